Source: an optimization exercise on an open RTL-to-GDS flow (aim: small area). Production flows keep margins and buffers that such runs may drop.
At most, simulation tests tie the RTL to the original design; equivalence was not proved.
Order is by start time. A run may have started before the one above it ended, and the first run may already hold edits.
Not every run is shown, and edits may drop behaviour that the tests do not exercise.
No functional check of the RTL was part of runs 1 to 6.
Power is estimated from default activity; no workload was simulated.

### flow/config.mk
export PLATFORM = sky130hd
export DESIGN_NAME = turbosound
export DESIGN_NICKNAME = turbosound
export VERILOG_FILES = /design/flow/design.v
export SDC_FILE = /design/flow/constraint.sdc
export NUM_CORES = 4
export LEC_CHECK = 0
export CAP_MARGIN = 20
export CORE_MARGIN = 2
export CORE_UTILIZATION = 40
export SLEW_MARGIN = 20
### flow/constraint.sdc
create_clock -name core_clock -period 10.0 [get_ports {clk}]
set_input_delay 2.0000 -clock core_clock [delete_from_list [all_inputs] [get_ports {clk}]]
set_output_delay 2.0000 -clock core_clock [all_outputs]
set_load 0.01 [all_outputs]
### flow/design.v
`timescale 1ns / 1ps
`default_nettype none
module ay_3_8192 (
  input wire clk,
  input wire clken,
  input wire rst_n,
  input wire a8,
  input wire bdir,
  input wire bc1,
  input wire bc2,
  input wire [7:0] din,
  output reg [7:0] dout,
  output reg oe_n,
  output reg [7:0] channel_a,
  output reg [7:0] channel_b,
  output reg [7:0] channel_c,
  input wire [7:0] port_a_din,
  output wire [7:0] port_a_dout,
  output wire port_a_oe_n
  );
  reg [11:0] period_a, period_b, period_c;
  reg [4:0] noise_period;
  reg [7:0] enable_chan;
    wire input_enable_b_n = enable_chan[7];
    wire input_enable_a_n = enable_chan[6];
    assign port_a_oe_n    = ~enable_chan[6];   
    wire enable_noise_c_n = enable_chan[5];
    wire enable_noise_b_n = enable_chan[4];
    wire enable_noise_a_n = enable_chan[3];
    wire enable_tone_c_n  = enable_chan[2];
    wire enable_tone_b_n  = enable_chan[1];
    wire enable_tone_a_n  = enable_chan[0];
  reg ampmode_a, ampmode_b, ampmode_c;
  reg [3:0] amp_a, amp_b, amp_c;
  reg [15:0] envelope_period;
  reg [3:0] envelope_shape;
    wire cont   = envelope_shape[3];
    wire attack = envelope_shape[2];
    wire altern = envelope_shape[1];
    wire hold   = envelope_shape[0];
  reg [7:0] reg_port_a, reg_port_b;
  assign port_a_dout = reg_port_a;
  reg [7:0] regaddr;
  always @(posedge clk) begin
    if (rst_n == 1'b0) begin
      regaddr         <= 4'h0;
      period_a        <= 12'h000;
      period_b        <= 12'h000;
      period_c        <= 12'h000;
      noise_period    <= 5'b00000;
      enable_chan     <= 8'hFF;
      ampmode_a       <= 1'b0;
      ampmode_b       <= 1'b0;
      ampmode_c       <= 1'b0;
      amp_a           <= 4'b0000;
      amp_b           <= 4'b0000;
      amp_c           <= 4'b0000;
      envelope_period <= 16'h0000;
      envelope_shape  <= 4'b0000;
      reg_port_a      <= 8'h00;
      reg_port_b      <= 8'h00;
    end
    else begin  
      if (a8 == 1'b1) begin
        case ({bdir,bc2,bc1})
          3'b001,
          3'b100,
          3'b111: regaddr <= din;   
          3'b110: 
            begin  
              if (regaddr[7:4] == 4'b0000) begin
                case (regaddr[3:0])
                  4'd0 : period_a[7:0]         <= din;
                  4'd1 : period_a[11:8]        <= din[3:0];
                  4'd2 : period_b[7:0]         <= din;
                  4'd3 : period_b[11:8]        <= din[3:0];
                  4'd4 : period_c[7:0]         <= din;
                  4'd5 : period_c[11:8]        <= din[3:0];
                  4'd6 : noise_period          <= din[4:0];
                  4'd7 : enable_chan           <= din;
                  4'd8 : {ampmode_a,amp_a}     <= din[4:0];
                  4'd9 : {ampmode_b,amp_b}     <= din[4:0];
                  4'd10: {ampmode_c,amp_c}     <= din[4:0];
                  4'd11: envelope_period[7:0]  <= din;
                  4'd12: envelope_period[15:8] <= din;
                  4'd13: envelope_shape        <= din[3:0];
                  4'd14: reg_port_a            <= din;
                  4'd15: reg_port_b            <= din;
                endcase
              end
            end
        endcase
      end
    end
  end
  reg reset_envelope;
  always @* begin
    if (a8 == 1'b1 && {bdir,bc2,bc1} == 3'b110 && regaddr == 8'd13)
      reset_envelope = 1'b1;
    else
      reset_envelope = 1'b0;
  end
  always @* begin
    dout = 8'hFF;
    oe_n = 1'b1;
    if (a8 == 1'b1) begin
      if ({bdir,bc2,bc1} == 3'b011) begin
        if (regaddr[7:4] == 4'b0000) begin
          oe_n = 1'b0;
          case (regaddr[3:0])
            4'd0 : dout = period_a[7:0];
            4'd1 : dout = {4'b0000, period_a[11:8]};
            4'd2 : dout = period_b[7:0];
            4'd3 : dout = {4'b0000, period_b[11:8]};
            4'd4 : dout = period_c[7:0];
            4'd5 : dout = {4'b0000, period_c[11:8]};
            4'd6 : dout = {3'b000, noise_period};
            4'd7 : dout = enable_chan;
            4'd8 : dout = {3'b000, ampmode_a, amp_a};
            4'd9 : dout = {3'b000, ampmode_b, amp_b};
            4'd10: dout = {3'b000, ampmode_c, amp_c};
            4'd11: dout = envelope_period[7:0];
            4'd12: dout = envelope_period[15:8];
            4'd13: dout = {4'b0000, envelope_shape};
            4'd14: dout = (input_enable_a_n == 1'b0)? port_a_din : reg_port_a;
            4'd15: dout = (input_enable_b_n == 1'b0)? 8'hFF : reg_port_b;   
            default: dout = 8'hFF;
          endcase
        end
      end
    end
  end
  reg [15:0] divprescaler; 
  wire clken_presc = divprescaler[0] | divprescaler[8];
  wire clken_presc_env = divprescaler[0];
  always @(posedge clk) begin
    if (rst_n == 1'b0)
      divprescaler <= 16'h0001;
    else if (clken == 1'b1)
      divprescaler <= {divprescaler[14:0], divprescaler[15]};
  end
  reg tone_a, tone_b, tone_c, tone_noise;
  reg [11:0] counter_tone_a, counter_tone_b, counter_tone_c;
  reg [4:0] counter_noise;
  reg [16:0] noise_shiftreg;
  always @(posedge clk) begin
    if (rst_n == 1'b0) begin
      tone_a <= 1'b0;
      tone_b <= 1'b0;
      tone_c <= 1'b0;
      tone_noise <= 1'b0;
      counter_tone_a <= 12'h001;
      counter_tone_b <= 12'h001;
      counter_tone_c <= 12'h001;
      counter_noise <= 5'b00001;
      noise_shiftreg <= 17'h00001;
    end
    else begin
      if (clken == 1'b1 && clken_presc == 1'b1) begin
        if (counter_tone_a >= period_a) begin
          tone_a <= ~tone_a;
          counter_tone_a <= 12'h001;
        end
        else begin
          counter_tone_a <= counter_tone_a + 12'h001;
        end
        if (counter_tone_b >= period_b) begin
          tone_b <= ~tone_b;
          counter_tone_b <= 12'h001;
        end
        else begin
          counter_tone_b <= counter_tone_b + 12'h001;
        end
        if (counter_tone_c >= period_c) begin
          tone_c <= ~tone_c;
          counter_tone_c <= 12'h001;
        end
        else begin
          counter_tone_c <= counter_tone_c + 12'h001;
        end
        if (counter_noise >= noise_period) begin
          counter_noise <= 5'b00001;
          noise_shiftreg <= {noise_shiftreg[0] ^ noise_shiftreg[3], noise_shiftreg[16:1]};
          tone_noise <= tone_noise ^ noise_shiftreg[0];   
        end
        else begin
          counter_noise <= counter_noise + 5'b00001;
        end
      end  
    end   
  end   
  wire tone_noise_a = (tone_a | enable_tone_a_n) & (tone_noise | enable_noise_a_n);
  wire tone_noise_b = (tone_b | enable_tone_b_n) & (tone_noise | enable_noise_b_n);
  wire tone_noise_c = (tone_c | enable_tone_c_n) & (tone_noise | enable_noise_c_n);
  reg [3:0] envelope;
  reg [4:0] envelope_sample_seq;
  reg env_shape_first_period;
  reg [15:0] counter_envelope;
  always @(posedge clk) begin
    if (rst_n == 1'b0 || reset_envelope == 1'b1) begin
      envelope_sample_seq <= 5'h00;
      env_shape_first_period <= 1'b1;
      counter_envelope <= 16'h0001;
    end
    else begin
      if (clken == 1'b1 && clken_presc_env == 1'b1) begin
        if (counter_envelope >= envelope_period) begin
          counter_envelope <= 16'h0001;
          if (envelope_sample_seq == 5'b0_1111)
            env_shape_first_period <= 1'b0;
          envelope_sample_seq <= envelope_sample_seq + 5'h01;
        end
        else
          counter_envelope <= counter_envelope + 16'd1;
      end
    end
  end
  always @* begin
    envelope = 4'b1111;
    if (env_shape_first_period == 1'b1) begin    
      if (attack == 1'b1)                        
        envelope = envelope_sample_seq[3:0];
      else
        envelope = ~envelope_sample_seq[3:0];
    end
    else begin                                   
      if (cont == 1'b0)                          
        envelope = 4'b0000;
      else begin                                
        if (hold == 1'b1) begin                  
          case ({attack,altern})
            2'b00, 2'b11: envelope = 4'b0000;
            2'b01, 2'b10: envelope = 4'b1111;
          endcase
        end
        else begin                               
          case ({attack,altern})
            2'b00: envelope = ~envelope_sample_seq[3:0];
            2'b01: 
              if (envelope_sample_seq[4] == 1'b0)
                envelope = ~envelope_sample_seq[3:0];
              else
                envelope = envelope_sample_seq[3:0];
            2'b10: envelope = envelope_sample_seq[3:0];
            2'b11:
              if (envelope_sample_seq[4] == 1'b0)
                envelope = envelope_sample_seq[3:0];
              else
                envelope = ~envelope_sample_seq[3:0];
          endcase
        end
      end
    end
  end
  reg [3:0] linear_chan_a, linear_chan_b, linear_chan_c;
  always @(posedge clk) begin
    if (clken == 1'b1) begin
      linear_chan_a <= ((ampmode_a == 1'b0)? amp_a : envelope) & {4{tone_noise_a}};
      linear_chan_b <= ((ampmode_b == 1'b0)? amp_b : envelope) & {4{tone_noise_b}};
      linear_chan_c <= ((ampmode_c == 1'b0)? amp_c : envelope) & {4{tone_noise_c}};
    end
  end
  localparam [127:0] lin2log = {8'd255, 8'd208, 8'd166, 8'd130,
                                8'd98,  8'd77,  8'd55,  8'd34,
                                8'd29,  8'd18,  8'd13,  8'd9,
                                8'd6,   8'd4,   8'd3,   8'd0};
  always @(posedge clk) begin
    if (clken == 1'b1) begin
      channel_a <= lin2log[linear_chan_a*8 +: 8];
      channel_b <= lin2log[linear_chan_b*8 +: 8];
      channel_c <= lin2log[linear_chan_c*8 +: 8];
    end
  end
endmodule
`timescale 1ns / 1ps
`default_nettype none
module turbosound (
    input wire clk,
		input wire clk35en,
		input wire clk175en,
    input wire reset_n,
    input wire disable_ay,
    input wire disable_turboay,
    input wire bdir,
    input wire bc1,
    input wire [7:0] din,
    output reg [7:0] dout,
    output reg oe,
    output reg midi_out,
    output wire [23:0] audio_out_ay1_splitted,
    output wire [23:0] audio_out_ay2_splitted
    );
	reg ay_select;
	always @(posedge clk) begin
		if (reset_n==1'b0)
			ay_select <= 1'b1;    
		else if (disable_ay == 1'b0 && disable_turboay == 1'b0 && bdir && bc1 && din[7:1]==7'b1111111)   
			ay_select <= din[0];   
	end
	wire oe_n_ay1, oe_n_ay2;
	wire [7:0] dout_ay1, dout_ay2;
  wire [7:0] port_a_ay1, port_a_ay2;
  always @* begin
    if (ay_select == 1'b0) begin
      midi_out = port_a_ay2[2];
      dout = dout_ay2;
      if (!disable_ay && !disable_turboay)
        oe = ~oe_n_ay2;
      else
        oe = 1'b0;
    end
    else begin
      midi_out = port_a_ay1[2];
      dout = dout_ay1;
      if (!disable_ay)
        oe = ~oe_n_ay1;
      else
        oe = 1'b0;
    end
  end
  ay_3_8192 ay1 (
    .clk(clk),
	  .clken(~disable_ay & clk175en),
	  .rst_n(reset_n),
	  .a8(ay_select),
	  .bdir(bdir),
	  .bc1(bc1),
	  .bc2(1'b1),
	  .din(din),
	  .dout(dout_ay1),
	  .oe_n(oe_n_ay1),
	  .channel_a(audio_out_ay1_splitted[23:16]),
	  .channel_b(audio_out_ay1_splitted[15:8]),
	  .channel_c(audio_out_ay1_splitted[7:0]),
    .port_a_din(8'h00),
	  .port_a_dout(port_a_ay1),
	  .port_a_oe_n()
  );
  ay_3_8192 ay2 (
    .clk(clk),
	  .clken(~disable_ay & ~disable_turboay & clk175en),
	  .rst_n(reset_n),
	  .a8(~ay_select),
	  .bdir(bdir),
	  .bc1(bc1),
	  .bc2(1'b1),
	  .din(din),
	  .dout(dout_ay2),
	  .oe_n(oe_n_ay2),
	  .channel_a(audio_out_ay2_splitted[23:16]),
	  .channel_b(audio_out_ay2_splitted[15:8]),
	  .channel_c(audio_out_ay2_splitted[7:0]),
    .port_a_din(8'h00),
	  .port_a_dout(port_a_ay2),
	  .port_a_oe_n()
  );
endmodule
### flow/run.sh
#!/bin/bash
# synth_recipe.tcl (not shown) runs the flow's synth.tcl, then flattens the netlist and writes it again
# the make line also repeats each setting of config.mk as NAME=value (left out here)
make -C /OpenROAD-flow-scripts/flow DESIGN_CONFIG=/design/flow/config.mk WORK_HOME=/design/flow/orfs CLKGATE_MAP_FILE= SYNTH_SCRIPT=/design/flow/synth_recipe.tcl finish
==> flow_results.org, run 1 <==
** Worst setup path
- STA classifies the critical path startpoint as an input port.
- In this run the critical register-to-register path is launched from ay1.regaddr[0].
- Reg-to-reg critical path endpoint :: ay1.counter_envelope[15]
- Req. time, crit path :: 8000 ps
- Endpoint arrival time on the critical path :: 4750 ps
- The worst setup path is captured at an output pin.
- Reg-to-reg setup timing slack :: 6810 ps
- Crit path kind :: in2out
- The largest single stage delay on the critical path is 600 ps.
- Maximum fanout along the worst path :: 5
- Among all stages on the critical path, the largest delay is contributed by sky130_fd_sc_hd__nor3b_1.
- Walking the worst path, the cells encountered are clkdlybuf4s50_1 -> nand2b_1 -> nor3b_1 -> nand2_1 -> a2111oi_0 -> nor3b_1 -> clkdlybuf4s50_1.
- Worst R2R Path Depth :: 6

** Global route
- Fraction of met3 tracks used by global routing :: 3.351%
- Entering global routing, the biggest net connects 106 pins.
- Grt total ovfl :: 0
- Across every metal layer, demand over resource in global routing totals 20.81%.
- Number of antenna violations at the first check in global routing :: 2
- GR met1 Demand/Resource :: 29.27%
- Global routing used 32.60% of the available met2 tracks.
- The layer flagged by global routing as most heavily used is met2.
- Global-route wire length before repair :: 107,100 µm
- The via count of the first global-routing pass came to 19,650.

** Detailed routing
- Detailed-route vias per instance :: 5.522
- In this run, the number of DRC markers left after iteration 0 of detailed routing was 1,698.
- Total DRC errors in the routed layout :: 0
- Post-route antenna net violation count :: 0
- Wire length per cell :: 17.93 µm
- Detailed routing inserted a total of 20,700 vias.
- Before antenna repair, the detailed router went through 6 iterations.
- After detailed routing, the total wire length is 67,220 µm.

** Place
- Once detailed placement completed, the half-perimeter wirelength came to 46,800 µm.
- RePlAce Congestion :: 0.9212
- The placed instances occupy a cell area of 26,110 µm².
- Port buffering added 72 buffers.

** Finish
- The finished cells cover 27,810 µm².
- Share of layout cells above drive strength 1 :: 5.069%
- The repair_antennas step left the layout with diodes totalling 0.
- Net count, final :: 3,094
- Total of fill cells in the finished design :: 5,858
- Core utilization of the finished layout :: 45.23%
- Registers take 10,510 µm².
- Compared with the post-synthesis result, the final layout area differs by 12.29%.
- The multi-input combinational cells in the finished layout cover a total of 12,990 µm².

** Logic synthesis
- Synthesis produced a netlist with a net count of 3,102.
- Warnings, synthesis :: 2
- In the synthesized netlist the async set-or-reset flop fraction comes to 0%.
- Yosys instantiated no cell more often than sky130_fd_sc_hd__nand2_1.
- Synth top cells by count :: sky130_fd_sc_hd__nand2_1 (422), sky130_fd_sc_hd__dfxtp_1 (417), sky130_fd_sc_hd__nor2_1 (275)
- Post-synthesis instance area :: 24,770 µm²
- Counting flops and latches in the post-synthesis netlist gives 489.
- Post-synthesis sequential area ratio :: 42.43%
- The cell count after synthesis came out at 2,928.
- For this run, the leading register cell type out of synthesis is sky130_fd_sc_hd__dfxtp_1.
- Counting distinct cell types in the post-synthesis netlist gives 80.
- Per-instance average area after synthesis :: 8.459 µm²
- Yosys mapped a number of flops with a built-in enable equal to 72.
- Of the post-synthesis cell area, the dominant cell type holds 33.71%.
- Dominant cell type by area after synthesis :: sky130_fd_sc_hd__dfxtp_1
- Cell types occupying the most area after synthesis :: sky130_fd_sc_hd__dfxtp_1 (34%), sky130_fd_sc_hd__edfxtp_1 (8.7%), sky130_fd_sc_hd__ha_1 (8.0%)

** Run
- Max-cap violations in this run came to 0.

** Power and ir drop
- In this run the power density over the cells is 153.0 nW/µm².
- Leakage :: 10.48 nW
- Summing internal, switching and leakage power gives 4.254 mW.
- Highest ir drop seen on vdd :: 0.0001097 V

** Clock tree
- After clock tree synthesis, the clock-pin slew on the worst setup and hold paths is 60 ps.
- Number of buffers added by the clock tree synthesis step :: 51
- Clock sink count :: 489
- Count of instances resized after the clock tree is built :: 0
- CTS placed an instance of sky130_fd_sc_hd__clkbuf_16 at the clock tree root.
- Once the clock tree was built, the setup fixing pass inserted 0 buffers.
- In this run the number of H-tree levels came out at 2.
- CTS Buffer Depth :: 3
- Hold bufs inserted after CTS :: 0
- Clock tree from TritonCTS :: done
- For the worst-skew pair, the clock arrives at the later sink with an insertion delay of 590 ps.

** STA
- For the pin with the worst max-slew slack, the measured transition is 1038 ps.
- For this run, the top clock speed supported by timing is 148.1 MHz.
- Setup tns final :: 0 ps
- After layout, the worst path uses 67.53% of the clock period.
- Slew headroom :: 30.77%
- Setup violations remaining at the end of the flow were counted as 0.
- The final max-slew violation count is 0.
- Between clock sinks in the finished design, the worst skew comes to 14.71 ps.
- For the finished layout, the period the worst path requires is 6753 ps.
- The count of endpoints failing hold in the final timing report was 0.
- Setup repair after global routing left no endpoint under its margin.

** Floorplanning
- The die is 252.8 µm tall.
- Area of the die :: 63,930 µm²
- Number of top-level pins :: 74
- Initial standard-cell utilization of the core :: 40.28%
- The core region is 61,480 µm².
- Number of core rows :: 91
- Die extent in x :: 252.8 µm

** Min path
- In this run the worst hold path is classified as reg2reg.
- The path with the worst hold slack has its endpoint at ay1.divprescaler[6].
- Hold depth :: 2
- Startpoint of the most critical hold path :: ay1.divprescaler[5]

** Status
- Status :: finished clean
[metrics by stage]
| stage | hold slack, ps | instances | setup slack, ps |
|---|---|---|---|
| 2_1_floorplan | 431.2 | 2928 | 4806 |
| 3_3_place_gp | 436.3 | 3657 | 3216 |
| 3_5_place_dp | 444.2 | 3657 | 3260 |
| 4_1_cts | 453.1 | 3749 | 3253 |
| 5_1_grt | 468.9 | 3749 | 3053 |
| 6_report | 454.8 | 3749 | 3247 |
[kinds of logic (layout without fill, tap and decap cells)]
kind of cell,after synthesis,after routing,share of synthesized area [%]
flip-flops,489,489,42.43
AND/OR/NAND/NOR,1131,1131,20.71
buffers and inverters,332,363,5.183
adder cells (fa/ha/maj),158,158,7.982
multiplexers,144,144,6.098
AO/OA/AOI/OAI,561,561,13.60
XOR/XNOR,113,113,3.996
[how the worst max path moves through the flow]
stage          cells after the start  from  slack (ps)       to
5_1_grt                            7  bdir        3050  dout[3]
3_5_place_dp                       7  bdir        3260  dout[3]
2_1_floorplan                      7  bdir        4810  dout[4]
4_1_cts                            7  bdir        3250  dout[3]
6_report                           7   bc1        3250  dout[3]
3_3_place_gp                       6  bdir        3220  dout[2]
[critical path, delay by kind of cell]
family	cells	cell delay, ps
AO/OA/AOI/OAI	1	490
AND/OR/NAND/NOR	4	1160
buffers and inverters	2	1090
[cell usage in the layout (no fill, tap or decap), types with 17 or more instances in the layout]
master | Yosys | routed
sky130_fd_sc_hd__xor2_1 | 76 | 76
sky130_fd_sc_hd__clkdlybuf4s50_1 | 0 | 71
sky130_fd_sc_hd__a211oi_1 | 42 | 42
sky130_fd_sc_hd__nor3_1 | 22 | 21
sky130_fd_sc_hd__nor2_1 | 275 | 273
sky130_fd_sc_hd__o22ai_1 | 19 | 19
sky130_fd_sc_hd__mux2i_1 | 134 | 134
sky130_fd_sc_hd__nor2b_1 | 22 | 20
sky130_fd_sc_hd__xnor2_1 | 37 | 37
sky130_fd_sc_hd__nand4_1 | 32 | 32
sky130_fd_sc_hd__clkbuf_1 | 139 | 17
sky130_fd_sc_hd__and2_1 | 24 | 24
sky130_fd_sc_hd__nand2b_1 | 38 | 38
sky130_fd_sc_hd__o21ai_0 | 102 | 97
sky130_fd_sc_hd__dfxtp_1 | 417 | 417
sky130_fd_sc_hd__nand3_1 | 211 | 211
sky130_fd_sc_hd__and3_1 | 30 | 30
sky130_fd_sc_hd__buf_4 | 3 | 39
sky130_fd_sc_hd__inv_1 | 157 | 157
sky130_fd_sc_hd__nand2_1 | 422 | 422
sky130_fd_sc_hd__clkbuf_16 | 0 | 52
sky130_fd_sc_hd__a21oi_1 | 256 | 256
sky130_fd_sc_hd__ha_1 | 158 | 158
sky130_fd_sc_hd__edfxtp_1 | 72 | 72
[flip-flops by register name, summed over array words and instances (netlist names), 16 cells and up]
signal and cells:
ay1.divprescaler 16, ay2.envelope_period 16, ay1.noise_shiftreg 17, ay2.noise_shiftreg 17, ay1.envelope_period 16, ay1.counter_envelope 16, ay2.divprescaler 16, ay2.counter_envelope 16
[power by group]
part	switching, mW	internal (mW)	leakage, nW
logic	0.161	0.0804	5.60
registers	0.0231	2.02	4.05
clock network	0.806	1.17	0.833
total	0.990	3.26	10.5
[final cells by class]
| cell class | count | area share [%] |
|---|---|---|
| clock inverters | 15 | 0.8368 |
| multi-input cells | 2107 | 46.72 |
| repair buffers | 111 | 3.626 |
| well taps | 790 | 3.554 |
| inverters | 160 | 2.191 |
| flip-flops and latches | 489 | 37.79 |
| clock buffers | 77 | 5.282 |
[per-layer routing]
layer	vias to the layer above	wire (µm)
met3	141	4032
li1	10100	-
met4	4	2043
met2	581	29760
met1	9873	31370
met5	-	21
==> run 2, diff against run 1 <==
==> flow/design.v (replaced) <==
`timescale 1ns / 1ps
`default_nettype none
module ay_period_counter #(parameter W = 12) (
  input wire clk,
  input wire rst_n,        
  input wire tick,
  input wire [W-1:0] period,
  output wire wrap
  );
  reg [W-1:0] cnt;
  reg [W:0] ge;            
  reg [W:0] cy;            
  reg [W-1:0] nxt;
  integer i;
  always @* begin
    ge[0] = 1'b1;
    cy[0] = tick;
    for (i = 0; i < W; i = i + 1) begin
      ge[i+1] = (cnt[i] & ~period[i]) | ((cnt[i] | ~period[i]) & ge[i]);
      cy[i+1] = cy[i] & cnt[i];
      nxt[i]  = cnt[i] ^ cy[i];
    end
  end
  assign wrap = tick & ge[W];
  wire clr = ~rst_n | wrap;
  always @(posedge clk)
    cnt <= clr ? {{(W-1){1'b0}}, 1'b1} : nxt;
endmodule
module ay_3_8192 (
  input wire clk,
  input wire clken,
  input wire rst_n,
  input wire a8,
  input wire bdir,
  input wire bc1,
  input wire [7:0] din,
  input wire [7:0] din_z,      
  output reg [7:0] dout,       
  output wire rd_ok,           
  output wire midi,            
  output wire [7:0] channel_a,
  output wire [7:0] channel_b,
  output wire [7:0] channel_c
  );
  reg [3:0] ra;
  reg ra_ok;
  wire latch = a8 & bdir & bc1;
  always @(posedge clk)
    if (~rst_n | latch) begin
      ra    <= din_z[3:0];
      ra_ok <= ~rst_n | (din[7:4] == 4'b0000);
    end
  wire wr = a8 & bdir & ~bc1 & ra_ok;
  assign rd_ok = ~bdir & bc1 & ra_ok;
  wire [15:0] we;
  genvar g;
  generate
    for (g = 0; g < 16; g = g + 1) begin : dec
      assign we[g] = ~rst_n | (wr & (ra == g));
    end
  endgenerate
  reg [11:0] period_a, period_b, period_c;
  reg [4:0] noise_period;
  reg [7:0] enable_chan;
  reg [4:0] vol_a, vol_b, vol_c;    
  reg [15:0] envelope_period;
  reg [3:0] envelope_shape;
  reg [7:0] reg_port_a, reg_port_b;
  always @(posedge clk) begin
    if (we[0])  period_a[7:0]         <= din_z;
    if (we[1])  period_a[11:8]        <= din_z[3:0];
    if (we[2])  period_b[7:0]         <= din_z;
    if (we[3])  period_b[11:8]        <= din_z[3:0];
    if (we[4])  period_c[7:0]         <= din_z;
    if (we[5])  period_c[11:8]        <= din_z[3:0];
    if (we[6])  noise_period          <= din_z[4:0];
    if (we[7])  enable_chan           <= din | {8{~rst_n}};
    if (we[8])  vol_a                 <= din_z[4:0];
    if (we[9])  vol_b                 <= din_z[4:0];
    if (we[10]) vol_c                 <= din_z[4:0];
    if (we[11]) envelope_period[7:0]  <= din_z;
    if (we[12]) envelope_period[15:8] <= din_z;
    if (we[13]) envelope_shape        <= din_z[3:0];
    if (we[14]) reg_port_a            <= din_z;
    if (we[15]) reg_port_b            <= din_z;
  end
  assign midi = reg_port_a[2];
  always @* begin
    case (ra)
      4'd0 : dout = period_a[7:0];
      4'd1 : dout = {4'b0000, period_a[11:8]};
      4'd2 : dout = period_b[7:0];
      4'd3 : dout = {4'b0000, period_b[11:8]};
      4'd4 : dout = period_c[7:0];
      4'd5 : dout = {4'b0000, period_c[11:8]};
      4'd6 : dout = {3'b000, noise_period};
      4'd7 : dout = enable_chan;
      4'd8 : dout = {3'b000, vol_a};
      4'd9 : dout = {3'b000, vol_b};
      4'd10: dout = {3'b000, vol_c};
      4'd11: dout = envelope_period[7:0];
      4'd12: dout = envelope_period[15:8];
      4'd13: dout = {4'b0000, envelope_shape};
      4'd14: dout = reg_port_a & {8{enable_chan[6]}};
      default: dout = reg_port_b | {8{~enable_chan[7]}};
    endcase
  end
  reg [3:0] presc;
  always @(posedge clk)
    presc <= {4{rst_n}} & (presc + {3'b000, clken});
  wire tick     = clken & (presc[2:0] == 3'b000);
  wire tick_env = tick & ~presc[3];
  wire wrap_a, wrap_b, wrap_c, wrap_n;
  ay_period_counter #(12) cnt_a (.clk(clk), .rst_n(rst_n), .tick(tick), .period(period_a), .wrap(wrap_a));
  ay_period_counter #(12) cnt_b (.clk(clk), .rst_n(rst_n), .tick(tick), .period(period_b), .wrap(wrap_b));
  ay_period_counter #(12) cnt_c (.clk(clk), .rst_n(rst_n), .tick(tick), .period(period_c), .wrap(wrap_c));
  ay_period_counter #(5)  cnt_n (.clk(clk), .rst_n(rst_n), .tick(tick), .period(noise_period), .wrap(wrap_n));
  reg tone_a, tone_b, tone_c, tone_noise;
  reg [16:0] noise_shiftreg;
  always @(posedge clk) begin
    tone_a     <= rst_n & (tone_a ^ wrap_a);
    tone_b     <= rst_n & (tone_b ^ wrap_b);
    tone_c     <= rst_n & (tone_c ^ wrap_c);
    tone_noise <= rst_n & (tone_noise ^ (wrap_n & noise_shiftreg[0]));
    if (~rst_n | wrap_n)
      noise_shiftreg <= rst_n ? {noise_shiftreg[0] ^ noise_shiftreg[3], noise_shiftreg[16:1]} : 17'h00001;
  end
  wire tone_noise_a = (tone_a | enable_chan[0]) & (tone_noise | enable_chan[3]);
  wire tone_noise_b = (tone_b | enable_chan[1]) & (tone_noise | enable_chan[4]);
  wire tone_noise_c = (tone_c | enable_chan[2]) & (tone_noise | enable_chan[5]);
  wire env_rst_n = rst_n & ~(wr & (ra == 4'd13));
  wire wrap_e;
  ay_period_counter #(16) cnt_e (.clk(clk), .rst_n(env_rst_n), .tick(tick_env), .period(envelope_period), .wrap(wrap_e));
  reg [4:0] env_seq;
  reg env_first;
  always @(posedge clk) begin
    if (~env_rst_n | wrap_e)
      env_seq <= {5{env_rst_n}} & (env_seq + 5'd1);
    env_first <= ~env_rst_n | (env_first & ~(wrap_e & (env_seq[3:0] == 4'b1111) & ~env_seq[4]));
  end
  wire cont   = envelope_shape[3];
  wire attack = envelope_shape[2];
  wire altern = envelope_shape[1];
  wire hold   = envelope_shape[0];
  reg [3:0] envelope;
  always @* begin
    if (env_first)
      envelope = env_seq[3:0] ^ {4{~attack}};
    else if (~cont)
      envelope = 4'b0000;
    else if (hold)
      envelope = {4{attack ^ altern}};
    else
      envelope = env_seq[3:0] ^ {4{~attack ^ (altern & env_seq[4])}};
  end
  reg [3:0] lin_a, lin_b, lin_c;      
  reg [3:0] lvl_a, lvl_b, lvl_c;      
  always @(posedge clk) begin
    if (clken) begin
      lin_a <= (vol_a[4] ? envelope : vol_a[3:0]) & {4{tone_noise_a}};
      lin_b <= (vol_b[4] ? envelope : vol_b[3:0]) & {4{tone_noise_b}};
      lin_c <= (vol_c[4] ? envelope : vol_c[3:0]) & {4{tone_noise_c}};
      lvl_a <= lin_a;
      lvl_b <= lin_b;
      lvl_c <= lin_c;
    end
  end
  localparam [127:0] lin2log = {8'd255, 8'd208, 8'd166, 8'd130,
                                8'd98,  8'd77,  8'd55,  8'd34,
                                8'd29,  8'd18,  8'd13,  8'd9,
                                8'd6,   8'd4,   8'd3,   8'd0};
  assign channel_a = lin2log[lvl_a*8 +: 8];
  assign channel_b = lin2log[lvl_b*8 +: 8];
  assign channel_c = lin2log[lvl_c*8 +: 8];
endmodule
`timescale 1ns / 1ps
`default_nettype none
module turbosound (
    input wire clk,
    input wire clk35en,
    input wire clk175en,
    input wire reset_n,
    input wire disable_ay,
    input wire disable_turboay,
    input wire bdir,
    input wire bc1,
    input wire [7:0] din,
    output reg [7:0] dout,
    output reg oe,
    output reg midi_out,
    output wire [23:0] audio_out_ay1_splitted,
    output wire [23:0] audio_out_ay2_splitted
    );
  reg ay_select;
  wire sel_en = ~reset_n | (~disable_ay & ~disable_turboay & bdir & bc1 & (&din[7:1]));
  always @(posedge clk)
    if (sel_en)
      ay_select <= ~reset_n | din[0];
  wire [7:0] din_z = din & {8{reset_n}};
  wire rd_ok1, rd_ok2;
  wire [7:0] dout_ay1, dout_ay2;
  wire midi1, midi2;
  always @* begin
    if (ay_select == 1'b0) begin
      midi_out = midi2;
      dout = dout_ay2;
      oe = ~disable_ay & ~disable_turboay & rd_ok2;
    end
    else begin
      midi_out = midi1;
      dout = dout_ay1;
      oe = ~disable_ay & rd_ok1;
    end
  end
  ay_3_8192 ay1 (
    .clk(clk),
    .clken(~disable_ay & clk175en),
    .rst_n(reset_n),
    .a8(ay_select),
    .bdir(bdir),
    .bc1(bc1),
    .din(din),
    .din_z(din_z),
    .dout(dout_ay1),
    .rd_ok(rd_ok1),
    .midi(midi1),
    .channel_a(audio_out_ay1_splitted[23:16]),
    .channel_b(audio_out_ay1_splitted[15:8]),
    .channel_c(audio_out_ay1_splitted[7:0])
  );
  ay_3_8192 ay2 (
    .clk(clk),
    .clken(~disable_ay & ~disable_turboay & clk175en),
    .rst_n(reset_n),
    .a8(~ay_select),
    .bdir(bdir),
    .bc1(bc1),
    .din(din),
    .din_z(din_z),
    .dout(dout_ay2),
    .rd_ok(rd_ok2),
    .midi(midi2),
    .channel_a(audio_out_ay2_splitted[23:16]),
    .channel_b(audio_out_ay2_splitted[15:8]),
    .channel_c(audio_out_ay2_splitted[7:0])
  );
endmodule
--- a/flow/config.mk
+++ b/flow/config.mk
@@ -7,5 +7,8 @@
 export LEC_CHECK = 0
+export ABC_AREA = 1
 export CAP_MARGIN = 20
 export CORE_MARGIN = 2
-export CORE_UTILIZATION = 40
+export CORE_UTILIZATION = 60
+export CTS_BUF_LIST = sky130_fd_sc_hd__clkbuf_8
+export CTS_CLUSTER_SIZE = 30
 export SLEW_MARGIN = 20
==> flow_results.org, run 2 <==
** STA
- Setup repair after global routing missed its margin :: no
- After routing, the total negative slack on setup checks comes to 0 ps.
- Tightest Pin Transition :: 1123 ps
- Worst Hold Slack :: 415.7 ps
- The final max-slew violation count came to 0.
- The count of endpoints failing hold in the final timing report is 0.
- The routed design could run at a clock period as short as 6427 ps.
- Setup violations remaining at the end of the flow were counted as 0.
- Max Fclk :: 155.6 MHz
- Of the available clock period, the critical path in the final layout requires 64.27%.
- On the final layout, the worst clock skew is 38.74 ps.
- The worst pin sits at a relative slew slack of 23.18%.

** Floorplanning
- Number of core rows :: 67
- The floorplan step set the die width to 188.3 µm.
- The die covers 35,470 µm².
- Initial standard-cell utilization of the core :: 60.80%
- Die outline height :: 188.3 µm
- In this run the standard cell core region covers 33,530 µm².
- 74 I/O pins were placed.

** Place
- Detail Placement HPWL :: 32,850 µm
- Count of input and output buffers :: 72
- RePlAce Congestion :: 0.8927

** Finish
- Net count, final :: 2,358
- From synthesis to final layout, the design area changed by 12.69%.
- In the final layout, the registers with the most flip-flops are ay1.noise_shiftreg x17, ay2.noise_shiftreg x17.
- Share of layout cells above drive strength 1 :: 6.167%
- Leaving out fill and tap cells, the most frequent cell in the layout is sky130_fd_sc_hd__inv_1.
- Antenna cells :: 0
- In the layout the commonest cells are sky130_fd_sc_hd__inv_1 (483), sky130_fd_sc_hd__nand2_1 (337), sky130_fd_sc_hd__edfxtp_1 (303).

** Logic synthesis
- Proportion of synthesized flip-flops having asynchronous set or reset :: 0%
- The average instance in the mapped netlist occupies 9.774 µm².
- Post-synthesis instance area :: 20,390 µm²
- Flip-flop cell with the highest count after synthesis :: sky130_fd_sc_hd__edfxtp_1
- The top cell type by area accounts for 44.63% of the synthesized area.
- The synthesized design contains 435 register bits.
- When the netlist entered floorplanning its net count stood at 2,232.
- Sorting the synthesized cells by area gives the leading types as sky130_fd_sc_hd__edfxtp_1 (45%), sky130_fd_sc_hd__dfxtp_1 (13%), sky130_fd_sc_hd__inv_1 (8.3%).
- Number of cells produced by synthesis :: 2,086
- Number of enable-type register cells in the synthesized netlist :: 303
- Of all cell types, the one taking the most synthesized area is sky130_fd_sc_hd__edfxtp_1.
- For this run, the number of Yosys warnings is 5.
- sky130_fd_sc_hd__inv_1 is the most common cell in the netlist.
- Post-synthesis sequential area ratio :: 57.59%
- Synth top cells by count :: sky130_fd_sc_hd__inv_1 (449), sky130_fd_sc_hd__nand2_1 (337), sky130_fd_sc_hd__edfxtp_1 (303)
- Yosys mapped the design onto 53 distinct sky130hd cell types.

** Min path
- In this run the most critical hold path is launched from ay2.lin_b[0].
- Class of the worst hold path :: reg2reg
- Hold Crit Endpoint :: ay2.lvl_b[0]
- Counting instances, the worst hold path has a depth of 0.

** Power and ir drop
- In this run the static leakage power is 10.22 nW.
- Power per standard cell area :: 168.4 nW/µm²
- Highest ir drop seen on vdd :: 0.0001151 V

** Run
- Across the run, the number of max-cap violations was 0.

** Worst setup path
- At the worst endpoint, the required time is 10,460 ps.
- Critical path's most frequent cell :: sky130_fd_sc_hd__ha_1
- The critical path contains buffers and inverters numbering 3 combined.
- Of all nets on the critical path, the largest fanout is 26.
- Crit path kind :: in2reg
- On the worst path, the slowest cell contributes a delay of 560 ps.
- STA puts the critical path data arrival time at 6890 ps.
- Reg-to-reg setup timing slack :: 5490 ps
- For the worst flop-to-flop path, the logic depth is 21.
- Walking the worst path, the cells encountered are clkdlybuf4s50_1 -> nor2_2 -> buf_4 -> and2_1 -> inv_1 -> nor2_1 -> ha_1 -> ha_1 -> ha_1 -> ha_1 -> ha_1 -> ha_1 -> ha_1 -> ha_1 -> ha_1 -> ha_1 -> ha_1 -> ha_1 -> ha_1 -> ha_1 -> ha_1 -> xnor2_1 -> nor2_1.
- The endpoint identified for the worst register-to-register timing path is ay1.cnt_e.cnt[15].
- The worst setup path is captured at a flop.
- The worst setup path is launched from an input port.
- On the critical path the largest part of the delay comes from adder cells.
- Reg-to-reg startpoint :: ay1.presc[2]
- Critical Path Slowest Stage Cell :: sky130_fd_sc_hd__clkdlybuf4s50_1

** Clock tree
- TritonCTS built the clock tree.
- At the later pin of the worst-skew pair, clock insertion delay measures 630 ps.
- The clock passes through at most 3 buffers.
- TritonCTS created 73 clock buffers.
- CTS H-tree lvls :: 3
- Post-CTS setup-driven buffer insertion count :: 0
- The tree built by TritonCTS fans out to 435 sinks.
- Clock root buffer :: sky130_fd_sc_hd__clkbuf_8
- Count of instances resized after the clock tree is built :: 0
- Clock-pin slew reported for the worst setup and hold paths after clock tree synthesis :: 60 ps
- Hold repair after CTS inserted 0 buffers.

** Global route
- Number of antenna violations at the first check in global routing :: 0
- The via count of the first global-routing pass was 14,150.
- Entering global routing, the biggest net connects 59 pins.
- The first global-routing pass estimated 73,050 µm of wire.
- Global routing consumed, over all layers together, 26.57% of the routing resources.
- For this run the aggregate overflow at the end of global routing stands at 0.

** Detailed routing
- Post-route antenna net violation count :: 0
- After detailed routing, the average wire length per cell comes to 16.95 µm.
- The routed design has 46,080 µm of wire.
- Overall via count from detail_route :: 14,720
- In the routed design, unresolved DRC markers number 0.
- Violation count after the first detailed-route iteration :: 1,199
- Dividing the detail-routed via count by the number of cells gives 5.415.
- First drt pass iteration count :: 5

** Status
- Status :: finished clean
-- run 2: cell types whose count changed after synthesis, sizes merged, moves of 57 or more --
| cell | previous run | this run |
|---|---|---|
| nor2 | 278 | 221 |
| inv | 160 | 449 |
| nand2 | 422 | 341 |
| edfxtp | 72 | 303 |
| dfxtp | 417 | 132 |
| clkbuf | 139 | 15 |
| xor2 | 76 | 8 |
| mux2i | 134 | 0 |
| nand3 | 211 | 42 |
| a21oi | 256 | 55 |
-- run 2: stage by stage --
step | area, µm² | utilization [%] | power, mW | cells | setup WS, ps
3_3_place_gp | 21600 | 64.42 | 2.411 | 2585 | 3034
6_report | 22980 | 68.52 | 3.869 | 2718 | 3573
5_1_grt | 22980 | 68.52 | 4.013 | 2718 | 3266
2_1_floorplan | 20390 | - | 2.286 | 2086 | 3091
3_5_place_dp | 21610 | 64.43 | 2.422 | 2585 | 2946
4_1_cts | 22970 | 68.50 | 3.892 | 2718 | 3555
-- run 2: where the power goes --
group	switching, mW	internal, mW	total [mW]
clock network	0.708	0.772	1.48
registers	0.0526	2.02	2.07
logic	0.207	0.109	0.316
-- run 2: kinds of logic after synthesis --
family,after synthesis,synth area share (%)
AO/OA/AOI/OAI,349,10.83
XOR/XNOR,31,1.332
adder cells (fa/ha/maj),133,8.144
buffers and inverters,482,9.052
flip-flops,435,57.59
AND/OR/NAND/NOR,656,13.06
-- run 2: area by class of cell --
| class | instances | area [µm²] |
|---|---|---|
| Sequential cell | 435 | 11740 |
| Fill cell | 2631 | 10560 |
| Multi-Input combinational cell | 1169 | 6819 |
| Inverter | 450 | 1689 |
| Clock buffer | 81 | 1115 |
| Timing Repair Buffer | 83 | 800.8 |
| Tap cell | 448 | 560.5 |
| Clock inverter | 52 | 250.2 |
-- run 2: layer usage --
metal / routed length, µm / vias to the layer above / share of wire, % / GRT usage, %
met5: 0 / - / 0 / 0
met4: 1229 / 0 / 2.7 / 9.976
met3: 4094 / 92 / 8.9 / 5.848
met2: 20690 / 565 / 45 / 41.51
met1: 20060 / 6857 / 44 / 36.68
li1: - / 7204 / - / -
-- run 2: how the worst max path moves through the flow --
stage                          startpoint                 to  slack (ps)  depth (start not counted)
after global placement         disable_ay  ay1.cnt_e.cnt[15]        3030                         23
final                          disable_ay  ay1.cnt_e.cnt[15]        3570                         23
after floorplan           disable_turboay  ay2.cnt_e.cnt[15]        3090                         22
after detailed placement       disable_ay  ay1.cnt_e.cnt[15]        2950                         23
after global routing           disable_ay  ay1.cnt_e.cnt[15]        3270                         23
after CTS                      disable_ay  ay1.cnt_e.cnt[15]        3550                         23
==> run 3, diff against run 2 <==
--- a/flow/config.mk
+++ b/flow/config.mk
@@ -10,5 +10,5 @@
 export CORE_MARGIN = 2
-export CORE_UTILIZATION = 60
-export CTS_BUF_LIST = sky130_fd_sc_hd__clkbuf_8
-export CTS_CLUSTER_SIZE = 30
+export CORE_UTILIZATION = 70
+export CTS_BUF_LIST = sky130_fd_sc_hd__clkbuf_4
+export CTS_CLUSTER_SIZE = 20
 export SLEW_MARGIN = 20
==> flow_results.org, run 3 <==
** STA
- The final max-slew violation count is 0.
- Derived from the worst setup path, the maximum achievable clock frequency is 159.4 MHz.
- Dividing the final minimum period by the clock period gives 62.75%.
- Setup repair after global routing left no endpoint under its margin.
- Fin. Hold Viols :: 0
- The smallest clock period supported by the final layout is computed as 6275 ps.
- At the pin with the least slew margin, the transition time is 1170 ps.
- On the final layout, the worst clock skew is 45.95 ps.
- Measured against its own limit, the worst slew margin works out to 21.20%.
- Adding up every negative setup slack in the final design gives 0 ps.
- Setup violations remaining at the end of the flow were counted as 0.

** Floorplanning
- Measured along the y axis, the die boundary spans 174.7 µm.
- Number of core rows :: 62
- Core Region :: 28,700 µm²
- For this configuration, the core starts out at a cell density of 71.03%.
- In this run the count of I/O pins placed on the die edge is 74.
- Area of the die :: 30,510 µm²
- The floorplan step set the die width to 174.7 µm.

** Logic synthesis
- Post-synthesis xor/xnor area fraction :: 1.332%
- Top cell type's share of synthesized area :: 44.63%
- The commonest cells after synthesis are sky130_fd_sc_hd__inv_1 (449), sky130_fd_sc_hd__nand2_1 (337), sky130_fd_sc_hd__edfxtp_1 (303).
- Per-instance average area after synthesis :: 9.774 µm²
- Proportion of synthesized flip-flops having asynchronous set or reset :: 0%
- Distinct cells, synth :: 53
- Synthesis handed over a netlist of 2,086 instances.
- Most common cell in the netlist :: sky130_fd_sc_hd__inv_1
- Dominant cell type by area after synthesis :: sky130_fd_sc_hd__edfxtp_1
- Synthesis produced a netlist with a net count of 2,232.
- Count of state elements after synthesis :: 435
- The synthesized netlist devotes 8.144% of its cell area to adder and majority cells.
- During synthesis, Yosys emitted a total of 5 warnings.
- By area the synthesized netlist is led by sky130_fd_sc_hd__edfxtp_1 (45%), sky130_fd_sc_hd__dfxtp_1 (13%), sky130_fd_sc_hd__inv_1 (8.3%).
- Number of enable-type register cells in the synthesized netlist :: 303
- By area, the combinational part of the netlist is dominated by simple AND/OR/NAND/NOR gates.
- For this run, the leading register cell type out of synthesis is sky130_fd_sc_hd__edfxtp_1.
- Post-synthesis compound-gate area fraction :: 10.83%
- After synthesis, flip-flops and latches occupy 57.59% of the total area.
- After Yosys synthesis, and, or, nand and nor cells account for 13.06% of the synthesized area.
- After synthesis, the share of cell area in mux cells is 0%.
- Post-synthesis instance area :: 20,390 µm²

** Worst setup path
- Critical path launch point type :: input port
- Reg-to-reg setup timing slack :: 5430 ps
- Worst R2R Path Depth :: 21
- Critical Path Slowest Stage Cell :: sky130_fd_sc_hd__clkdlybuf4s50_1
- Endpoint arrival time on the critical path :: 6860 ps
- Crit path kind :: in2reg
- The startpoint identified for the worst register-to-register timing path is ay2.presc[2].
- Following the worst setup path forward leads to its endpoint at ay1.cnt_e.cnt[15].
- The endpoint identified for the worst register-to-register timing path is ay2.cnt_e.cnt[15].
- The most critical setup path has its startpoint at disable_ay.
- List of cells traversed by the critical path :: clkdlybuf4s50_1 -> nor2_2 -> buf_4 -> and2_1 -> inv_1 -> nor2_1 -> ha_1 -> ha_1 -> ha_1 -> ha_1 -> ha_1 -> ha_1 -> ha_1 -> ha_1 -> ha_1 -> ha_1 -> ha_1 -> ha_1 -> ha_1 -> ha_1 -> ha_1 -> xnor2_1 -> nor2_1
- Critical path's largest stage delay :: 590 ps
- Maximum fanout along the worst path :: 26
- Req. time, crit path :: 10,580 ps
- Sort of element at the end of the critical path :: flop
- In this design, the critical path's most frequently occurring cell is sky130_fd_sc_hd__ha_1.

** Global route
- Fraction of met3 tracks used by global routing :: 6.854%
- Global routing used 40.56% of the available met1 tracks.
- Overall fraction of global-route tracks in use :: 30.49%
- Entering global routing, the biggest net connects 70 pins.
- The layer flagged by global routing as most heavily used is met2.
- Global-route wire length before repair :: 72,870 µm
- Number of global-route vias before repair :: 14,690
- GR met2 Demand/Resource :: 49.82%
- Global routing finished with a remaining overflow of 0.
- Number of antenna violations at the first check in global routing :: 1

** Power and ir drop
- Power per standard cell area :: 169.1 nW/µm²
- Across the VDD grid, the largest voltage drop is 0.0001730 V.
- The analysis attributes to cell leakage a power of 10.24 nW.

** Clock tree
- Clock root buffer :: sky130_fd_sc_hd__clkbuf_4
- Clock sink count :: 435
- After clock tree synthesis, the flow added hold-fix buffers numbering 0.
- Buffers added to address setup during post-CTS repair amount to 0.
- After clock tree synthesis, the clock-pin slew on the worst setup and hold paths is 60 ps.
- Count of instances resized after the clock tree is built :: 0
- Clock insertion delay at the later pin of the skew report :: 780 ps
- TritonCTS built the clock tree.
- Number of buffers added by the clock tree synthesis step :: 103
- No sink is reached through more buffers than the 3 on the longest clock path.
- CTS H-tree lvls :: 3

** Finish
- Share of layout cells above drive strength 1 :: 9.653%
- In the final layout, the registers with the most flip-flops are ay1.noise_shiftreg x17, ay2.noise_shiftreg x17.
- Core utilization of the finished layout :: 79.93%
- Commonest cells after routing, fill and taps aside :: sky130_fd_sc_hd__inv_1 (449), sky130_fd_sc_hd__nand2_1 (337), sky130_fd_sc_hd__edfxtp_1 (303)
- Net count, final :: 2,389
- The library cell used most frequently in the layout, excluding fill and tap cells, is sky130_fd_sc_hd__inv_1.
- The filler cells instantiated in the layout total 1,890.
- Compared with the post-synthesis result, the final layout area differs by 12.53%.

** Place
- Count of input and output buffers :: 72
- Detail Placement HPWL :: 32,350 µm
- Routability-driven placement finished with a final weighted congestion of 0.9596.

** Detailed routing
- Total Wirelength :: 46,190 µm
- Violation count after the first detailed-route iteration :: 1,643
- First drt pass iteration count :: 8
- For this run, design rule violations remaining after detail routing come to 0.
- The count of nets left with antenna violations once routing finished came out at 0.
- Detailed routing inserted a total of 15,280 vias.
- Detailed-route vias per instance :: 5.626
- Wire length per cell :: 17.01 µm

** Min path
- Class of the worst hold path :: reg2reg
- Startpoint of the most critical hold path :: ay1.lin_b[0]

** Status
- Status :: finished clean

** Run
- Number of maximum-capacitance constraint violations :: 0
==> run 3: cell counts after synthesis <==
No cell type changed its count.
==> run 3: cell type report <==
class / instances / area [µm²] / area share, %
antenna: 1 / 2.502 / 0.01091
clock buffer: 160 / 1201 / 5.235
clock inverter: 33 / 206.4 / 0.8998
inverter: 450 / 1689 / 7.362
multi-input combinational: 1169 / 6819 / 29.72
sequential: 435 / 11740 / 51.18
tap: 384 / 480.5 / 2.094
timing repair buffer: 84 / 803.3 / 3.501
==> run 3: cell families after synthesis <==
family | after synthesis
AND/OR/NAND/NOR | 656
buffers and inverters | 482
flip-flops | 435
AO/OA/AOI/OAI | 349
adder cells (fa/ha/maj) | 133
XOR/XNOR | 31
==> run 3: power breakdown <==
part | leakage, nW | internal (mW) | switching, mW
Clock | 0.841 | 0.787 | 0.702
Sequential | 4.11 | 2.02 | 0.0532
Combinational | 5.29 | 0.110 | 0.208
==> run 3: per-layer routing <==
| layer | vias up | share of wire (%) |
|---|---|---|
| li1 | 7341 | - |
| met4 | 0 | 2.4 |
| met2 | 766 | 47 |
| met5 | - | 0 |
| met3 | 103 | 10 |
| met1 | 7071 | 40 |
==> run 3: through the flow <==
step	setup WS [ps]	cell area, µm²	hold slack [ps]	instances	total power [mW]
2_1_floorplan	3091	20390	400.3	2086	2.286
5_1_grt	3495	22940	422.2	2716	4.023
6_report	3725	22940	420.2	2716	3.879
3_3_place_gp	3110	21510	401.0	2520	2.403
3_5_place_dp	3012	21510	404.5	2520	2.418
4_1_cts	3760	22920	421.3	2713	3.885
==> run 3: worst max-delay path, delay by kind of cell <==
kind	cells	cell delay [ps]
AND/OR/NAND/NOR	4	560
XOR/XNOR	1	130
buffers and inverters	3	1150
adder cells (fa/ha/maj)	15	3000
==> run 3: worst min path at each step <==
stage / end / slack [ps] / cells past startpoint
floorplan: ay1.lvl_a[0] / 400 / 0
global placement: ay1.lvl_a[3] / 400 / 0
detailed placement: ay2.lvl_c[1] / 400 / 0
CTS: ay2.lvl_b[2] / 420 / 0
global route: ay1.lvl_b[3] / 420 / 0
finish: ay1.lvl_b[0] / 420 / 0
==> run 4, diff against run 3 <==
==> flow/flow/run.sh (new file) <==
#!/bin/bash
# Standard ORFS layout (standard.sh, unchanged synthesis) with two changes:
#  - clock tree: no dummy loads, larger sink clusters, clkbuf_8 buffers
#  - port buffers: buf_1 instead of the default choice
set -euo pipefail
export CTS_ARGS="-sink_clustering_enable -repair_clock_nets -dont_use_dummy_load -sink_clustering_size 15 -sink_clustering_max_diameter 80 -buf_list sky130_fd_sc_hd__clkbuf_8"
export BUFFER_PORTS_ARGS="-buffer_cell sky130_fd_sc_hd__buf_1"
bash standard.sh > standard.log 2>&1
==> flow/standard.sh (new file) <==
#!/bin/bash
# synth_recipe.tcl (not shown) runs the flow's synth.tcl, then flattens the netlist and writes it again
# the make line also repeats each setting of config.mk as NAME=value (left out here)
make -C /OpenROAD-flow-scripts/flow DESIGN_CONFIG=/design/flow/config.mk WORK_HOME=/design/flow/orfs CLKGATE_MAP_FILE= SYNTH_SCRIPT=/design/flow/synth_recipe.tcl "${@:-finish}"
--- a/flow/config.mk
+++ b/flow/config.mk
@@ -10,5 +10,3 @@
 export CORE_MARGIN = 2
-export CORE_UTILIZATION = 70
-export CTS_BUF_LIST = sky130_fd_sc_hd__clkbuf_4
-export CTS_CLUSTER_SIZE = 20
+export CORE_UTILIZATION = 60
 export SLEW_MARGIN = 20
removed: flow/run.sh
==> flow_results.org, run 4 <==
** Logic synthesis
- The synthesized netlist contains 53 unique library cells.
- Ranked by instance count, the synthesized netlist is headed by sky130_fd_sc_hd__inv_1 (449), sky130_fd_sc_hd__nand2_1 (337), sky130_fd_sc_hd__edfxtp_1 (303).
- Simple-gate portion of the synthesized area :: 13.06%
- Adder-cell area share of the yosys netlist :: 8.144%
- In the synthesized netlist the async set-or-reset flop fraction comes to 0%.
- In this run the cell area of the synthesized design comes to 20,390 µm².
- Post-synthesis compound-gate area fraction :: 10.83%
- After synthesis, the largest family of logic cells by area is simple AND/OR/NAND/NOR gates.
- Averaged over all synthesized cells, the footprint is 9.774 µm².
- Of all cell types, the one taking the most synthesized area is sky130_fd_sc_hd__edfxtp_1.
- Post-synthesis xor/xnor area fraction :: 1.332%
- The most used flip-flop cell after synthesis is sky130_fd_sc_hd__edfxtp_1.
- Yosys instantiated no cell more often than sky130_fd_sc_hd__inv_1.
- Of the post-synthesis cell area, the part taken by muxes is 0%.
- Of the post-synthesis cell area, the dominant cell type holds 44.63%.
- Cell types occupying the most area after synthesis :: sky130_fd_sc_hd__edfxtp_1 (45%), sky130_fd_sc_hd__dfxtp_1 (13%), sky130_fd_sc_hd__inv_1 (8.3%)
- Warnings, synthesis :: 5
- Number of enable-type register cells in the synthesized netlist :: 303
- Count of state elements after synthesis :: 435
- Of the synthesized area, sequential elements account for 57.59%.
- Number of cells produced by synthesis :: 2,086
- Counting every net in the synthesized netlist gives 2,232.

** Clock tree
- Number of buffers added by the clock tree synthesis step :: 35
- CTS H-tree lvls :: 2
- Post-CTS setup-driven buffer insertion count :: 0
- The tree built by TritonCTS fans out to 435 sinks.
- For the worst-skew pair, the clock arrives at the later sink with an insertion delay of 580 ps.
- Clock root buffer :: sky130_fd_sc_hd__clkbuf_8
- Clock-pin slew was measured on the worst setup and hold paths at 100 ps.
- Count of instances resized after the clock tree is built :: 0
- CTS Buffer Depth :: 3
- Clock tree from TritonCTS :: done
- Buffers inserted to repair hold after CTS numbered 0.

** Worst setup path
- Req. time, crit path :: 10,450 ps
- The critical path is of the in2reg type.
- Endpoint arrival time on the critical path :: 6510 ps
- In this run the worst path has a maximum fanout of 26.
- Sort of element at the end of the critical path :: flop
- The worst setup path is launched from an input port.

** Detailed routing
- In this run, the number of DRC markers left after iteration 0 of detailed routing was 1,217.
- First drt pass iteration count :: 6
- Using the TritonRoute via totals, the vias-per-cell ratio works out to 5.462.
- In this run the remaining antenna-violating nets after routing total 0.
- After detailed routing, the average wire length per cell comes to 17.31 µm.
- Overall via count from detail_route :: 14,320
- After detailed routing, the number of remaining DRC violations is 0.
- The final layout contains routed wiring with a total length of 45,380 µm.

** Finish
- Share of layout cells above drive strength 1 :: 3.867%
- Cell Count, Final, Fillers Out :: 2,622
- For this run, the post-layout net count is 2,320.
- Post-route cell area :: 21,650 µm²
- Commonest cells after routing, fill and taps aside :: sky130_fd_sc_hd__inv_1 (449), sky130_fd_sc_hd__nand2_1 (337), sky130_fd_sc_hd__edfxtp_1 (303)
- Compared with the post-synthesis result, the final layout area differs by 6.205%.
- After filler insertion, the fill cell instance count of the layout stands at 2,835.
- Cells fill 64.57% of the core in the end.
- Most frequent standard cell in the layout excluding fill and tap cells :: sky130_fd_sc_hd__inv_1
- The largest registers in the layout are ay1.noise_shiftreg x17, ay2.noise_shiftreg x17.

** Place
- Once placement completed, the tool counted placed cells totaling 2,585.
- Input and output buffers added on the ports amount to 72.
- At the end of routability-driven placement, the weighted congestion stood at 0.9375.
- Once placement finished, the instance area stood at 21,160 µm².
- Detail Placement HPWL :: 32,790 µm
- OpenSTA, run right after detailed placement, puts the worst setup slack at 3335 ps.

** Power and ir drop
- Summing internal, switching and leakage power gives 3.224 mW.
- The share of total power dissipated in combinational logic is 9.1%.
- Dividing total power by cell area gives a power density of 148.9 nW/µm².
- VDD sags by at most 0.0001273 V.
- In this run, flip-flops and latches consume 64.2% of the power.
- Cell Int Power :: 2.420 mW
- Clock power frac :: 26.7%
- Net switching is 24.94% of the power.
- Leakage :: 9.457 nW
- Power spent charging and discharging nets :: 803.9 µW

** Floorplanning
- Row generation in the floorplan step produced 67 rows.
- Number of top-level pins :: 74
- Core Region :: 33,530 µm²
- Area of the die :: 35,470 µm²
- Initial standard-cell utilization of the core :: 60.80%
- The die is 188.3 µm tall.
- Die extent in x :: 188.3 µm

** STA
- Setup tns final :: 0 ps
- Setup repair after global routing missed its margin :: no
- Slew headroom :: 24.46%
- Crit path time final :: 6062 ps
- Max Fclk :: 165.0 MHz
- The worst path uses 60.62% of the clock period.
- Setup violations remaining at the end of the flow were counted as 0.
- Worst path setup slack after routing :: 3938 ps
- Fin. Hold Viols :: 0
- Tightest Pin Transition :: 1121 ps
- Pins over their slew limit :: 0
- Max Clock Skew :: 44.71 ps
- The tightest hold path in the finished design has a slack of 423.1 ps.

** Global route
- Number of antenna violations at the first check in global routing :: 2
- Entering global routing, the biggest net connects 69 pins.
- Global-route wire length before repair :: 71,640 µm
- Number of global-route vias before repair :: 13,620
- In the global route stage, overall resource usage came out at 26.00%.
- Grt total ovfl :: 0

** Status
- The flow ran to the end and the layout has no timing, DRC or antenna violations.

** Min path
- Class of the worst hold path :: reg2reg

** Run
- Across the run, the number of max-cap violations was 0.
[run 4: path summary, 6_finish.rpt]
path                                   start  slack (ps)  cells after the start           endpoint
worst max-delay path              disable_ay        3940                     23  ay2.cnt_e.cnt[15]
worst min-delay path            ay1.lin_c[3]         420                      0       ay1.lvl_c[3]
worst max register to register  ay2.presc[2]        5440                     21  ay2.cnt_e.cnt[15]
worst min register to register  ay1.lin_c[3]         420                      0       ay1.lvl_c[3]
[run 4: area by class of cell]
| type | instances | area, µm² | area share (%) |
|---|---|---|---|
| antenna | 2 | 5.005 | 0.02311 |
| multi-input combinational | 1169 | 6819 | 31.49 |
| clock buffer | 35 | 481.7 | 2.225 |
| inverter | 450 | 1689 | 7.801 |
| timing repair buffer | 83 | 356.6 | 1.647 |
| sequential | 435 | 11740 | 54.22 |
| tap | 448 | 560.5 | 2.589 |
[run 4: power groups by stage]
stage | combinational (mW) | sequential (mW) | clock (mW)
after detailed placement | 0.290 | 2.11 | 0
after floorplan | 0.199 | 2.09 | 0
after global placement | 0.282 | 2.11 | 0
after CTS | 0.292 | 2.07 | 0.880
final | 0.294 | 2.07 | 0.862
after global routing | 0.329 | 2.08 | 0.938
[run 4: routing by layer]
metal  track usage, %  up-vias  share of wire [%]
met4            6.821        0                2.1
li1                 -     7073                  -
met5                0        -                  0
met3            4.749       73                7.9
met1            36.86     6680                 45
met2            41.64      495                 45
[run 4: cells by family after synthesis]
family / Yosys count
adders and majority gates: 133
DFF: 435
and+or+nand+nor: 656
xor gates and xnor gates: 31
buffers and inverters: 482
AOI/OAI and AO/OA: 349
[run 4: critical path: stages]
cell,delay [ps]
sky130_fd_sc_hd__buf_1,200
sky130_fd_sc_hd__nor3_2,70
sky130_fd_sc_hd__buf_4,240
sky130_fd_sc_hd__and2_1,420
sky130_fd_sc_hd__inv_1,240
sky130_fd_sc_hd__nor2_1,100
sky130_fd_sc_hd__ha_1,220
sky130_fd_sc_hd__ha_1,210
sky130_fd_sc_hd__ha_1,190
sky130_fd_sc_hd__ha_1,190
sky130_fd_sc_hd__ha_1,200
sky130_fd_sc_hd__ha_1,190
sky130_fd_sc_hd__ha_1,200
sky130_fd_sc_hd__ha_1,200
sky130_fd_sc_hd__ha_1,190
sky130_fd_sc_hd__ha_1,200
sky130_fd_sc_hd__ha_1,200
sky130_fd_sc_hd__ha_1,210
sky130_fd_sc_hd__ha_1,200
sky130_fd_sc_hd__ha_1,220
sky130_fd_sc_hd__ha_1,210
sky130_fd_sc_hd__xnor2_1,140
sky130_fd_sc_hd__nor2_1,60
==> run 5, diff against run 4 <==
--- a/flow/design.v
+++ b/flow/design.v
@@ -6,3 +6,3 @@
   input wire tick,
-  input wire [W-1:0] period,
+  input wire [W-1:0] period_n,    
   output wire wrap
@@ -18,3 +18,3 @@
     for (i = 0; i < W; i = i + 1) begin
-      ge[i+1] = (cnt[i] & ~period[i]) | ((cnt[i] | ~period[i]) & ge[i]);
+      ge[i+1] = (cnt[i] & period_n[i]) | ((cnt[i] | period_n[i]) & ge[i]);
       cy[i+1] = cy[i] & cnt[i];
@@ -61,7 +61,7 @@
   endgenerate
-  reg [11:0] period_a, period_b, period_c;
-  reg [4:0] noise_period;
+  reg [11:0] period_a_n, period_b_n, period_c_n;    
+  reg [4:0] noise_period_n;
   reg [7:0] enable_chan;
   reg [4:0] vol_a, vol_b, vol_c;    
-  reg [15:0] envelope_period;
+  reg [15:0] envelope_period_n;
   reg [3:0] envelope_shape;
@@ -69,9 +69,9 @@
   always @(posedge clk) begin
-    if (we[0])  period_a[7:0]         <= din_z;
-    if (we[1])  period_a[11:8]        <= din_z[3:0];
-    if (we[2])  period_b[7:0]         <= din_z;
-    if (we[3])  period_b[11:8]        <= din_z[3:0];
-    if (we[4])  period_c[7:0]         <= din_z;
-    if (we[5])  period_c[11:8]        <= din_z[3:0];
-    if (we[6])  noise_period          <= din_z[4:0];
+    if (we[0])  period_a_n[7:0]       <= ~din_z;
+    if (we[1])  period_a_n[11:8]      <= ~din_z[3:0];
+    if (we[2])  period_b_n[7:0]       <= ~din_z;
+    if (we[3])  period_b_n[11:8]      <= ~din_z[3:0];
+    if (we[4])  period_c_n[7:0]       <= ~din_z;
+    if (we[5])  period_c_n[11:8]      <= ~din_z[3:0];
+    if (we[6])  noise_period_n        <= ~din_z[4:0];
     if (we[7])  enable_chan           <= din | {8{~rst_n}};
@@ -80,4 +80,4 @@
     if (we[10]) vol_c                 <= din_z[4:0];
-    if (we[11]) envelope_period[7:0]  <= din_z;
-    if (we[12]) envelope_period[15:8] <= din_z;
+    if (we[11]) envelope_period_n[7:0]  <= ~din_z;
+    if (we[12]) envelope_period_n[15:8] <= ~din_z;
     if (we[13]) envelope_shape        <= din_z[3:0];
@@ -89,9 +89,9 @@
     case (ra)
-      4'd0 : dout = period_a[7:0];
-      4'd1 : dout = {4'b0000, period_a[11:8]};
-      4'd2 : dout = period_b[7:0];
-      4'd3 : dout = {4'b0000, period_b[11:8]};
-      4'd4 : dout = period_c[7:0];
-      4'd5 : dout = {4'b0000, period_c[11:8]};
-      4'd6 : dout = {3'b000, noise_period};
+      4'd0 : dout = ~period_a_n[7:0];
+      4'd1 : dout = {4'b0000, ~period_a_n[11:8]};
+      4'd2 : dout = ~period_b_n[7:0];
+      4'd3 : dout = {4'b0000, ~period_b_n[11:8]};
+      4'd4 : dout = ~period_c_n[7:0];
+      4'd5 : dout = {4'b0000, ~period_c_n[11:8]};
+      4'd6 : dout = {3'b000, ~noise_period_n};
       4'd7 : dout = enable_chan;
@@ -100,4 +100,4 @@
       4'd10: dout = {3'b000, vol_c};
-      4'd11: dout = envelope_period[7:0];
-      4'd12: dout = envelope_period[15:8];
+      4'd11: dout = ~envelope_period_n[7:0];
+      4'd12: dout = ~envelope_period_n[15:8];
       4'd13: dout = {4'b0000, envelope_shape};
@@ -113,6 +113,6 @@
   wire wrap_a, wrap_b, wrap_c, wrap_n;
-  ay_period_counter #(12) cnt_a (.clk(clk), .rst_n(rst_n), .tick(tick), .period(period_a), .wrap(wrap_a));
-  ay_period_counter #(12) cnt_b (.clk(clk), .rst_n(rst_n), .tick(tick), .period(period_b), .wrap(wrap_b));
-  ay_period_counter #(12) cnt_c (.clk(clk), .rst_n(rst_n), .tick(tick), .period(period_c), .wrap(wrap_c));
-  ay_period_counter #(5)  cnt_n (.clk(clk), .rst_n(rst_n), .tick(tick), .period(noise_period), .wrap(wrap_n));
+  ay_period_counter #(12) cnt_a (.clk(clk), .rst_n(rst_n), .tick(tick), .period_n(period_a_n), .wrap(wrap_a));
+  ay_period_counter #(12) cnt_b (.clk(clk), .rst_n(rst_n), .tick(tick), .period_n(period_b_n), .wrap(wrap_b));
+  ay_period_counter #(12) cnt_c (.clk(clk), .rst_n(rst_n), .tick(tick), .period_n(period_c_n), .wrap(wrap_c));
+  ay_period_counter #(5)  cnt_n (.clk(clk), .rst_n(rst_n), .tick(tick), .period_n(noise_period_n), .wrap(wrap_n));
   reg tone_a, tone_b, tone_c, tone_noise;
@@ -132,3 +132,3 @@
   wire wrap_e;
-  ay_period_counter #(16) cnt_e (.clk(clk), .rst_n(env_rst_n), .tick(tick_env), .period(envelope_period), .wrap(wrap_e));
+  ay_period_counter #(16) cnt_e (.clk(clk), .rst_n(env_rst_n), .tick(tick_env), .period_n(envelope_period_n), .wrap(wrap_e));
   reg [4:0] env_seq;
==> flow/flow/run.sh (replaced) <==
#!/bin/bash
# Standard ORFS layout through standard.sh, with these changes:
#  - synthesis: same script, but ABC maps with an area-oriented script
#    (flow/abc_area.script) and Yosys does not pre-extract half/full adders,
#    so ABC optimises that logic too; registers are untouched
#  - clock tree: no dummy loads, sink clusters of up to 15, clkbuf_8 buffers
#  - port buffers: buf_1
set -euo pipefail
W=$PWD
rm -rf "$W/scripts_local"
cp -r "$FLOW_HOME/scripts" "$W/scripts_local"
cp "$W/flow/abc_area.script" "$W/scripts_local/abc_area.script"
export CTS_ARGS="-sink_clustering_enable -repair_clock_nets -dont_use_dummy_load -sink_clustering_size 15 -sink_clustering_max_diameter 80 -buf_list sky130_fd_sc_hd__clkbuf_8"
export BUFFER_PORTS_ARGS="-buffer_cell sky130_fd_sc_hd__buf_1"
bash standard.sh SCRIPTS_DIR="$W/scripts_local" ADDER_MAP_FILE= finish > standard.log 2>&1
==> flow/flow/abc_area.script (new file) <==
&get -n
&st
&syn2
&dch -f
&nf -a -p -F 8 -A 4
&st
&syn2
&dch -f
&nf -a -p -F 8 -A 4
&put
topo
--- a/flow/config.mk
+++ b/flow/config.mk
@@ -10,3 +10,3 @@
 export CORE_MARGIN = 2
-export CORE_UTILIZATION = 60
+export CORE_UTILIZATION = 75
 export SLEW_MARGIN = 20
==> flow_results.org, run 5 <==
** Floorplanning
- The floorplan step defined a core boundary enclosing 23,470 µm².
- Die outline height :: 158.7 µm
- The floorplan step defined a die boundary enclosing 25,190 µm².
- 74 I/O pins were placed.
- The initial utilization of the core area, before any placement, comes to 76.47%.
- Number of core rows :: 56
- From left edge to right edge, the die measures 158.7 µm.

** Worst setup path
- For this design, the slowest cell found on the critical path is sky130_fd_sc_hd__a2111oi_0.
- On the worst path, the slowest cell contributes a delay of 730 ps.
- Req. time, crit path :: 8000 ps
- Critical path's most frequent cell :: sky130_fd_sc_hd__o221ai_1
- Data on the critical path arrives at its endpoint at 3550 ps.
- The worst setup path is of the reg2out kind.
- Reg-to-reg critical path endpoint :: ay1.cnt_e.cnt[0]
- Family with the most delay on the worst path :: compound AO/OA/AOI/OAI gates
- Maximum fanout along the worst path :: 9
- STA classifies the critical path endpoint as an output pin.
- The startpoint identified for the worst register-to-register timing path is ay1.envelope_period_n[2].
- In this run the register-to-register setup slack is 6530 ps.
- List of cells traversed by the critical path :: nor2b_1 -> and3_1 -> nand2_1 -> o221ai_1 -> a2111oi_0 -> o2111ai_1 -> o221ai_1 -> o21ai_0 -> buf_1
- STA classifies the critical path startpoint as a flop.
- Counting both buffers and inverters, the worst setup path holds a total of 1.
- The number of cells on the worst reg-to-reg path is 13.

** STA
- The final max-slew violation count was 0.
- Setup violations remaining at the end of the flow were counted as 0.
- Measured against its own limit, the worst slew margin works out to 30.37%.
- Fin. Hold Viols :: 0
- Across all setup checks in the final design, the least slack found is 4449 ps.
- For this run, the top clock speed supported by timing is 180.2 MHz.
- In the final timing run, aggregate negative setup slack is 0 ps.
- Tightest Pin Transition :: 1042 ps
- Final hold analysis gives a worst-case slack of 423.6 ps.
- Dividing the final minimum period by the clock period gives 55.51%.
- Crit path time final :: 5551 ps
- Setup repair after global routing left no endpoint under its margin.
- Max Clock Skew :: 37.80 ps

** Clock tree
- After clock tree synthesis, the clock-pin slew on the worst setup and hold paths is 100 ps.
- Clock root buffer :: sky130_fd_sc_hd__clkbuf_8
- Clock insertion delay at the later pin of the skew report :: 570 ps
- After clock tree synthesis, the repair step resized 0 gates.
- CTS H-tree lvls :: 2
- TritonCTS built the clock tree.
- Number of buffers added by the clock tree synthesis step :: 34
- No sink is reached through more buffers than the 3 on the longest clock path.
- The number of hold buffers added after CTS was 0.
- For this design, the sink count on the clock tree is 435.
- Post-CTS timing repair inserted 0 buffers for setup.

** Logic synthesis
- Post-synthesis instance area :: 17,950 µm²
- Synthesis handed over a netlist of 1,505 instances.
- Net count after synthesis :: 1,521
- Cell types occupying the most area after synthesis :: sky130_fd_sc_hd__edfxtp_1 (51%), sky130_fd_sc_hd__dfxtp_1 (15%), sky130_fd_sc_hd__o21ai_0 (3.8%)
- Yosys instantiated no cell more often than sky130_fd_sc_hd__edfxtp_1.
- The most used flip-flop cell after synthesis is sky130_fd_sc_hd__edfxtp_1.
- In this run the biggest area consumer among cell types represents 50.69% of the synthesized area.
- The synthesized design contains 435 register bits.
- During synthesis, Yosys emitted a total of 5 warnings.
- sky130_fd_sc_hd__edfxtp_1 takes more of the synthesized area than any other cell.
- Distinct cells, synth :: 49
- Number of enable-type register cells in the synthesized netlist :: 303
- Counting flops with an async set or reset pin after synthesis yields a share of 0%.
- Synth top cells by count :: sky130_fd_sc_hd__edfxtp_1 (303), sky130_fd_sc_hd__o21ai_0 (136), sky130_fd_sc_hd__dfxtp_1 (132)
- A synthesized cell averages 11.93 µm².
- Sequential cells were found to cover 65.41% of the synthesized design area.

** Global route
- Maximum number of pins on one net before global-route repair :: 73
- Across every metal layer, demand over resource in global routing totals 35.68%.
- The first global-routing pass estimated 69,900 µm of wire.
- The via count of the first global-routing pass was 12,930.
- Number of antenna violations at the first check in global routing :: 2
- Grt total ovfl :: 0

** Detailed routing
- The detailed router finished its first iteration with 2,249 violations.
- Wire length per cell :: 23.18 µm
- The first detailed-routing pass took 7 iterations.
- After detailed routing, the number of vias per cell comes to 6.958.
- In the routed design, unresolved DRC markers number 0.
- Overall via count from detail_route :: 13,530
- Once detail routing completed, the nets flagged for antenna violations numbered 0.
- The routed design has 45,080 µm of wire.

** Power and ir drop
- Total Power :: 3.149 mW
- Clock power frac :: 26.5%
- The internal power of the cells totals 2.393 mW.
- In this run the static leakage power is 6.215 nW.
- Power spent charging and discharging nets :: 755.8 µW
- Combinational share of power :: 7.3%
- Net switching share of the total power :: 24.00%
- Power per standard cell area :: 163.9 nW/µm²
- Per report_power, the sequential group accounts for 66.2% of the total.
- Highest ir drop seen on vdd :: 0.0001384 V

** Finish
- Cells fill 81.88% of the core in the end.
- Antenna cells :: 0
- Syn-to-layout area delta :: 7.068%
- Largest regs :: ay1.noise_shiftreg x17, ay2.noise_shiftreg x17
- Most frequent standard cell in the layout excluding fill and tap cells :: sky130_fd_sc_hd__edfxtp_1
- The finished cells cover 19,220 µm².
- Share of layout cells above drive strength 1 :: 3.260%
- After the last flow step, the layout net total stands at 1,644.
- Cell Count, Final, Fillers Out :: 1,945
- In the layout the commonest cells are sky130_fd_sc_hd__edfxtp_1 (303), sky130_fd_sc_hd__dfxtp_1 (132), sky130_fd_sc_hd__o21ai_0 (122).

** Place
- Placed cell count :: 1,911
- RePlAce Congestion :: 1.012
- Once placement finished, the instance area stood at 18,750 µm².
- Worst slack, placed :: 4403 ps
- Count of input and output buffers :: 72
- Summed over all nets, the half-perimeter wirelength after detailed placement is 32,110 µm.

** Min path
- Hold depth :: 0
- The worst hold path terminates at ay2.lvl_c[3].
- Class of the worst hold path :: reg2reg
- Startpoint of the most critical hold path :: ay2.lin_c[3]

** Status
- Status :: finished clean

** Run
- Number of maximum-capacitance constraint violations :: 0
-- run 5: cell types whose count changed after synthesis, sizes merged, moves of 29 or more --
cell	before	now
inv	449	0
and3	1	34
and2	2	66
a21oi	55	117
nor3	6	56
nor2	221	120
clkinv	1	30
nand2	341	92
ha	130	0
-- run 5: power by group through the flow --
stage	Sequential (mW)	Clock [mW]	Combinational, mW
3_5_place_dp	2.12	0	0.221
2_1_floorplan	2.09	0	0.141
3_3_place_gp	2.12	0	0.210
6_report	2.09	0.834	0.229
4_1_cts	2.08	0.832	0.222
5_1_grt	2.09	0.895	0.246
-- run 5: routing by layer --
| layer | vias up | wire [µm] | track usage, % |
|---|---|---|---|
| met5 | - | 29 | 0 |
| met3 | 126 | 6492 | 9.770 |
| met4 | 4 | 1286 | 10.76 |
| li1 | 6045 | - | - |
| met2 | 943 | 20310 | 54.90 |
| met1 | 6415 | 16970 | 50.48 |
-- run 5: how the worst max path moves through the flow --
stage	start	to	slack, ps	cells after the start
finish	ay1.ra[2]	dout[0]	4450	9
global route	ay1.ra[2]	dout[0]	4480	9
CTS	ay1.ra[2]	dout[0]	4640	9
detailed placement	disable_ay	ay2.cnt_e.cnt[14]	4400	15
global placement	disable_ay	ay2.cnt_e.cnt[14]	4500	15
floorplan	disable_ay	ay2.cnt_e.cnt[14]	3010	12
-- run 5: cell type report --
type,instances,area (µm²)
tap,319,399.1
timing repair buffer,87,386.6
sequential,435,11740
fill,1326,4254
clock buffer,34,467.9
inverter,30,112.6
multi-input combinational,1040,6111
-- run 5: cell families after synthesis --
group / Yosys count / synth area share (%)
AOI/OAI and AO/OA: 485 / 16.86
xor gates and xnor gates: 67 / 3.269
muxes: 1 / 0.06273
adders and majority gates: 2 / 0.1115
and+or+nand+nor: 485 / 13.66
buffers and inverters: 30 / 0.6274
DFF: 435 / 65.41
==> run 6, diff against run 5 <==
--- a/flow/config.mk
+++ b/flow/config.mk
@@ -10,3 +10,3 @@
 export CORE_MARGIN = 2
-export CORE_UTILIZATION = 75
+export CORE_UTILIZATION = 60
 export SLEW_MARGIN = 20
==> flow_results.org, run 6 <==
** Status
- The run finished with no timing, DRC or antenna violations.

** Floorplanning
- Die outline height :: 177.0 µm
- Die extent in x :: 177.0 µm
- Once the floorplan was initialized, standard cells occupied 60.72% of the core.
- The die covers 31,310 µm².
- Number of top-level pins :: 74
- The floorplan has 63 rows.
- Core Region :: 29,560 µm²

** Clock tree
- In this run, post-CTS hold repair placed 0 buffers.
- CTS H-tree lvls :: 2
- The tree is rooted in a sky130_fd_sc_hd__clkbuf_8.
- The clock passes through at most 3 buffers.
- The clock reaches the later pin of the worst-skew pair after 570 ps.
- After clock tree synthesis, the setup repair step added 0 buffers.
- TritonCTS built the clock tree.
- Clock sink count :: 435
- Once the clock tree was built, the resizer swapped 0 gates to a different size.
- Clock-pin slew was measured on the worst setup and hold paths at 100 ps.
- Clock tree synthesis inserted a total of 34 buffers.

** Logic synthesis
- Counting every net in the synthesized netlist gives 1,521.
- Among all flip-flop cells after synthesis, the most frequent one is sky130_fd_sc_hd__edfxtp_1.
- Number of enable-type register cells in the synthesized netlist :: 303
- Number of cells produced by synthesis :: 1,505
- Most common cell in the netlist :: sky130_fd_sc_hd__edfxtp_1
- Yosys attributes the largest share of cell area to sky130_fd_sc_hd__edfxtp_1 (51%), sky130_fd_sc_hd__dfxtp_1 (15%), sky130_fd_sc_hd__o21ai_0 (3.8%).
- sky130_fd_sc_hd__edfxtp_1 takes more of the synthesized area than any other cell.
- Per-instance average area after synthesis :: 11.93 µm²
- Distinct cells, synth :: 49
- Synth top cells by count :: sky130_fd_sc_hd__edfxtp_1 (303), sky130_fd_sc_hd__o21ai_0 (136), sky130_fd_sc_hd__dfxtp_1 (132)
- Warnings, synthesis :: 5
- Top cell type's share of synthesized area :: 50.69%
- For this run, the register share of the synthesized area comes to 65.41%.
- Summing every instance area after synthesis gives 17,950 µm².
- Proportion of synthesized flip-flops having asynchronous set or reset :: 0%
- The synthesized design contains 435 register bits.

** Finish
- The post-route netlist has 2.961% of its cells at a drive strength greater than 1.
- Commonest cells after routing, fill and taps aside :: sky130_fd_sc_hd__edfxtp_1 (303), sky130_fd_sc_hd__dfxtp_1 (132), sky130_fd_sc_hd__o21ai_0 (125)
- Leaving out fill and tap cells, the most frequent cell in the layout is sky130_fd_sc_hd__edfxtp_1.
- Net count, final :: 1,639
- Largest regs :: ay1.noise_shiftreg x17, ay2.noise_shiftreg x17
- From synthesis to final layout, the design area changed by 7.368%.
- Total of fill cells in the finished design :: 2,255

** STA
- Tightest Pin Transition :: 1183 ps
- Setup repair after global routing left no endpoint under its margin.
- Based on the critical path, the design can be clocked at up to 179.8 MHz.
- Final number of setup-violating endpoints :: 0
- Fin. Hold Viols :: 0
- Counting I/O delays and the setup requirement, the final critical path takes 5562 ps.
- The final critical path takes up 55.62% of the cycle.
- The worst pin sits at a relative slew slack of 20.27%.
- Setup tns final :: 0 ps
- Max Clock Skew :: 46.10 ps
- Across all hold checks on the routed design, the worst slack comes to 424.2 ps.
- The final max-slew violation count is 0.

** Place
- The congestion estimate from routability-driven global placement came to 0.9515.
- Once detailed placement completed, the half-perimeter wirelength came to 30,920 µm.
- Count of input and output buffers :: 72

** Detailed routing
- Overall via count from detail_route :: 12,960
- Dividing the detail-routed wire length by the instance count gives 21.84 µm.
- After detailed routing, the number of remaining DRC violations is 0.
- Detailed-route vias per instance :: 6.441
- Violation count after the first detailed-route iteration :: 1,330
- Total Wirelength :: 43,940 µm
- For this run, the detailed router's first-pass iteration total came to 5.
- Once detail routing completed, the nets flagged for antenna violations numbered 0.

** Global route
- The number of antenna violations at the first check in global routing is 1.
- Overall fraction of global-route tracks in use :: 28.10%
- Global-route wire length before repair :: 66,870 µm
- Summed over all layers, the global routing overflow is 0.
- The via count of the first global-routing pass was 11,740.
- Entering global routing, the biggest net connects 67 pins.

** Worst setup path
- Crit path kind :: reg2out
- Measured in cells, the most critical reg-to-reg path has a length of 13.
- Reg-to-reg setup timing slack :: 6540 ps
- In this run the worst setup path terminates at dout[0].
- Reg-to-reg critical path endpoint :: ay1.cnt_e.cnt[3]
- The critical path starts at ay1.ra[2].
- STA classifies the critical path endpoint as an output pin.
- Data on the critical path is required at its endpoint by 8000 ps.
- Reg-to-reg startpoint :: ay1.envelope_period_n[1]
- For the worst setup path, the data arrival time is 3560 ps.
- Critical path launch point type :: flop
- In this run the worst path has a maximum fanout of 9.

** Run
- Across the run, the number of max-cap violations was 0.

** Power and ir drop
- IR analysis of the VDD net gives a maximum drop of 0.0001496 V.
- Power per standard cell area :: 163.3 nW/µm²
- Leakage :: 6.192 nW

** Min path
- The tightest min-delay check is of the reg2reg type.
- In this run the most critical hold path is launched from ay1.lin_b[3].
[run 6: cell count changes in the layout (fill, tap and decap cells not counted)]
cell / delta
sky130_fd_sc_hd__diode_2: +1
sky130_fd_sc_hd__o21ai_0: +3
sky130_fd_sc_hd__buf_4: -5
sky130_fd_sc_hd__o21ai_1: -3
[run 6: how the worst min path moves through the flow]
stage                         endpoint  slack (ps)  cells after the start
after floorplan           ay1.lvl_a[0]         400                      0
after global placement    ay2.lvl_c[0]         400                      0
after detailed placement  ay1.lvl_b[3]         400                      0
after CTS                 ay1.lvl_b[3]         430                      0
after global routing      ay1.lvl_b[2]         420                      0
final                     ay1.lvl_b[3]         420                      0
[run 6: through the flow]
| stage | area (µm²) | instances | util, % | power (mW) | setup WS [ps] |
|---|---|---|---|---|---|
| 4_1_cts | 19270 | 2011 | 65.19 | 3.154 | 4576 |
| 2_1_floorplan | 17950 | 1505 | - | 2.232 | 3015 |
| 3_5_place_dp | 18800 | 1977 | 63.61 | 2.342 | 4416 |
| 5_1_grt | 19270 | 2012 | 65.20 | 3.253 | 4379 |
| 3_3_place_gp | 18800 | 1977 | 63.61 | 2.336 | 4459 |
| 6_report | 19270 | 2012 | 65.20 | 3.148 | 4438 |
[run 6: layer usage]
| layer | track usage, % | vias up | part of all wire [%] |
|---|---|---|---|
| li1 | - | 6044 | - |
| met1 | 43.26 | 6218 | 44 |
| met2 | 41.08 | 637 | 43 |
| met3 | 6.293 | 61 | 11 |
| met4 | 5.888 | 0 | 1.7 |
| met5 | 0 | - | 0 |
[run 6: kinds of logic (layout without fill, tap and decap cells)]
group | after synthesis | count (layout) | share of synthesized area (%)
and+or+nand+nor | 485 | 485 | 13.66
muxes | 1 | 1 | 0.06273
xor gates and xnor gates | 67 | 67 | 3.269
DFF | 435 | 435 | 65.41
AOI/OAI and AO/OA | 485 | 485 | 16.86
adders and majority gates | 2 | 2 | 0.1115
other | 0 | 1 | 0
buffers and inverters | 30 | 146 | 0.6274
[run 6: layout make-up]
type	instances	area, µm²	share of cell area, %
Multi-Input combinational cell	1040	6111	31.71
Timing Repair Buffer	82	349.1	1.811
Tap cell	390	488.0	2.532
Clock buffer	34	467.9	2.428
Sequential cell	435	11740	60.92
Inverter	30	112.6	0.5843
Antenna cell	1	2.502	0.01298
[run 6: critical path, stage by stage, from the launching register on]
cell	delay [ps]
sky130_fd_sc_hd__edfxtp_1	480
sky130_fd_sc_hd__nor2b_1	210
sky130_fd_sc_hd__and3_1	340
sky130_fd_sc_hd__nand2_1	200
sky130_fd_sc_hd__o221ai_1	210
sky130_fd_sc_hd__a2111oi_0	680
sky130_fd_sc_hd__o2111ai_1	250
sky130_fd_sc_hd__o221ai_1	200
sky130_fd_sc_hd__o21ai_0	220
sky130_fd_sc_hd__buf_1	200
[run 6: report_power, final]
part | switching [mW] | internal [mW] | leakage (nW)
Combinational | 0.152 | 0.0710 | 1.98
Sequential | 0.0709 | 2.01 | 3.97
Clock | 0.533 | 0.307 | 0.244
Total | 0.755 | 2.39 | 6.19
==> run 7, diff against run 6 <==
--- a/flow/design.v
+++ b/flow/design.v
@@ -118,3 +118,5 @@
   reg tone_a, tone_b, tone_c, tone_noise;
-  reg [16:0] noise_shiftreg;
+  localparam [16:0] NS_INV = 17'h0AAAA;
+  reg [16:0] ns_q;
+  wire [16:0] noise_shiftreg = ns_q ^ NS_INV;
   always @(posedge clk) begin
@@ -125,3 +127,3 @@
     if (~rst_n | wrap_n)
-      noise_shiftreg <= rst_n ? {noise_shiftreg[0] ^ noise_shiftreg[3], noise_shiftreg[16:1]} : 17'h00001;
+      ns_q <= NS_INV ^ (rst_n ? {noise_shiftreg[0] ^ noise_shiftreg[3], noise_shiftreg[16:1]} : 17'h00001);
   end
==> flow_results.org, run 7 <==
** Logic synthesis
- Per-instance average area after synthesis :: 11.94 µm²
- Proportion of synthesized flip-flops having asynchronous set or reset :: 0%
- Synth top cells by count :: sky130_fd_sc_hd__edfxtp_1 (303), sky130_fd_sc_hd__dfxtp_1 (132), sky130_fd_sc_hd__o21ai_0 (130)
- Of the total synthesized cell area, the portion taken by full adders, half adders and majority gates is 0%.
- Among all flip-flop cells after synthesis, the most frequent one is sky130_fd_sc_hd__edfxtp_1.
- Synthesis produced a netlist with a net count of 1,518.
- Cell types occupying the most area after synthesis :: sky130_fd_sc_hd__edfxtp_1 (51%), sky130_fd_sc_hd__dfxtp_1 (15%), sky130_fd_sc_hd__o21ai_0 (3.6%)
- Distinct cells, synth :: 51
- After Yosys synthesis, XOR and XNOR cells account for 3.371% of the synthesized area.
- Combinational family with the most area after synthesis :: compound AO/OA/AOI/OAI gates
- The share of the Yosys chip area taken by registers is 65.49%.
- Number of enable-type register cells in the synthesized netlist :: 303
- Simple-gate portion of the synthesized area :: 13.04%
- During synthesis, Yosys emitted a total of 5 warnings.
- Most common cell in the netlist :: sky130_fd_sc_hd__edfxtp_1
- Portion of netlist area occupied by mux cells :: 0.2303%
- The synthesized design contains 435 register bits.
- sky130_fd_sc_hd__edfxtp_1 takes more of the synthesized area than any other cell.
- The synthesized netlist devotes 17.22% of its cell area to compound gates.
- In this run the cell area of the synthesized design comes to 17,930 µm².
- Number of cells produced by synthesis :: 1,502
- The synthesized design devotes to its leading area cell type 50.75% of total area.

** Detailed routing
- The routed design uses 18,560 µm of met2 wire.
- For this run, design rule violations remaining after detail routing come to 0.
- First drt pass iteration count :: 7
- Detailed-route vias per instance :: 6.446
- Routed length on met3 :: 4527 µm
- Routed metal-1 wirelength :: 19,750 µm
- Wire length per cell :: 21.78 µm
- Overall via count from detail_route :: 12,930
- Violation count after the first detailed-route iteration :: 1,523
- After detailed routing, the total wire length is 43,700 µm.
- The detailed router used layers up to and including met4.
- In this run the remaining antenna-violating nets after routing total 0.

** Worst setup path
- By startpoint and endpoint, the worst setup path is classified as reg2out.
- At the worst endpoint, the arrival time is 3340 ps.
- Critical path's most frequent cell :: sky130_fd_sc_hd__o221ai_1
- The worst setup path is launched from a flop.
- For this run, the slowest stage of the critical path takes 620 ps.
- The cell family contributing the most delay on the critical path is simple AND/OR/NAND/NOR gates.
- Maximum fanout along the worst path :: 10
- Critical Path Slowest Stage Cell :: sky130_fd_sc_hd__edfxtp_1
- CP Buf/Inv Count :: 2
- Sort of element at the end of the critical path :: output pin
- Req. time, crit path :: 8000 ps
- Traced cell by cell, the critical path runs through clkinv_1 -> nor2_1 -> nand3_1 -> nor2b_1 -> nand2_1 -> o221ai_1 -> a211oi_1 -> o211ai_1 -> o221ai_1 -> o21ai_0 -> buf_1.

** Power and ir drop
- Summing internal, switching and leakage power gives 3.147 mW.
- Highest ir drop seen on vdd :: 0.0001199 V
- Power per standard cell area :: 163.5 nW/µm²
- Leakage :: 6.177 nW

** Finish
- Net count, final :: 1,634
- Core utilization of the finished layout :: 65.10%
- Largest regs :: ay1.ns_q x17, ay2.ns_q x17
- The number of antenna diodes in the final layout is 0.
- Most frequent standard cell in the layout excluding fill and tap cells :: sky130_fd_sc_hd__edfxtp_1
- Compared with the post-synthesis result, the final layout area differs by 7.342%.
- Cells with a size suffix above 1 make up 2.970% of the layout.
- Total of fill cells in the finished design :: 2,328
- The top cell types in the final layout, fill and taps aside, are sky130_fd_sc_hd__edfxtp_1 (303), sky130_fd_sc_hd__dfxtp_1 (132), sky130_fd_sc_hd__nor2_1 (122).
- The finished layout holds 2,006 standard cells, fillers aside.

** STA
- Setup repair after global routing left no endpoint under its margin.
- Final number of setup-violating endpoints :: 0
- Max Fclk :: 187.3 MHz
- Of the available clock period, the critical path in the final layout requires 53.40%.
- The final max-slew violation count came to 0.
- In this run the tightest slew margin relative to its limit is 23.49%.
- For the final database, setup skew stands at 19.60 ps.
- Fin. Hold Viols :: 0
- Tightest Pin Transition :: 1136 ps
- Subtracting the final worst setup slack from the clock period gives 5340 ps.
- Once routing completed, OpenROAD measured the worst setup slack at 4660 ps.
- In the final timing run, aggregate negative setup slack is 0 ps.

** Clock tree
- The number of hold buffers added after CTS was 0.
- TritonCTS built the clock tree.
- Count of instances resized after the clock tree is built :: 0
- The clock passes through at most 3 buffers.
- Post-CTS setup-driven buffer insertion count :: 0
- CTS built an H-tree with a depth of 2.
- Clock insertion delay at the later pin of the skew report :: 560 ps
- Clock root buffer :: sky130_fd_sc_hd__clkbuf_8
- Number of buffers added by the clock tree synthesis step :: 34
- Clock-pin slew reported for the worst setup and hold paths after clock tree synthesis :: 90 ps
- Clock sink count :: 435

** Place
- Worst slack, placed :: 4467 ps
- Summed over all nets, the half-perimeter wirelength after detailed placement is 30,910 µm.
- Placed cell count :: 1,972
- Buffers placed on the I/O ports in this run total 72.
- RePlAce Congestion :: 0.9373

** Floorplanning
- Core Region :: 29,560 µm²
- For this configuration, the core starts out at a cell density of 60.65%.
- Number of top-level pins :: 74
- Area of the die :: 31,280 µm²
- Die extent in x :: 176.9 µm
- Die outline height :: 176.9 µm
- Number of core rows :: 63

** Global route
- The first global-routing pass estimated 67,060 µm of wire.
- Maximum number of pins on one net before global-route repair :: 76
- For this run the aggregate overflow at the end of global routing stands at 0.
- The number of antenna violations at the first check in global routing was 0.
- Number of global-route vias before repair :: 11,780
- Overall fraction of global-route tracks in use :: 28.12%

** Min path
- Class of the worst hold path :: reg2reg

** Status
- Status :: finished clean

** Run
- Max-cap violations in this run came to 0.
[run 7: cell types whose count changed after synthesis, moves of 6 or more]
cell	change
sky130_fd_sc_hd__and2_0	-38
sky130_fd_sc_hd__nand2_1	+18
sky130_fd_sc_hd__a22oi_1	+9
sky130_fd_sc_hd__nor2b_1	+9
sky130_fd_sc_hd__o221ai_1	+8
sky130_fd_sc_hd__o21ai_0	-6
[run 7: cells by family (layout without fill, tap and decap cells)]
group | Yosys count | after routing
AOI/OAI and AO/OA | 491 | 491
DFF | 435 | 435
xor gates and xnor gates | 69 | 69
muxes | 4 | 4
and+or+nand+nor | 472 | 472
buffers and inverters | 31 | 145
[run 7: power by group]
part           internal, mW  switching (mW)
Clock                 0.307           0.534
Combinational        0.0705           0.151
Sequential             2.01          0.0731
[run 7: layout make-up]
class	instances	area [µm²]	area share (%)
multi-input combinational	1036	6097	31.68
sequential	435	11740	61.01
inverter	31	116.4	0.6046
clock buffer	34	467.9	2.432
timing repair buffer	80	334.1	1.736
tap	390	488.0	2.536
[run 7: routing by layer]
layer / vias to the layer above / global-route usage (%)
met5: - / 0
met4: 0 / 6.405
met3: 66 / 5.326
met2: 579 / 41.19
met1: 6221 / 43.69
li1: 6065 / -
[run 7: per-stage QoR]
step	hold WS (ps)	cell area, µm²
2_1_floorplan	400.3	17930
3_3_place_gp	400.9	18770
3_5_place_dp	404.5	18770
4_1_cts	424.1	19240
5_1_grt	427.8	19240
6_report	425.2	19240
[run 7: final timing paths]
path	endpoint	start	cells after the start	slack (ps)
max	dout[4]	ay1.ra[1]	11	4660
min	ay1.lvl_a[1]	ay1.lin_a[1]	0	430
max reg2reg	ay1.cnt_e.cnt[0]	ay1.envelope_period_n[1]	11	6600
min reg2reg	ay1.lvl_a[1]	ay1.lin_a[1]	0	430
==> run 8, diff against run 7 <==
==> flow/flow/abc_area.script (replaced) <==
&get -n
&st
&syn2
&dch -f
&nf -a -p -F 8 -A 4
&st
&deepsyn -T 60
&dch -f
&nf -a -p -F 8 -A 4
&put
topo
==> flow_results.org, run 8 <==
** Worst setup path
- The number of buffers and inverters on the critical path is 1.
- Sort of element at the end of the critical path :: output pin
- Crit path kind :: reg2out
- Critical path launch point type :: flop
- Worst R2R Path Depth :: 10
- Endpoint arrival time on the critical path :: 3350 ps
- Critical Path Slowest Stage Cell :: sky130_fd_sc_hd__a21oi_1
- The critical path goes through and3_1 -> a21oi_1 -> o211ai_1 -> a2111oi_0 -> nand3_1 -> o221ai_1 -> a21oi_1 -> buf_1.
- Crit path depth :: 8
- Family with the most delay on the worst path :: compound AO/OA/AOI/OAI gates
- Data on the critical path is required at its endpoint by 8000 ps.
- In this design, the critical path's most frequently occurring cell is sky130_fd_sc_hd__a21oi_1.
- The endpoint identified for the worst register-to-register timing path is ay1.cnt_e.cnt[14].
- Critical path's largest stage delay :: 570 ps
- Capture point of the worst path :: dout[3]
- The worst register-to-register path begins at ay1.presc[0].
- For flop-to-flop paths, the worst setup slack is 6680 ps.
- The critical path starts at ay2.ra[3].
- Maximum fanout along the worst path :: 9

** STA
- Based on the critical path, the design can be clocked at up to 186.8 MHz.
- Max Clock Skew :: 41.57 ps
- Measured against its own limit, the worst slew margin works out to 24.69%.
- Setup repair after global routing missed its margin :: no
- Across all hold checks on the routed design, the worst slack comes to 422.3 ps.
- The final max-slew violation count was 0.
- Period utilisation layout :: 53.52%
- Setup violations remaining at the end of the flow were counted as 0.
- Subtracting the final worst setup slack from the clock period gives 5352 ps.
- Setup slack on the critical path of the routed design comes to 4648 ps.
- For the final routed database, the setup TNS stands at 0 ps.
- Tightest Pin Transition :: 1118 ps
- Fin. Hold Viols :: 0

** Min path
- Class of the worst hold path :: reg2reg

** Floorplanning
- The die covers 31,160 µm².
- Die extent in x :: 176.5 µm
- Initial standard-cell utilization of the core :: 60.58%
- Number of core rows :: 63
- The die is 176.5 µm tall.
- Core Region :: 29,480 µm²
- Number of top-level pins :: 74

** Clock tree
- The H-tree generated during clock tree synthesis spans 2 levels.
- Clock-pin slew was measured on the worst setup and hold paths at 110 ps.
- The number of gates resized after CTS was 0.
- Clock tree from TritonCTS :: done
- The cell sitting at the root of the clock tree is a sky130_fd_sc_hd__clkbuf_8.
- After clock tree synthesis, the flow added hold-fix buffers numbering 0.
- Counting the buffers created by CTS gives 34.
- Clock insertion delay at the later pin of the skew report :: 580 ps
- In this run the deepest clock path goes through 3 buffers.
- The clock drives 435 sinks.
- Post-CTS setup-driven buffer insertion count :: 0

** Logic synthesis
- Ranked by instance count, the synthesized netlist is headed by sky130_fd_sc_hd__edfxtp_1 (303), sky130_fd_sc_hd__nand2_1 (165), sky130_fd_sc_hd__dfxtp_1 (132).
- The share of synthesized area in the top cell type comes to 50.95%.
- After synthesis, the share of flip-flops with an asynchronous set or reset is 0%.
- Number of enable-type register cells in the synthesized netlist :: 303
- Dominant cell type by area after synthesis :: sky130_fd_sc_hd__edfxtp_1
- Cell types occupying the most area after synthesis :: sky130_fd_sc_hd__edfxtp_1 (51%), sky130_fd_sc_hd__dfxtp_1 (15%), sky130_fd_sc_hd__nand2_1 (3.5%)
- Among all flip-flop cells after synthesis, the most frequent one is sky130_fd_sc_hd__edfxtp_1.
- Most common cell in the netlist :: sky130_fd_sc_hd__edfxtp_1
- During synthesis, Yosys emitted a total of 5 warnings.
- Dividing the synthesized area by the synthesized cell count gives 11.98 µm².
- Summing the sequential cell areas from Yosys gives 65.75% of the chip area.
- When the netlist entered floorplanning its net count stood at 1,507.
- Number of cells produced by synthesis :: 1,491
- Post-synthesis instance area :: 17,860 µm²
- Synthesis instantiated 47 different standard cells from the library.
- Count of state elements after synthesis :: 435

** Finish
- Leaving out fill and tap cells, the most frequent cell in the layout is sky130_fd_sc_hd__edfxtp_1.
- In the final design database the tool counted 1,627 nets.
- Core utilization of the finished layout :: 65.14%
- The finished layout holds 1,999 standard cells, fillers aside.
- Largest regs :: ay1.ns_q x17, ay2.ns_q x17
- The finished cells cover 19,200 µm².
- Share of layout cells above drive strength 1 :: 3.232%
- Commonest cells after routing, fill and taps aside :: sky130_fd_sc_hd__edfxtp_1 (303), sky130_fd_sc_hd__nand2_1 (165), sky130_fd_sc_hd__dfxtp_1 (132)
- From synthesis to final layout, the design area changed by 7.539%.
- The number of antenna diodes in the final layout is 0.

** Global route
- Global routing used 28.35% of the available tracks.
- The number of antenna violations at the first check in global routing was 0.
- The first global-routing pass estimated 67,100 µm of wire.
- Summed over all layers, the global routing overflow is 0.
- Number of global-route vias before repair :: 11,600
- Maximum number of pins on one net before global-route repair :: 60

** Place
- Instance area after placement :: 18,720 µm²
- Count of input and output buffers :: 72
- Detail Placement HPWL :: 30,800 µm
- RePlAce Congestion :: 0.9954
- Including well taps, the total number of placed cells is 1,965.
- Prior to clock tree synthesis, the placed netlist has a worst setup slack of 4777 ps.

** Detailed routing
- The detail route stage leaves a number of antenna-violating nets equal to 0.
- Violation count after the first detailed-route iteration :: 1,696
- First drt pass iteration count :: 6
- In the final routed layout, each cell accounts on average for 22.08 µm.
- Summing over every cut layer, the via total after detailed routing is 13,050.
- Detailed-route vias per instance :: 6.529
- After detailed routing, the number of remaining DRC violations is 0.
- Total Wirelength :: 44,140 µm

** Status
- Status :: finished clean

** Power and ir drop
- Total Power :: 3.158 mW
- Power per standard cell area :: 164.4 nW/µm²
- For this design the static power due to leakage is 6.155 nW.
- Across the VDD grid, the largest voltage drop is 0.0001156 V.

** Run
- The tool flagged a number of max-cap violations equal to 0.
==> run 8: changes by cell type after synthesis, moves of 12 or more <==
cell,delta
sky130_fd_sc_hd__a21oi_1,-57
sky130_fd_sc_hd__nand2_1,+55
sky130_fd_sc_hd__o211ai_1,-13
sky130_fd_sc_hd__and3_1,-18
sky130_fd_sc_hd__xnor2_1,-16
sky130_fd_sc_hd__a31oi_1,+12
sky130_fd_sc_hd__a221oi_1,-13
==> run 8: layout make-up <==
class	count	area (µm²)
sequential	435	11740
fill	2317	10280
multi-input combinational	1031	6050
tap	390	488.0
clock buffer	34	467.9
timing repair buffer	84	364.1
inverter	25	93.84
==> run 8: metal layers <==
metal  global-route usage (%)  routed length (µm)  share of wire, %  up-vias
met5                        0                   0                 0        -
met4                    6.164                 921               2.1        0
met3                    6.955                4977                11       74
met2                    41.55               18920                43      682
met1                    43.12               19320                44     6275
li1                         -                   -                 -     6020
==> run 8: how the worst min path moves through the flow <==
stage                      start      endpoint  slack [ps]  depth (start not counted)
floorplan           ay1.lin_a[0]  ay1.lvl_a[0]         400                          0
global placement    ay1.lin_a[0]  ay1.lvl_a[0]         400                          0
detailed placement  ay1.lin_c[3]  ay1.lvl_c[3]         400                          0
CTS                 ay2.lin_a[3]  ay2.lvl_a[3]         420                          0
global route        ay2.lin_a[3]  ay2.lvl_a[3]         430                          0
finish              ay2.lin_a[3]  ay2.lvl_a[3]         420                          0
==> run 8: where the power goes <==
part           internal [mW]  switching [mW]
Clock                  0.307           0.542
Sequential              2.01          0.0687
Combinational         0.0712           0.157
Total                   2.39           0.767
==> run 8: kinds of logic (layout without fill, tap and decap cells) <==
group	Yosys count	count (layout)	share of synthesized area, %
and+or+nand+nor	529	529	14.49
AOI/OAI and AO/OA	437	437	16.04
DFF	435	435	65.75
xor gates and xnor gates	64	64	3.139
buffers and inverters	25	143	0.5255
muxes	1	1	0.06305
==> run 8: worst reg2reg max path, cell delays in order, from the launching register on <==
cell and delay [ps]:
sky130_fd_sc_hd__dfxtp_1 360, sky130_fd_sc_hd__or4b_1 560, sky130_fd_sc_hd__nor3_1 460, sky130_fd_sc_hd__and3_1 350, sky130_fd_sc_hd__and4_1 310, sky130_fd_sc_hd__and4_1 310, sky130_fd_sc_hd__and4_1 290, sky130_fd_sc_hd__and3_1 240
sky130_fd_sc_hd__and2_0 180, sky130_fd_sc_hd__nor2_1 50, sky130_fd_sc_hd__nor3_1 140
==> run 9, diff against run 8 <==
--- a/flow/flow/run.sh
+++ b/flow/flow/run.sh
@@ -5,3 +5,3 @@
 #    so ABC optimises that logic too; registers are untouched
-#  - clock tree: no dummy loads, sink clusters of up to 15, clkbuf_8 buffers
+#  - clock tree: no dummy loads, sink clusters of up to 8, clkbuf_4 buffers
 #  - port buffers: buf_1
@@ -12,3 +12,3 @@
 cp "$W/flow/abc_area.script" "$W/scripts_local/abc_area.script"
-export CTS_ARGS="-sink_clustering_enable -repair_clock_nets -dont_use_dummy_load -sink_clustering_size 15 -sink_clustering_max_diameter 80 -buf_list sky130_fd_sc_hd__clkbuf_8"
+export CTS_ARGS="-sink_clustering_enable -repair_clock_nets -dont_use_dummy_load -sink_clustering_size 8 -sink_clustering_max_diameter 60 -buf_list sky130_fd_sc_hd__clkbuf_4"
 export BUFFER_PORTS_ARGS="-buffer_cell sky130_fd_sc_hd__buf_1"
==> flow_results.org, run 9 <==
** Logic synthesis
- Simple-gate portion of the synthesized area :: 14.49%
- Warnings, synthesis :: 5
- Dominant cell type by area after synthesis :: sky130_fd_sc_hd__edfxtp_1
- Multiplexer cells account for 0.06306% of the synthesized area.
- Flip-flop cell with the highest count after synthesis :: sky130_fd_sc_hd__edfxtp_1
- The number of nets handed over by synthesis was 1,507.
- Distinct cells, synth :: 47
- Post-synthesis compound-gate area fraction :: 16.04%
- Post-synthesis sequential area ratio :: 65.75%
- Post-synthesis instance area :: 17,860 µm²
- Post-synthesis xor/xnor area fraction :: 3.139%
- Number of enable-type register cells in the synthesized netlist :: 303
- By count the netlist is led by sky130_fd_sc_hd__edfxtp_1 (303), sky130_fd_sc_hd__nand2_1 (165), sky130_fd_sc_hd__dfxtp_1 (132).
- The most common cell in the synthesized netlist is sky130_fd_sc_hd__edfxtp_1.
- Combinational family with the most area after synthesis :: compound AO/OA/AOI/OAI gates
- Synthesis inferred 435 register bits.
- Yosys attributes the largest share of cell area to sky130_fd_sc_hd__edfxtp_1 (51%), sky130_fd_sc_hd__dfxtp_1 (15%), sky130_fd_sc_hd__nand2_1 (3.5%).
- After synthesis, the largest area contributor takes up 50.95% of total cell area.
- Of all flip-flops after synthesis, the portion carrying an async set or reset was 0%.
- Per-instance average area after synthesis :: 11.98 µm²
- Number of cells produced by synthesis :: 1,491
- Adder-cell area share of the yosys netlist :: 0%

** STA
- Setup repair after global routing left no endpoint under its margin.
- In the final timing run, aggregate negative setup slack is 0 ps.
- After layout, the minimum clock period comes to 5507 ps.
- In this run the tightest slew margin relative to its limit is 27.56%.
- Setup violations remaining at the end of the flow were counted as 0.
- Tightest Pin Transition :: 1075 ps
- Period utilisation layout :: 55.07%
- Fin. Hold Viols :: 0
- For this run, the top clock speed supported by timing is 181.6 MHz.
- Worst path setup slack after routing :: 4493 ps
- Pins over their slew limit :: 0
- Max Clock Skew :: 79.15 ps

** Worst setup path
- Reg-to-reg critical path endpoint :: ay1.cnt_e.cnt[14]
- STA classifies the critical path endpoint as an output pin.
- The largest single stage delay on the critical path is 550 ps.
- The critical path is of the reg2out type.
- Critical path launch point type :: flop
- Worst R2R Path Depth :: 10
- Crit path depth :: 8
- CP Buf/Inv Count :: 1
- Data on the critical path is required at its endpoint by 8000 ps.
- List of cells traversed by the critical path :: and3_1 -> a21oi_1 -> o211ai_1 -> a2111oi_0 -> nand3_1 -> o221ai_1 -> a21oi_1 -> buf_1
- Of all nets on the critical path, the largest fanout is 9.
- Family with the most delay on the worst path :: compound AO/OA/AOI/OAI gates
- Reg-to-reg setup timing slack :: 6660 ps
- Critical path's most frequent cell :: sky130_fd_sc_hd__a21oi_1
- Endpoint arrival time on the critical path :: 3510 ps
- The startpoint identified for the worst register-to-register timing path is ay1.presc[0].
- The slowest stage of the critical path is the sky130_fd_sc_hd__a21oi_1 cell.

** Clock tree
- Clock tree synthesis found a total of 435 sinks.
- CTS Buffer Depth :: 3
- The tree is rooted in a sky130_fd_sc_hd__clkbuf_4.
- Hold repair after CTS inserted 0 buffers.
- Post-CTS timing repair inserted 0 buffers for setup.
- In this run, post-CTS repair resized a total of 0 instances.
- The H-tree generated during clock tree synthesis spans 2 levels.
- Clock tree from TritonCTS :: done
- Clock-pin slew reported for the worst setup and hold paths after clock tree synthesis :: 100 ps
- Buffers inserted during clock tree synthesis total 60.
- Clock insertion delay at the later pin of the skew report :: 750 ps

** Floorplanning
- Die outline height :: 176.5 µm
- Measured along the x axis, the die boundary spans 176.5 µm.
- Once the floorplan was initialized, standard cells occupied 60.58% of the core.
- Pin placement for this block handled 74 I/O pins.
- Area of the die :: 31,160 µm²
- In this run the standard cell core region covers 29,480 µm².
- Number of core rows :: 63

** Min path
- The worst hold path terminates at ay2.lvl_b[0].
- In this run the worst hold path is classified as reg2reg.
- The worst hold path passes through 0 cells.
- Startpoint of the most critical hold path :: ay2.lin_b[0]

** Power and ir drop
- In this run the static leakage power is 6.187 nW.
- Power per standard cell area :: 163.7 nW/µm²
- The completed layout was analyzed and its total power is 3.141 mW.
- Highest ir drop seen on vdd :: 0.0001002 V

** Place
- Placed cell count :: 1,965
- Count of input and output buffers :: 72
- Routability-driven placement finished with a final weighted congestion of 0.9954.
- Worst slack, placed :: 4777 ps
- The wire-length estimate of the detail-placed layout is 30,800 µm.

** Finish
- Excluding fillers, the count of instances in the completed layout stands at 2,026.
- Commonest cells after routing, fill and taps aside :: sky130_fd_sc_hd__edfxtp_1 (303), sky130_fd_sc_hd__nand2_1 (165), sky130_fd_sc_hd__dfxtp_1 (132)
- Multi-input gate area :: 6050 µm²
- Most frequent standard cell in the layout excluding fill and tap cells :: sky130_fd_sc_hd__edfxtp_1
- The sequential cells in the finished layout cover a total of 11,740 µm².
- Syn-to-layout area delta :: 7.455%
- In the final layout, the share of cells above drive strength 1 is 4.771%.
- After the last flow step, the layout net total stands at 1,653.
- Total of fill cells in the finished design :: 2,351
- The largest registers in the layout are ay1.ns_q x17, ay2.ns_q x17.

** Detailed routing
- The detailed router placed 13,120 vias in this run.
- Wires add up to 44,500 µm.
- First drt pass iteration count :: 6
- After detailed routing, the average wire length per cell comes to 21.96 µm.
- Once detail routing completed, the nets flagged for antenna violations numbered 0.
- Violation count after the first detailed-route iteration :: 1,546
- For this run, design rule violations remaining after detail routing come to 0.
- Using the TritonRoute via totals, the vias-per-cell ratio works out to 6.477.

** Global route
- The number of antenna violations at the first check in global routing was 1.
- The first global-routing pass estimated 67,550 µm of wire.
- The via count of the first global-routing pass is 11,870.
- Entering global routing, the biggest net connects 60 pins.
- In the global route stage, overall resource usage came out at 28.59%.
- Global routing finished with a remaining overflow of 0.

** Status
- The flow ran to the end and the layout has no timing, DRC or antenna violations.

** Run
- Number of maximum-capacitance constraint violations :: 0
-- run 9: stage by stage --
stage,instance area (µm²),hold WS [ps],utilization (%)
after global routing,19190,423.1,65.09
after CTS,19170,412.0,65.04
final,19190,411.2,65.09
after detailed placement,18720,404.5,63.51
after global placement,18720,402.2,63.51
after floorplan,17860,400.3,-
-- run 9: final cells by class --
cell class / count / share of cell area, %
antenna: 1 / 0.01304
clock buffer: 60 / 2.347
inverter: 25 / 0.4890
multi-input combinational: 1031 / 31.52
sequential: 435 / 61.19
tap: 390 / 2.543
timing repair buffer: 84 / 1.897
-- run 9: cell families (layout without fill, tap and decap cells) --
| logic type | Yosys count | after routing |
|---|---|---|
| DFF | 435 | 435 |
| and+or+nand+nor | 529 | 529 |
| other | 0 | 1 |
| AOI/OAI and AO/OA | 437 | 437 |
| buffers and inverters | 25 | 169 |
| xor gates and xnor gates | 64 | 64 |
| muxes | 1 | 1 |
-- run 9: worst max-delay path by stage --
stage | start | to | slack (ps)
final | ay2.ra[3] | dout[3] | 4490
after global routing | ay2.ra[3] | dout[3] | 4340
after CTS | ay2.ra[3] | dout[3] | 4510
after global placement | disable_ay | ay1.cnt_e.cnt[14] | 4880
after floorplan | disable_turboay | ay2.ns_q[0] | 4270
after detailed placement | disable_ay | ay1.cnt_e.cnt[14] | 4780
-- run 9: power breakdown --
part / leakage, nW / switching [mW] / internal, mW
clock network: 0.276 / 0.559 / 0.273
logic: 1.97 / 0.156 / 0.0712
registers: 3.94 / 0.0690 / 2.01
total: 6.19 / 0.784 / 2.36
-- run 9: layer usage --
layer  up-vias  wire, µm  track usage [%]
li1       6095         -                -
met1      6257     19410            42.29
met2       672     18860            41.06
met3        96      5165            8.764
met4         2      1019            7.782
met5         -        40            1.122
==> run 10, diff against run 9 <==
--- a/flow/config.mk
+++ b/flow/config.mk
@@ -8,5 +8,5 @@
 export ABC_AREA = 1
-export CAP_MARGIN = 20
+export CAP_MARGIN = 5
 export CORE_MARGIN = 2
 export CORE_UTILIZATION = 60
-export SLEW_MARGIN = 20
+export SLEW_MARGIN = 5
==> flow_results.org, run 10 <==
** Status
- Status :: finished clean

** STA
- Summed over all failing endpoints, the final setup total negative slack is 0 ps.
- Tightest Pin Transition :: 1281 ps
- Worst Hold Slack :: 413.9 ps
- Pins over their slew limit :: 0
- Max Fclk :: 182.0 MHz
- Setup repair after global routing left no endpoint under its margin.
- The count of endpoints failing hold in the final timing report is 0.
- Slew headroom :: 13.69%
- Max Clock Skew :: 75.76 ps
- The clock period could shrink to 5495 ps.
- The final critical path takes up 54.95% of the cycle.
- Worst path setup slack after routing :: 4505 ps
- Setup violations remaining at the end of the flow were counted as 0.

** Logic synthesis
- Counting distinct cell types in the post-synthesis netlist gives 47.
- Yosys mapped a number of flops with a built-in enable equal to 303.
- Cell types occupying the most area after synthesis :: sky130_fd_sc_hd__edfxtp_1 (51%), sky130_fd_sc_hd__dfxtp_1 (15%), sky130_fd_sc_hd__nand2_1 (3.5%)
- The commonest cells after synthesis are sky130_fd_sc_hd__edfxtp_1 (303), sky130_fd_sc_hd__nand2_1 (165), sky130_fd_sc_hd__dfxtp_1 (132).
- The share of synthesized area in the top cell type comes to 50.95%.
- In the post-synthesis netlist, the cell with the most instances is sky130_fd_sc_hd__edfxtp_1.
- Post-synthesis instance area :: 17,860 µm²
- Counting every net in the synthesized netlist gives 1,507.
- Counting flops with an async set or reset pin after synthesis yields a share of 0%.
- The cell count after synthesis came out at 1,491.
- Post-synthesis sequential area ratio :: 65.75%
- Of all cell types, the one taking the most synthesized area is sky130_fd_sc_hd__edfxtp_1.
- A synthesized cell averages 11.98 µm².
- Flip-flop cell with the highest count after synthesis :: sky130_fd_sc_hd__edfxtp_1
- Count of state elements after synthesis :: 435
- Yosys printed 5 warnings.

** Clock tree
- Count of instances resized after the clock tree is built :: 0
- Clock sink count :: 435
- The H-tree was split into 2 levels.
- The tree is rooted in a sky130_fd_sc_hd__clkbuf_4.
- Clock-pin slew reported for the worst setup and hold paths after clock tree synthesis :: 100 ps
- Clock tree from TritonCTS :: done
- CTS Buffer Depth :: 3
- Hold bufs inserted after CTS :: 0
- Buffers added to address setup during post-CTS repair amount to 0.
- At the later pin of the worst-skew pair, clock insertion delay measures 760 ps.
- Clock tree synthesis inserted a total of 60 buffers.

** Floorplanning
- Number of top-level pins :: 74
- Area of the die :: 31,160 µm²
- The floorplan step defined a core boundary enclosing 29,480 µm².
- Initial standard-cell utilization of the core :: 60.58%
- Number of core rows :: 63
- The die is 176.5 µm wide.
- Die outline height :: 176.5 µm

** Finish
- Multi-input gate area :: 6037 µm²
- Total of fill cells in the finished design :: 2,352
- The largest registers in the layout are ay1.ns_q x17, ay2.ns_q x17.
- Syn-to-layout area delta :: 7.384%
- Of the cells placed in the final design, the portion with a size suffix greater than 1 is 4.709%.
- Cell Count, Final, Fillers Out :: 2,026
- The sequential cells in the finished layout cover a total of 11,740 µm².
- Core utilization of the finished layout :: 65.05%
- Leaving out fill and tap cells, the most frequent cells in the layout are sky130_fd_sc_hd__edfxtp_1 (303), sky130_fd_sc_hd__nand2_1 (165), sky130_fd_sc_hd__dfxtp_1 (132).
- Most frequent standard cell in the layout excluding fill and tap cells :: sky130_fd_sc_hd__edfxtp_1
- Net count, final :: 1,653

** Power and ir drop
- For this design the ratio of total power to cell area is 163.6 nW/µm².
- Leakage :: 6.184 nW
- Highest ir drop seen on vdd :: 0.0001002 V

** Worst setup path
- For the worst setup path, the data arrival time is 3500 ps.
- Maximum fanout along the worst path :: 9
- STA classifies the critical path startpoint as a flop.
- At the worst endpoint, the required time is 8000 ps.
- The worst setup path is captured at an output pin.
- The worst setup path is of the reg2out kind.

** Global route
- The number of antenna violations at the first check in global routing is 1.
- Grt total ovfl :: 0
- Number of global-route vias before repair :: 11,870
- The first global-routing pass estimated 67,550 µm of wire.
- Entering global routing, the biggest net connects 60 pins.
- Overall fraction of global-route tracks in use :: 28.59%

** Detailed routing
- For this run, the detailed router's first-pass iteration total came to 5.
- Wire length per cell :: 21.92 µm
- Overall via count from detail_route :: 13,110
- Post-route antenna net violation count :: 0
- Violation count after the first detailed-route iteration :: 1,609
- Total DRC errors in the routed layout :: 0
- For this block, the routed nets add up to 44,410 µm of wire.
- Detailed-route vias per instance :: 6.473

** Run
- Number of maximum-capacitance constraint violations :: 0

** Place
- The wire-length estimate of the detail-placed layout is 30,800 µm.
- After detailed placement, the design holds a cell count of 1,965.
- Port buffering added 72 buffers.
- Worst slack, placed :: 4777 ps
- The congestion estimate from routability-driven global placement came to 0.9954.

** Min path
- Class of the worst hold path :: reg2reg
## run 10: changes by cell type in the layout (fill, tap and decap cells not counted)
cell / change
sky130_fd_sc_hd__o41ai_2: -1
sky130_fd_sc_hd__o21ai_1: -9
sky130_fd_sc_hd__nor2b_2: +1
sky130_fd_sc_hd__nor2b_4: -1
sky130_fd_sc_hd__o21ai_0: +9
sky130_fd_sc_hd__o41ai_1: +1
## run 10: final timing paths
path | startpoint | end | slack (ps) | depth (start not counted)
worst max-delay path | ay2.ra[3] | dout[3] | 4500 | 8
worst min-delay path | ay2.lin_b[0] | ay2.lvl_b[0] | 410 | 0
worst max register to register | ay1.presc[0] | ay1.cnt_e.cnt[14] | 6680 | 10
worst min register to register | ay2.lin_b[0] | ay2.lvl_b[0] | 410 | 0
## run 10: through the flow
| step | area (µm²) | power, mW |
|---|---|---|
| 2_1_floorplan | 17860 | 2.231 |
| 3_3_place_gp | 18720 | 2.337 |
| 3_5_place_dp | 18720 | 2.342 |
| 4_1_cts | 19170 | 3.147 |
| 5_1_grt | 19180 | 3.248 |
| 6_report | 19180 | 3.138 |
## run 10: cell type report
cell class	count	area share, %
tap	390	2.545
clock buffer	60	2.349
sequential	435	61.23
antenna	1	0.01305
timing repair buffer	84	1.899
inverter	25	0.4893
multi-input combinational	1031	31.48
## run 10: power breakdown
part / total [mW] / switching [mW] / internal (mW) / leakage, nW
registers: 2.08 / 0.0689 / 2.01 / 3.94
logic: 0.227 / 0.156 / 0.0708 / 1.97
clock network: 0.830 / 0.557 / 0.274 / 0.276
## run 10: per-layer routing
metal / track usage [%] / vias up / part of all wire (%)
met5: 1.122 / - / 0.088
met4: 7.782 / 2 / 2.4
met3: 8.764 / 91 / 11
met2: 41.06 / 619 / 43
met1: 42.29 / 6310 / 44
li1: - / 6092 / -
## run 10: cell families (layout without fill, tap and decap cells)
kind of cell | after synthesis | after routing | share of synthesized area, %
AO/OA/AOI/OAI | 437 | 437 | 16.04
XOR/XNOR | 64 | 64 | 3.139
flip-flops | 435 | 435 | 65.75
buffers and inverters | 25 | 169 | 0.5255
AND/OR/NAND/NOR | 529 | 529 | 14.49
multiplexers | 1 | 1 | 0.06305
other | 0 | 1 | 0
## run 10: critical path, cell delays in order (launching register included)
cell	delay, ps
sky130_fd_sc_hd__edfxtp_1	530
sky130_fd_sc_hd__and3_1	350
sky130_fd_sc_hd__a21oi_1	560
sky130_fd_sc_hd__o211ai_1	250
sky130_fd_sc_hd__a2111oi_0	410
sky130_fd_sc_hd__nand3_1	190
sky130_fd_sc_hd__o221ai_1	160
sky130_fd_sc_hd__a21oi_1	120
sky130_fd_sc_hd__buf_1	150
==> run 11, diff against run 10 <==
--- a/flow/design.v
+++ b/flow/design.v
@@ -138,4 +138,3 @@
   always @(posedge clk) begin
-    if (~env_rst_n | wrap_e)
-      env_seq <= {5{env_rst_n}} & (env_seq + 5'd1);
+    env_seq <= {5{env_rst_n}} & (env_seq + {4'b0000, wrap_e});
     env_first <= ~env_rst_n | (env_first & ~(wrap_e & (env_seq[3:0] == 4'b1111) & ~env_seq[4]));
--- a/flow/config.mk
+++ b/flow/config.mk
@@ -8,5 +8,5 @@
 export ABC_AREA = 1
-export CAP_MARGIN = 5
+export CAP_MARGIN = 20
 export CORE_MARGIN = 2
 export CORE_UTILIZATION = 60
-export SLEW_MARGIN = 5
+export SLEW_MARGIN = 20
==> flow_results.org, run 11 <==
** Status
- The run finished with no timing, DRC or antenna violations.

** STA
- Max Fclk :: 187.0 MHz
- The final max-slew violation count came to 0.
- The count of endpoints failing hold in the final timing report was 0.
- Setup violations remaining at the end of the flow were counted as 0.
- Tightest Pin Transition :: 1061 ps
- The clock period could shrink to 5348 ps.
- Across the routed clock network, the largest skew measured is 83.03 ps.
- In the final timing run, aggregate negative setup slack is 0 ps.
- Slew headroom :: 28.50%
- Period utilisation layout :: 53.48%
- Setup repair after global routing missed its margin :: no
- Worst path setup slack after routing :: 4652 ps

** Detailed routing
- Dividing the detail-routed via count by the number of cells gives 6.404.
- In the routed design, unresolved DRC markers number 0.
- Across all layers, the routed design uses 13,200 vias.
- Violation count after the first detailed-route iteration :: 1,281
- Routed length on met3 :: 4997 µm
- In this run the top signal layer used is met4.
- After detailed routing, the wire length on met1 is 18,710 µm.
- First drt pass iteration count :: 6
- Post-route antenna net violation count :: 0
- Dividing the detail-routed wire length by the instance count gives 21.06 µm.
- Met2 wire len :: 18,840 µm
- After detailed routing, the total wire length is 43,410 µm.

** Min path
- Hold depth :: 0
- Startpoint of the most critical hold path :: ay2.lin_a[1]
- Class of the worst hold path :: reg2reg
- For hold timing, the worst endpoint is ay2.lvl_a[1].

** Worst setup path
- STA puts the critical path data required time at 8000 ps.
- STA classifies the critical path endpoint as an output pin.
- By startpoint and endpoint, the worst setup path is classified as reg2out.
- Among all stages on the critical path, the largest delay is contributed by sky130_fd_sc_hd__nor3_1.
- List of cells traversed by the critical path :: nand2b_1 -> nor3_1 -> a21oi_1 -> o221ai_1 -> a2111oi_0 -> nand3_1 -> o21ai_0 -> nor2_1 -> buf_1
- For flop-to-flop paths, the worst setup slack is 6320 ps.
- Maximum fanout along the worst path :: 7
- Critical path launch point type :: flop
- Critical path's largest stage delay :: 790 ps
- Worst R2R Path Depth :: 13
- Endpoint arrival time on the critical path :: 3350 ps
- Reg-to-reg critical path endpoint :: ay2.cnt_e.cnt[13]
- Reg-to-reg startpoint :: ay2.envelope_period_n[1]

** Finish
- The largest registers in the layout are ay1.ns_q x17, ay2.ns_q x17.
- Commonest cells after routing, fill and taps aside :: sky130_fd_sc_hd__edfxtp_1 (293), sky130_fd_sc_hd__nand2_1 (149), sky130_fd_sc_hd__dfxtp_1 (142)
- Leaving out fill and tap cells, the most frequent cell in the layout is sky130_fd_sc_hd__edfxtp_1.
- The finished layout holds 2,061 standard cells, fillers aside.
- Syn-to-layout area delta :: 7.411%
- The post-route netlist has 4.556% of its cells at a drive strength greater than 1.
- Net count, final :: 1,686

** Floorplanning
- From bottom edge to top edge, the die measures 176.4 µm.
- The total area inside the core boundary comes to 29,480 µm².
- Initial standard-cell utilization of the core :: 60.47%
- Number of core rows :: 63
- Die extent in x :: 176.4 µm
- Area of the die :: 31,110 µm²
- Number of top-level pins :: 74

** Clock tree
- The clock tree synthesis step divided the H-tree into 2 levels.
- CTS Buffer Depth :: 3
- Hold bufs inserted after CTS :: 0
- Clock tree from TritonCTS :: done
- Post-CTS setup-driven buffer insertion count :: 0
- Number of buffers added by the clock tree synthesis step :: 60
- Clock-pin slew was measured on the worst setup and hold paths at 90 ps.
- After clock tree synthesis, the repair step resized 0 gates.
- Clock insertion delay at the later pin of the skew report :: 740 ps
- Clock root buffer :: sky130_fd_sc_hd__clkbuf_4
- Clock sink count :: 435

** Logic synthesis
- Counting instances in the post-synthesis netlist gives the leading cell types as sky130_fd_sc_hd__edfxtp_1 (293), sky130_fd_sc_hd__nand2_1 (149), sky130_fd_sc_hd__dfxtp_1 (142).
- Yosys attributes the largest share of cell area to sky130_fd_sc_hd__edfxtp_1 (49%), sky130_fd_sc_hd__dfxtp_1 (16%), sky130_fd_sc_hd__o21ai_0 (3.8%).
- The biggest area contributor in the post-synthesis netlist is sky130_fd_sc_hd__edfxtp_1.
- Warnings, synthesis :: 5
- Summed over its instances, the top area cell type makes up 49.35% of the synthesized netlist area.
- Per-instance average area after synthesis :: 11.69 µm²
- Most common cell in the netlist :: sky130_fd_sc_hd__edfxtp_1
- By area, the combinational part of the netlist is dominated by compound AO/OA/AOI/OAI gates.
- The cell count after synthesis came out at 1,525.
- Yosys mapped the design onto 50 distinct sky130hd cell types.
- Summing the areas of all and, or, nand and nor instances in the mapped netlist gives 15.25% of the synthesized area.
- The synthesized netlist devotes 16.23% of its cell area to compound gates.
- Counting flops and latches in the post-synthesis netlist gives 435.
- Number of enable-type register cells in the synthesized netlist :: 293
- After synthesis the cells add up to 17,830 µm².
- Post-synthesis xor/xnor area fraction :: 2.555%
- Of the total synthesized cell area, the portion taken by full adders, half adders and majority gates is 0%.
- In the synthesized netlist the dominant register cell turns out to be sky130_fd_sc_hd__edfxtp_1.
- Measured against the total synthesized area, the mux share comes to 0.06316%.
- Synthesis produced a netlist with a net count of 1,541.
- Proportion of synthesized flip-flops having asynchronous set or reset :: 0%
- After synthesis, flip-flops and latches occupy 65.30% of the total area.

** Run
- The tool flagged a number of max-cap violations equal to 0.

** Power and ir drop
- Highest ir drop seen on vdd :: 0.0001105 V
- Leakage :: 6.186 nW
- Power per standard cell area :: 162.3 nW/µm²

** Place
- RePlAce Congestion :: 0.9445
- OpenSTA, run right after detailed placement, puts the worst setup slack at 4502 ps.
- Detail Placement HPWL :: 30,280 µm
- Placed cell count :: 1,998
- Count of input and output buffers :: 72

** Global route
- Global routing consumed, over all layers together, 27.71% of the routing resources.
- Entering global routing, the biggest net connects 51 pins.
- Number of global-route vias before repair :: 12,100
- Global-route wire length before repair :: 66,100 µm
- Number of antenna violations at the first check in global routing :: 1
- Grt total ovfl :: 0
run 11: per-layer routing:
layer  up-vias  GRT usage, %
li1       6176             -
met1      6285         40.94
met2       667         41.65
met3        70         6.891
met4         0         6.577
met5         -             0
run 11: cells by family after synthesis:
family	count (synthesis)
simple gates	547
compound gates	461
flops	435
xor+xnor	52
buf+inv	29
mux	1
run 11: cell type report:
type	instances	area, µm²
tap	390	488.0
antenna	3	7.507
timing repair buffer	83	356.6
sequential	435	11640
clock buffer	60	450.4
inverter	29	108.9
multi-input combinational	1061	6097
fill	2323	10330
run 11: where the power goes:
| group | internal (mW) | switching, mW |
|---|---|---|
| Combinational | 0.0669 | 0.151 |
| Clock | 0.273 | 0.553 |
| Sequential | 2.00 | 0.0628 |
| Total | 2.34 | 0.767 |
run 11: worst max path at each step:
stage / to / startpoint / slack (ps) / depth (start not counted)
floorplan: ay2.cnt_e.cnt[14] / disable_ay / 3120 / 12
global placement: ay2.cnt_e.cnt[14] / disable_ay / 4540 / 15
CTS: dout[2] / ay1.ra[2] / 4760 / 9
global route: dout[0] / ay1.ra[3] / 4560 / 8
detailed placement: ay2.cnt_e.cnt[14] / disable_ay / 4500 / 15
finish: dout[2] / ay1.ra[2] / 4650 / 9
run 11: stage by stage:
| stage | utilization (%) | total power, mW | cell area, µm² | hold slack, ps |
|---|---|---|---|---|
| 6_report | 64.96 | 3.109 | 19150 | 416.6 |
| 3_3_place_gp | 63.40 | 2.312 | 18690 | 402.8 |
| 4_1_cts | 64.93 | 3.118 | 19140 | 416.1 |
| 5_1_grt | 64.94 | 3.214 | 19140 | 422.7 |
| 2_1_floorplan | - | 2.212 | 17830 | 400.3 |
| 3_5_place_dp | 63.40 | 2.318 | 18690 | 404.5 |
run 11: critical path, delay by kind of cell (launching register included):
kind | cells | cell delay [ps]
flops | 1 | 470
simple gates | 4 | 1420
buf+inv | 1 | 190
compound gates | 4 | 540
==> run 12, diff against run 11 <==
--- a/flow/config.mk
+++ b/flow/config.mk
@@ -10,3 +10,3 @@
 export CORE_MARGIN = 2
-export CORE_UTILIZATION = 60
+export CORE_UTILIZATION = 45
 export SLEW_MARGIN = 20
==> flow_results.org, run 12 <==
** Power and ir drop
- Of the total power, combinational logic draws 7.0%.
- The clock network is responsible for 27.1% of the overall power.
- For this design the static power due to leakage is 6.186 nW.
- The worst-case IR drop observed on VDD is 0.00006215 V.
- Power spent charging and discharging nets :: 793.2 µW
- Cell Int Power :: 2.341 mW
- Dividing total power by cell area gives a power density of 162.3 nW/µm².
- Net switching is 25.31% of the power.
- Registers are responsible for 65.9% of the overall power.

** Clock tree
- Clock sink count :: 435
- In this run the post-CTS setup repair buffer count came out at 0.
- For the worst-skew pair, the clock arrives at the later sink with an insertion delay of 820 ps.
- The H-tree was split into 2 levels.
- In this run, post-CTS hold repair placed 0 buffers.
- CTS Buffer Depth :: 3
- After clock tree synthesis, the clock-pin slew on the worst setup and hold paths is 90 ps.
- The tree is rooted in a sky130_fd_sc_hd__clkbuf_4.
- Clock tree from TritonCTS :: done
- Count of instances resized after the clock tree is built :: 0
- Buffers inserted during clock tree synthesis total 60.

** Worst setup path
- Reg-to-reg startpoint :: ay1.presc[0]
- The slowest stage of the critical path is the sky130_fd_sc_hd__a2111oi_0 cell.
- Data on the critical path is required at its endpoint by 8000 ps.
- The worst register-to-register path has a setup slack of 6320 ps.
- Reg-to-reg critical path endpoint :: ay1.cnt_e.cnt[14]
- The worst setup path is captured at an output pin.
- The worst setup path is launched from a flop.
- For this run, the slowest stage of the critical path takes 550 ps.
- By startpoint and endpoint, the worst setup path is classified as reg2out.
- Endpoint arrival time on the critical path :: 3370 ps
- Measured in cells, the most critical reg-to-reg path has a length of 13.
- List of cells traversed by the critical path :: nand2b_1 -> nand3b_1 -> o22ai_1 -> a2111oi_0 -> nand4_1 -> o221ai_1 -> a31oi_1 -> buf_1
- Maximum fanout along the worst path :: 9

** Global route
- For this run the aggregate overflow at the end of global routing stands at 0.
- Number of antenna violations at the first check in global routing :: 2
- Overall fraction of global-route tracks in use :: 21.96%
- The via count of the first global-routing pass is 12,270.
- Maximum number of pins on one net before global-route repair :: 69
- Global-route wire length before repair :: 69,460 µm

** STA
- Period utilisation layout :: 53.72%
- Crit path time final :: 5372 ps
- Setup repair after global routing left no endpoint under its margin.
- Worst Hold Slack :: 416.4 ps
- Fin. Hold Viols :: 0
- The final max-slew violation count was 0.
- Tightest Pin Transition :: 1154 ps
- Max Fclk :: 186.1 MHz
- Slew headroom :: 22.27%
- Setup tns final :: 0 ps
- Setup violations remaining at the end of the flow were counted as 0.
- On the final layout, the worst clock skew is 40.70 ps.

** Floorplanning
- Die outline height :: 203.0 µm
- The core region is 38,920 µm².
- Die extent in x :: 203.0 µm
- In this run the count of I/O pins placed on the die edge is 74.
- The floorplan has 72 rows.
- Initial standard-cell utilization of the core :: 45.81%
- Area of the die :: 41,230 µm²

** Detailed routing
- Once detail routing completed, the nets flagged for antenna violations numbered 0.
- Detailed-route vias per instance :: 6.013
- Wires add up to 45,580 µm.
- Violation count after the first detailed-route iteration :: 1,335
- Met2 wire len :: 19,570 µm
- The routed layout has 13,150 vias.
- Routed metal-1 wirelength :: 20,650 µm
- Routed length on met3 :: 4087 µm
- Total DRC errors in the routed layout :: 0
- Wire length per cell :: 20.84 µm
- Max Used Layer :: met4
- First drt pass iteration count :: 5

** Logic synthesis
- Ranked by instance count, the synthesized netlist is headed by sky130_fd_sc_hd__edfxtp_1 (293), sky130_fd_sc_hd__nand2_1 (149), sky130_fd_sc_hd__dfxtp_1 (142).
- Number of enable-type register cells in the synthesized netlist :: 293
- The average instance in the mapped netlist occupies 11.69 µm².
- For this run, the leading register cell type out of synthesis is sky130_fd_sc_hd__edfxtp_1.
- Synthesis produced 1,525 cells.
- Most common cell in the netlist :: sky130_fd_sc_hd__edfxtp_1
- Net count after synthesis :: 1,541
- Top cell type's share of synthesized area :: 49.35%
- Sequential elements use 65.30% of the synthesized area.
- Counting flops with an async set or reset pin after synthesis yields a share of 0%.
- The synthesized design contains 435 register bits.
- In this run, distinct cell masters in the synthesized netlist total 50.
- Dominant cell type by area after synthesis :: sky130_fd_sc_hd__edfxtp_1
- Cell types occupying the most area after synthesis :: sky130_fd_sc_hd__edfxtp_1 (49%), sky130_fd_sc_hd__dfxtp_1 (16%), sky130_fd_sc_hd__o21ai_0 (3.8%)
- Yosys printed 5 warnings.
- Post-synthesis instance area :: 17,830 µm²

** Run
- Across the run, the number of max-cap violations was 0.

** Finish
- After the last flow step, the layout net total stands at 1,686.
- Leaving out fill and tap cells, the most frequent cells in the layout are sky130_fd_sc_hd__edfxtp_1 (293), sky130_fd_sc_hd__nand2_1 (148), sky130_fd_sc_hd__dfxtp_1 (142).
- Largest regs :: ay1.ns_q x17, ay2.ns_q x17
- Compared with the post-synthesis result, the final layout area differs by 8.296%.
- Counting the fill cells in the layout gives 3,540.
- Share of layout cells above drive strength 1 :: 4.616%
- The library cell used most frequently in the layout, excluding fill and tap cells, is sky130_fd_sc_hd__edfxtp_1.

** Min path
- The worst hold path belongs to the class reg2reg.
- For hold timing, the worst endpoint is ay2.lvl_c[2].
- In this run the most critical hold path is launched from ay2.lin_c[2].
- Hold depth :: 0

** Place
- Detailed placement finished with a half-perimeter wire length of 31,620 µm.
- RePlAce Congestion :: 0.9087
- Input and output buffers added on the ports amount to 72.

** Status
- Status :: finished clean
-- run 12: cell count changes in the layout (fill, tap and decap cells not counted) --
cell and delta:
sky130_fd_sc_hd__nand2_2 +1, sky130_fd_sc_hd__diode_2 -2, sky130_fd_sc_hd__o21ai_0 -5, sky130_fd_sc_hd__o21ai_1 +5, sky130_fd_sc_hd__nand2_1 -1
-- run 12: final cells by class --
class	count	area, µm²	share of cell area (%)
well taps	518	648.1	3.357
clock buffers	60	450.4	2.333
multi-input cells	1061	6100	31.59
diodes	1	2.502	0.01296
flip-flops and latches	435	11640	60.29
inverters	29	108.9	0.5638
repair buffers	83	356.6	1.847
-- run 12: how the worst max path moves through the flow --
stage               startpoint                end  slack (ps)
global route         ay1.ra[2]            dout[0]        4460
floorplan           disable_ay  ay2.cnt_e.cnt[14]        3120
global placement    disable_ay  ay2.cnt_e.cnt[14]        4480
CTS                  ay2.ra[2]            dout[6]        4640
detailed placement  disable_ay  ay2.cnt_e.cnt[14]        4410
finish               ay1.ra[3]            dout[0]        4630
-- run 12: power groups by stage --
stage	combinational, mW	sequential, mW	clock (mW)
6_report	0.220	2.07	0.849
5_1_grt	0.241	2.07	0.931
4_1_cts	0.218	2.06	0.866
3_5_place_dp	0.217	2.10	0
3_3_place_gp	0.213	2.10	0
2_1_floorplan	0.136	2.08	0
-- run 12: routing by layer --
metal	GRT usage, %	up-vias
met4	8.055	0
met5	0	-
met1	31.78	6360
li1	-	6168
met3	4.446	85
met2	32.79	537
-- run 12: cells by family after synthesis --
kind of cell | share of synthesized area [%]
mux | 0.06316
simple gates | 15.25
compound gates | 16.23
flops | 65.30
buf+inv | 0.6105
xor+xnor | 2.555
-- run 12: critical path, delay by kind of cell, from the launching register on --
family,cells,cell delay (ps)
buffers and inverters,1,180
AND/OR/NAND/NOR,3,800
AO/OA/AOI/OAI,4,1090
flip-flops,1,500
-- run 12: per-stage QoR --
stage                     std cells  instance area, µm²  total power [mW]  utilization, %  setup slack [ps]
after CTS                      2185               19290             3.148           49.58              4638
final                          2187               19310             3.135           49.61              4628
after floorplan                1525               17830             2.212               -              3120
after detailed placement       2125               18840             2.322           48.42              4413
after global routing           2187               19310             3.246           49.61              4463
after global placement         2124               18840             2.316           48.40              4477
==> run 13, diff against run 12 <==
--- a/flow/config.mk
+++ b/flow/config.mk
@@ -10,3 +10,4 @@
 export CORE_MARGIN = 2
-export CORE_UTILIZATION = 45
+export CORE_UTILIZATION = 70
+export PLACE_DENSITY = 0.8
 export SLEW_MARGIN = 20
==> flow_results.org, run 13 <==
** Status
- Status :: finished clean

** Power and ir drop
- Combinational logic burns 7.0% of the power.
- Power per standard cell area :: 162.6 nW/µm²
- Total Power :: 3.097 mW
- Power spent charging and discharging nets :: 755.8 µW
- Sequential cells account for 66.7% of the total power.
- Of the total power, the share spent switching nets is 24.40%.
- Highest ir drop seen on vdd :: 0.0001363 V
- Per report_power, the clock group accounts for 26.3% of the total.
- The internal portion of the total power is 2.341 mW.
- Leakage :: 6.165 nW

** Place
- Detail Placement HPWL :: 30,250 µm
- Placed cell count :: 1,934
- The congestion estimate from routability-driven global placement came to 1.000.
- Count of input and output buffers :: 72

** Logic synthesis
- Cell types occupying the most area after synthesis :: sky130_fd_sc_hd__edfxtp_1 (49%), sky130_fd_sc_hd__dfxtp_1 (16%), sky130_fd_sc_hd__o21ai_0 (3.8%)
- Top cell type's share of synthesized area :: 49.35%
- Simple-gate portion of the synthesized area :: 15.25%
- After Yosys synthesis, full adders, half adders and majority gates account for 0% of the synthesized area.
- Synthesis handed over a netlist of 1,525 instances.
- Synth top cells by count :: sky130_fd_sc_hd__edfxtp_1 (293), sky130_fd_sc_hd__nand2_1 (149), sky130_fd_sc_hd__dfxtp_1 (142)
- After Yosys synthesis, XOR and XNOR cells account for 2.555% of the synthesized area.
- Dominant cell type by area after synthesis :: sky130_fd_sc_hd__edfxtp_1
- After synthesis, the mean cell area works out to 11.69 µm².
- By area, the combinational part of the netlist is dominated by compound AO/OA/AOI/OAI gates.
- After synthesis, the share of flip-flops with an asynchronous set or reset is 0%.
- Most common cell in the netlist :: sky130_fd_sc_hd__edfxtp_1
- Flip-flop cell with the highest count after synthesis :: sky130_fd_sc_hd__edfxtp_1
- The synthesized netlist devotes 16.23% of its cell area to compound gates.
- Counting flops and latches in the post-synthesis netlist gives 435.
- During synthesis, Yosys emitted a total of 5 warnings.
- Portion of netlist area occupied by mux cells :: 0.06316%
- Distinct cells, synth :: 50
- The share of the Yosys chip area taken by registers is 65.30%.
- Net count after synthesis :: 1,541
- The cell area that synthesis handed to floorplanning was 17,830 µm².
- In this run, synthesis inferred 293 flip-flops with an integrated enable.

** Detailed routing
- Dividing the detail-routed via count by the number of cells gives 6.708.
- After detailed routing, the average wire length per cell comes to 21.50 µm.
- The detail route stage leaves a number of antenna-violating nets equal to 0.
- For this run, design rule violations remaining after detail routing come to 0.
- Overall via count from detail_route :: 13,380
- First drt pass iteration count :: 6
- Summed over all layers, the routed wires come to 42,890 µm.
- The first routing iteration left 1,825 violations.

** STA
- Crit path time final :: 5255 ps
- Setup repair after global routing left no endpoint under its margin.
- The final max-slew violation count came to 0.
- Setup tns final :: 0 ps
- Of the available clock period, the critical path in the final layout requires 52.55%.
- Slew headroom :: 22.32%
- Final hold analysis gives a worst-case slack of 422.1 ps.
- For the pin with the worst max-slew slack, the measured transition is 1153 ps.
- The count of endpoints failing hold in the final timing report came to 0.
- Timing would allow up to 190.3 MHz.
- Max Clock Skew :: 44.74 ps
- Final number of setup-violating endpoints :: 0

** Clock tree
- Clock insertion delay at the later pin of the skew report :: 740 ps
- Post-CTS repair changed the size of 0 cells.
- Post-CTS setup-driven buffer insertion count :: 0
- CTS saw 435 sinks.
- Hold bufs inserted after CTS :: 0
- CTS H-tree lvls :: 2
- Buffers inserted during clock tree synthesis total 60.
- No sink is reached through more buffers than the 3 on the longest clock path.
- The root buffer cell chosen for the clock tree is sky130_fd_sc_hd__clkbuf_4.
- Clock tree from TritonCTS :: done
- Clock-pin slew reported for the worst setup and hold paths after clock tree synthesis :: 90 ps

** Finish
- Largest regs :: ay1.ns_q x17, ay2.ns_q x17
- Total of fill cells in the finished design :: 1,688
- Registers take 11,640 µm².
- Core utilization of the finished layout :: 75.84%
- Summing all multi-input logic gate instances after layout gives 6100 µm².
- Most frequent standard cell in the layout excluding fill and tap cells :: sky130_fd_sc_hd__edfxtp_1
- Compared with the post-synthesis result, the final layout area differs by 6.807%.
- The finished layout holds 1,995 standard cells, fillers aside.
- Net count, final :: 1,682
- In the final layout, the share of cells above drive strength 1 is 4.327%.
- Commonest cells after routing, fill and taps aside :: sky130_fd_sc_hd__edfxtp_1 (293), sky130_fd_sc_hd__nand2_1 (149), sky130_fd_sc_hd__dfxtp_1 (142)

** Worst setup path
- In this design, the largest share of critical-path delay is due to compound AO/OA/AOI/OAI gates.
- Crit path kind :: reg2out
- Counting buffers and inverters, the worst setup path is 10 cells deep.
- Data on the critical path is required at its endpoint by 8000 ps.
- Critical path launch point type :: flop
- Worst R2R Path Depth :: 13
- Critical path's largest stage delay :: 560 ps
- For this design, the slowest cell found on the critical path is sky130_fd_sc_hd__edfxtp_1.
- The critical path goes through nor2_1 -> nand2_1 -> nor2_1 -> a21oi_1 -> o221ai_1 -> a2111oi_0 -> nand3_1 -> o21ai_0 -> nor2_1 -> buf_1.
- CP Buf/Inv Count :: 1
- Data arrives at the worst endpoint at 3260 ps.
- Sort of element at the end of the critical path :: output pin
- Maximum fanout along the worst path :: 12
- The cell that appears most often on the critical path is sky130_fd_sc_hd__nor2_1.

** Global route
- After global routing the overflow that remains totals 0.
- Across every metal layer, demand over resource in global routing totals 32.14%.
- Number of global-route vias before repair :: 12,170
- Number of antenna violations at the first check in global routing :: 2
- Entering global routing, the biggest net connects 64 pins.
- The first global-routing pass estimated 65,370 µm of wire.

** Min path
- The min-delay analysis places its worst path in the category reg2reg.
- The worst hold path passes through 0 cells.

** Floorplanning
- Die outline height :: 163.6 µm
- The die covers 26,760 µm².
- Once the floorplan was initialized, standard cells occupied 71.00% of the core.
- Number of top-level pins :: 74
- Number of core rows :: 58
- After floorplanning, the core was sized to cover 25,110 µm².
- Measured along the x axis, the die boundary spans 163.6 µm.

** Run
- Number of maximum-capacitance constraint violations :: 0
[run 13: power groups by stage]
stage	combinational, mW	clock [mW]	sequential (mW)
6_report	0.217	0.815	2.06
5_1_grt	0.236	0.884	2.07
4_1_cts	0.212	0.817	2.06
3_5_place_dp	0.211	0	2.10
3_3_place_gp	0.205	0	2.10
2_1_floorplan	0.136	0	2.08
[run 13: kinds of logic (layout without fill, tap and decap cells)]
group                     after synthesis  after routing
other                                   0              1
buffers and inverters                  29            168
AOI/OAI and AO/OA                     461            461
muxes                                   1              1
xor gates and xnor gates               52             52
and+or+nand+nor                       547            547
DFF                                   435            435
[run 13: layer usage]
layer / part of all wire [%] / up-vias / GRT usage (%)
met2: 44 / 824 / 48.73
met4: 2.4 / 0 / 8.732
met1: 41 / 6306 / 47.43
met3: 13 / 88 / 7.288
li1: - / 6165 / -
met5: 0 / - / 0
[run 13: area by class of cell]
cell class / instances / area share, %
Multi-Input combinational cell: 1061 / 32.03
Clock buffer: 60 / 2.365
Inverter: 29 / 0.5717
Sequential cell: 435 / 61.13
Tap cell: 330 / 2.168
Antenna cell: 1 / 0.01314
Timing Repair Buffer: 79 / 1.715
[run 13: worst reg2reg max path: stages, from the launching register on]
cell and delay [ps]:
sky130_fd_sc_hd__dfxtp_1 370, sky130_fd_sc_hd__nor4_2 300, sky130_fd_sc_hd__buf_4 340, sky130_fd_sc_hd__and2_0 320, sky130_fd_sc_hd__and3_1 270, sky130_fd_sc_hd__and3_1 210, sky130_fd_sc_hd__and2_0 250, sky130_fd_sc_hd__and3_1 240
sky130_fd_sc_hd__and2_0 250, sky130_fd_sc_hd__and3_1 230, sky130_fd_sc_hd__and2_0 260, sky130_fd_sc_hd__and4_1 310, sky130_fd_sc_hd__xnor2_1 140, sky130_fd_sc_hd__nor2_1 60
[run 13: worst paths after layout]
| check | endpoint | slack (ps) | startpoint |
|---|---|---|---|
| setup / recovery | dout[2] | 4740 | ay1.ra[1] |
| hold / removal | ay1.lvl_b[1] | 420 | ay1.lin_b[1] |
| setup reg to reg | ay1.cnt_e.cnt[14] | 6310 | ay1.presc[0] |
| hold reg to reg | ay1.lvl_b[1] | 420 | ay1.lin_b[1] |
[run 13: stage by stage]
stage	worst slack, ps	cell area [µm²]
floorplan	3120	17830
global placement	4621	18580
detailed placement	4520	18580
CTS	4697	19030
global route	4564	19040
finish	4745	19040
==> run 14, diff against run 13 <==
--- a/flow/flow/run.sh
+++ b/flow/flow/run.sh
@@ -5,3 +5,3 @@
 #    so ABC optimises that logic too; registers are untouched
-#  - clock tree: no dummy loads, sink clusters of up to 8, clkbuf_4 buffers
+#  - clock tree: no dummy loads, sink clusters of up to 9, clkbuf_4 buffers
 #  - port buffers: buf_1
@@ -12,3 +12,3 @@
 cp "$W/flow/abc_area.script" "$W/scripts_local/abc_area.script"
-export CTS_ARGS="-sink_clustering_enable -repair_clock_nets -dont_use_dummy_load -sink_clustering_size 8 -sink_clustering_max_diameter 60 -buf_list sky130_fd_sc_hd__clkbuf_4"
+export CTS_ARGS="-sink_clustering_enable -repair_clock_nets -dont_use_dummy_load -sink_clustering_size 9 -sink_clustering_max_diameter 60 -buf_list sky130_fd_sc_hd__clkbuf_4"
 export BUFFER_PORTS_ARGS="-buffer_cell sky130_fd_sc_hd__buf_1"
==> flow_results.org, run 14 <==
** Min path
- In this run the most critical hold path is launched from ay1.lin_b[1].
- Hold depth :: 0
- The tightest min-delay check is of the reg2reg type.
- The worst hold path terminates at ay1.lvl_b[1].

** Logic synthesis
- Post-synthesis instance area :: 17,830 µm²
- Sequential elements use 65.30% of the synthesized area.
- The synthesized design contains 293 enable-type register cells.
- Sorting the synthesized cells by area gives the leading types as sky130_fd_sc_hd__edfxtp_1 (49%), sky130_fd_sc_hd__dfxtp_1 (16%), sky130_fd_sc_hd__o21ai_0 (3.8%).
- Most common cell in the netlist :: sky130_fd_sc_hd__edfxtp_1
- The number of nets handed over by synthesis was 1,541.
- The Yosys step of the flow raised 5 warnings.
- Among all flip-flop cells after synthesis, the most frequent one is sky130_fd_sc_hd__edfxtp_1.
- sky130_fd_sc_hd__edfxtp_1 takes more of the synthesized area than any other cell.
- In this run the biggest area consumer among cell types represents 49.35% of the synthesized area.
- Number of cells produced by synthesis :: 1,525
- The commonest cells after synthesis are sky130_fd_sc_hd__edfxtp_1 (293), sky130_fd_sc_hd__nand2_1 (149), sky130_fd_sc_hd__dfxtp_1 (142).
- Of all flip-flops after synthesis, the portion carrying an async set or reset was 0%.
- The number of different library cells used by synthesis comes to 50.
- Dividing the synthesized area by the synthesized cell count gives 11.69 µm².
- Count of state elements after synthesis :: 435

** Power and ir drop
- Highest ir drop seen on vdd :: 0.0001271 V
- The share of total power dissipated in the clock network is 25.6%.
- In this run switching power makes up 24.50% of total power.
- The analysis attributes to cell leakage a power of 6.137 nW.
- Cell Int Power :: 2.315 mW
- Combinational share of power :: 7.1%
- The design draws 3.066 mW.
- Power spread over the standard cell area amounts to 161.4 nW/µm².
- Share of power burned in registers :: 67.3%
- The analysis attributes to net switching a power of 751.3 µW.

** Detailed routing
- First drt pass iteration count :: 6
- Post-route antenna net violation count :: 0
- The detailed router placed 13,350 vias in this run.
- Dividing the detail-routed wire length by the instance count gives 21.60 µm.
- Total Wirelength :: 42,960 µm
- Detailed-route vias per instance :: 6.714
- Violation count after the first detailed-route iteration :: 1,805
- For this run, design rule violations remaining after detail routing come to 0.

** Worst setup path
- The worst setup path is of the reg2out kind.
- The worst register-to-register path ends at ay1.cnt_e.cnt[14].
- At the worst endpoint, the arrival time is 3230 ps.
- Sort of element at the end of the critical path :: output pin
- Reg-to-reg startpoint :: ay1.presc[0]
- Critical path launch point type :: flop
- Maximum fanout along the worst path :: 7
- STA puts the critical path data required time at 8000 ps.
- The worst register-to-register path has a depth of 13.
- Reg-to-reg setup timing slack :: 6290 ps

** Run
- Number of maximum-capacitance constraint violations :: 0

** Global route
- The number of antenna violations at the first check in global routing came to 2.
- Maximum number of pins on one net before global-route repair :: 64
- The first global-routing pass estimated 65,300 µm of wire.
- After global routing the overflow that remains totals 0.
- Overall fraction of global-route tracks in use :: 32.06%
- The via count of the first global-routing pass is 12,100.

** Place
- Instance area after placement :: 18,580 µm²
- Count of input and output buffers :: 72
- Detail Placement HPWL :: 30,250 µm
- Routability-driven placement finished with a final weighted congestion of 1.000.
- Worst slack, placed :: 4520 ps

** Clock tree
- The cell sitting at the root of the clock tree is a sky130_fd_sc_hd__clkbuf_4.
- Buffers added to address setup during post-CTS repair amount to 0.
- CTS Buffer Depth :: 3
- Clock tree from TritonCTS :: done
- CTS H-tree lvls :: 2
- For this design, the CTS-stage hold fixing added 0 buffers.
- Clock insertion delay at the later pin of the skew report :: 740 ps
- Count of instances resized after the clock tree is built :: 0
- Clock-pin slew reported for the worst setup and hold paths after clock tree synthesis :: 100 ps
- Clock sink count :: 435
- In this run, CTS created clock tree buffers numbering 54.

** Finish
- Leaving out fill and tap cells, the most frequent cells in the layout are sky130_fd_sc_hd__edfxtp_1 (293), sky130_fd_sc_hd__nand2_1 (149), sky130_fd_sc_hd__dfxtp_1 (142).
- Post-route cell area :: 19,000 µm²
- Leaving out fill and tap cells, the most frequent cell in the layout is sky130_fd_sc_hd__edfxtp_1.
- Share of layout cells above drive strength 1 :: 3.981%
- Largest regs :: ay1.ns_q x17, ay2.ns_q x17
- From synthesis to final layout, the design area changed by 6.555%.
- In the final design database the tool counted 1,676 nets.

** Floorplanning
- Number of core rows :: 58
- The die is 163.6 µm wide.
- Die outline height :: 163.6 µm
- Number of top-level pins :: 74
- Initial standard-cell utilization of the core :: 71.00%
- The die covers 26,760 µm².
- After floorplanning, the core was sized to cover 25,110 µm².

** STA
- Static timing analysis puts the maximum clock frequency at 191.1 MHz.
- Worst path setup slack after routing :: 4766 ps
- Max Clock Skew :: 53.78 ps
- The count of endpoints failing hold in the final timing report was 0.
- Pins over their slew limit :: 0
- Slew headroom :: 22.44%
- Setup violations remaining at the end of the flow were counted as 0.
- The smallest clock period supported by the final layout is computed as 5234 ps.
- After routing, the total negative slack on setup checks comes to 0 ps.
- Of the available clock period, the critical path in the final layout requires 52.34%.
- Setup repair after global routing missed its margin :: no
- Final hold analysis gives a worst-case slack of 419.2 ps.
- Tightest Pin Transition :: 1151 ps

** Status
- Status :: finished clean
[run 14: metal layers]
metal	track usage (%)	part of all wire (%)	up-vias
li1	-	-	6151
met1	47.66	41	6342
met2	48.71	44	773
met3	6.729	12	88
met4	8.573	2.2	0
met5	0	0	-
[run 14: worst max-delay path, cell delays in order (launching register included)]
cell                        delay [ps]
sky130_fd_sc_hd__edfxtp_1          470
sky130_fd_sc_hd__nand2b_1          260
sky130_fd_sc_hd__nor3_1            700
sky130_fd_sc_hd__a21oi_1           160
sky130_fd_sc_hd__o221ai_1          140
sky130_fd_sc_hd__a2111oi_0         140
sky130_fd_sc_hd__nand3_1           110
sky130_fd_sc_hd__o21ai_0            90
sky130_fd_sc_hd__nor2_1            240
sky130_fd_sc_hd__buf_1             180
[run 14: cell families (layout without fill, tap and decap cells)]
logic type      after synthesis  in the layout  synth area share (%)
compound gates              461            461                 16.23
xor+xnor                     52             52                 2.555
buf+inv                      29            162                0.6105
flops                       435            435                 65.30
mux                           1              1               0.06316
other cells                   0              1                     0
simple gates                547            547                 15.25
[run 14: worst max-delay path by stage]
stage / end / slack [ps] / start
4_1_cts: dout[4] / 4690 / ay2.ra[0]
3_5_place_dp: ay1.cnt_e.cnt[14] / 4520 / disable_ay
6_report: dout[2] / 4770 / ay1.ra[2]
3_3_place_gp: ay2.cnt_e.cnt[14] / 4620 / disable_ay
5_1_grt: dout[2] / 4560 / ay1.ra[1]
2_1_floorplan: ay2.cnt_e.cnt[14] / 3120 / disable_ay
[run 14: through the flow]
step	utilization [%]	std cells
2_1_floorplan	-	1525
3_3_place_gp	74.01	1934
3_5_place_dp	74.01	1934
4_1_cts	75.62	1988
5_1_grt	75.66	1989
6_report	75.66	1989
[run 14: cell type report]
type	instances	area [µm²]
well taps	330	412.9
fillers	1715	6112
flip-flops and latches	435	11640
repair buffers	79	326.6
inverters	29	108.9
diodes	1	2.502
clock buffers	54	405.4
multi-input cells	1061	6100
[run 14: power groups by stage]
| stage | clock network (mW) | logic [mW] | registers (mW) |
|---|---|---|---|
| 2_1_floorplan | 0 | 0.136 | 2.08 |
| 3_3_place_gp | 0 | 0.205 | 2.10 |
| 3_5_place_dp | 0 | 0.211 | 2.10 |
| 4_1_cts | 0.785 | 0.213 | 2.06 |
| 5_1_grt | 0.852 | 0.236 | 2.07 |
| 6_report | 0.785 | 0.217 | 2.06 |

[what the ideal ports hide]
The flow's constraints put no driver on any port. The routed layouts listed below were extracted and timed again, unchanged, in two steps.
Step 1, drivers: a clkbuf_16 drives clk and a buf_2 each remaining input, both assumed.
Step 2 adds t to the input delays and takes it off the output delays; t is the mean of the earliest and latest rising clock arrival at the registers after step 1. Input paths then give back, and output paths get back, about the clock's delay inside the block.
a / b / c = ideal / step 1 / step 2; a / b = the first two.
| run | t, ns | slack for setup (ns) | worst setup path at the end | clock arrival spread, ns | slew at the worst register clock pin (ns) |
|---|---|---|---|---|---|
| run 1 | 0.649 | 3.247 / 3.167 / 3.167 | input to output | 0.015 / 0.016 | 0.07 / 0.07 |
| run 2 | 0.661 | 3.573 / 3.592 / 2.932 | input to register | 0.040 / 0.041 | 0.07 / 0.07 |
| run 3 | 0.796 | 3.725 / 3.747 / 2.951 | input to register | 0.055 / 0.055 | 0.08 / 0.08 |
| run 4 | 0.610 | 3.938 / 3.963 / 3.353 | input to register | 0.057 / 0.056 | 0.11 / 0.11 |
| run 5 | 0.599 | 4.449 / 4.402 / 4.284 | input to register | 0.047 / 0.046 | 0.11 / 0.11 |
| run 6 | 0.597 | 4.438 / 4.391 / 4.419 | input to register | 0.048 / 0.048 | 0.11 / 0.11 |
| run 7 | 0.600 | 4.660 / 4.610 / 4.454 | input to register | 0.021 / 0.020 | 0.11 / 0.11 |
| run 8 | 0.605 | 4.648 / 4.602 / 4.796 | input to register | 0.046 / 0.046 | 0.11 / 0.11 |
| run 9 | 0.764 | 4.493 / 4.444 / 4.801 | input to register | 0.079 / 0.079 | 0.10 / 0.10 |
| run 10 | 0.775 | 4.505 / 4.457 / 4.806 | input to register | 0.076 / 0.076 | 0.10 / 0.10 |
| run 11 | 0.751 | 4.652 / 4.603 / 4.446 | input to register | 0.092 / 0.092 | 0.11 / 0.11 |
| run 12 | 0.843 | 4.628 / 4.582 / 4.415 | input to register | 0.053 / 0.053 | 0.11 / 0.11 |
| run 13 | 0.762 | 4.745 / 4.696 / 4.479 | input to register | 0.045 / 0.045 | 0.10 / 0.10 |
| run 14 | 0.764 | 4.766 / 4.721 / 4.454 | input to register | 0.054 / 0.053 | 0.11 / 0.11 |
After both steps setup and hold are still met in every run listed. For run 3, which loses most, drivers alone change the setup slack by +0.022 ns; drivers and shift together by -0.774 ns.
